Source: an optimization exercise on an open RTL-to-GDS flow (aim: small area). Production flows keep margins and buffers that such runs may drop. RTL that was checked went through simulation tests only; none was proved equivalent to the original. The runs stand in the order in which they began. Some may have run side by side, so a run need not build on the results above it, and the first need not be the original design. Not every run is shown, and edits may drop behaviour that the tests do not exercise. Function not checked in run 2: the RTL went through the layout flow alone. In runs 16 and 18 to 20 the design's own scripts or RTL, not TritonCTS, make the clock network. The clock port is modelled as an ideal driver, which makes a skipped or thinned clock tree look cheaper than it is; a real chip needs a root buffer or a tree. Power figures rest on the tool's default switching activity, not on a simulated workload.

--- flow/design.v ---
module Counter10(Q, nCR, EN, CP);
    input CP, nCR, EN;
    output [3:0]	Q;
    reg    [3:0] 	Q;
    always @(posedge CP or negedge nCR)
    begin
      if(~nCR)    Q <= 4'b0000;          
      else if(~EN)  Q <= Q;                
      else if(Q == 4'b1001)  Q <= 4'b0000; 
      else 	Q <= Q + 1'b1;        
    end
endmodule 
module Counter6(Q, nCR, EN, CP);
    input CP, nCR, EN;
    output [3:0] Q;
    reg    [3:0] Q;
    always @(posedge CP or negedge nCR)
    begin
      if(~nCR)  Q <= 4'b0000;    
      else if(~EN)  Q <= Q;      
      else if(Q == 4'b0101) Q <= 4'b0000;
      else 	Q <= Q + 1'b1;       
    end
endmodule 
module Counter60(Cnt, nCR, EN, CP);
    input CP, nCR, EN;
    output wire [7:0] Cnt;        
    wire  ENP;                  
   Counter10 UC0 (Cnt[3:0], nCR, EN, CP);   
   Counter6  UC1 (Cnt[7:4], nCR, ENP, CP);  
   assign  ENP = (Cnt[3:0]==4'h9) &EN;  
endmodule 
module Counter24 (CntH, CntL, nCR, EN, CP);
input CP, nCR, EN;   
output [3:0] CntH, CntL;   
reg [3:0] CntH, CntL;   
      always @(posedge CP or negedge nCR) 
      begin
      if(~nCR)     {CntH, CntL} <= 8'h00;      
      else if(~EN) {CntH, CntL} <= {CntH, CntL};  
	else if ((CntH>2)||(CntL>9)||((CntH==2)&&(CntL>=3)))
  		{CntH, CntL} <= 8'h00;   
	else if ((CntH==2)&&(CntL<3))        
		begin  CntH <= CntH;  CntL <= CntL + 1'b1; end
      	else if (CntL==9)      
		begin  CntH <= CntH + 1'b1;  CntL <= 4'b0000; end
	else                 
		begin  CntH <= CntH;  CntL <= CntL + 1'b1; end
	end
endmodule
module Top_Clock (pulse_day, Hour, Minute, Second, clk, tick, nCR, AdjMinKey, AdjHrKey);
    input  clk, tick, nCR, AdjHrKey, AdjMinKey;
    output [7:0] Hour, Minute, Second;
    output pulse_day;
    wire [7:0] Hour, Minute, Second;
    wire MinEN, HrEN;
    Counter60 UT1(Second, nCR, tick, clk);
    Counter60 UT2(Minute, nCR, MinEN, clk);
    Counter24 UT3(Hour[7:4], Hour[3:0], nCR, HrEN, clk);
    assign MinEN = tick & (AdjMinKey | (Second == 8'h59));
    assign HrEN  = tick & (AdjHrKey  | ({Minute, Second} == 16'h5959));
    assign pulse_day = ({Hour, Minute, Second} == 24'h235959) ? 1'b1 : 1'b0;
endmodule
module wannianli(clk, nCR, tick, pulse_day, day_add, month_add, year_add,
                 day_bcd, month_bcd, year_bcd, runnian, xqj);
    input  clk, nCR, tick;
    input  pulse_day, day_add, month_add, year_add;
    output reg [7:0]  day_bcd;
    output reg [7:0]  month_bcd;
    output reg [15:0] year_bcd;
    output runnian;
    output [2:0] xqj;
    reg [4:0]  day;
    reg [3:0]  month;
    reg [13:0] year;
    wire leap = ((year % 4 == 0) && (year % 100 != 0)) || (year % 400 == 0);
    assign runnian = leap;
    reg [4:0] mlen;
    always @* begin
        if (month == 1 || month == 3 || month == 5 || month == 7 || month == 8 || month == 10 || month == 12)
            mlen = 5'd31;
        else if (month == 4 || month == 6 || month == 9 || month == 11)
            mlen = 5'd30;
        else if (month == 2 && leap)
            mlen = 5'd29;
        else
            mlen = 5'd28;
    end
    wire [4:0]  day_next   = (day >= mlen) ? 5'd1 : day + 5'd1;
    wire [3:0]  month_next = (month >= 12) ? 4'd1 : month + 4'd1;
    wire [13:0] year_next  = (year >= 9999) ? 14'd1 : year + 14'd1;
    wire pulse_month = pulse_day && (day == mlen);
    wire pulse_year  = pulse_month && (month == 4'd12);
    always @(posedge clk or negedge nCR) begin
        if (!nCR) begin
            day   <= 5'd12;
            month <= 4'd12;
            year  <= 14'd2023;
        end else if (tick) begin
            if (pulse_day)      day <= day_next;
            else if (day_add)   day <= day_next;
            if (pulse_month)    month <= month_next;
            else if (month_add) month <= month_next;
            if (pulse_year)     year <= year_next;
            else if (year_add)  year <= year_next;
        end
    end
    integer i, j, n;
    always @* begin
        day_bcd = 8'b0;
        for (i = 4; i >= 0; i = i - 1) begin
            if (day_bcd[3:0] >= 5) day_bcd[3:0] = day_bcd[3:0] + 3;
            if (day_bcd[7:4] >= 5) day_bcd[7:4] = day_bcd[7:4] + 3;
            day_bcd = day_bcd << 1;
            day_bcd[0] = day[i];
        end
    end
    always @* begin
        month_bcd = 8'b0;
        for (j = 3; j >= 0; j = j - 1) begin
            if (month_bcd[3:0] >= 5) month_bcd[3:0] = month_bcd[3:0] + 3;
            month_bcd = month_bcd << 1;
            month_bcd[0] = month[j];
        end
    end
    always @* begin
        year_bcd = 16'b0;
        for (n = 13; n >= 0; n = n - 1) begin
            if (year_bcd[3:0]   >= 5) year_bcd[3:0]   = year_bcd[3:0]   + 3;
            if (year_bcd[7:4]   >= 5) year_bcd[7:4]   = year_bcd[7:4]   + 3;
            if (year_bcd[11:8]  >= 5) year_bcd[11:8]  = year_bcd[11:8]  + 3;
            if (year_bcd[15:12] >= 5) year_bcd[15:12] = year_bcd[15:12] + 3;
            year_bcd = year_bcd << 1;
            year_bcd[0] = year[n];
        end
    end
    reg [13:0] y;
    reg [4:0]  m;
    reg [6:0]  k;
    reg [6:0]  p;
    reg [9:0]  s;
    reg [2:0]  h;
    always @* begin
        if (month == 1 || month == 2) begin
            m = {1'b0, month} + 5'd12;
            y = year - 14'd1;
        end else begin
            m = {1'b0, month};
            y = year;
        end
        k = y % 100;
        p = y / 100;
        s = day + (13 * (m + 1)) / 5 + k + k / 4 + p / 4 + 5 * p;
        h = s % 7;
    end
    assign xqj = (h == 3'd0) ? 3'd6 : h - 3'd1;
endmodule
module calendar_clock (
    input         clk,
    input         rst_n,
    input         tick,
    input         adj_min,
    input         adj_hr,
    input         day_add,
    input         month_add,
    input         year_add,
    input         set_min,
    input         set_hr,
    input         bell_en,
    output [7:0]  hour,
    output [7:0]  minute,
    output [7:0]  second,
    output [7:0]  day,
    output [7:0]  month,
    output [15:0] year,
    output        leap,
    output [2:0]  weekday,
    output        pulse_day,
    output [7:0]  alarm_hr,
    output [7:0]  alarm_min,
    output        alarm,
    output        chime
);
    Top_Clock U1 (.pulse_day(pulse_day), .Hour(hour), .Minute(minute), .Second(second),
                  .clk(clk), .tick(tick), .nCR(rst_n), .AdjMinKey(adj_min), .AdjHrKey(adj_hr));
    wannianli U4 (.clk(clk), .nCR(rst_n), .tick(tick), .pulse_day(pulse_day),
                  .day_add(day_add), .month_add(month_add), .year_add(year_add),
                  .day_bcd(day), .month_bcd(month), .year_bcd(year),
                  .runnian(leap), .xqj(weekday));
    Counter60 SU1 (alarm_min, rst_n, tick & set_min, clk);
    Counter24 SU2 (alarm_hr[7:4], alarm_hr[3:0], rst_n, tick & set_hr, clk);
    assign alarm = bell_en & (alarm_hr == hour) & (alarm_min == minute);
    assign chime = (minute == 8'h59) & ((second == 8'h55) | (second == 8'h59));
endmodule
--- flow/run.sh ---
#!/bin/bash
# synth_recipe.tcl (not shown) runs the flow's synth.tcl, then flattens the netlist and writes it again
# the make line also repeats each setting of config.mk as NAME=value (left out here)
make -C /OpenROAD-flow-scripts/flow DESIGN_CONFIG=/design/flow/config.mk WORK_HOME=/design/flow/orfs CLKGATE_MAP_FILE= SYNTH_SCRIPT=/design/flow/synth_recipe.tcl finish
--- flow/config.mk ---
export PLATFORM = sky130hd
export DESIGN_NAME = calendar_clock
export DESIGN_NICKNAME = calendar_clock
export VERILOG_FILES = /design/flow/design.v
export SDC_FILE = /design/flow/constraint.sdc
export NUM_CORES = 4
export LEC_CHECK = 0
export ABC_AREA = 1
export CAP_MARGIN = 20
export CORE_MARGIN = 2
export CORE_UTILIZATION = 40
export PLACE_DENSITY = 0.6
export SLEW_MARGIN = 20
--- flow/constraint.sdc ---
create_clock -name core_clock -period 24.0 [get_ports {clk}]
set_input_delay 4.8000 -clock core_clock [delete_from_list [all_inputs] [get_ports {clk}]]
set_output_delay 4.8000 -clock core_clock [all_outputs]
set_load 0.01 [all_outputs]
==> results of run 1 <==
==> path summary, 6_finish.rpt <==
check / startpoint / to / slack [ns] / cells past startpoint
min in group asynchronous: rst_n / SU2.CntH[3]$_DFFE_PN0P_ / 4.65 / 2
max in group asynchronous: rst_n / U4.year[12]$_DFFE_PN0P_ / 18.79 / 2
worst max register to register: U4.year[1]$_DFFE_PN1P_ / U4.year[12]$_DFFE_PN0P_ / 14.69 / 60
worst max-delay path: U4.month[2]$_DFFE_PN1P_ / weekday[2] / 1.78 / 115
worst min-delay path: U1.UT1.UC1.Q[0]$_DFFE_PN0P_ / U1.UT1.UC1.Q[0]$_DFFE_PN0P_ / 0.50 / 1
worst min register to register: U1.UT1.UC1.Q[0]$_DFFE_PN0P_ / U1.UT1.UC1.Q[0]$_DFFE_PN0P_ / 0.50 / 1
==> registers in the layout, indices dropped and copies added (netlist names) <==
register / count
SU2.CntH: 4
U4.month: 4
U1.UT3.CntL: 4
SU2.CntL: 4
U1.UT3.CntH: 4
U1.UT1.UC0.Q: 4
SU1.UC1.Q: 4
U1.UT1.UC1.Q: 4
SU1.UC0.Q: 4
U4.year: 14
U1.UT2.UC1.Q: 4
U4.day: 5
U1.UT2.UC0.Q: 4
==> cells by family (layout without fill, tap and decap cells) <==
logic type | Yosys count | after routing | share of synthesized area
AND/OR/NAND/NOR | 1186 | 1186 | 0.407
other | 2 | 8 | 0.000523
adder cells (fa/ha/maj) | 169 | 169 | 0.163
AO/OA/AOI/OAI | 288 | 288 | 0.116
flip-flops | 63 | 63 | 0.111
XOR/XNOR | 118 | 118 | 0.0725
buffers and inverters | 458 | 529 | 0.130
==> cells in the final DEF (no fill, tap or decap), drive strengths merged, types with 2 or more instances in the layout <==
| cell | n |
|---|---|
| dfstp | 13 |
| a21boi | 3 |
| nor3 | 20 |
| clkinv | 10 |
| nand3b | 13 |
| o21ai | 155 |
| o22ai | 12 |
| o21a | 4 |
| fa | 31 |
| xnor2 | 17 |
| ha | 138 |
| clkbuf | 10 |
| a21oi | 84 |
| o21bai | 4 |
| a31o | 2 |
| conb | 8 |
| nor4 | 5 |
| or2 | 13 |
| nor2 | 228 |
| nand3 | 186 |
| a211oi | 2 |
| dfrtp | 50 |
| xor2 | 101 |
| nand2 | 630 |
| nand4 | 87 |
| a31oi | 2 |
| o31ai | 3 |
| o211ai | 7 |
| buf | 4 |
| clkdlybuf4s50 | 83 |
| a221oi | 4 |
| inv | 420 |
==> stage by stage <==
step | utilization | hold slack, ns | cells
floorplan | - | 0.522 | 2290
global placement | 0.438 | 0.498 | 2805
detailed placement | 0.438 | 0.502 | 2805
CTS | 0.446 | 0.514 | 2821
global route | 0.449 | 0.547 | 2822
finish | 0.449 | 0.504 | 2822
==> repair_timing <==
item / CTS / global route
hold buffers: 0 / 0
hold endpoints to repair: 0 / 0
buffers inserted: 0 / 1
gates resized for setup: 0 / 17
setup endpoints to repair: 0 / 3
==> area by class of cell <==
cell class                      count  area [µm²]
Inverter                          426        1600
Clock inverter                      6        61.3
Fill cell                        3732       19600
Timing Repair Buffer               87         858
Sequential cell                    63        1590
Tap cell                          461         577
Multi-Input combinational cell   1769       11000
Clock buffer                       10         229
==> metal layers <==
metal	part of all wire	global-route usage
met5	0	0
met4	0.017	0.0401
met3	0.041	0.0197
met2	0.46	0.324
met1	0.49	0.258
==> worst max-delay path: cells and delay by family, from the launching register on <==
kind | cells | cell delay [ns]
compound gates | 8 | 1.32
simple gates | 69 | 7.55
xor+xnor | 4 | 0.85
buf+inv | 19 | 1.75
fa+ha+maj | 15 | 4.94
flops | 1 | 0.64
==> key figures, run 1 <==
Run status
  – Status: no timing/DRC/antenna violations

Global routing
  – Global router's overall resource usage: 0.189
  – Overflow left after global routing: 0
  – Global-route wire length before repair: 61.5 mm
  – Number of antenna violations at the first check in global routing: 0
  – Pin count of the biggest net entering global routing: 64
  – Vias in the first global route: 13.3k

Floorplan
  – Initial cell density of the core: 0.405
  – Die extent in y: 193 µm
  – Die width: 193 µm
  – Core Box Area: 35500 µm²
  – Total I/O pin count: 90
  – Std-Cell Rows: 69
  – Die ar.: 37400 µm²

Synth
  – Synth cell types: 66
  – Post-synth top area cell: nand2_1
  – Proportion of synthesized chip area in sequential cells: 0.111
  – Number of synthesized flops with an enable pin: 0
  – Main flop type after synthesis: dfrtp_1
  – Yosys top cell area share: 0.144
  – Warnings, synthesis: 4
  – Register bit count reported by yosys: 63
  – Mean instance size in the synthesized netlist: 6.29 µm²
  – Synthesized cell area: 14400 µm²
  – Mapped Cells: 2284
  – Main area contributors after synthesis: nand2_1, ha_1, inv_1, dfrtp_1, xor2_1
  – Library cell with the highest instance count after synthesis: nand2_1
  – Proportion of synthesized flip-flops having asynchronous set or reset: 1.00
  – Leading post-synthesis cells by instance count: nand2_1, inv_1, nor2_1

Routing
  – Remaining number of nets flagged by the antenna check after routing: 0
  – Iter 0 DRT Violations: 692
  – Via count normalized by instance count: 5.00
  – Routed via count: 14.1k
  – Drt first pass iters: 5
  – Final routed DRC violation total: 0
  – Wirelength per Cell: 12.8 µm
  – Final wirelength: 36.0 mm

STA
  – Transition at the pin with the smallest max-transition slack: 0.842 ns
  – Slew Viols, Final: 0
  – Post-layout worst setup margin: 1.78 ns
  – Minimum period implied by the final worst setup slack: 22.22 ns
  – Final clock period utilization by the worst path: 0.926
  – Final setup TNS: 0 ns
  – Final setup vio count: 0
  – Max Clk Rate: 45.0 MHz
  – Number of endpoints with negative hold slack in the final report: 0
  – Clock skew: 0.00898 ns
  – Max-Slew Margin vs Limit: 0.439

Flow run
  – Max-capacitance violation count: 0

Clock tree
  – Clock buffer depth: 2
  – Clock sink count: 63
  – Clock tree from TritonCTS: yes
  – Post-CTS clock slew at the launch and capture registers of the worst setup and hold paths: 0.06 ns
  – Cell at the root of the clock tree: clkbuf_16
  – Number of H-tree levels: 3
  – Clock latency of the later-clocked register in the worst-skew pair: 0.33 ns
  – Number of buffers created by CTS: 9

Worst hold path
  – Worst hold path type: flop to flop

Finish
  – Number of diodes: 0
  – Total Nets Final: 2536
  – Share of cells above drive strength 1: 0.100
  – Area of all placed cells without fillers: 15900 µm²
  – Signed area change from the synthesized netlist to the final layout: 10.8%

Worst setup path
  – Maximum fanout along the worst path: 12
  – Category of the critical setup timing path: flop to output pin
  – Required time at the endpoint of the critical path: 19.20 ns
  – Worst Setup Start Kind: flop
  – Kind of end point of the critical path: output pin
  – Peak per-stage delay on the critical path: 0.64 ns
  – Worst path arrival time: 17.42 ns
  – Most numerous cell on the critical path: nand2_1
  – Cell at the slowest stage of the critical path: dfstp_2

Placement
  – Pre-CTS setup slack: 1.58 ns
  – HPWL Detailed: 29.7 mm
  – Total of buffers placed on input and output ports: 84
  – Cell area after placement: 15500 µm²
  – Final Wtd Congestion: 0.862
Power of run 1 is left out: the tool's default activity adds up to more than one toggle a clock period on the data nets, which glitch-free logic cannot reach.
==> inputs of run 2 (changes only) <==
==> flow/design.v (replaced) <==
module calendar_clock (
    input         clk,
    input         rst_n,
    input         tick,
    input         adj_min,
    input         adj_hr,
    input         day_add,
    input         month_add,
    input         year_add,
    input         set_min,
    input         set_hr,
    input         bell_en,
    output [7:0]  hour,
    output [7:0]  minute,
    output [7:0]  second,
    output [7:0]  day,
    output [7:0]  month,
    output [15:0] year,
    output        leap,
    output [2:0]  weekday,
    output        pulse_day,
    output [7:0]  alarm_hr,
    output [7:0]  alarm_min,
    output        alarm,
    output        chime
);
    function [3:0] inc10(input [3:0] u);
        inc10 = {u[3] ^ (u[0] & (u[3] | (u[1] & u[2]))),
                 u[2] ^ (u[0] & u[1]),
                 u[1] ^ (u[0] & ~u[3]),
                 ~u[0]};
    endfunction
    function [2:0] inc6(input [2:0] t);
        inc6 = {t[2] ^ (t[0] & (t[1] | t[2])),
                t[1] ^ (t[0] & ~t[2]),
                ~t[0]};
    endfunction
    function is9(input [3:0] u);
        is9 = u[3] & u[0];
    endfunction
    function is5(input [2:0] t);
        is5 = t[2] & t[0];
    endfunction
    reg [2:0] s_t, m_t, am_t;
    reg [3:0] s_u, m_u, am_u;
    reg [1:0] h_t, ah_t, d_t;
    reg [3:0] h_u, ah_u, d_u;
    reg [3:0] mo;                  
    reg [3:0] y3, y2, y1, y0;      
    wire s59   = is5(s_t) & is9(s_u);
    wire m59   = is5(m_t) & is9(m_u);
    wire h23   = h_t[1] & h_u[1] & h_u[0];
    wire ah23  = ah_t[1] & ah_u[1] & ah_u[0];
    assign pulse_day = h23 & m59 & s59;
    wire feb  = ~mo[3] & ~mo[2] & mo[1] & ~mo[0];
    wire l31  = mo[3] ^ mo[0];
    wire l30  = ~l31 & ~feb;
    wire l29  = feb & leap;
    wire l28  = feb & ~leap;
    wire dt3  = d_t[1] & d_t[0];
    wire dt2  = d_t[1] & ~d_t[0];
    wire day_ge = dt3 ? (~l31 | d_u[0]) : (dt2 & (l29 ? is9(d_u) : l28 & d_u[3]));
    wire day_eq = (l31 & dt3 & d_u[0]) | (l30 & dt3 & ~d_u[0]) |
                  (l29 & dt2 & is9(d_u)) | (l28 & dt2 & d_u[3] & ~d_u[0]);
    wire pulse_month = pulse_day & day_eq;
    wire pulse_year  = pulse_month & mo[3] & mo[2];
    wire y9999 = is9(y3) & is9(y2) & is9(y1) & is9(y0);
    wire en_min = tick & (adj_min | s59);
    wire en_hr  = tick & (adj_hr | (m59 & s59));
    wire en_day = tick & (pulse_day | day_add);
    wire en_mon = tick & (pulse_month | month_add);
    wire en_yr  = tick & (pulse_year | year_add);
    always @(posedge clk or negedge rst_n) begin
        if (!rst_n) begin
            s_t <= 3'd0; s_u <= 4'd0;
            m_t <= 3'd0; m_u <= 4'd0;
            h_t <= 2'd0; h_u <= 4'd0;
            am_t <= 3'd0; am_u <= 4'd0;
            ah_t <= 2'd0; ah_u <= 4'd0;
            d_t <= 2'd1; d_u <= 4'd2;
            mo  <= 4'd12;
            y3 <= 4'd2; y2 <= 4'd0; y1 <= 4'd2; y0 <= 4'd3;
        end else begin
            if (tick) begin
                s_u <= inc10(s_u);
                if (is9(s_u)) s_t <= inc6(s_t);
            end
            if (en_min) begin
                m_u <= inc10(m_u);
                if (is9(m_u)) m_t <= inc6(m_t);
            end
            if (en_hr) begin
                if (h23) begin
                    h_t <= 2'd0; h_u <= 4'd0;
                end else begin
                    h_u <= inc10(h_u);
                    if (is9(h_u)) h_t <= h_t + 2'd1;
                end
            end
            if (tick & set_min) begin
                am_u <= inc10(am_u);
                if (is9(am_u)) am_t <= inc6(am_t);
            end
            if (tick & set_hr) begin
                if (ah23) begin
                    ah_t <= 2'd0; ah_u <= 4'd0;
                end else begin
                    ah_u <= inc10(ah_u);
                    if (is9(ah_u)) ah_t <= ah_t + 2'd1;
                end
            end
            if (en_day) begin
                if (day_ge) begin
                    d_t <= 2'd0; d_u <= 4'd1;
                end else begin
                    d_u <= inc10(d_u);
                    if (is9(d_u)) d_t <= d_t + 2'd1;
                end
            end
            if (en_mon)
                mo <= (mo[3] & mo[2]) ? 4'd1 : mo + 4'd1;
            if (en_yr) begin
                y0 <= y9999 ? 4'd1 : inc10(y0);
                if (is9(y0)) y1 <= inc10(y1);
                if (is9(y0) & is9(y1)) y2 <= inc10(y2);
                if (is9(y0) & is9(y1) & is9(y2)) y3 <= inc10(y3);
            end
        end
    end
    assign second    = {1'b0, s_t, s_u};
    assign minute    = {1'b0, m_t, m_u};
    assign hour      = {2'b0, h_t, h_u};
    assign alarm_min = {1'b0, am_t, am_u};
    assign alarm_hr  = {2'b0, ah_t, ah_u};
    assign day       = {2'b0, d_t, d_u};
    wire mo_ten = mo[3] & (mo[2] | mo[1]);
    assign month     = {3'b0, mo_ten, mo[3] & ~mo_ten, mo[2] & ~mo_ten,
                        mo_ten ? mo[2] : mo[1], mo[0]};
    assign year      = {y3, y2, y1, y0};
    wire k4 = ~y0[0] & (y0[1] ~^ y1[0]);      
    wire j4 = ~y2[0] & (y2[1] ~^ y3[0]);      
    wire kz = (y1 == 4'd0) & (y0 == 4'd0);
    assign leap = k4 & (~kz | j4);
    assign alarm = bell_en & (alarm_hr == hour) & (alarm_min == minute);
    assign chime = m59 & is5(s_t) & s_u[0] & (s_u[3] | (s_u[2] & ~s_u[1]));
    reg [2:0] am;
    always @* begin
        case (mo)
            4'd1:  am = leap ? 3'd5 : 3'd6;
            4'd2:  am = leap ? 3'd1 : 3'd2;
            4'd3:  am = 3'd2;
            4'd4:  am = 3'd5;
            4'd5:  am = 3'd0;
            4'd6:  am = 3'd3;
            4'd7:  am = 3'd5;
            4'd8:  am = 3'd1;
            4'd9:  am = 3'd4;
            4'd10: am = 3'd6;
            4'd11: am = 3'd2;
            default: am = 3'd4;
        endcase
    end
    wire [4:0] k2 = {y1, 1'b0} + {1'b0, y0};       
    wire [4:0] j2 = {y3, 1'b0} + {1'b0, y2};
    wire [7:0] wsum = {6'd0, d_t} * 8'd3 + d_u + am
                    + y1 * 8'd5 + y0 + k2[4:2]
                    + y3 * 8'd3 + y2 * 8'd5 + j2[4:2];
    wire [4:0] f1 = wsum[7:6] + wsum[5:3] + wsum[2:0];
    wire [3:0] f2 = f1[4:3] + f1[2:0];
    wire [2:0] f3 = f2[3] + f2[2:0];
    assign weekday = (f3 == 3'd7) ? 3'd0 : f3;
endmodule
==> run 2 against run 1 <==
  * Final area is 59% lower
  * Wire length is 67% lower
  * Global-route usage is 1.2 points lower
  * Clock-buffer cell count is 2 higher
  * Critical path type unchanged
  * Flip-flop and latch count is 4 lower
  * Sequential share of layout area is 13 points higher
  * Worst setup slack better by 8.1 ns
  * Synthesized area is 63% lower
==> key figures, run 2 <==
Flow run
  – Max-capacitance violation count: 0

Synth
  – Mapped Cells: 644
  – Main flop type after synthesis: dfrtp_1
  – Register bit count reported by yosys: 59
  – Post-synth top area cell: dfrtp_1
  – Proportion of synthesized chip area in sequential cells: 0.278
  – Mean instance size in the synthesized netlist: 8.31 µm²
  – Library cell with the highest instance count after synthesis: inv_1
  – Proportion of synthesized flip-flops having asynchronous set or reset: 1.00
  – Number of synthesized flops with an enable pin: 0
  – Synthesized cell area: 5350 µm²
  – Yosys top cell area share: 0.238
  – Main area contributors after synthesis: dfrtp_1, fa_1, ha_1, inv_1, nand2_1
  – Warnings, synthesis: 1
  – Synth cell types: 40
  – Leading post-synthesis cells by instance count: inv_1, nand2_1, dfrtp_1

Clock tree
  – Resized Gates After CTS: 0
  – Post-CTS clock slew at the launch and capture registers of the worst setup and hold paths: 0.06 ns
  – Number of hold-repair buffers added at the cts stage: 0
  – Clock tree from TritonCTS: yes
  – Clock latency of the later-clocked register in the worst-skew pair: 0.34 ns
  – Number of H-tree levels: 3
  – Post-CTS setup-driven buffer insertion count: 0
  – Clock sink count: 59
  – Clock buffer depth: 2
  – Number of buffers created by CTS: 9
  – Cell at the root of the clock tree: clkbuf_16

Floorplan
  – Initial cell density of the core: 0.408
  – Std-Cell Rows: 42
  – Die width: 120 µm
  – Core Box Area: 13100 µm²
  – Die extent in y: 120 µm
  – Die ar.: 14300 µm²
  – Total I/O pin count: 90

Run status
  – Status: no timing/DRC/antenna violations

Global routing
  – Global-route wire length before repair: 20.2 mm
  – Number of antenna violations at the first check in global routing: 0
  – Global router's overall resource usage: 0.178
  – Pin count of the biggest net entering global routing: 60
  – Vias in the first global route: 4320
  – Overflow left after global routing: 0

Worst setup path
  – Most numerous cell on the critical path: inv_1
  – Category of the critical setup timing path: flop to output pin
  – Crit path buffers/inverters: 11
  – Peak per-stage delay on the critical path: 0.56 ns
  – Worst path arrival time: 9.31 ns
  – Required time at the endpoint of the critical path: 19.20 ns
  – Logic depth of the worst register-to-register path: 10
  – Largest delay share family, worst path: adder cells
  – Cell at the slowest stage of the critical path: dfrtp_1
  – R2r startpoint: d_t[1]$_DFFE_PN0P_
  – Worst Setup Start Kind: flop
  – Maximum fanout along the worst path: 11
  – Startpoint of the worst setup timing path: y1[0]$_DFFE_PN0P_
  – Kind of end point of the critical path: output pin
  – R2R Setup Slk: 21.79 ns
  – Crit Reg-Reg Endpoint: y3[0]$_DFFE_PN0P_

Finish
  – Commonest non-fill, non-tap cell in the layout: inv_1
  – Commonest cells after routing, fill and taps aside: inv_1, nand2_1, clkdlybuf4s50_1
  – Signed area change from the synthesized netlist to the final layout: 21.6%
  – Number of diodes: 0
  – Multi-input logic area: 3240 µm²
  – Share of cells above drive strength 1: 0.0495
  – Total Nets Final: 824
  – Fill cell instance count of the final layout: 1276
  – Area taken by flip-flops and latches: 1490 µm²

STA
  – Max-Slew Margin vs Limit: 0.484
  – Slew Viols, Final: 0
  – Minimum period implied by the final worst setup slack: 14.11 ns
  – Final clock period utilization by the worst path: 0.588
  – Clock skew: 0.00767 ns
  – RSZ-0062 raised after global routing: no
  – Post-layout worst setup margin: 9.89 ns
  – Final setup TNS: 0 ns
  – Worst hold margin: 0.514 ns
  – Max Clk Rate: 70.9 MHz
  – Transition at the pin with the smallest max-transition slack: 0.775 ns
  – Final setup vio count: 0
  – Number of endpoints with negative hold slack in the final report: 0

Routing
  – Drt first pass iters: 4
  – Iter 0 DRT Violations: 237
  – Final wirelength: 12.0 mm
  – Via count normalized by instance count: 4.87
  – Remaining number of nets flagged by the antenna check after routing: 0
  – Routed via count: 4398
  – Final routed DRC violation total: 0
  – Wirelength per Cell: 13.3 µm

Placement
  – HPWL Detailed: 9.45 mm
  – Final Wtd Congestion: 0.840
  – Total of buffers placed on input and output ports: 77
  – Pre-CTS setup slack: 10.25 ns

Worst hold path
  – Launch instance of the worst min-delay path: s_t[1]$_DFFE_PN0P_
  – Worst hold path type: flop to flop
  – Number of cells on the worst hold path: 1
  – Hold Path End: s_t[1]$_DFFE_PN0P_
==> run 2: changes by cell type after synthesis, moves of 67 or more <==
cell     change
nand2_1    -433
inv_1      -270
nor2_1     -155
nand3_1    -130
o21ai_0     -96
ha_1        -88
xor2_1      -72
nand4_1     -67
==> run 2: per-layer routing <==
layer  wire length (µm)  global-route usage  part of all wire  vias up
met1               5430               0.224              0.45     2154
met5                  0                   0                 0        -
li1                   -                   -                 -     2156
met3                411              0.0404             0.034       13
met4                131              0.0515             0.011        0
met2               6030               0.305              0.50       75
==> run 2: final cells by class <==
type                            instances  share of cell area
Multi-Input combinational cell        437               0.497
Sequential cell                        59               0.228
Timing Repair Buffer                   79               0.120
Inverter                              137              0.0790
Clock buffer                           12              0.0378
Tap cell                              176              0.0338
Clock inverter                          4             0.00423
==> run 2: cells by family after synthesis <==
logic type / synth area share
other: 0.000700
AO/OA/AOI/OAI: 0.0792
adder cells (fa/ha/maj): 0.266
AND/OR/NAND/NOR: 0.180
XOR/XNOR: 0.0703
buffers and inverters: 0.125
flip-flops: 0.278
==> run 2: how the worst max path moves through the flow <==
stage | end | slack, ns | cells past startpoint
2_1_floorplan | weekday[0] | 11.06 | 34
3_3_place_gp | weekday[1] | 10.45 | 38
3_5_place_dp | weekday[1] | 10.25 | 35
4_1_cts | weekday[1] | 9.86 | 38
5_1_grt | weekday[0] | 9.29 | 38
6_report | weekday[1] | 9.89 | 38
==> run 2: per-stage QoR <==
step	cells	instance area, µm²	utilization
after global routing	904	6510	0.496
after floorplan	655	5400	-
after global placement	888	6240	0.475
after CTS	904	6510	0.496
after detailed placement	888	6240	0.475
final	904	6510	0.496
==> run 2: worst register-to-register path: stages, from the launching register on <==
cell and delay, ns:
dfrtp_1 0.60, ha_1 0.23, nand2_1 0.08, nor3_1 0.31
nand3_1 0.11, nand3_1 0.15, nand3_2 0.10, nand2_4 0.19
nand3_1 0.18, nand2_1 0.10, nand2_1 0.05
Power of run 2 is left out for the same reason.
==> inputs of run 3 (changes only) <==
--- a/flow/design.v
+++ b/flow/design.v
@@ -143,30 +143,67 @@
     assign leap = k4 & (~kz | j4);
     assign alarm = bell_en & (alarm_hr == hour) & (alarm_min == minute);
     assign chime = m59 & is5(s_t) & s_u[0] & (s_u[3] | (s_u[2] & ~s_u[1]));
-    reg [2:0] am;
+    weekday_calc U_wd (.dt(d_t), .du(d_u), .mo(mo), .leap(leap),
+                       .y3(y3), .y2(y2), .y1(y1), .y0(y0), .weekday(weekday));
+endmodule
+module weekday_calc (
+    input  [1:0] dt,
+    input  [3:0] du,
+    input  [3:0] mo,
+    input        leap,
+    input  [3:0] y3, y2, y1, y0,
+    output [2:0] weekday
+);
+    wire [2:0] t1 = {du[2], du[1] | (du[3] & du[0]), du[0] ^ du[3]};         
+    wire [2:0] t2 = {dt[1] & ~dt[0], dt[1] | dt[0], dt[0] & ~dt[1]};         
+    wire [2:0] t3 = {y1[1] | (y1[3] & y1[0]), y1[0] ^ y1[3], y1[2]};         
+    reg  [2:0] t4;                                                           
+    always @* begin
+        case ({y1[0], y0})
+            5'd0:  t4 = 3'd0; 5'd1:  t4 = 3'd1; 5'd2:  t4 = 3'd2; 5'd3:  t4 = 3'd3;
+            5'd4:  t4 = 3'd5; 5'd5:  t4 = 3'd6; 5'd6:  t4 = 3'd0; 5'd7:  t4 = 3'd1;
+            5'd8:  t4 = 3'd3; 5'd9:  t4 = 3'd4;
+            5'd16: t4 = 3'd3; 5'd17: t4 = 3'd4; 5'd18: t4 = 3'd6; 5'd19: t4 = 3'd0;
+            5'd20: t4 = 3'd1; 5'd21: t4 = 3'd2; 5'd22: t4 = 3'd4; 5'd23: t4 = 3'd5;
+            5'd24: t4 = 3'd6; 5'd25: t4 = 3'd0;
+            default: t4 = 3'bxxx;
+        endcase
+    end
+    wire [1:0] rj = {y2[1] ^ y3[0], y2[0]};
+    wire [2:0] t6 = {rj[0] & ~rj[1], rj[1] & ~rj[0], rj[0] | rj[1]};         
+    reg  [2:0] t7;
     always @* begin
         case (mo)
-            4'd1:  am = leap ? 3'd5 : 3'd6;
-            4'd2:  am = leap ? 3'd1 : 3'd2;
-            4'd3:  am = 3'd2;
-            4'd4:  am = 3'd5;
-            4'd5:  am = 3'd0;
-            4'd6:  am = 3'd3;
-            4'd7:  am = 3'd5;
-            4'd8:  am = 3'd1;
-            4'd9:  am = 3'd4;
-            4'd10: am = 3'd6;
-            4'd11: am = 3'd2;
-            default: am = 3'd4;
+            4'd1:  t7 = leap ? 3'd5 : 3'd6;
+            4'd2:  t7 = leap ? 3'd1 : 3'd2;
+            4'd3:  t7 = 3'd2;
+            4'd4:  t7 = 3'd5;
+            4'd5:  t7 = 3'd0;
+            4'd6:  t7 = 3'd3;
+            4'd7:  t7 = 3'd5;
+            4'd8:  t7 = 3'd1;
+            4'd9:  t7 = 3'd4;
+            4'd10: t7 = 3'd6;
+            4'd11: t7 = 3'd2;
+            4'd12: t7 = 3'd4;
+            default: t7 = 3'bxxx;
         endcase
     end
-    wire [4:0] k2 = {y1, 1'b0} + {1'b0, y0};       
-    wire [4:0] j2 = {y3, 1'b0} + {1'b0, y2};
-    wire [7:0] wsum = {6'd0, d_t} * 8'd3 + d_u + am
-                    + y1 * 8'd5 + y0 + k2[4:2]
-                    + y3 * 8'd3 + y2 * 8'd5 + j2[4:2];
-    wire [4:0] f1 = wsum[7:6] + wsum[5:3] + wsum[2:0];
-    wire [3:0] f2 = f1[4:3] + f1[2:0];
-    wire [2:0] f3 = f2[3] + f2[2:0];
-    assign weekday = (f3 == 3'd7) ? 3'd0 : f3;
+    function [1:0] fa(input a, input b, input c);    
+        fa = {(a & b) | (a & c) | (b & c), a ^ b ^ c};
+    endfunction
+    wire [1:0] a0 = fa(t1[0], t2[0], t3[0]), b0 = fa(t4[0], t6[0], t7[0]);
+    wire [1:0] a1 = fa(t1[1], t2[1], t3[1]), b1 = fa(t4[1], t6[1], t7[1]);
+    wire [1:0] a2 = fa(t1[2], t2[2], t3[2]), b2 = fa(t4[2], t6[2], t7[2]);
+    wire [1:0] c0 = fa(a0[0], b0[0], a2[1]);
+    wire [1:0] c1 = fa(a1[0], b1[0], a0[1]);
+    wire [1:0] c2 = fa(a2[0], b2[0], a1[1]);
+    wire [1:0] e0 = fa(c0[0], b2[1], c2[1]);
+    wire [1:0] e1 = fa(c1[0], b0[1], c0[1]);
+    wire [1:0] e2 = fa(c2[0], b1[1], c1[1]);
+    wire [2:0] x = {e2[0], e1[0], e0[0]};
+    wire [2:0] y = {e1[1], e0[1], e2[1]};
+    wire [3:0] s = x + y;
+    wire [2:0] r = s[2:0] + s[3];
+    assign weekday = (r == 3'd7) ? 3'd0 : r;
 endmodule
--- a/flow/config.mk
+++ b/flow/config.mk
@@ -9,5 +9,6 @@
 export CAP_MARGIN = 20
 export CORE_MARGIN = 2
 export CORE_UTILIZATION = 40
+export CTS_BUF_LIST = sky130_fd_sc_hd__clkbuf_2 sky130_fd_sc_hd__clkbuf_4
 export PLACE_DENSITY = 0.6
 export SLEW_MARGIN = 20
==> run 3 against run 2 <==
  * Still clean
  * Critical path depth decreased by 32
  * Hold slack got worse by 0.0039 ns
  * Utilization increased by 0.88 points
  * Non-clock buffer count unchanged
  * Clock skew about the same
  * Global-route usage increased by 0.86 points
  * Maximum frequency increased by 27%
  * Clock-buffer cell count decreased by 3
  * Cell count decreased by 16%
==> key figures, run 3 <==
Worst setup path
  – Largest delay share family, worst path: buffers and inverters
  – Category of the critical setup timing path: primary input to output pin
  – Required time at the endpoint of the critical path: 19.20 ns
  – Cell at the slowest stage of the critical path: clkdlybuf4s50_1
  – Crit path buffers/inverters: 2
  – Worst path arrival time: 6.27 ns
  – R2R Setup Slk: 21.81 ns
  – CP Cell Sequence: clkdlybuf4s50_1, nand2_1, nor4_1, nand2_1, nor2_1, clkdlybuf4s50_1
  – Peak per-stage delay on the critical path: 0.53 ns
  – Kind of end point of the critical path: output pin
  – Worst Setup Start Kind: primary input
  – Maximum fanout along the worst path: 1

Synth
  – Register bit count reported by yosys: 59
  – Mean instance size in the synthesized netlist: 7.83 µm²
  – Synth cell types: 45
  – Yosys top cell area share: 0.303
  – Leading post-synthesis cells by instance count: nand2_1, inv_1, dfrtp_1
  – Proportion of synthesized flip-flops having asynchronous set or reset: 1.00
  – Synthesized cell area: 4210 µm²
  – Main flop type after synthesis: dfrtp_1
  – Number of synthesized flops with an enable pin: 0
  – Warnings, synthesis: 2
  – Library cell with the highest instance count after synthesis: nand2_1
  – Proportion of synthesized chip area in sequential cells: 0.353
  – Post-synth top area cell: dfrtp_1
  – Mapped Cells: 537
  – Main area contributors after synthesis: dfrtp_1, nand2_1, inv_1, ha_1, fa_1

Floorplan
  – Core Box Area: 10300 µm²
  – Die extent in y: 107 µm
  – Die width: 107 µm
  – Total I/O pin count: 90
  – Std-Cell Rows: 37
  – Die ar.: 11300 µm²
  – Initial cell density of the core: 0.409

Finish
  – Multi-input logic area: 2240 µm²
  – Fill cell instance count of the final layout: 1017
  – Commonest cells after routing, fill and taps aside: nand2_1, inv_1, clkdlybuf4s50_1
  – Commonest non-fill, non-tap cell in the layout: nand2_1
  – Number of diodes: 0
  – Total Nets Final: 662
  – Area of all placed cells without fillers: 5180 µm²
  – Signed area change from the synthesized netlist to the final layout: 23.3%
  – Share of cells above drive strength 1: 0.0788
  – Fin cells: 758
  – Area taken by flip-flops and latches: 1490 µm²

Clock tree
  – Post-CTS clock slew at the launch and capture registers of the worst setup and hold paths: 0.11 ns
  – Cell at the root of the clock tree: clkbuf_4
  – Number of hold-repair buffers added at the cts stage: 0
  – Clock sink count: 59
  – Resized Gates After CTS: 0
  – Clock buffer depth: 2
  – Clock tree from TritonCTS: yes
  – Post-CTS setup-driven buffer insertion count: 0
  – Number of buffers created by CTS: 9
  – Clock latency of the later-clocked register in the worst-skew pair: 0.43 ns
  – Number of H-tree levels: 3

STA
  – Max Clk Rate: 90.3 MHz
  – Transition at the pin with the smallest max-transition slack: 0.770 ns
  – Post-layout worst setup margin: 12.93 ns
  – Max-Slew Margin vs Limit: 0.487
  – Number of endpoints with negative hold slack in the final report: 0
  – Slew Viols, Final: 0
  – Minimum period implied by the final worst setup slack: 11.07 ns
  – Final setup TNS: 0 ns
  – RSZ-0062 raised after global routing: no
  – Final clock period utilization by the worst path: 0.461
  – Clock skew: 0.00783 ns
  – Final setup vio count: 0

Routing
  – Via count normalized by instance count: 4.92
  – Remaining number of nets flagged by the antenna check after routing: 0
  – Wirelength per Cell: 13.2 µm
  – Final wirelength: 9.98 mm
  – Final routed DRC violation total: 0
  – Drt first pass iters: 4
  – Iter 0 DRT Violations: 142
  – Routed via count: 3727

Global routing
  – Global-route wire length before repair: 16.6 mm
  – Pin count of the biggest net entering global routing: 60
  – Overflow left after global routing: 0
  – Global router's overall resource usage: 0.186
  – Number of antenna violations at the first check in global routing: 0
  – Vias in the first global route: 3614

Run status
  – Status: no timing/DRC/antenna violations

Placement
  – Cell area after placement: 5050 µm²
  – Total of buffers placed on input and output ports: 77
  – Total placed cells including tap cells: 742
  – Pre-CTS setup slack: 12.92 ns
  – HPWL Detailed: 7.49 mm
  – Final Wtd Congestion: 0.903

Flow run
  – Max-capacitance violation count: 0

Worst hold path
  – Worst hold path type: flop to flop
## run 3: cell types whose count changed in the layout (fill, tap and decap cells not counted), moves of 4 or more
cell	previous run	this run
clkbuf_16	9	0
clkbuf_4	0	9
fa_1	40	13
ha_1	50	21
inv_1	135	91
inv_2	1	7
nand2_1	119	109
nand3_1	26	30
o21ai_0	26	18
o21ai_1	0	9
o22ai_1	7	11
xnor2_1	15	7
xor2_1	28	19
## run 3: final timing paths
path | depth (start not counted) | to | startpoint
worst min register to register | 2 | y3[1]$_DFFE_PN1P_ | y3[1]$_DFFE_PN1P_
worst max register to register | 14 | y3[3]$_DFFE_PN0P_ | y0[0]$_DFFE_PN1P_
worst max-delay path | 6 | alarm | bell_en
worst min-delay path | 2 | y3[1]$_DFFE_PN1P_ | y3[1]$_DFFE_PN1P_
min in group asynchronous | 2 | am_t[2]$_DFFE_PN0P_ | rst_n
max in group asynchronous | 2 | mo[0]$_DFFE_PN0P_ | rst_n
## run 3: worst reg2reg max path, cell delays in order, from the launching register on
cell and delay [ns]:
dfstp_2 0.63, inv_1 0.11, ha_1 0.24, nand2_1 0.07, nor2_1 0.04, nand2_1 0.08, nand3_1 0.10, nand2_1 0.07
inv_1 0.04, nand2_2 0.07, nand3_2 0.09, nand2_4 0.18, nand3_1 0.18, nand2_1 0.11, nand2_1 0.06
## run 3: routing by layer
layer / GRT usage / wire, µm / vias to the layer above
met4: 0.0853 / 251 / 0
met2: 0.310 / 4770 / 100
li1: - / - / 1856
met5: 0 / 0 / -
met3: 0.0362 / 448 / 20
met1: 0.233 / 4510 / 1751
## run 3: final cells by class
| cell class | count | share of cell area |
|---|---|---|
| clock buffers | 9 | 0.0130 |
| clock inverters | 7 | 0.0133 |
| inverters | 99 | 0.0717 |
| multi-input cells | 369 | 0.432 |
| flip-flops and latches | 59 | 0.287 |
| well taps | 136 | 0.0328 |
| repair buffers | 79 | 0.151 |
## run 3: cell families (layout without fill, tap and decap cells)
logic type / Yosys count / in the layout / synth area share
AO/OA/AOI/OAI: 81 / 81 / 0.110
XOR/XNOR: 26 / 26 / 0.0542
buffers and inverters: 120 / 194 / 0.124
flip-flops: 59 / 59 / 0.353
adder cells (fa/ha/maj): 34 / 34 / 0.124
other: 1 / 12 / 0.000892
AND/OR/NAND/NOR: 216 / 216 / 0.233
## run 3: through the flow
stage	utilization	hold WS (ns)
2_1_floorplan	-	0.493
3_3_place_gp	0.491	0.485
3_5_place_dp	0.491	0.495
4_1_cts	0.505	0.514
5_1_grt	0.505	0.539
6_report	0.505	0.511
Power of run 3 is left out for the same reason.
==> inputs of run 4 (changes only) <==
==> flow/flow/run.sh (new file) <==
#!/bin/bash
# Own flow: the standard synthesis, then the combinational logic between the
# (unchanged) registers is re-mapped by ABC for area, then the standard
# layout, with the port buffers made from the smallest buffer cell.
set -euo pipefail
W=$(pwd)
F=$W/flow
R=$W/orfs/results/$FLOW_PLATFORM/calendar_clock/base
LIB=$FLOW_HOME/platforms/$FLOW_PLATFORM/lib/sky130_fd_sc_hd__tt_025C_1v80.lib
export BUFFER_PORTS_ARGS="-buffer_cell sky130_fd_sc_hd__buf_1"

bash standard.sh synth > $W/standard_synth.log 2>&1

cp $R/1_2_yosys.v $W/synth_standard.v
DU=$(sed -n '/DONT_USE_CELLS/,/^$/p' $FLOW_HOME/platforms/$FLOW_PLATFORM/config.mk | grep -o 'sky130_fd_sc_hd__[a-z0-9_]*' | sed 's/^/-dont_use /' | tr '\n' ' ')
cat > $W/remap.ys <<EOY
read_liberty -ignore_miss_func $LIB
read_verilog $W/synth_standard.v
hierarchy -top $FLOW_TOP
blackbox sky130_fd_sc_hd__df*
flatten
rename -hide w:* i:* o:* %u %d
opt_clean
tee -o $W/remap_stat_before.txt stat -liberty $LIB
abc -liberty $LIB -script $F/remap.abc $DU
opt_clean -purge
hilomap -hicell sky130_fd_sc_hd__conb_1 HI -locell sky130_fd_sc_hd__conb_1 LO
splitnets
opt_clean -purge
hierarchy -top $FLOW_TOP
tee -o $W/remap_stat_after.txt stat -liberty $LIB
write_verilog -noattr -nohex -nodec $W/synth_remap.v
EOY
yosys -s $W/remap.ys > $W/remap.log 2>&1

# Prove the re-mapped netlist equal to the standard one (same registers,
# internal nets hidden); keep the standard netlist if the proof fails.
cat > $W/remap_eq.ys <<EOY
read_liberty -ignore_miss_func $LIB
read_verilog $W/synth_standard.v
rename $FLOW_TOP gold
read_verilog $W/synth_remap.v
rename $FLOW_TOP gate
flatten gold gate
rename -hide gold/w:* gold/i:* gold/o:* %u %d
rename -hide gate/w:* gate/i:* gate/o:* %u %d
opt_clean
async2sync
equiv_make gold gate eq
hierarchy -top eq
equiv_simple -seq 2
equiv_induct -seq 2
equiv_status -assert
EOY
if yosys -s $W/remap_eq.ys > $W/remap_eq.log 2>&1; then
  cp $W/synth_remap.v $R/1_2_yosys.v
  touch $R/1_2_yosys.v
else
  echo "re-mapped netlist not proven equal; keeping the standard netlist" >> $W/remap_eq.log
fi

bash standard.sh > $W/standard_layout.log 2>&1
==> flow/flow/remap.abc (new file) <==
strash
&get -n
&deepsyn -T 30
&put
dch -f
amap
==> flow/standard.sh (new file) <==
#!/bin/bash
# synth_recipe.tcl (not shown) runs the flow's synth.tcl, then flattens the netlist and writes it again
# the make line also repeats each setting of config.mk as NAME=value (left out here)
make -C /OpenROAD-flow-scripts/flow DESIGN_CONFIG=/design/flow/config.mk WORK_HOME=/design/flow/orfs CLKGATE_MAP_FILE= SYNTH_SCRIPT=/design/flow/synth_recipe.tcl "${@:-finish}"
removed: flow/run.sh
==> run 4 against run 3 <==
  * Wire length decreased by 18%
  * Clock-buffer cell count up 3
  * Utilization fell by 2.4 points
  * Synthesized cell count down 14%
  * Sequential share of layout area up 9.2 points
  * Still clean
  * Largest cell class unchanged
  * First-iteration DRC count increased by 5.6%
==> key figures, run 4 <==
Run status
  – Status: no timing/DRC/antenna violations

Finish
  – Fill cell instance count of the final layout: 879
  – Number of diodes: 0
  – Signed area change from the synthesized netlist to the final layout: 16.7%
  – Commonest non-fill, non-tap cell in the layout: nor2_1
  – Total Nets Final: 560
  – Share of cells above drive strength 1: 0.0433
  – Commonest cells after routing, fill and taps aside: nor2_1, buf_1, clkinv_1

STA
  – Final clock period utilization by the worst path: 0.439
  – Clock skew: 0.0220 ns
  – Final setup TNS: 0 ns
  – Final setup vio count: 0
  – Number of endpoints with negative hold slack in the final report: 0
  – Transition at the pin with the smallest max-transition slack: 0.736 ns
  – Slew Viols, Final: 0
  – Max Clk Rate: 94.8 MHz
  – Minimum period implied by the final worst setup slack: 10.55 ns
  – Max-Slew Margin vs Limit: 0.509
  – RSZ-0062 raised after global routing: no

Floorplan
  – Die extent in y: 95.7 µm
  – Die ar.: 9160 µm²
  – Core Box Area: 8180 µm²
  – Total I/O pin count: 90
  – Std-Cell Rows: 33
  – Initial cell density of the core: 0.412
  – Die width: 95.7 µm

Clock tree
  – Resized Gates After CTS: 0
  – Clock buffer depth: 2
  – Number of hold-repair buffers added at the cts stage: 0
  – Clock latency of the later-clocked register in the worst-skew pair: 0.39 ns
  – Clock tree from TritonCTS: yes
  – Number of buffers created by CTS: 9
  – Number of H-tree levels: 3
  – Post-CTS setup-driven buffer insertion count: 0
  – Cell at the root of the clock tree: clkbuf_4
  – Post-CTS clock slew at the launch and capture registers of the worst setup and hold paths: 0.09 ns
  – Clock sink count: 59

Routing
  – Wirelength per Cell: 12.4 µm
  – Final wirelength: 8.15 mm
  – Via count normalized by instance count: 5.05
  – Routed via count: 3328
  – Iter 0 DRT Violations: 150
  – Final routed DRC violation total: 0
  – Drt first pass iters: 5
  – Remaining number of nets flagged by the antenna check after routing: 0

Worst setup path
  – Maximum fanout along the worst path: 1
  – Critical Path End: alarm
  – Kind of end point of the critical path: output pin
  – Worst path arrival time: 5.75 ns
  – Worst Setup Start Kind: primary input
  – Required time at the endpoint of the critical path: 19.20 ns
  – Crit Reg-Reg Endpoint: y0[0]$_DFFE_PN1P_
  – R2r startpoint: s_u[0]$_DFFE_PN0P_
  – Category of the critical setup timing path: primary input to output pin
  – Logic depth of the worst register-to-register path: 16
  – R2R Setup Slk: 20.09 ns
  – Startpoint of the worst setup timing path: bell_en

Placement
  – Total of buffers placed on input and output ports: 77
  – Final Wtd Congestion: 0.819
  – HPWL Detailed: 6.49 mm

Synth
  – Mean instance size in the synthesized netlist: 7.32 µm²
  – Warnings, synthesis: 2
  – Synthesized cell area: 3370 µm²
  – Mapped Cells: 460

Worst hold path
  – Number of cells on the worst hold path: 1
  – Worst hold path type: flop to flop

Flow run
  – Max-capacitance violation count: 0

Global routing
  – Global router's overall resource usage: 0.194
  – Vias in the first global route: 3098
  – Global-route wire length before repair: 13.8 mm
  – Number of antenna violations at the first check in global routing: 0
  – Pin count of the biggest net entering global routing: 60
  – Overflow left after global routing: 0
[run 4: cell count changes in the layout (fill, tap and decap cells not counted), moves of 11 or more]
cell             previous run  this run
inv_1                      91         0
nor2_1                     41       120
buf_1                       0        76
clkdlybuf4s50_1            76         0
nand2_1                   109        40
clkinv_1                    2        61
nand3_1                    30         8
ha_1                       21         0
o21ai_0                    18        39
xor2_1                     19         0
fa_1                       13         0
nand4_1                    13         1
nor3_1                      3        14
[run 4: worst max-delay path, cell delays in order]
cell and delay [ns]:
buf_1 0.07, o21ai_0 0.07, or4_1 0.39, nor4_1 0.23
buf_1 0.18
[run 4: worst min-delay path by stage]
stage / start / end / slack, ns
floorplan: mo[3]$_DFFE_PN1P_ / mo[3]$_DFFE_PN1P_ / 0.51
global placement: s_t[1]$_DFFE_PN0P_ / s_t[1]$_DFFE_PN0P_ / 0.49
detailed placement: s_t[1]$_DFFE_PN0P_ / s_t[1]$_DFFE_PN0P_ / 0.50
CTS: s_t[1]$_DFFE_PN0P_ / s_t[1]$_DFFE_PN0P_ / 0.52
global route: y2[2]$_DFFE_PN0P_ / y2[2]$_DFFE_PN0P_ / 0.56
finish: s_t[1]$_DFFE_PN0P_ / s_t[1]$_DFFE_PN0P_ / 0.51
[run 4: area by class of cell]
type                       count  area [µm²]  share of cell area
tap                          105         131              0.0335
timing repair buffer          78         298              0.0758
multi-input combinational    342        1660               0.422
inverter                      59         221              0.0564
clock inverter                 4        42.5              0.0108
sequential                    59        1490               0.378
clock buffer                  12        90.1              0.0229
[run 4: metrics by stage]
stage | area, µm² | utilization | setup slack [ns] | hold WS (ns) | cells
6_report | 3930 | 0.480 | 13.45 | 0.510 | 659
4_1_cts | 3930 | 0.480 | 13.45 | 0.521 | 659
3_3_place_gp | 3790 | 0.464 | 13.48 | 0.493 | 643
5_1_grt | 3930 | 0.480 | 13.36 | 0.562 | 659
2_1_floorplan | 3370 | - | 13.54 | 0.513 | 460
3_5_place_dp | 3790 | 0.464 | 13.45 | 0.504 | 643
[run 4: routing by layer]
layer  routed length [µm]  global-route usage  part of all wire
met1                 3700               0.244              0.45
met2                 3950               0.331              0.48
met3                  434              0.0470             0.053
met4                   68              0.0560            0.0083
met5                    0                   0                 0
Power of run 4 is not shown: the default activity estimate is doubtful for this run.
==> inputs of run 5 (changes only) <==
--- a/flow/design.v
+++ b/flow/design.v
@@ -143,67 +143,30 @@
     assign leap = k4 & (~kz | j4);
     assign alarm = bell_en & (alarm_hr == hour) & (alarm_min == minute);
     assign chime = m59 & is5(s_t) & s_u[0] & (s_u[3] | (s_u[2] & ~s_u[1]));
-    weekday_calc U_wd (.dt(d_t), .du(d_u), .mo(mo), .leap(leap),
-                       .y3(y3), .y2(y2), .y1(y1), .y0(y0), .weekday(weekday));
+    reg [2:0] wd;
+    assign weekday = wd;
+    wire [2:0] dd = ~en_day ? 3'd0 :
+                    ~day_ge ? 3'd1 :
+                    d_t[0] ? {1'b1, ~d_u[0], d_u[0]} : {2'b00, ~d_u[0]};
+    wire y99   = is9(y1) & is9(y0);
+    wire k3    = y0[0] & (y0[1] ^ y1[0]);           
+    wire j3    = y2[0] & (y2[1] ^ y3[0]);           
+    wire leap1 = k3 & (~y99 | j3);
+    wire lnew  = en_yr ? (leap1 & ~y9999) : leap;
+    wire janfeb = ~mo[3] & ~mo[2] & ~(mo[1] & mo[0]);
+    wire dec   = mo[3] & mo[2];
+    wire [1:0] dm = ~en_mon ? 2'd0 :
+                    feb ? {1'b0, lnew} :
+                    dec ? {~lnew, lnew} :
+                    l31 ? 2'd3 : 2'd2;
+    wire [1:0] dy = ~en_yr ? 2'd0 :
+                    y9999 ? 2'd3 :
+                    {janfeb ? leap : leap1, ~(janfeb ? leap : leap1)};
+    wire [4:0] wsum = wd + dd + dm + dy;
+    wire [3:0] wf1  = wsum[4:3] + wsum[2:0];
+    wire [2:0] wf2  = wf1[3] + wf1[2:0];
+    wire [2:0] wd_next = (wf2 == 3'd7) ? 3'd0 : wf2;
+    always @(posedge clk or negedge rst_n)
+        if (!rst_n) wd <= 3'd2;         
+        else        wd <= wd_next;
 endmodule
-module weekday_calc (
-    input  [1:0] dt,
-    input  [3:0] du,
-    input  [3:0] mo,
-    input        leap,
-    input  [3:0] y3, y2, y1, y0,
-    output [2:0] weekday
-);
-    wire [2:0] t1 = {du[2], du[1] | (du[3] & du[0]), du[0] ^ du[3]};         
-    wire [2:0] t2 = {dt[1] & ~dt[0], dt[1] | dt[0], dt[0] & ~dt[1]};         
-    wire [2:0] t3 = {y1[1] | (y1[3] & y1[0]), y1[0] ^ y1[3], y1[2]};         
-    reg  [2:0] t4;                                                           
-    always @* begin
-        case ({y1[0], y0})
-            5'd0:  t4 = 3'd0; 5'd1:  t4 = 3'd1; 5'd2:  t4 = 3'd2; 5'd3:  t4 = 3'd3;
-            5'd4:  t4 = 3'd5; 5'd5:  t4 = 3'd6; 5'd6:  t4 = 3'd0; 5'd7:  t4 = 3'd1;
-            5'd8:  t4 = 3'd3; 5'd9:  t4 = 3'd4;
-            5'd16: t4 = 3'd3; 5'd17: t4 = 3'd4; 5'd18: t4 = 3'd6; 5'd19: t4 = 3'd0;
-            5'd20: t4 = 3'd1; 5'd21: t4 = 3'd2; 5'd22: t4 = 3'd4; 5'd23: t4 = 3'd5;
-            5'd24: t4 = 3'd6; 5'd25: t4 = 3'd0;
-            default: t4 = 3'bxxx;
-        endcase
-    end
-    wire [1:0] rj = {y2[1] ^ y3[0], y2[0]};
-    wire [2:0] t6 = {rj[0] & ~rj[1], rj[1] & ~rj[0], rj[0] | rj[1]};         
-    reg  [2:0] t7;
-    always @* begin
-        case (mo)
-            4'd1:  t7 = leap ? 3'd5 : 3'd6;
-            4'd2:  t7 = leap ? 3'd1 : 3'd2;
-            4'd3:  t7 = 3'd2;
-            4'd4:  t7 = 3'd5;
-            4'd5:  t7 = 3'd0;
-            4'd6:  t7 = 3'd3;
-            4'd7:  t7 = 3'd5;
-            4'd8:  t7 = 3'd1;
-            4'd9:  t7 = 3'd4;
-            4'd10: t7 = 3'd6;
-            4'd11: t7 = 3'd2;
-            4'd12: t7 = 3'd4;
-            default: t7 = 3'bxxx;
-        endcase
-    end
-    function [1:0] fa(input a, input b, input c);    
-        fa = {(a & b) | (a & c) | (b & c), a ^ b ^ c};
-    endfunction
-    wire [1:0] a0 = fa(t1[0], t2[0], t3[0]), b0 = fa(t4[0], t6[0], t7[0]);
-    wire [1:0] a1 = fa(t1[1], t2[1], t3[1]), b1 = fa(t4[1], t6[1], t7[1]);
-    wire [1:0] a2 = fa(t1[2], t2[2], t3[2]), b2 = fa(t4[2], t6[2], t7[2]);
-    wire [1:0] c0 = fa(a0[0], b0[0], a2[1]);
-    wire [1:0] c1 = fa(a1[0], b1[0], a0[1]);
-    wire [1:0] c2 = fa(a2[0], b2[0], a1[1]);
-    wire [1:0] e0 = fa(c0[0], b2[1], c2[1]);
-    wire [1:0] e1 = fa(c1[0], b0[1], c0[1]);
-    wire [1:0] e2 = fa(c2[0], b1[1], c1[1]);
-    wire [2:0] x = {e2[0], e1[0], e0[0]};
-    wire [2:0] y = {e1[1], e0[1], e2[1]};
-    wire [3:0] s = x + y;
-    wire [2:0] r = s[2:0] + s[3];
-    assign weekday = (r == 3'd7) ? 3'd0 : r;
-endmodule
==> run 5 against run 4 <==
  * Synthesized cell count down 10%
  * Worst setup slack better by 0.026 ns
  * Flip-flop and latch count up 3
  * Final area down 4.2%
  * Highest routed layer unchanged
  * Clock-buffer cell count up 1
  * Synthesized area down 4.9%
  * Critical endpoint unchanged
  * Utilization up 0.66 points
==> key figures, run 5 <==
Worst setup path
  – Logic depth of the worst register-to-register path: 23
  – Kind of end point of the critical path: output pin
  – Startpoint of the worst setup timing path: bell_en
  – R2R Setup Slk: 19.26 ns
  – Crit Reg-Reg Endpoint: wd[1]$_DFF_PN1_
  – Maximum fanout along the worst path: 1
  – Worst Setup Start Kind: primary input
  – R2r startpoint: m_t[2]$_DFFE_PN0P_
  – Required time at the endpoint of the critical path: 19.20 ns
  – Category of the critical setup timing path: primary input to output pin
  – Critical Path End: alarm
  – Worst path arrival time: 5.72 ns

Floorplan
  – Std-Cell Rows: 32
  – Initial cell density of the core: 0.414
  – Die ar.: 8740 µm²
  – Die extent in y: 93.5 µm
  – Core Box Area: 7730 µm²
  – Total I/O pin count: 90
  – Die width: 93.5 µm

Run status
  – Status: no timing/DRC/antenna violations

Clock tree
  – Number of H-tree levels: 3
  – Number of hold-repair buffers added at the cts stage: 0
  – Clock sink count: 62
  – Clock latency of the later-clocked register in the worst-skew pair: 0.38 ns
  – Resized Gates After CTS: 0
  – Clock tree from TritonCTS: yes
  – Cell at the root of the clock tree: clkbuf_4
  – Clock buffer depth: 2
  – Post-CTS setup-driven buffer insertion count: 0
  – Number of buffers created by CTS: 9
  – Post-CTS clock slew at the launch and capture registers of the worst setup and hold paths: 0.09 ns

Global routing
  – Pin count of the biggest net entering global routing: 63
  – Number of antenna violations at the first check in global routing: 0
  – Global-route wire length before repair: 12.9 mm
  – Global router's overall resource usage: 0.187
  – Vias in the first global route: 2730
  – Overflow left after global routing: 0

STA
  – Number of endpoints with negative hold slack in the final report: 0
  – Worst hold margin: 0.507 ns
  – Clock skew: 0.0164 ns
  – Transition at the pin with the smallest max-transition slack: 0.795 ns
  – Final setup vio count: 0
  – Final clock period utilization by the worst path: 0.438
  – Minimum period implied by the final worst setup slack: 10.52 ns
  – RSZ-0062 raised after global routing: no
  – Max Clk Rate: 95.1 MHz
  – Max-Slew Margin vs Limit: 0.470
  – Final setup TNS: 0 ns
  – Slew Viols, Final: 0

Pwr
  – Static leakage: 1.49 nW
  – Combinational share of power: 0.450
  – Fraction of power consumed by sequential logic: 0.405
  – Internal power of the cells: 0.000270 W
  – Peak ir drop on the vdd network: 0.0000476 V
  – Power density over cell area: 134 nW/µm²
  – Total power consumption of the routed design: 0.000503 W
  – Net switching share of the total power: 0.462
  – Net switching power: 0.000232 W
  – Clock network fraction of design power: 0.145

Synth
  – Mapped Cells: 413
  – Mean instance size in the synthesized netlist: 7.75 µm²
  – Warnings, synthesis: 1
  – Synthesized cell area: 3200 µm²

Placement
  – Total placed cells including tap cells: 593
  – HPWL Detailed: 5.82 mm
  – Final Wtd Congestion: 0.886
  – Total of buffers placed on input and output ports: 77

Worst hold path
  – Worst hold path type: flop to flop

Routing
  – Final routed DRC violation total: 0
  – Final wirelength: 7.62 mm
  – Remaining number of nets flagged by the antenna check after routing: 0
  – Iter 0 DRT Violations: 120
  – Routed via count: 2991
  – Via count normalized by instance count: 4.91
  – Drt first pass iters: 4
  – Wirelength per Cell: 12.5 µm

Finish
  – Commonest non-fill, non-tap cell in the layout: nor2_1
  – Share of cells above drive strength 1: 0.0513
  – Commonest cells after routing, fill and taps aside: nor2_1, buf_1, clkinv_1
  – Number of diodes: 0
  – Signed area change from the synthesized netlist to the final layout: 17.5%
  – Total Nets Final: 513
  – Fin cells: 609

Flow run
  – Max-capacitance violation count: 0
[run 5: how the worst min path moves through the flow]
stage	startpoint	to	slack [ns]	cells past startpoint
final	d_t[0]$_DFFE_PN1P_	d_t[0]$_DFFE_PN1P_	0.51	2
after CTS	d_t[0]$_DFFE_PN1P_	d_t[0]$_DFFE_PN1P_	0.51	2
after global placement	y3[1]$_DFFE_PN1P_	y3[1]$_DFFE_PN1P_	0.49	2
after global routing	d_t[0]$_DFFE_PN1P_	d_t[0]$_DFFE_PN1P_	0.53	2
after detailed placement	d_t[0]$_DFFE_PN1P_	d_t[0]$_DFFE_PN1P_	0.49	2
after floorplan	d_t[0]$_DFFE_PN1P_	d_t[0]$_DFFE_PN1P_	0.50	2
[run 5: cell type report]
cell class                 count  area (µm²)
inverter                      62         233
clock inverter                 3        38.8
multi-input combinational    289        1410
timing repair buffer          78         298
sequential                    62        1560
clock buffer                  13        97.6
fill                         803        3960
tap                          102         128
[run 5: worst max-delay path, stage by stage]
cell and delay [ns]:
buf_1 0.06, o21ai_0 0.06, or4_1 0.40, nor4_1 0.22
buf_1 0.18
[run 5: metrics by stage]
stage	utilization	instance area, µm²	setup slack, ns
detailed placement	0.469	3630	13.47
floorplan	-	3200	13.54
global route	0.487	3760	13.35
CTS	0.487	3760	13.47
finish	0.487	3760	13.48
global placement	0.469	3630	13.48
[run 5: power by group through the flow]
stage	sequential, W	combinational [W]	clock (W)
2_1_floorplan	0.000215	0.000140	0
3_3_place_gp	0.000204	0.000222	0
3_5_place_dp	0.000205	0.000227	0
4_1_cts	0.000204	0.000228	0.0000760
5_1_grt	0.000212	0.000264	0.0000806
6_report	0.000203	0.000226	0.0000729
[run 5: metal layers]
layer  wire length [µm]  share of wire  up-vias  GRT usage
li1                   -              -     1580          -
met1               3940           0.52     1343      0.274
met2               3250           0.43       64      0.274
met3                376          0.049        4     0.0467
met4                 55         0.0072        0     0.0551
met5                  0              0        -          0
==> inputs of run 6 (changes only) <==
--- a/flow/config.mk
+++ b/flow/config.mk
@@ -10,5 +10,7 @@
 export CORE_MARGIN = 2
 export CORE_UTILIZATION = 40
 export CTS_BUF_LIST = sky130_fd_sc_hd__clkbuf_2 sky130_fd_sc_hd__clkbuf_4
+export CTS_CLUSTER_DIAMETER = 100
+export CTS_CLUSTER_SIZE = 30
 export PLACE_DENSITY = 0.6
 export SLEW_MARGIN = 20
==> run 6 against run 5 <==
  * Still clean
  * Global-route usage is the same
  * Largest power group unchanged
  * Worst setup slack is the same
  * Cell count is the same
  * Via count is the same
  * Synthesized area is the same
  * Flip-flop and latch count is the same
==> key figures, run 6 <==
STA
  – Transition at the pin with the smallest max-transition slack: 0.795 ns
  – RSZ-0062 raised after global routing: no
  – Post-layout worst setup margin: 13.48 ns
  – Final clock period utilization by the worst path: 0.438
  – Max-Slew Margin vs Limit: 0.470
  – Max Clk Rate: 95.1 MHz
  – Minimum period implied by the final worst setup slack: 10.52 ns
  – Clock skew: 0.0164 ns
  – Number of endpoints with negative hold slack in the final report: 0
  – Final setup vio count: 0
  – Slew Viols, Final: 0
  – Final setup TNS: 0 ns

Finish
  – Area of all placed cells without fillers: 3760 µm²
  – Commonest cells after routing, fill and taps aside: nor2_1, buf_1, clkinv_1
  – Total Nets Final: 513
  – Number of diodes: 0
  – Share of cells above drive strength 1: 0.0513
  – Fill cell instance count of the final layout: 803
  – Multi-input logic area: 1410 µm²
  – Area taken by flip-flops and latches: 1560 µm²
  – Signed area change from the synthesized netlist to the final layout: 17.5%
  – Commonest non-fill, non-tap cell in the layout: nor2_1

Floorplan
  – Die extent in y: 93.5 µm
  – Total I/O pin count: 90
  – Initial cell density of the core: 0.414
  – Die ar.: 8740 µm²
  – Std-Cell Rows: 32
  – Core Box Area: 7730 µm²
  – Die width: 93.5 µm

Worst setup path
  – R2R Setup Slk: 19.26 ns
  – Worst path arrival time: 5.72 ns
  – Worst Setup Start Kind: primary input
  – R2r startpoint: m_t[2]$_DFFE_PN0P_
  – Required time at the endpoint of the critical path: 19.20 ns
  – Logic depth of the worst register-to-register path: 23
  – Crit Reg-Reg Endpoint: wd[1]$_DFF_PN1_
  – Kind of end point of the critical path: output pin
  – Category of the critical setup timing path: primary input to output pin
  – Maximum fanout along the worst path: 1

Flow run
  – Max-capacitance violation count: 0

Clock tree
  – Number of hold-repair buffers added at the cts stage: 0
  – Post-CTS clock slew at the launch and capture registers of the worst setup and hold paths: 0.09 ns
  – Cell at the root of the clock tree: clkbuf_4
  – Resized Gates After CTS: 0
  – Number of buffers created by CTS: 9
  – Number of H-tree levels: 3
  – Clock buffer depth: 2
  – Clock sink count: 62
  – Clock latency of the later-clocked register in the worst-skew pair: 0.38 ns
  – Post-CTS setup-driven buffer insertion count: 0
  – Clock tree from TritonCTS: yes

Pwr
  – Peak ir drop on the vdd network: 0.0000476 V
  – Power density over cell area: 134 nW/µm²
  – Static leakage: 1.49 nW

Routing
  – Final routed DRC violation total: 0
  – DR WL met3: 376 µm
  – Highest routed layer: met4
  – Iter 0 DRT Violations: 120
  – Wirelength per Cell: 12.5 µm
  – Remaining number of nets flagged by the antenna check after routing: 0
  – Drt first pass iters: 4
  – Via count normalized by instance count: 4.91
  – Met2 Wirelength: 3.25 mm
  – Final wirelength: 7.62 mm
  – Post-route met1 wirelength: 3.94 mm
  – Routed via count: 2991

Run status
  – Status: no timing/DRC/antenna violations

Placement
  – Total of buffers placed on input and output ports: 77
  – HPWL Detailed: 5.82 mm
  – Final Wtd Congestion: 0.886
  – Cell area after placement: 3630 µm²
  – Pre-CTS setup slack: 13.47 ns

Synth
  – Warnings, synthesis: 1
  – Mean instance size in the synthesized netlist: 7.75 µm²
  – Mapped Cells: 413
  – Synthesized cell area: 3200 µm²

Global routing
  – Number of antenna violations at the first check in global routing: 0
  – Vias in the first global route: 2730
  – Global-route wire length before repair: 12.9 mm
  – Overflow left after global routing: 0
  – Pin count of the biggest net entering global routing: 63
  – Global router's overall resource usage: 0.187

Worst hold path
  – Worst hold path type: flop to flop
  – Launch instance of the worst min-delay path: d_t[0]$_DFFE_PN1P_
  – Hold Path End: d_t[0]$_DFFE_PN1P_
  – Number of cells on the worst hold path: 2
[run 6: stage by stage]
| step | util | total power [W] | cells | hold WS [ns] |
|---|---|---|---|---|
| 2_1_floorplan | - | 0.000355 | 413 | 0.496 |
| 3_3_place_gp | 0.469 | 0.000427 | 593 | 0.494 |
| 3_5_place_dp | 0.469 | 0.000433 | 593 | 0.492 |
| 4_1_cts | 0.487 | 0.000508 | 609 | 0.508 |
| 5_1_grt | 0.487 | 0.000556 | 609 | 0.532 |
| 6_report | 0.487 | 0.000503 | 609 | 0.507 |
[run 6: worst max path at each step]
stage / start / end / slack (ns) / cells after the start
detailed placement: bell_en / alarm / 13.47 / 5
CTS: bell_en / alarm / 13.47 / 5
global route: bell_en / alarm / 13.35 / 5
finish: bell_en / alarm / 13.48 / 5
global placement: bell_en / alarm / 13.48 / 5
floorplan: bell_en / alarm / 13.54 / 3
[run 6: final cells by class]
cell class,count,share of cell area
clock buffers,13,0.0259
repair buffers,78,0.0791
inverters,62,0.0618
clock inverters,3,0.0103
well taps,102,0.0339
flip-flops and latches,62,0.415
multi-input cells,289,0.374
[run 6: report_power, final]
part / switching (W) / internal (W) / leakage (nW)
clock network: 0.0000368 / 0.0000362 / 0.0794
logic: 0.000146 / 0.0000803 / 0.697
registers: 0.0000495 / 0.000154 / 0.715
total: 0.000232 / 0.000270 / 1.49
[run 6: critical path, cell delays in order]
cell and delay [ns]:
buf_1 0.06, o21ai_0 0.06, or4_1 0.40, nor4_1 0.22, buf_1 0.18
[run 6: metal layers]
| layer | vias up | track usage |
|---|---|---|
| li1 | 1580 | - |
| met1 | 1343 | 0.274 |
| met2 | 64 | 0.274 |
| met3 | 4 | 0.0467 |
| met4 | 0 | 0.0551 |
| met5 | - | 0 |
==> inputs of run 7 (changes only) <==
--- a/flow/config.mk
+++ b/flow/config.mk
@@ -9,8 +9,8 @@
 export CAP_MARGIN = 20
 export CORE_MARGIN = 2
 export CORE_UTILIZATION = 40
-export CTS_BUF_LIST = sky130_fd_sc_hd__clkbuf_2 sky130_fd_sc_hd__clkbuf_4
-export CTS_CLUSTER_DIAMETER = 100
-export CTS_CLUSTER_SIZE = 30
+export CTS_BUF_LIST = sky130_fd_sc_hd__clkbuf_4 sky130_fd_sc_hd__clkbuf_8
+export CTS_CLUSTER_DIAMETER = 300
+export CTS_CLUSTER_SIZE = 64
 export PLACE_DENSITY = 0.6
 export SLEW_MARGIN = 20
==> run 7 against run 6 <==
  * Still clean on timing, DRC and antenna
  * Non-clock buffer count did not move
  * Utilization increased by 0.86 points
  * Critical path depth unchanged
  * Total power up 4.7%
  * Clock skew fell by 0.0080 ns
  * Global-route usage grew 0.29 points
  * Clock-buffer cell count increased by 1
  * Highest routed layer unchanged
==> key figures, run 7 <==
Run status
  – Status: no timing/DRC/antenna violations

Finish
  – Area taken by flip-flops and latches: 1560 µm²
  – Final standard cell utilization of the core: 0.496
  – Commonest non-fill, non-tap cell in the layout: nor2_1
  – Share of cells above drive strength 1: 0.0533
  – Number of diodes: 0
  – Total Nets Final: 513
  – Multi-input logic area: 1410 µm²
  – Commonest cells after routing, fill and taps aside: nor2_1, buf_1, clkinv_1
  – Fill cell instance count of the final layout: 796
  – Signed area change from the synthesized netlist to the final layout: 19.6%
  – Area of all placed cells without fillers: 3830 µm²

Clock tree
  – Clock buffer depth: 2
  – Clock sink count: 62
  – Cell at the root of the clock tree: clkbuf_8
  – Number of buffers created by CTS: 9
  – Clock tree from TritonCTS: yes
  – Post-CTS clock slew at the launch and capture registers of the worst setup and hold paths: 0.06 ns
  – Resized Gates After CTS: 0
  – Number of H-tree levels: 3
  – Number of hold-repair buffers added at the cts stage: 0
  – Clock latency of the later-clocked register in the worst-skew pair: 0.34 ns
  – Post-CTS setup-driven buffer insertion count: 0

Worst setup path
  – Kind of end point of the critical path: output pin
  – Worst Setup Start Kind: primary input
  – Maximum fanout along the worst path: 1
  – Required time at the endpoint of the critical path: 19.20 ns
  – Worst path arrival time: 5.72 ns
  – Category of the critical setup timing path: primary input to output pin

Routing
  – Final routed DRC violation total: 0
  – Drt first pass iters: 4
  – Routed via count: 3006
  – Remaining number of nets flagged by the antenna check after routing: 0
  – Iter 0 DRT Violations: 121
  – Via count normalized by instance count: 4.94
  – Final wirelength: 7.71 mm
  – Wirelength per Cell: 12.7 µm

Synth
  – Synthesized cell area: 3200 µm²
  – Warnings, synthesis: 1
  – Mean instance size in the synthesized netlist: 7.75 µm²
  – Mapped Cells: 413

Pwr
  – Total power consumption of the routed design: 0.000526 W
  – Static leakage: 1.52 nW
  – Power density over cell area: 137 nW/µm²
  – Peak ir drop on the vdd network: 0.0000544 V

Placement
  – Final Wtd Congestion: 0.886
  – HPWL Detailed: 5.82 mm
  – Total of buffers placed on input and output ports: 77
  – Cell area after placement: 3630 µm²

Floorplan
  – Std-Cell Rows: 32
  – Die width: 93.5 µm
  – Die extent in y: 93.5 µm
  – Die ar.: 8740 µm²
  – Initial cell density of the core: 0.414
  – Total I/O pin count: 90
  – Core Box Area: 7730 µm²

STA
  – Transition at the pin with the smallest max-transition slack: 0.798 ns
  – Final setup vio count: 0
  – Slew Viols, Final: 0
  – Max-Slew Margin vs Limit: 0.468
  – Minimum period implied by the final worst setup slack: 10.52 ns
  – Max Clk Rate: 95.0 MHz
  – RSZ-0062 raised after global routing: no
  – Final setup TNS: 0 ns
  – Final clock period utilization by the worst path: 0.438
  – Clock skew: 0.00841 ns
  – Number of endpoints with negative hold slack in the final report: 0

Global routing
  – Pin count of the biggest net entering global routing: 63
  – Global-route wire length before repair: 13.0 mm
  – Global router's overall resource usage: 0.190
  – Overflow left after global routing: 0
  – Vias in the first global route: 2734
  – Number of antenna violations at the first check in global routing: 0

Worst hold path
  – Worst hold path type: flop to flop

Flow run
  – Max-capacitance violation count: 0
run 7: final cells by class:
type | instances | share of cell area
flip-flops and latches | 62 | 0.408
multi-input cells | 289 | 0.367
repair buffers | 78 | 0.0778
inverters | 62 | 0.0608
clock buffers | 14 | 0.0438
well taps | 102 | 0.0333
clock inverters | 2 | 0.00915
run 7: layer usage:
metal / up-vias / track usage / routed length, µm
li1: 1575 / - / -
met1: 1352 / 0.274 / 3870
met3: 9 / 0.0467 / 447
met4: 0 / 0.0699 / 114
met2: 70 / 0.277 / 3270
met5: - / 0 / 0
run 7: final timing paths:
path                                    startpoint                  to  slack, ns  cells after the start
worst max-delay path                       bell_en               alarm      13.48                      5
worst min-delay path            d_t[0]$_DFFE_PN1P_  d_t[0]$_DFFE_PN1P_       0.50                      2
worst max register to register  m_t[2]$_DFFE_PN0P_     wd[1]$_DFF_PN1_      19.28                     23
worst min register to register  d_t[0]$_DFFE_PN1P_  d_t[0]$_DFFE_PN1P_       0.50                      2
max in group asynchronous                    rst_n   mo[1]$_DFFE_PN0P_      18.84                      2
min in group asynchronous                    rst_n     wd[2]$_DFF_PN0_       4.61                      2
run 7: critical path: stages:
cell and delay, ns:
buf_1 0.06, o21ai_0 0.06, or4_1 0.40, nor4_1 0.22, buf_1 0.18
run 7: per-stage QoR:
stage               hold WS (ns)  cells  worst slack, ns
floorplan                  0.496    413            13.54
global placement           0.494    593            13.48
global route               0.527    609            13.35
CTS                        0.503    609            13.47
finish                     0.502    609            13.48
detailed placement         0.492    593            13.47
run 7: power breakdown:
part | switching (W) | leakage [nW] | total, W | internal [W]
clock | 0.0000407 | 0.108 | 0.0000961 | 0.0000554
sequential | 0.0000495 | 0.715 | 0.000204 | 0.000154
combinational | 0.000146 | 0.697 | 0.000226 | 0.0000803
total | 0.000236 | 1.52 | 0.000526 | 0.000290
==> inputs of run 8 (changes only) <==
==> flow/flow/run.sh (replaced) <==
#!/bin/bash
# Own flow: the standard synthesis; then the combinational logic between the
# (unchanged) registers is re-mapped by ABC for area with a few scripts, and
# the smallest result that is proven equal to the standard netlist is kept;
# then the standard layout, with port buffers of the smallest buffer cell
# and, if flow/cts_args.txt exists, those clock tree options.
set -euo pipefail
W=$(pwd)
F=$W/flow
R=$W/orfs/results/$FLOW_PLATFORM/calendar_clock/base
LIB=$FLOW_HOME/platforms/$FLOW_PLATFORM/lib/sky130_fd_sc_hd__tt_025C_1v80.lib
export BUFFER_PORTS_ARGS="-buffer_cell sky130_fd_sc_hd__buf_1"
if [[ -f $F/cts_args.txt ]]; then
  export CTS_ARGS="$(cat $F/cts_args.txt)"
fi

bash standard.sh synth > $W/standard_synth.log 2>&1
cp $R/1_2_yosys.v $W/synth_standard.v

DU=$(sed -n '/DONT_USE_CELLS/,/^$/p' $FLOW_HOME/platforms/$FLOW_PLATFORM/config.mk | grep -o 'sky130_fd_sc_hd__[a-z0-9_]*' | sed 's/^/-dont_use /' | tr '\n' ' ')

remap() {   # remap N: re-map with flow/remapN.abc into synth_remapN.v
  local n=$1
  cat > $W/remap$n.ys <<EOY
read_liberty -ignore_miss_func $LIB
read_verilog $W/synth_standard.v
hierarchy -top $FLOW_TOP
blackbox sky130_fd_sc_hd__df*
flatten
rename -hide w:* i:* o:* %u %d
opt_clean
abc -liberty $LIB -script $F/remap$n.abc $DU
opt_clean -purge
hilomap -hicell sky130_fd_sc_hd__conb_1 HI -locell sky130_fd_sc_hd__conb_1 LO
splitnets
opt_clean -purge
hierarchy -top $FLOW_TOP
tee -o $W/remap${n}_stat.txt stat -liberty $LIB
write_verilog -noattr -nohex -nodec $W/synth_remap$n.v
EOY
  yosys -s $W/remap$n.ys > $W/remap$n.log 2>&1 || true
}

equal() {   # equal FILE: prove FILE equal to the standard netlist
  local n=$1
  cat > $W/remap${n}_eq.ys <<EOY
read_liberty -ignore_miss_func $LIB
read_verilog $W/synth_standard.v
rename $FLOW_TOP gold
read_verilog $W/synth_remap$n.v
rename $FLOW_TOP gate
flatten gold gate
rename -hide gold/w:* gold/i:* gold/o:* %u %d
rename -hide gate/w:* gate/i:* gate/o:* %u %d
opt_clean
async2sync
equiv_make gold gate eq
hierarchy -top eq
equiv_simple -seq 2
equiv_induct -seq 2
equiv_status -assert
EOY
  yosys -s $W/remap${n}_eq.ys > $W/remap${n}_eq.log 2>&1
}

N=$(ls $F/remap*.abc | wc -l)
for n in $(seq 1 $N); do remap $n & done
wait
: > $W/remap_choice.txt
for n in $(seq 1 $N); do
  a=$(grep -s 'Chip area' $W/remap${n}_stat.txt | awk '{print $NF}' || true)
  [[ -n "$a" && -f $W/synth_remap$n.v ]] && echo "$a $n" >> $W/remap_choice.txt
done
chosen=""
for n in $(sort -g $W/remap_choice.txt | awk '{print $2}'); do
  if equal $n; then chosen=$n; break; fi
done
if [[ -n "$chosen" ]]; then
  echo "chosen: remap$chosen" >> $W/remap_choice.txt
  cp $W/synth_remap$chosen.v $R/1_2_yosys.v
  touch $R/1_2_yosys.v
else
  echo "none proven equal; keeping the standard netlist" >> $W/remap_choice.txt
fi

bash standard.sh > $W/standard_layout.log 2>&1
==> flow/flow/cts_args.txt (new file) <==
-sink_clustering_enable -repair_clock_nets -dont_use_dummy_load -sink_clustering_size 16 -sink_clustering_max_diameter 300 -buf_list {sky130_fd_sc_hd__clkbuf_2 sky130_fd_sc_hd__clkbuf_4}
==> flow/flow/remap1.abc (new file) <==
strash
&get -n
&deepsyn -T 20
&put
dch -f
amap
strash
&get -n
&deepsyn -T 20
&put
dch -f
amap
==> flow/flow/remap2.abc (new file) <==
strash
&get -n
&deepsyn -T 20
&put
dch -f
amap
mfs3 -a
strash
&get -n
&deepsyn -T 20
&put
dch -f
amap
==> flow/flow/remap3.abc (new file) <==
strash
&get -n
&deepsyn -T 20
&put
dch -f
amap
strash
&get -n
&deepsyn -T 20
&put
dch -f
amap
strash
&get -n
&deepsyn -T 20
&put
dch -f
amap
==> flow/flow/remap4.abc (new file) <==
strash
&get -n
&deepsyn -T 60
&put
dch -f
amap
--- a/flow/config.mk
+++ b/flow/config.mk
@@ -9,8 +9,6 @@
 export CAP_MARGIN = 20
 export CORE_MARGIN = 2
 export CORE_UTILIZATION = 40
-export CTS_BUF_LIST = sky130_fd_sc_hd__clkbuf_4 sky130_fd_sc_hd__clkbuf_8
-export CTS_CLUSTER_DIAMETER = 300
-export CTS_CLUSTER_SIZE = 64
+export CTS_BUF_LIST = sky130_fd_sc_hd__clkbuf_2 sky130_fd_sc_hd__clkbuf_4
 export PLACE_DENSITY = 0.6
 export SLEW_MARGIN = 20
removed: flow/flow/remap.abc
==> run 8 against run 7 <==
  * Non-clock buffer count is the same
  * Via count fell by 3.8%
  * Wire length decreased by 5.4%
  * Synthesized cell count down 6.1%
  * Sequential power barely moved
  * Register-to-register slack got worse by 0.67 ns
  * Utilization fell by 2.3 points
  * Total power decreased by 11%
  * Critical path type unchanged
  * Largest cell class unchanged
  * Highest routed layer unchanged
==> key figures, run 8 <==
Run status
  – Status: no timing/DRC/antenna violations

Worst setup path
  – Critical Path Stages: 5
  – Kind of end point of the critical path: output pin
  – Worst path arrival time: 5.83 ns
  – CP Cell Sequence: buf_1, o21ai_0, or4_1, nor4_1, buf_1
  – Logic depth of the worst register-to-register path: 29
  – Crit path buffers/inverters: 2
  – Category of the critical setup timing path: primary input to output pin
  – Peak per-stage delay on the critical path: 0.41 ns
  – Required time at the endpoint of the critical path: 19.20 ns
  – Largest delay share family, worst path: simple AND/OR/NAND/NOR gates
  – Cell at the slowest stage of the critical path: or4_1
  – R2R Setup Slk: 18.61 ns
  – Maximum fanout along the worst path: 1
  – Worst Setup Start Kind: primary input
  – Most numerous cell on the critical path: buf_1

Clock tree
  – Post-CTS setup-driven buffer insertion count: 0
  – Resized Gates After CTS: 0
  – Number of hold-repair buffers added at the cts stage: 0
  – Cell at the root of the clock tree: clkbuf_4
  – Clock buffer depth: 2
  – Clock sink count: 62
  – Clock tree from TritonCTS: yes
  – Post-CTS clock slew at the launch and capture registers of the worst setup and hold paths: 0.10 ns
  – Clock latency of the later-clocked register in the worst-skew pair: 0.39 ns
  – Number of H-tree levels: 3
  – Number of buffers created by CTS: 9

Worst hold path
  – Number of cells on the worst hold path: 1
  – Worst hold path type: flop to flop

Routing
  – Final wirelength: 7.29 mm
  – Wirelength per Cell: 12.6 µm
  – Iter 0 DRT Violations: 72
  – Remaining number of nets flagged by the antenna check after routing: 0
  – Via count normalized by instance count: 5.01
  – Drt first pass iters: 4
  – Final routed DRC violation total: 0
  – Routed via count: 2891

Synth
  – Mapped Cells: 388
  – Synthesized cell area: 3120 µm²
  – Warnings, synthesis: 1
  – Mean instance size in the synthesized netlist: 8.05 µm²

Finish
  – Multi-input logic area: 1360 µm²
  – Number of diodes: 0
  – Share of cells above drive strength 1: 0.0421
  – Commonest non-fill, non-tap cell in the layout: nor2_1
  – Signed area change from the synthesized netlist to the final layout: 15.8%
  – Area taken by flip-flops and latches: 1560 µm²
  – Area of all placed cells without fillers: 3620 µm²
  – Commonest cells after routing, fill and taps aside: nor2_1, buf_1, clkinv_1, dfrtp_1, nand2_1
  – Total Nets Final: 488
  – Fill cell instance count of the final layout: 809

STA
  – Transition at the pin with the smallest max-transition slack: 0.802 ns
  – Final clock period utilization by the worst path: 0.443
  – Max-Slew Margin vs Limit: 0.465
  – Number of endpoints with negative hold slack in the final report: 0
  – Slew Viols, Final: 0
  – Clock skew: 0.0213 ns
  – Worst hold margin: 0.497 ns
  – RSZ-0062 raised after global routing: no
  – Final setup vio count: 0
  – Max Clk Rate: 94.1 MHz
  – Final setup TNS: 0 ns
  – Minimum period implied by the final worst setup slack: 10.63 ns

Global routing
  – Number of antenna violations at the first check in global routing: 0
  – Overflow left after global routing: 0
  – Global-route wire length before repair: 12.3 mm
  – Global router's overall resource usage: 0.182
  – Pin count of the biggest net entering global routing: 63
  – Vias in the first global route: 2673

Placement
  – Total of buffers placed on input and output ports: 77
  – Final Wtd Congestion: 0.872
  – Cell area after placement: 3550 µm²
  – HPWL Detailed: 5.50 mm

Pwr
  – Fraction of power consumed by sequential logic: 0.444
  – Peak ir drop on the vdd network: 0.0000546 V
  – Combinational share of power: 0.447
  – Internal power of the cells: 0.000250 W
  – Total power consumption of the routed design: 0.000467 W
  – Net switching share of the total power: 0.464
  – Clock network fraction of design power: 0.110
  – Net switching power: 0.000217 W
  – Power density over cell area: 129 nW/µm²
  – Static leakage: 1.42 nW

Floorplan
  – Die width: 92.4 µm
  – Initial cell density of the core: 0.408
  – Total I/O pin count: 90
  – Die extent in y: 92.4 µm
  – Die ar.: 8530 µm²
  – Std-Cell Rows: 32
  – Core Box Area: 7650 µm²

Flow run
  – Max-capacitance violation count: 0
-- run 8: layout make-up --
type,count,share of cell area
multi-input combinational,273,0.376
tap,102,0.0353
timing repair buffer,78,0.0824
clock buffer,9,0.0187
sequential,62,0.432
inverter,53,0.0550
-- run 8: power by group through the flow --
stage,Combinational (W),Clock (W),Sequential (W)
after floorplan,0.000127,0,0.000219
after global placement,0.000207,0,0.000209
after detailed placement,0.000210,0,0.000210
after CTS,0.000211,0.0000537,0.000208
after global routing,0.000242,0.0000581,0.000216
final,0.000209,0.0000513,0.000207
-- run 8: stage by stage --
step / worst slack (ns) / cells / utilization
after floorplan: 13.54 / 388 / -
after global placement: 13.36 / 568 / 0.464
after detailed placement: 13.38 / 568 / 0.464
after CTS: 13.37 / 577 / 0.473
after global routing: 13.27 / 577 / 0.473
final: 13.37 / 577 / 0.473
-- run 8: layer usage --
layer | wire [µm] | vias to the layer above | GRT usage
met5 | 0 | - | 0
met4 | 131 | 0 | 0.0709
met3 | 364 | 11 | 0.0358
met2 | 3110 | 69 | 0.269
met1 | 3680 | 1304 | 0.263
li1 | - | 1507 | -
-- run 8: final timing paths --
path / startpoint / end
min reg2reg: y1[2]$_DFFE_PN0P_ / y1[2]$_DFFE_PN0P_
max: bell_en / alarm
min in group asynchronous: rst_n / y0[3]$_DFFE_PN0P_
min: y1[2]$_DFFE_PN0P_ / y1[2]$_DFFE_PN0P_
max reg2reg: y3[0]$_DFFE_PN0P_ / wd[1]$_DFF_PN1_
max in group asynchronous: rst_n / m_u[0]$_DFFE_PN0P_
==> inputs of run 9 (changes only) <==
==> flow/flow/cts_args.txt (replaced) <==
-sink_clustering_enable -repair_clock_nets -dont_use_dummy_load -sink_clustering_size 32 -sink_clustering_max_diameter 400 -buf_list {sky130_fd_sc_hd__clkbuf_4 sky130_fd_sc_hd__clkbuf_8}
==> run 9 against run 8 <==
  * Maximum frequency hardly changed
  * Die area stayed put
  * First-iteration DRC count is 13% higher
  * Critical path type unchanged
==> key figures, run 9 <==
Clock tree
  – Number of hold-repair buffers added at the cts stage: 0
  – Number of buffers created by CTS: 9
  – Cell at the root of the clock tree: clkbuf_8
  – Clock buffer depth: 2
  – Post-CTS setup-driven buffer insertion count: 0
  – Clock sink count: 62
  – Clock tree from TritonCTS: yes
  – Number of H-tree levels: 3
  – Post-CTS clock slew at the launch and capture registers of the worst setup and hold paths: 0.06 ns
  – Clock latency of the later-clocked register in the worst-skew pair: 0.32 ns
  – Resized Gates After CTS: 0

Synth
  – Mean instance size in the synthesized netlist: 8.05 µm²
  – Warnings, synthesis: 1
  – Synthesized cell area: 3120 µm²
  – Mapped Cells: 388

Worst hold path
  – Worst hold path type: flop to flop
  – Launch instance of the worst min-delay path: y1[2]$_DFFE_PN0P_
  – Number of cells on the worst hold path: 1

STA
  – Final setup TNS: 0 ns
  – Final clock period utilization by the worst path: 0.443
  – Number of endpoints with negative hold slack in the final report: 0
  – Transition at the pin with the smallest max-transition slack: 0.797 ns
  – Final setup vio count: 0
  – RSZ-0062 raised after global routing: no
  – Clock skew: 0.0118 ns
  – Minimum period implied by the final worst setup slack: 10.63 ns
  – Slew Viols, Final: 0
  – Max Clk Rate: 94.1 MHz
  – Max-Slew Margin vs Limit: 0.468

Pwr
  – Static leakage: 1.44 nW
  – Total power consumption of the routed design: 0.000484 W
  – Power density over cell area: 132 nW/µm²
  – Peak ir drop on the vdd network: 0.0000547 V

Finish
  – Commonest non-fill, non-tap cell in the layout: nor2_1
  – Area of all placed cells without fillers: 3670 µm²
  – Signed area change from the synthesized netlist to the final layout: 17.6%
  – Total Nets Final: 488
  – Share of cells above drive strength 1: 0.0421
  – Commonest cells after routing, fill and taps aside: nor2_1, buf_1, clkinv_1, dfrtp_1, nand2_1
  – Number of diodes: 0

Routing
  – Drt first pass iters: 4
  – Final routed DRC violation total: 0
  – Remaining number of nets flagged by the antenna check after routing: 0
  – Routed via count: 2903
  – Wirelength per Cell: 12.6 µm
  – Final wirelength: 7.26 mm
  – Iter 0 DRT Violations: 81
  – Via count normalized by instance count: 5.03

Floorplan
  – Initial cell density of the core: 0.408
  – Core Box Area: 7650 µm²
  – Std-Cell Rows: 32
  – Die width: 92.4 µm
  – Die ar.: 8530 µm²
  – Total I/O pin count: 90
  – Die extent in y: 92.4 µm

Worst setup path
  – Startpoint of the worst setup timing path: bell_en
  – Required time at the endpoint of the critical path: 19.20 ns
  – Worst Setup Start Kind: primary input
  – Maximum fanout along the worst path: 1
  – Worst path arrival time: 5.83 ns
  – Category of the critical setup timing path: primary input to output pin
  – R2r startpoint: m_t[2]$_DFFE_PN0P_
  – Logic depth of the worst register-to-register path: 29
  – Kind of end point of the critical path: output pin

Placement
  – Cell area after placement: 3550 µm²
  – Total of buffers placed on input and output ports: 77
  – HPWL Detailed: 5.50 mm
  – Final Wtd Congestion: 0.872

Global routing
  – Global router's overall resource usage: 0.181
  – Global-route wire length before repair: 12.3 mm
  – Number of antenna violations at the first check in global routing: 0
  – Grt met2 use: 0.271
  – Global-route track usage on met1: 0.263
  – Overflow left after global routing: 0
  – Vias in the first global route: 2676
  – Pin count of the biggest net entering global routing: 63
  – Layer with the highest usage after global routing: met2
  – Grt met3 use: 0.0334

Flow run
  – Max-capacitance violation count: 0

Run status
  – Status: no timing/DRC/antenna violations
run 9: layout make-up:
type / instances / area, µm²
flip-flops and latches: 62 / 1560
fillers: 796 / 3980
repair buffers: 78 / 298
clock buffers: 9 / 124
inverters: 53 / 199
well taps: 102 / 128
multi-input cells: 273 / 1360
run 9: critical path: stages:
cell and delay, ns:
buf_1 0.06, o21ai_0 0.10, or4_1 0.41, nor4_1 0.26, buf_1 0.19
run 9: worst paths after layout:
check | endpoint | slack, ns
setup reg to reg | wd[1]$_DFF_PN1_ | 18.57
min in group asynchronous | y0[3]$_DFFE_PN0P_ | 4.64
hold reg to reg | y1[2]$_DFFE_PN0P_ | 0.49
max in group asynchronous | d_t[1]$_DFFE_PN0P_ | 18.82
setup / recovery | alarm | 13.37
hold / removal | y1[2]$_DFFE_PN0P_ | 0.49
run 9: power by group:
| part | leakage [nW] | internal (W) | switching [W] |
|---|---|---|---|
| logic | 0.670 | 0.0000781 | 0.000131 |
| registers | 0.707 | 0.000155 | 0.0000524 |
| clock network | 0.0647 | 0.0000334 | 0.0000344 |
| total | 1.44 | 0.000267 | 0.000218 |
run 9: through the flow:
stage	utilization	cells	setup WS, ns	hold slack [ns]
floorplan	-	388	13.54	0.500
global placement	0.464	568	13.36	0.485
detailed placement	0.464	568	13.38	0.488
CTS	0.480	577	13.37	0.497
global route	0.480	577	13.27	0.547
finish	0.480	577	13.37	0.492
run 9: metal layers:
layer  routed length, µm  vias to the layer above
li1                    -                     1509
met1                3650                     1319
met2                3190                       69
met3                 333                        6
met4                  78                        0
met5                   0                        -
==> inputs of run 10 (changes only) <==
==> flow/flow/cts_args.txt (replaced) <==
-sink_clustering_enable -repair_clock_nets -dont_use_dummy_load -sink_clustering_size 32 -sink_clustering_max_diameter 500 -sink_clustering_levels 1 -buf_list {sky130_fd_sc_hd__clkbuf_4}
==> run 10 against run 9 <==
  * Clock skew rose by 0.011 ns
  * Flip-flop and latch count stayed put
  * Non-clock buffer count unchanged
  * Synthesized area up 1.1%
  * Sequential share of layout area increased by 0.26 points
  * Die area grew 1.0%
==> key figures, run 10 <==
Run status
  – Status: no timing/DRC/antenna violations

Routing
  – Remaining number of nets flagged by the antenna check after routing: 0
  – Drt first pass iters: 4
  – Final routed DRC violation total: 0
  – Iter 0 DRT Violations: 132
  – Wirelength per Cell: 12.6 µm
  – Final wirelength: 7.41 mm
  – Routed via count: 2948
  – Via count normalized by instance count: 5.02

Worst setup path
  – CP Cell Sequence: buf_1, o21ai_0, or4_1, nor4b_1, buf_1
  – Maximum fanout along the worst path: 1
  – Worst path arrival time: 5.81 ns
  – R2R Setup Slk: 18.57 ns
  – Most numerous cell on the critical path: buf_1
  – Kind of end point of the critical path: output pin
  – Category of the critical setup timing path: primary input to output pin
  – Cell at the slowest stage of the critical path: or4_1
  – Logic depth of the worst register-to-register path: 28
  – Crit Reg-Reg Endpoint: wd[2]$_DFF_PN0_
  – Peak per-stage delay on the critical path: 0.40 ns
  – Required time at the endpoint of the critical path: 19.20 ns
  – R2r startpoint: y3[0]$_DFFE_PN0P_
  – Worst Setup Start Kind: primary input

STA
  – Number of endpoints with negative hold slack in the final report: 0
  – Clock skew: 0.0223 ns
  – Final setup vio count: 0
  – Worst hold margin: 0.520 ns
  – Slew Viols, Final: 0
  – RSZ-0062 raised after global routing: no
  – Max Clk Rate: 94.3 MHz
  – Max-Slew Margin vs Limit: 0.464
  – Final clock period utilization by the worst path: 0.442
  – Minimum period implied by the final worst setup slack: 10.61 ns
  – Transition at the pin with the smallest max-transition slack: 0.803 ns
  – Final setup TNS: 0 ns

Finish
  – Multi-input logic area: 1390 µm²
  – Signed area change from the synthesized netlist to the final layout: 15.6%
  – Commonest non-fill, non-tap cell in the layout: nor2_1
  – Area taken by flip-flops and latches: 1560 µm²
  – Commonest cells after routing, fill and taps aside: nor2_1, buf_1, clkinv_1
  – Fill cell instance count of the final layout: 819
  – Total Nets Final: 498
  – Number of diodes: 0
  – Share of cells above drive strength 1: 0.0412

Global routing
  – Pin count of the biggest net entering global routing: 63
  – Global-route wire length before repair: 12.6 mm
  – Vias in the first global route: 2767
  – Global router's overall resource usage: 0.186
  – Overflow left after global routing: 0
  – Number of antenna violations at the first check in global routing: 0

Clock tree
  – Resized Gates After CTS: 0
  – Clock sink count: 62
  – Cell at the root of the clock tree: clkbuf_4
  – Post-CTS setup-driven buffer insertion count: 0
  – Clock buffer depth: 2
  – Number of buffers created by CTS: 9
  – Post-CTS clock slew at the launch and capture registers of the worst setup and hold paths: 0.10 ns
  – Number of H-tree levels: 3
  – Clock tree from TritonCTS: yes
  – Clock latency of the later-clocked register in the worst-skew pair: 0.38 ns
  – Number of hold-repair buffers added at the cts stage: 0

Pwr
  – Net switching share of the total power: 0.464
  – Power density over cell area: 125 nW/µm²
  – Fraction of power consumed by sequential logic: 0.444
  – Combinational share of power: 0.447
  – Peak ir drop on the vdd network: 0.0000516 V
  – Static leakage: 1.44 nW
  – Internal power of the cells: 0.000245 W
  – Net switching power: 0.000212 W
  – Clock network fraction of design power: 0.109

Floorplan
  – Std-Cell Rows: 32
  – Total I/O pin count: 90
  – Die width: 92.8 µm
  – Die extent in y: 92.8 µm
  – Core Box Area: 7690 µm²
  – Die ar.: 8620 µm²
  – Initial cell density of the core: 0.411

Flow run
  – Max-capacitance violation count: 0

Synth
  – Mean instance size in the synthesized netlist: 7.93 µm²
  – Mapped Cells: 398
  – Synthesized cell area: 3160 µm²
  – Warnings, synthesis: 1

Worst hold path
  – Launch instance of the worst min-delay path: mo[2]$_DFFE_PN1P_
  – Hold Path End: mo[2]$_DFFE_PN1P_
  – Number of cells on the worst hold path: 2
  – Worst hold path type: flop to flop

Placement
  – Total of buffers placed on input and output ports: 77
  – Final Wtd Congestion: 0.850
  – HPWL Detailed: 5.66 mm
-- run 10: power groups by stage --
| stage | clock, W | combinational, W | sequential [W] |
|---|---|---|---|
| after floorplan | 0 | 0.000124 | 0.000214 |
| after global placement | 0 | 0.000203 | 0.000205 |
| after detailed placement | 0 | 0.000205 | 0.000205 |
| after CTS | 0.0000531 | 0.000207 | 0.000203 |
| after global routing | 0.0000577 | 0.000235 | 0.000212 |
| final | 0.0000496 | 0.000205 | 0.000203 |
-- run 10: cell type report --
type	count	share of cell area
clock buffers	9	0.0185
inverters	54	0.0555
multi-input cells	282	0.381
flip-flops and latches	62	0.428
well taps	102	0.0350
repair buffers	78	0.0816
-- run 10: per-layer routing --
metal	vias up	wire [µm]	track usage
li1	1524	-	-
met1	1341	3390	0.237
met2	81	3510	0.306
met3	2	477	0.0651
met4	0	26	0.0417
met5	-	0	0
-- run 10: how the worst max path moves through the flow --
stage | startpoint | slack (ns) | cells past startpoint | to
final | bell_en | 13.39 | 5 | alarm
after global routing | bell_en | 13.31 | 5 | alarm
after CTS | bell_en | 13.39 | 5 | alarm
after detailed placement | bell_en | 13.40 | 5 | alarm
after global placement | bell_en | 13.46 | 5 | alarm
after floorplan | bell_en | 13.51 | 3 | alarm
-- run 10: stage by stage --
stage	instances	total power, W	worst slack, ns	area [µm²]	utilization
6_report	587	0.000457	13.39	3650	0.475
4_1_cts	587	0.000463	13.39	3650	0.475
5_1_grt	587	0.000504	13.31	3650	0.475
3_3_place_gp	578	0.000408	13.46	3580	0.466
2_1_floorplan	398	0.000338	13.51	3160	-
3_5_place_dp	578	0.000410	13.40	3580	0.466
-- run 10: critical path, delay by kind of cell --
kind / cells / cell delay [ns]
buffers and inverters: 2 / 0.25
AO/OA/AOI/OAI: 1 / 0.07
AND/OR/NAND/NOR: 2 / 0.69
==> inputs of run 11 (changes only) <==
==> flow/flow/cts_args.txt (replaced) <==
-repair_clock_nets -dont_use_dummy_load -root_buf sky130_fd_sc_hd__clkbuf_4 -distance_between_buffers 500 -buf_list {sky130_fd_sc_hd__clkbuf_4}
==> run 11 against run 10 <==
  * Synthesized area is the same
  * Clock power is essentially flat
  * Cell count is the same
  * Largest power group unchanged
  * Sequential share of layout area is the same
  * Non-clock buffer count is the same
  * Still clean
  * Clock-buffer cell count is the same
  * Critical path type unchanged
  * Sequential power is essentially flat
  * Worst setup slack is the same
  * Hold slack is the same
  * Flip-flop and latch count is the same
  * Maximum frequency is the same
  * Final area is the same
==> key figures, run 11 <==
Finish
  – Share of cells above drive strength 1: 0.0412
  – Fin cells: 587
  – Commonest cells after routing, fill and taps aside: nor2_1, buf_1, clkinv_1
  – Number of diodes: 0
  – Total Nets Final: 498
  – Commonest non-fill, non-tap cell in the layout: nor2_1
  – Signed area change from the synthesized netlist to the final layout: 15.6%

Global routing
  – Number of antenna violations at the first check in global routing: 0
  – Global router's overall resource usage: 0.186
  – Global-route wire length before repair: 12.6 mm
  – Overflow left after global routing: 0
  – Vias in the first global route: 2767
  – Pin count of the biggest net entering global routing: 63

Routing
  – Final routed DRC violation total: 0
  – Remaining number of nets flagged by the antenna check after routing: 0
  – Via count normalized by instance count: 5.02
  – Final wirelength: 7.41 mm
  – Wirelength per Cell: 12.6 µm
  – Iter 0 DRT Violations: 132
  – Drt first pass iters: 4
  – Routed via count: 2948

Floorplan
  – Initial cell density of the core: 0.411
  – Die extent in y: 92.8 µm
  – Std-Cell Rows: 32
  – Core Box Area: 7690 µm²
  – Total I/O pin count: 90
  – Die width: 92.8 µm
  – Die ar.: 8620 µm²

Worst setup path
  – Peak per-stage delay on the critical path: 0.40 ns
  – R2R Setup Slk: 18.57 ns
  – Worst Setup Start Kind: primary input
  – Maximum fanout along the worst path: 1
  – Crit Reg-Reg Endpoint: wd[2]$_DFF_PN0_
  – Worst path arrival time: 5.81 ns
  – Kind of end point of the critical path: output pin
  – Required time at the endpoint of the critical path: 19.20 ns
  – Cell at the slowest stage of the critical path: or4_1
  – Logic depth of the worst register-to-register path: 28
  – CP Cell Sequence: buf_1, o21ai_0, or4_1, nor4b_1, buf_1
  – Most numerous cell on the critical path: buf_1
  – R2r startpoint: y3[0]$_DFFE_PN0P_
  – Category of the critical setup timing path: primary input to output pin

STA
  – Final clock period utilization by the worst path: 0.442
  – Post-layout worst setup margin: 13.39 ns
  – Slew Viols, Final: 0
  – Max-Slew Margin vs Limit: 0.464
  – Worst hold margin: 0.520 ns
  – Final setup TNS: 0 ns
  – Number of endpoints with negative hold slack in the final report: 0
  – Transition at the pin with the smallest max-transition slack: 0.803 ns
  – Final setup vio count: 0
  – RSZ-0062 raised after global routing: no
  – Clock skew: 0.0223 ns
  – Max Clk Rate: 94.3 MHz
  – Minimum period implied by the final worst setup slack: 10.61 ns

Clock tree
  – Clock buffer depth: 2
  – Clock latency of the later-clocked register in the worst-skew pair: 0.38 ns
  – Resized Gates After CTS: 0
  – Clock tree from TritonCTS: yes
  – Cell at the root of the clock tree: clkbuf_4
  – Post-CTS setup-driven buffer insertion count: 0
  – Number of hold-repair buffers added at the cts stage: 0
  – Clock sink count: 62
  – Number of H-tree levels: 3
  – Post-CTS clock slew at the launch and capture registers of the worst setup and hold paths: 0.10 ns
  – Number of buffers created by CTS: 9

Pwr
  – Power density over cell area: 125 nW/µm²
  – Combinational share of power: 0.447
  – Net switching power: 0.000212 W
  – Static leakage: 1.44 nW
  – Net switching share of the total power: 0.464
  – Fraction of power consumed by sequential logic: 0.444
  – Clock network fraction of design power: 0.109
  – Internal power of the cells: 0.000245 W
  – Peak ir drop on the vdd network: 0.0000516 V

Synth
  – Warnings, synthesis: 1
  – Mapped Cells: 398
  – Mean instance size in the synthesized netlist: 7.93 µm²
  – Synthesized cell area: 3160 µm²

Worst hold path
  – Hold Path End: mo[2]$_DFFE_PN1P_
  – Number of cells on the worst hold path: 2
  – Launch instance of the worst min-delay path: mo[2]$_DFFE_PN1P_
  – Worst hold path type: flop to flop

Placement
  – Total placed cells including tap cells: 578
  – Pre-CTS setup slack: 13.40 ns
  – Total of buffers placed on input and output ports: 77
  – HPWL Detailed: 5.66 mm
  – Final Wtd Congestion: 0.850

Flow run
  – Max-capacitance violation count: 0

Run status
  – Status: no timing/DRC/antenna violations
run 11: worst max path at each step:
stage,startpoint,endpoint,slack (ns),depth (start not counted)
after floorplan,bell_en,alarm,13.51,3
after global placement,bell_en,alarm,13.46,5
after detailed placement,bell_en,alarm,13.40,5
after CTS,bell_en,alarm,13.39,5
after global routing,bell_en,alarm,13.31,5
final,bell_en,alarm,13.39,5
run 11: metrics by stage:
| step | util | power (W) | area [µm²] |
|---|---|---|---|
| after CTS | 0.475 | 0.000463 | 3650 |
| after floorplan | - | 0.000338 | 3160 |
| after global routing | 0.475 | 0.000504 | 3650 |
| after global placement | 0.466 | 0.000408 | 3580 |
| after detailed placement | 0.466 | 0.000410 | 3580 |
| final | 0.475 | 0.000457 | 3650 |
run 11: power groups by stage:
stage	Clock (W)	Combinational [W]	Sequential, W
CTS	0.0000531	0.000207	0.000203
finish	0.0000496	0.000205	0.000203
global placement	0	0.000203	0.000205
detailed placement	0	0.000205	0.000205
floorplan	0	0.000124	0.000214
global route	0.0000577	0.000235	0.000212
run 11: layer usage:
layer | wire [µm] | GRT usage | vias to the layer above
met5 | 0 | 0 | -
met3 | 477 | 0.0651 | 2
li1 | - | - | 1524
met1 | 3390 | 0.237 | 1341
met2 | 3510 | 0.306 | 81
met4 | 26 | 0.0417 | 0
run 11: cell type report:
class	count	area, µm²
inverters	54	203
flip-flops and latches	62	1560
clock buffers	9	67.6
fillers	819	4040
well taps	102	128
repair buffers	78	298
multi-input cells	282	1390
run 11: critical path: cells and delay by family:
kind | cells | cell delay, ns
buf+inv | 2 | 0.25
compound gates | 1 | 0.07
simple gates | 2 | 0.69
==> inputs of run 12 (changes only) <==
--- a/flow/flow/run.sh
+++ b/flow/flow/run.sh
@@ -64,8 +64,9 @@
 }
 
 N=$(ls $F/remap*.abc | wc -l)
-for n in $(seq 1 $N); do remap $n & done
-wait
+export -f remap
+export W F LIB DU FLOW_TOP
+seq 1 $N | xargs -P ${NUM_CORES:-4} -I{} bash -c 'remap {}'
 : > $W/remap_choice.txt
 for n in $(seq 1 $N); do
   a=$(grep -s 'Chip area' $W/remap${n}_stat.txt | awk '{print $NF}' || true)
==> flow/flow/cts_args.txt (replaced) <==
-sink_clustering_enable -repair_clock_nets -dont_use_dummy_load -sink_clustering_size 16 -sink_clustering_max_diameter 300 -buf_list {sky130_fd_sc_hd__clkbuf_2 sky130_fd_sc_hd__clkbuf_4}
==> flow/flow/remap1.abc (replaced) <==
strash
&get -n
&deepsyn -S 1 -T 20
&put
dch -f
amap
mfs3 -a
strash
&get -n
&deepsyn -S 21 -T 20
&put
dch -f
amap
==> flow/flow/remap2.abc (replaced) <==
strash
&get -n
&deepsyn -S 2 -T 20
&put
dch -f
amap
mfs3 -a
strash
&get -n
&deepsyn -S 22 -T 20
&put
dch -f
amap
==> flow/flow/remap3.abc (replaced) <==
strash
&get -n
&deepsyn -S 3 -T 20
&put
dch -f
amap
mfs3 -a
strash
&get -n
&deepsyn -S 23 -T 20
&put
dch -f
amap
==> flow/flow/remap4.abc (replaced) <==
strash
&get -n
&deepsyn -S 4 -T 20
&put
dch -f
amap
mfs3 -a
strash
&get -n
&deepsyn -S 24 -T 20
&put
dch -f
amap
==> flow/flow/remap5.abc (new file) <==
strash
&get -n
&deepsyn -S 5 -T 40
&put
dch -f
amap
mfs3 -a
strash
&get -n
&deepsyn -S 25 -T 20
&put
dch -f
amap
==> flow/flow/remap6.abc (new file) <==
strash
&get -n
&deepsyn -S 6 -T 40
&put
dch -f
amap
mfs3 -a
strash
&get -n
&deepsyn -S 26 -T 20
&put
dch -f
amap
==> flow/flow/remap7.abc (new file) <==
strash
&get -n
&deepsyn -S 7 -T 40
&put
dch -f
amap
mfs3 -a
strash
&get -n
&deepsyn -S 27 -T 20
&put
dch -f
amap
==> flow/flow/remap8.abc (new file) <==
strash
&get -n
&deepsyn -S 8 -T 40
&put
dch -f
amap
mfs3 -a
strash
&get -n
&deepsyn -S 28 -T 20
&put
dch -f
amap
==> run 12 against run 11 <==
  * Clock-buffer cell count unchanged
  * Clock skew down 0.0011 ns
  * Synthesized area up 0.28%
  * Total power up 1.0%
  * Critical path type unchanged
  * Still clean on timing, DRC and antenna
  * Global-route usage down 0.19 points
  * Cell count up 0.68%
  * Flip-flop and latch count unchanged
  * Largest cell class unchanged
  * Critical endpoint unchanged
  * Worst setup slack worse by 0.0015 ns
  * Critical path depth unchanged
  * Die area up 0.27%
==> key figures, run 12 <==
Run status
  – Status: no timing/DRC/antenna violations

Worst setup path
  – Crit Reg-Reg Endpoint: wd[1]$_DFF_PN1_
  – Most numerous cell on the critical path: buf_1
  – Crit path buffers/inverters: 2
  – Critical Path End: alarm
  – Startpoint of the worst setup timing path: bell_en
  – Category of the critical setup timing path: primary input to output pin
  – Maximum fanout along the worst path: 1
  – Kind of end point of the critical path: output pin
  – Worst path arrival time: 5.81 ns
  – Worst Setup Start Kind: primary input
  – R2r startpoint: y3[0]$_DFFE_PN0P_
  – R2R Setup Slk: 17.85 ns
  – Cell at the slowest stage of the critical path: or4_1
  – Critical Path Stages: 5
  – Required time at the endpoint of the critical path: 19.20 ns
  – Logic depth of the worst register-to-register path: 37
  – Largest delay share family, worst path: simple AND/OR/NAND/NOR gates
  – Peak per-stage delay on the critical path: 0.46 ns
  – CP Cell Sequence: buf_1, o21ai_0, or4_1, nor4_1, buf_1

Pwr
  – Total power consumption of the routed design: 0.000462 W
  – Clock network fraction of design power: 0.109
  – Net switching power: 0.000216 W
  – Static leakage: 1.45 nW
  – Peak ir drop on the vdd network: 0.0000438 V
  – Combinational share of power: 0.446
  – Power density over cell area: 126 nW/µm²
  – Net switching share of the total power: 0.468
  – Fraction of power consumed by sequential logic: 0.445
  – Internal power of the cells: 0.000246 W

STA
  – Final clock period utilization by the worst path: 0.442
  – RSZ-0062 raised after global routing: no
  – Minimum period implied by the final worst setup slack: 10.61 ns
  – Slew Viols, Final: 0
  – Clock skew: 0.0213 ns
  – Transition at the pin with the smallest max-transition slack: 0.792 ns
  – Final setup TNS: 0 ns
  – Final setup vio count: 0
  – Number of endpoints with negative hold slack in the final report: 0
  – Worst hold margin: 0.522 ns
  – Max Clk Rate: 94.2 MHz
  – Max-Slew Margin vs Limit: 0.472

Routing
  – Highest routed layer: met4
  – Iter 0 DRT Violations: 99
  – Final routed DRC violation total: 0
  – Post-route met1 wirelength: 3.65 mm
  – DR WL met3: 376 µm
  – Via count normalized by instance count: 5.07
  – Wirelength per Cell: 12.6 µm
  – Final wirelength: 7.47 mm
  – Routed via count: 2999
  – Drt first pass iters: 4
  – Met2 Wirelength: 3.37 mm
  – Remaining number of nets flagged by the antenna check after routing: 0

Floorplan
  – Die width: 93.0 µm
  – Die ar.: 8640 µm²
  – Std-Cell Rows: 32
  – Total I/O pin count: 90
  – Initial cell density of the core: 0.412
  – Core Box Area: 7690 µm²
  – Die extent in y: 93.0 µm

Worst hold path
  – Worst hold path type: flop to flop

Clock tree
  – Number of H-tree levels: 3
  – Cell at the root of the clock tree: clkbuf_4
  – Clock tree from TritonCTS: yes
  – Post-CTS setup-driven buffer insertion count: 0
  – Clock latency of the later-clocked register in the worst-skew pair: 0.40 ns
  – Number of hold-repair buffers added at the cts stage: 0
  – Resized Gates After CTS: 0
  – Clock buffer depth: 2
  – Number of buffers created by CTS: 9
  – Clock sink count: 62
  – Post-CTS clock slew at the launch and capture registers of the worst setup and hold paths: 0.08 ns

Global routing
  – Vias in the first global route: 2666
  – Number of antenna violations at the first check in global routing: 0
  – Global-route wire length before repair: 12.6 mm
  – Global router's overall resource usage: 0.184
  – Overflow left after global routing: 0
  – Pin count of the biggest net entering global routing: 63

Synth
  – Synthesized cell area: 3170 µm²
  – Mapped Cells: 402
  – Warnings, synthesis: 1
  – Mean instance size in the synthesized netlist: 7.87 µm²

Placement
  – Total of buffers placed on input and output ports: 77
  – Final Wtd Congestion: 0.829
  – HPWL Detailed: 5.63 mm

Flow run
  – Max-capacitance violation count: 0

Finish
  – Total Nets Final: 502
  – Signed area change from the synthesized netlist to the final layout: 15.6%
  – Commonest cells after routing, fill and taps aside: nor2_1, buf_1, clkinv_1, dfrtp_1, a21oi_1
  – Share of cells above drive strength 1: 0.0409
  – Final standard cell utilization of the core: 0.476
  – Commonest non-fill, non-tap cell in the layout: nor2_1
  – Number of diodes: 0
## run 12: worst min-delay path by stage
stage,startpoint,end,cells past startpoint
finish,s_u[1]$_DFFE_PN0P_,s_u[1]$_DFFE_PN0P_,1
global placement,d_u[1]$_DFFE_PN1P_,d_u[1]$_DFFE_PN1P_,2
floorplan,d_t[0]$_DFFE_PN1P_,d_t[0]$_DFFE_PN1P_,2
CTS,s_u[1]$_DFFE_PN0P_,s_u[1]$_DFFE_PN0P_,1
detailed placement,s_u[1]$_DFFE_PN0P_,s_u[1]$_DFFE_PN0P_,1
global route,d_u[1]$_DFFE_PN1P_,d_u[1]$_DFFE_PN1P_,2
## run 12: through the flow
stage          worst slack [ns]  area, µm²  cells
6_report                  13.39       3660    591
2_1_floorplan             13.47       3170    402
3_5_place_dp              13.37       3590    582
3_3_place_gp              13.41       3590    582
4_1_cts                   13.37       3660    591
5_1_grt                   13.31       3660    591
## run 12: layout make-up
type	instances	area, µm²
Fill cell	814	4030
Clock buffer	9	67.6
Inverter	53	199
Multi-Input combinational cell	287	1400
Tap cell	102	128
Timing Repair Buffer	78	298
Sequential cell	62	1560
## run 12: power groups by stage
stage	Combinational (W)	Sequential [W]	Clock (W)
after global routing	0.000236	0.000214	0.0000578
after detailed placement	0.000207	0.000207	0
after global placement	0.000203	0.000207	0
after floorplan	0.000124	0.000217	0
final	0.000206	0.000206	0.0000504
after CTS	0.000208	0.000206	0.0000535
## run 12: layer usage
metal	up-vias	global-route usage
met2	62	0.276
li1	1534	-
met1	1397	0.262
met3	6	0.0391
met4	0	0.0699
met5	-	0
==> inputs of run 13 (changes only) <==
--- a/flow/flow/run.sh
+++ b/flow/flow/run.sh
@@ -10,6 +10,8 @@
 R=$W/orfs/results/$FLOW_PLATFORM/calendar_clock/base
 LIB=$FLOW_HOME/platforms/$FLOW_PLATFORM/lib/sky130_fd_sc_hd__tt_025C_1v80.lib
 export BUFFER_PORTS_ARGS="-buffer_cell sky130_fd_sc_hd__buf_1"
+[[ -f $F/pre_cts.tcl ]] && export PRE_CTS_TCL=$F/pre_cts.tcl
+[[ -f $F/post_cts.tcl ]] && export POST_CTS_TCL=$F/post_cts.tcl
 if [[ -f $F/cts_args.txt ]]; then
   export CTS_ARGS="$(cat $F/cts_args.txt)"
 fi
==> flow/flow/cts_args.txt (replaced) <==
-sink_clustering_enable -repair_clock_nets -dont_use_dummy_load -sink_clustering_size 32 -sink_clustering_max_diameter 400 -buf_list {sky130_fd_sc_hd__clkbuf_4 sky130_fd_sc_hd__clkbuf_8}
==> flow/flow/post_cts.tcl (new file) <==
set_max_fanout 100000 [current_design]
==> flow/flow/pre_cts.tcl (new file) <==
set_max_fanout 32 [current_design]
==> run 13 against run 12 <==
  * Still clean on timing, DRC and antenna
  * Sequential share of layout area fell by 0.65 points
  * Register-to-register slack barely moved
  * Maximum frequency barely moved
  * Via count rose by 1.5%
  * Critical path depth did not move
  * Hold slack got worse by 0.0023 ns
  * Utilization rose by 0.73 points
==> key figures, run 13 <==
Finish
  – Total Nets Final: 502
  – Commonest non-fill, non-tap cell in the layout: nor2_1
  – Fin cells: 591
  – Share of cells above drive strength 1: 0.0409
  – Fill cell instance count of the final layout: 805
  – Number of diodes: 0
  – Signed area change from the synthesized netlist to the final layout: 17.4%
  – Commonest cells after routing, fill and taps aside: nor2_1, buf_1, clkinv_1, dfrtp_1, a21oi_1

Worst setup path
  – CP Cell Sequence: buf_1, o21ai_0, or4_1, nor4_1, buf_1
  – Worst path arrival time: 5.81 ns
  – Cell at the slowest stage of the critical path: or4_1
  – Crit path buffers/inverters: 2
  – Logic depth of the worst register-to-register path: 37
  – Kind of end point of the critical path: output pin
  – Maximum fanout along the worst path: 1
  – Required time at the endpoint of the critical path: 19.20 ns
  – Worst Setup Start Kind: primary input
  – Peak per-stage delay on the critical path: 0.46 ns
  – Largest delay share family, worst path: simple AND/OR/NAND/NOR gates
  – R2r startpoint: y3[0]$_DFFE_PN0P_
  – Crit Reg-Reg Endpoint: wd[1]$_DFF_PN1_
  – R2R Setup Slk: 17.86 ns
  – Most numerous cell on the critical path: buf_1
  – Startpoint of the worst setup timing path: bell_en
  – Category of the critical setup timing path: primary input to output pin

Placement
  – Total of buffers placed on input and output ports: 77
  – Pre-CTS setup slack: 13.37 ns
  – Final Wtd Congestion: 0.829
  – Total placed cells including tap cells: 582
  – HPWL Detailed: 5.63 mm

Routing
  – Final wirelength: 7.59 mm
  – Iter 0 DRT Violations: 96
  – Wirelength per Cell: 12.8 µm
  – Drt first pass iters: 4
  – Remaining number of nets flagged by the antenna check after routing: 0
  – Via count normalized by instance count: 5.15
  – Final routed DRC violation total: 0
  – Routed via count: 3043

Global routing
  – Overflow left after global routing: 0
  – Global-route wire length before repair: 12.7 mm
  – Pin count of the biggest net entering global routing: 63
  – Vias in the first global route: 2668
  – Number of antenna violations at the first check in global routing: 0
  – Global router's overall resource usage: 0.185

Floorplan
  – Total I/O pin count: 90
  – Die extent in y: 93.0 µm
  – Initial cell density of the core: 0.412
  – Die ar.: 8640 µm²
  – Std-Cell Rows: 32
  – Die width: 93.0 µm
  – Core Box Area: 7690 µm²

Clock tree
  – Clock latency of the later-clocked register in the worst-skew pair: 0.34 ns
  – Post-CTS clock slew at the launch and capture registers of the worst setup and hold paths: 0.05 ns
  – Clock sink count: 62
  – Clock tree from TritonCTS: yes

Worst hold path
  – Hold Path End: s_u[1]$_DFFE_PN0P_
  – Number of cells on the worst hold path: 1
  – Launch instance of the worst min-delay path: s_u[1]$_DFFE_PN0P_
  – Worst hold path type: flop to flop

STA
  – Final setup TNS: 0 ns
  – Number of endpoints with negative hold slack in the final report: 0
  – Transition at the pin with the smallest max-transition slack: 0.798 ns
  – Worst hold margin: 0.519 ns
  – Slew Viols, Final: 0
  – Final setup vio count: 0
  – Max Clk Rate: 94.2 MHz
  – Clock skew: 0.0137 ns
  – Post-layout worst setup margin: 13.39 ns
  – RSZ-0062 raised after global routing: no
  – Final clock period utilization by the worst path: 0.442
  – Minimum period implied by the final worst setup slack: 10.61 ns
  – Max-Slew Margin vs Limit: 0.468

Synth
  – Mapped Cells: 402
  – Warnings, synthesis: 1
  – Mean instance size in the synthesized netlist: 7.87 µm²
  – Synthesized cell area: 3170 µm²

Pwr
  – Power density over cell area: 130 nW/µm²
  – Total power consumption of the routed design: 0.000482 W
  – Peak ir drop on the vdd network: 0.0000457 V
  – Static leakage: 1.47 nW

Run status
  – Status: no timing/DRC/antenna violations

Flow run
  – Max-capacitance violation count: 0
run 13: worst max-delay path by stage:
stage | to | depth (start not counted)
global placement | alarm | 5
global route | alarm | 5
detailed placement | alarm | 5
finish | alarm | 5
floorplan | alarm | 3
run 13: where the power goes:
part,switching [W],leakage [nW],internal [W]
Sequential,0.0000528,0.709,0.000154
Clock,0.0000356,0.0647,0.0000334
Combinational,0.000131,0.695,0.0000752
run 13: metal layers:
| layer | vias to the layer above | global-route usage | part of all wire |
|---|---|---|---|
| met5 | - | 0 | 0 |
| met4 | 0 | 0.0662 | 0.014 |
| met3 | 9 | 0.0366 | 0.055 |
| met2 | 70 | 0.282 | 0.45 |
| met1 | 1437 | 0.262 | 0.48 |
| li1 | 1527 | - | - |
run 13: cell type report:
cell class                      count  area (µm²)  share of cell area
Clock buffer                        9         124              0.0333
Inverter                           53         199              0.0536
Multi-Input combinational cell    287        1400               0.378
Sequential cell                    62        1560               0.421
Tap cell                          102         128              0.0344
Timing Repair Buffer               78         298              0.0802
run 13: metrics by stage:
| stage | cell area, µm² | util |
|---|---|---|
| final | 3710 | 0.483 |
| after global routing | 3710 | 0.483 |
| after detailed placement | 3590 | 0.467 |
| after global placement | 3590 | 0.467 |
| after floorplan | 3170 | - |
==> inputs of run 14 (changes only) <==
--- a/flow/flow/run.sh
+++ b/flow/flow/run.sh
@@ -10,8 +10,6 @@
 R=$W/orfs/results/$FLOW_PLATFORM/calendar_clock/base
 LIB=$FLOW_HOME/platforms/$FLOW_PLATFORM/lib/sky130_fd_sc_hd__tt_025C_1v80.lib
 export BUFFER_PORTS_ARGS="-buffer_cell sky130_fd_sc_hd__buf_1"
-[[ -f $F/pre_cts.tcl ]] && export PRE_CTS_TCL=$F/pre_cts.tcl
-[[ -f $F/post_cts.tcl ]] && export POST_CTS_TCL=$F/post_cts.tcl
 if [[ -f $F/cts_args.txt ]]; then
   export CTS_ARGS="$(cat $F/cts_args.txt)"
 fi
==> flow/flow/cts_args.txt (replaced) <==
-sink_clustering_enable -repair_clock_nets -dont_use_dummy_load -sink_clustering_size 16 -sink_clustering_max_diameter 300 -buf_list {sky130_fd_sc_hd__clkbuf_2 sky130_fd_sc_hd__clkbuf_4}
==> flow/flow/remap1.abc (replaced) <==
strash
&get -n
&deepsyn -S 0 -T 20
&put
dch -f
amap
mfs3 -a
strash
&get -n
&deepsyn -S 0 -T 20
&put
dch -f
amap
==> flow/flow/remap10.abc (new file) <==
strash
&get -n
&deepsyn -S 9 -T 20
&put
dch -f
amap
mfs3 -a
strash
&get -n
&deepsyn -S 9 -T 20
&put
dch -f
amap
==> flow/flow/remap11.abc (new file) <==
strash
&get -n
&deepsyn -S 10 -T 20
&put
dch -f
amap
mfs3 -a
strash
&get -n
&deepsyn -S 10 -T 20
&put
dch -f
amap
==> flow/flow/remap12.abc (new file) <==
strash
&get -n
&deepsyn -S 11 -T 20
&put
dch -f
amap
mfs3 -a
strash
&get -n
&deepsyn -S 11 -T 20
&put
dch -f
amap
==> flow/flow/remap2.abc (replaced) <==
strash
&get -n
&deepsyn -S 1 -T 20
&put
dch -f
amap
mfs3 -a
strash
&get -n
&deepsyn -S 1 -T 20
&put
dch -f
amap
==> flow/flow/remap3.abc (replaced) <==
strash
&get -n
&deepsyn -S 2 -T 20
&put
dch -f
amap
mfs3 -a
strash
&get -n
&deepsyn -S 2 -T 20
&put
dch -f
amap
==> flow/flow/remap4.abc (replaced) <==
strash
&get -n
&deepsyn -S 3 -T 20
&put
dch -f
amap
mfs3 -a
strash
&get -n
&deepsyn -S 3 -T 20
&put
dch -f
amap
==> flow/flow/remap5.abc (replaced) <==
strash
&get -n
&deepsyn -S 4 -T 20
&put
dch -f
amap
mfs3 -a
strash
&get -n
&deepsyn -S 4 -T 20
&put
dch -f
amap
==> flow/flow/remap6.abc (replaced) <==
strash
&get -n
&deepsyn -S 5 -T 20
&put
dch -f
amap
mfs3 -a
strash
&get -n
&deepsyn -S 5 -T 20
&put
dch -f
amap
==> flow/flow/remap7.abc (replaced) <==
strash
&get -n
&deepsyn -S 6 -T 20
&put
dch -f
amap
mfs3 -a
strash
&get -n
&deepsyn -S 6 -T 20
&put
dch -f
amap
==> flow/flow/remap8.abc (replaced) <==
strash
&get -n
&deepsyn -S 7 -T 20
&put
dch -f
amap
mfs3 -a
strash
&get -n
&deepsyn -S 7 -T 20
&put
dch -f
amap
==> flow/flow/remap9.abc (new file) <==
strash
&get -n
&deepsyn -S 8 -T 20
&put
dch -f
amap
mfs3 -a
strash
&get -n
&deepsyn -S 8 -T 20
&put
dch -f
amap
removed: flow/flow/post_cts.tcl
removed: flow/flow/pre_cts.tcl
==> run 14 against run 13 <==
  * Still clean
  * Clock skew up 0.0076 ns
  * Non-clock buffer count did not move
  * Global-route usage is 0.29 points lower
  * Clock power decreased by 26%
  * Register-to-register slack gained 0.75 ns
  * Total power is 2.9% lower
  * Largest power group is now combinational logic
==> key figures, run 14 <==
Clock tree
  – Number of hold-repair buffers added at the cts stage: 0
  – Post-CTS clock slew at the launch and capture registers of the worst setup and hold paths: 0.10 ns
  – Post-CTS setup-driven buffer insertion count: 0
  – Number of H-tree levels: 3
  – Clock latency of the later-clocked register in the worst-skew pair: 0.39 ns
  – Clock buffer depth: 2
  – Clock sink count: 62
  – Resized Gates After CTS: 0
  – Clock tree from TritonCTS: yes
  – Number of buffers created by CTS: 9
  – Cell at the root of the clock tree: clkbuf_4

Pwr
  – Net switching share of the total power: 0.464
  – Peak ir drop on the vdd network: 0.0000546 V
  – Static leakage: 1.42 nW
  – Internal power of the cells: 0.000250 W
  – Fraction of power consumed by sequential logic: 0.444
  – Combinational share of power: 0.447
  – Clock network fraction of design power: 0.110
  – Net switching power: 0.000217 W
  – Power density over cell area: 129 nW/µm²

Routing
  – Via count normalized by instance count: 5.01
  – Final wirelength: 7.29 mm
  – Routed via count: 2891
  – Final routed DRC violation total: 0
  – Wirelength per Cell: 12.6 µm
  – Drt first pass iters: 4
  – Remaining number of nets flagged by the antenna check after routing: 0
  – Iter 0 DRT Violations: 72

Finish
  – Fin cells: 577
  – Commonest cells after routing, fill and taps aside: nor2_1, buf_1, clkinv_1, dfrtp_1, nand2_1
  – Fill cell instance count of the final layout: 809
  – Share of cells above drive strength 1: 0.0421
  – Number of diodes: 0
  – Total Nets Final: 488
  – Commonest non-fill, non-tap cell in the layout: nor2_1
  – Signed area change from the synthesized netlist to the final layout: 15.8%
  – Area of all placed cells without fillers: 3620 µm²
  – Final standard cell utilization of the core: 0.473

STA
  – Final setup TNS: 0 ns
  – Slew Viols, Final: 0
  – Clock skew: 0.0213 ns
  – Minimum period implied by the final worst setup slack: 10.63 ns
  – Max-Slew Margin vs Limit: 0.465
  – Transition at the pin with the smallest max-transition slack: 0.802 ns
  – Final setup vio count: 0
  – Final clock period utilization by the worst path: 0.443
  – RSZ-0062 raised after global routing: no
  – Number of endpoints with negative hold slack in the final report: 0
  – Max Clk Rate: 94.1 MHz
  – Post-layout worst setup margin: 13.37 ns

Placement
  – Total placed cells including tap cells: 568
  – HPWL Detailed: 5.50 mm
  – Cell area after placement: 3550 µm²
  – Total of buffers placed on input and output ports: 77
  – Pre-CTS setup slack: 13.38 ns
  – Final Wtd Congestion: 0.872

Worst hold path
  – Worst hold path type: flop to flop
  – Launch instance of the worst min-delay path: y1[2]$_DFFE_PN0P_

Synth
  – Mean instance size in the synthesized netlist: 8.05 µm²
  – Synthesized cell area: 3120 µm²
  – Warnings, synthesis: 1
  – Mapped Cells: 388

Floorplan
  – Initial cell density of the core: 0.408
  – Total I/O pin count: 90
  – Die width: 92.4 µm
  – Die ar.: 8530 µm²
  – Die extent in y: 92.4 µm
  – Core Box Area: 7650 µm²
  – Std-Cell Rows: 32

Global routing
  – Global-route wire length before repair: 12.3 mm
  – Global router's overall resource usage: 0.182
  – Overflow left after global routing: 0
  – Pin count of the biggest net entering global routing: 63
  – Number of antenna violations at the first check in global routing: 0
  – Vias in the first global route: 2673

Worst setup path
  – R2R Setup Slk: 18.61 ns
  – R2r startpoint: y3[0]$_DFFE_PN0P_
  – Critical Path End: alarm
  – Kind of end point of the critical path: output pin
  – Maximum fanout along the worst path: 1
  – Crit Reg-Reg Endpoint: wd[1]$_DFF_PN1_
  – Worst Setup Start Kind: primary input
  – Startpoint of the worst setup timing path: bell_en
  – Worst path arrival time: 5.83 ns
  – Logic depth of the worst register-to-register path: 29
  – Required time at the endpoint of the critical path: 19.20 ns
  – Category of the critical setup timing path: primary input to output pin

Run status
  – Status: no timing/DRC/antenna violations

Flow run
  – Max-capacitance violation count: 0
[run 14: layer usage]
metal | vias up | global-route usage | part of all wire
li1 | 1507 | - | -
met1 | 1304 | 0.263 | 0.51
met2 | 69 | 0.269 | 0.43
met3 | 11 | 0.0358 | 0.050
met4 | 0 | 0.0709 | 0.018
met5 | - | 0 | 0
[run 14: worst min path at each step]
| stage | endpoint | slack, ns | cells past startpoint |
|---|---|---|---|
| after floorplan | mo[3]$_DFFE_PN1P_ | 0.50 | 2 |
| after global placement | y1[2]$_DFFE_PN0P_ | 0.49 | 1 |
| after detailed placement | y1[2]$_DFFE_PN0P_ | 0.49 | 1 |
| after CTS | y1[2]$_DFFE_PN0P_ | 0.50 | 1 |
| after global routing | y1[2]$_DFFE_PN0P_ | 0.55 | 1 |
| final | y1[2]$_DFFE_PN0P_ | 0.50 | 1 |
[run 14: cell type report]
| type | instances | area (µm²) | share of cell area |
|---|---|---|---|
| flip-flops and latches | 62 | 1560 | 0.432 |
| multi-input cells | 273 | 1360 | 0.376 |
| clock buffers | 9 | 67.6 | 0.0187 |
| repair buffers | 78 | 298 | 0.0824 |
| inverters | 53 | 199 | 0.0550 |
| well taps | 102 | 128 | 0.0353 |
[run 14: critical path, stage by stage]
cell,delay (ns)
buf_1,0.06
o21ai_0,0.10
or4_1,0.41
nor4_1,0.26
buf_1,0.19
[run 14: per-stage QoR]
stage	power (W)	hold slack, ns
2_1_floorplan	0.000346	0.500
3_3_place_gp	0.000415	0.485
3_5_place_dp	0.000420	0.488
4_1_cts	0.000472	0.502
5_1_grt	0.000516	0.552
6_report	0.000467	0.497
[run 14: power groups by stage]
stage	clock network [W]	registers (W)	logic, W
2_1_floorplan	0	0.000219	0.000127
3_3_place_gp	0	0.000209	0.000207
3_5_place_dp	0	0.000210	0.000210
4_1_cts	0.0000537	0.000208	0.000211
5_1_grt	0.0000581	0.000216	0.000242
6_report	0.0000513	0.000207	0.000209
==> inputs of run 15 (changes only) <==
--- a/flow/flow/run.sh
+++ b/flow/flow/run.sh
@@ -10,6 +10,7 @@
 R=$W/orfs/results/$FLOW_PLATFORM/calendar_clock/base
 LIB=$FLOW_HOME/platforms/$FLOW_PLATFORM/lib/sky130_fd_sc_hd__tt_025C_1v80.lib
 export BUFFER_PORTS_ARGS="-buffer_cell sky130_fd_sc_hd__buf_1"
+export SKIP_REPAIR_TIE_FANOUT=1
 if [[ -f $F/cts_args.txt ]]; then
   export CTS_ARGS="$(cat $F/cts_args.txt)"
 fi
@@ -31,7 +32,7 @@
 opt_clean
 abc -liberty $LIB -script $F/remap$n.abc $DU
 opt_clean -purge
-hilomap -hicell sky130_fd_sc_hd__conb_1 HI -locell sky130_fd_sc_hd__conb_1 LO
+hilomap -singleton -hicell sky130_fd_sc_hd__conb_1 HI -locell sky130_fd_sc_hd__conb_1 LO
 splitnets
 opt_clean -purge
 hierarchy -top $FLOW_TOP
removed: flow/flow/remap10.abc
removed: flow/flow/remap11.abc
removed: flow/flow/remap12.abc
removed: flow/flow/remap2.abc
removed: flow/flow/remap3.abc
removed: flow/flow/remap4.abc
removed: flow/flow/remap5.abc
removed: flow/flow/remap6.abc
removed: flow/flow/remap7.abc
removed: flow/flow/remap8.abc
removed: flow/flow/remap9.abc
==> run 15 against run 14 <==
  * Still clean
  * Maximum frequency is 0.29% higher
  * Critical path type unchanged
  * Sequential power hardly changed
  * Clock-buffer cell count stayed put
  * Total power is 0.12% lower
  * Highest routed layer unchanged
==> key figures, run 15 <==
Synth
  – Mapped Cells: 377
  – Mean instance size in the synthesized netlist: 8.17 µm²
  – Warnings, synthesis: 1
  – Synthesized cell area: 3080 µm²

Clock tree
  – Number of H-tree levels: 3
  – Clock buffer depth: 2
  – Number of hold-repair buffers added at the cts stage: 0
  – Post-CTS setup-driven buffer insertion count: 0
  – Post-CTS clock slew at the launch and capture registers of the worst setup and hold paths: 0.08 ns
  – Clock sink count: 62
  – Cell at the root of the clock tree: clkbuf_4
  – Resized Gates After CTS: 0
  – Number of buffers created by CTS: 9
  – Clock latency of the later-clocked register in the worst-skew pair: 0.38 ns
  – Clock tree from TritonCTS: yes

STA
  – Final setup vio count: 0
  – RSZ-0062 raised after global routing: no
  – Minimum period implied by the final worst setup slack: 10.60 ns
  – Final clock period utilization by the worst path: 0.442
  – Max-Slew Margin vs Limit: 0.474
  – Max Clk Rate: 94.4 MHz
  – Worst hold margin: 0.497 ns
  – Clock skew: 0.0305 ns
  – Transition at the pin with the smallest max-transition slack: 0.789 ns
  – Number of endpoints with negative hold slack in the final report: 0
  – Slew Viols, Final: 0
  – Final setup TNS: 0 ns

Global routing
  – Vias in the first global route: 2566
  – Global router's overall resource usage: 0.183
  – Number of antenna violations at the first check in global routing: 0
  – Overflow left after global routing: 0
  – Global-route wire length before repair: 12.2 mm
  – Pin count of the biggest net entering global routing: 63

Worst setup path
  – Worst Setup Start Kind: primary input
  – Crit path buffers/inverters: 2
  – Most numerous cell on the critical path: buf_1
  – Worst path arrival time: 5.80 ns
  – CP Cell Sequence: buf_1, o21ai_0, or4_1, nor4_1, buf_1
  – R2R Setup Slk: 18.58 ns
  – Peak per-stage delay on the critical path: 0.41 ns
  – Cell at the slowest stage of the critical path: or4_1
  – Kind of end point of the critical path: output pin
  – Largest delay share family, worst path: simple AND/OR/NAND/NOR gates
  – Required time at the endpoint of the critical path: 19.20 ns
  – Maximum fanout along the worst path: 1
  – Category of the critical setup timing path: primary input to output pin

Pwr
  – Static leakage: 1.38 nW
  – Peak ir drop on the vdd network: 0.0000492 V
  – Power density over cell area: 131 nW/µm²

Routing
  – DR WL met3: 266 µm
  – Routed via count: 2839
  – Iter 0 DRT Violations: 94
  – Post-route met1 wirelength: 3.71 mm
  – Highest routed layer: met4
  – Final wirelength: 7.26 mm
  – Met2 Wirelength: 3.23 mm
  – Wirelength per Cell: 12.8 µm
  – Final routed DRC violation total: 0
  – Via count normalized by instance count: 5.02
  – Remaining number of nets flagged by the antenna check after routing: 0
  – Drt first pass iters: 6

Placement
  – Final Wtd Congestion: 0.810
  – Total of buffers placed on input and output ports: 77
  – HPWL Detailed: 5.49 mm

Floorplan
  – Initial cell density of the core: 0.405
  – Total I/O pin count: 90
  – Die ar.: 8420 µm²
  – Std-Cell Rows: 32
  – Die width: 91.8 µm
  – Core Box Area: 7610 µm²
  – Die extent in y: 91.8 µm

Worst hold path
  – Worst hold path type: flop to flop

Finish
  – Signed area change from the synthesized netlist to the final layout: 16.0%
  – Commonest non-fill, non-tap cell in the layout: nor2_1
  – Commonest cells after routing, fill and taps aside: nor2_1, buf_1, clkinv_1, dfrtp_1, nand2_1
  – Number of diodes: 0
  – Total Nets Final: 477
  – Share of cells above drive strength 1: 0.0431

Flow run
  – Max-capacitance violation count: 0

Run status
  – Status: no timing/DRC/antenna violations
run 15: cell types whose count changed in the layout (fill, tap and decap cells not counted), sizes merged:
cell and change:
conb -11
run 15: report_power, final:
group          switching (W)  internal, W   total, W
combinational       0.000131    0.0000781   0.000209
sequential         0.0000524     0.000155   0.000207
clock              0.0000328    0.0000175  0.0000502
run 15: layer usage:
metal	vias to the layer above	global-route usage
li1	1484	-
met1	1296	0.266
met2	55	0.270
met3	4	0.0370
met4	0	0.0709
met5	-	0
run 15: metrics by stage:
stage / instances / area [µm²] / worst slack, ns / utilization / total power (W)
finish: 566 / 3570 / 13.40 / 0.470 / 0.000467
global route: 566 / 3570 / 13.30 / 0.470 / 0.000515
CTS: 566 / 3570 / 13.38 / 0.470 / 0.000472
detailed placement: 557 / 3510 / 13.39 / 0.461 / 0.000420
global placement: 557 / 3510 / 13.38 / 0.461 / 0.000415
floorplan: 377 / 3080 / 13.54 / - / 0.000346
run 15: final timing paths:
check	startpoint	to	depth (start not counted)
max	bell_en	alarm	5
min	y1[2]$_DFFE_PN0P_	y1[2]$_DFFE_PN0P_	1
max reg2reg	y3[0]$_DFFE_PN0P_	wd[1]$_DFF_PN1_	29
min reg2reg	y1[2]$_DFFE_PN0P_	y1[2]$_DFFE_PN0P_	1
max in group asynchronous	rst_n	wd[2]$_DFF_PN0_	2
min in group asynchronous	rst_n	mo[0]$_DFFE_PN0P_	2
run 15: area by class of cell:
cell class,instances,area [µm²]
Fill cell,809,4030
Tap cell,102,128
Timing Repair Buffer,78,298
Multi-Input combinational cell,262,1320
Sequential cell,62,1560
Clock buffer,9,67.6
Inverter,53,199
run 15: worst reg2reg max path, delay by kind of cell (launching register included):
family / cells / cell delay, ns
AND/OR/NAND/NOR: 13 / 2.69
AO/OA/AOI/OAI: 13 / 1.84
flip-flops: 1 / 0.44
buffers and inverters: 3 / 0.39
==> inputs of run 16 (changes only) <==
--- a/flow/flow/run.sh
+++ b/flow/flow/run.sh
@@ -10,7 +10,7 @@
 R=$W/orfs/results/$FLOW_PLATFORM/calendar_clock/base
 LIB=$FLOW_HOME/platforms/$FLOW_PLATFORM/lib/sky130_fd_sc_hd__tt_025C_1v80.lib
 export BUFFER_PORTS_ARGS="-buffer_cell sky130_fd_sc_hd__buf_1"
-export SKIP_REPAIR_TIE_FANOUT=1
+export PRE_CTS_TCL=$F/pre_cts.tcl
 if [[ -f $F/cts_args.txt ]]; then
   export CTS_ARGS="$(cat $F/cts_args.txt)"
 fi
@@ -32,7 +32,7 @@
 opt_clean
 abc -liberty $LIB -script $F/remap$n.abc $DU
 opt_clean -purge
-hilomap -singleton -hicell sky130_fd_sc_hd__conb_1 HI -locell sky130_fd_sc_hd__conb_1 LO
+hilomap -hicell sky130_fd_sc_hd__conb_1 HI -locell sky130_fd_sc_hd__conb_1 LO
 splitnets
 opt_clean -purge
 hierarchy -top $FLOW_TOP
==> flow/flow/pre_cts.tcl (new file) <==
# Clock tree built here instead of by clock_tree_synthesis: the flip-flops
# are split into four groups by position (halves in x, then halves in y)
# and each group is driven by one clock buffer placed at its centre; the
# four buffers are fed by the clock port.
set block [ord::get_db_block]
set db [ord::get_db]
set clknet [$block findNet clk]
set items {}
foreach it [$clknet getITerms] {
  set loc [[$it getInst] getLocation]
  lappend items [list [lindex $loc 0] [lindex $loc 1] $it]
}
set n [llength $items]
set byx [lsort -integer -index 0 $items]
set h [expr {$n / 2}]
set groups {}
foreach half [list [lrange $byx 0 [expr {$h - 1}]] [lrange $byx $h end]] {
  set byy [lsort -integer -index 1 $half]
  set m [expr {[llength $byy] / 2}]
  lappend groups [lrange $byy 0 [expr {$m - 1}]] [lrange $byy $m end]
}
set master [$db findMaster sky130_fd_sc_hd__clkbuf_8]
set i 0
foreach g $groups {
  set sx 0
  set sy 0
  foreach e $g {
    incr sx [lindex $e 0]
    incr sy [lindex $e 1]
  }
  set cx [expr {$sx / [llength $g]}]
  set cy [expr {$sy / [llength $g]}]
  set buf [odb::dbInst_create $block $master clkbuf_leaf_$i]
  set net [odb::dbNet_create $block clknet_leaf_$i]
  $net setSigType CLOCK
  [$buf findITerm A] connect $clknet
  [$buf findITerm X] connect $net
  foreach e $g {
    set it [lindex $e 2]
    $it disconnect
    $it connect $net
  }
  $buf setLocation $cx $cy
  $buf setPlacementStatus PLACED
  puts "clock buffer clkbuf_leaf_$i drives [llength $g] flip-flops"
  incr i
}
$clknet setSigType CLOCK
global_connect
rename clock_tree_synthesis __cts_not_used
proc clock_tree_synthesis { args } {
  puts "clock tree built by flow/pre_cts.tcl"
  set_propagated_clock [all_clocks]
}
removed: flow/flow/cts_args.txt
==> run 16 against run 15 <==
  * Clock power down 14%
  * Highest routed layer unchanged
  * Via count up 2.7%
  * Still clean on timing, DRC and antenna
  * Die area up 2.3%
  * First-iteration DRC count down 21%
  * Utilization up 0.32 points
  * Hold slack better by 0.024 ns
  * Sequential share of layout area down 0.75 points
  * Largest cell class unchanged
  * Clock skew down 0.019 ns
  * Global-route usage down 1.1 points
  * Wire length up 1.1%
  * Register-to-register slack about the same
  * Maximum frequency about the same
==> key figures, run 16 <==
Run status
  – Status: no timing/DRC/antenna violations

Global routing
  – Vias in the first global route: 2716
  – Global-route wire length before repair: 12.5 mm
  – Overflow left after global routing: 0
  – Pin count of the biggest net entering global routing: 63
  – Global router's overall resource usage: 0.172
  – Number of antenna violations at the first check in global routing: 0

STA
  – Clock skew: 0.0117 ns
  – Final clock period utilization by the worst path: 0.442
  – Transition at the pin with the smallest max-transition slack: 0.792 ns
  – Max Clk Rate: 94.3 MHz
  – RSZ-0062 raised after global routing: no
  – Number of endpoints with negative hold slack in the final report: 0
  – Final setup vio count: 0
  – Minimum period implied by the final worst setup slack: 10.60 ns
  – Final setup TNS: 0 ns
  – Max-Slew Margin vs Limit: 0.472
  – Slew Viols, Final: 0

Routing
  – Routed via count: 2916
  – Final wirelength: 7.34 mm
  – Final routed DRC violation total: 0
  – Remaining number of nets flagged by the antenna check after routing: 0
  – Drt first pass iters: 4
  – Iter 0 DRT Violations: 74
  – Wirelength per Cell: 12.6 µm
  – Via count normalized by instance count: 5.01

Flow run
  – Max-capacitance violation count: 0

Finish
  – Commonest cells after routing, fill and taps aside: nor2_1, buf_1, clkinv_1
  – Fin cells: 582
  – Fill cell instance count of the final layout: 820
  – Commonest non-fill, non-tap cell in the layout: nor2_1
  – Number of diodes: 0
  – Share of cells above drive strength 1: 0.0313
  – Total Nets Final: 493
  – Signed area change from the synthesized netlist to the final layout: 15.2%

Floorplan
  – Total I/O pin count: 90
  – Std-Cell Rows: 32
  – Die extent in y: 92.8 µm
  – Core Box Area: 7690 µm²
  – Initial cell density of the core: 0.411
  – Die ar.: 8620 µm²
  – Die width: 92.8 µm

Placement
  – Final Wtd Congestion: 0.850
  – Total placed cells including tap cells: 578
  – Total of buffers placed on input and output ports: 77
  – HPWL Detailed: 5.66 mm

Pwr
  – Static leakage: 1.42 nW
  – Power density over cell area: 124 nW/µm²
  – Peak ir drop on the vdd network: 0.0000574 V

Synth
  – Warnings, synthesis: 1
  – Synthesized cell area: 3160 µm²
  – Mean instance size in the synthesized netlist: 7.93 µm²
  – Mapped Cells: 398

Worst setup path
  – Logic depth of the worst register-to-register path: 28
  – R2r startpoint: y3[0]$_DFFE_PN0P_
  – Kind of end point of the critical path: output pin
  – Crit Reg-Reg Endpoint: wd[2]$_DFF_PN0_
  – Worst Setup Start Kind: primary input
  – Required time at the endpoint of the critical path: 19.20 ns
  – Worst path arrival time: 5.80 ns
  – R2R Setup Slk: 18.57 ns
  – Maximum fanout along the worst path: 1
  – Category of the critical setup timing path: primary input to output pin

Clock tree
  – Clock latency of the later-clocked register in the worst-skew pair: 0.16 ns
  – Post-CTS clock slew at the launch and capture registers of the worst setup and hold paths: 0.11 ns
  – Post-CTS setup-driven buffer insertion count: 0
  – Resized Gates After CTS: 0
  – Number of hold-repair buffers added at the cts stage: 0

Worst hold path
  – Number of cells on the worst hold path: 2
  – Worst hold path type: flop to flop
  – Launch instance of the worst min-delay path: mo[2]$_DFFE_PN1P_
  – Hold Path End: mo[2]$_DFFE_PN1P_
run 16: cell types whose count changed in the layout (fill, tap and decap cells not counted), moves of 4 or more:
| cell | change |
|---|---|
| conb_1 | +11 |
| clkbuf_4 | -9 |
| a211oi_1 | +5 |
| nor2_1 | +5 |
| a22oi_1 | +4 |
| clkbuf_8 | +4 |
| nor3_1 | +4 |
| o21ai_0 | +4 |
run 16: worst max path at each step:
stage,cells past startpoint,endpoint,slack [ns],startpoint
global placement,5,alarm,13.46,bell_en
floorplan,3,alarm,13.51,bell_en
finish,5,alarm,13.40,bell_en
detailed placement,5,alarm,13.40,bell_en
CTS,5,alarm,13.39,bell_en
global route,5,alarm,13.31,bell_en
run 16: report_power, final:
group          internal, W   total, W  switching (W)
clock            0.0000155  0.0000433      0.0000278
sequential        0.000153   0.000203      0.0000502
combinational    0.0000746   0.000204       0.000130
total             0.000243   0.000451       0.000208
run 16: through the flow:
step	instance area [µm²]	power (W)	hold slack (ns)	util	worst slack, ns
2_1_floorplan	3160	0.000338	0.495	-	13.51
3_3_place_gp	3580	0.000408	0.507	0.466	13.46
3_5_place_dp	3580	0.000410	0.507	0.466	13.40
4_1_cts	3640	0.000454	0.524	0.473	13.39
5_1_grt	3640	0.000495	0.544	0.473	13.31
6_report	3640	0.000451	0.521	0.473	13.40
run 16: routing by layer:
layer	global-route usage	vias up	part of all wire
met5	0	-	0
met4	0.0221	0	0.016
met3	0.0163	8	0.047
met2	0.298	67	0.46
met1	0.242	1329	0.48
li1	-	1512	-
run 16: layout make-up:
type	count	area, µm²	area share
sequential	62	1560	0.430
inverter	54	203	0.0557
tap	102	128	0.0351
buffer	4	55.1	0.0151
multi-input combinational	282	1390	0.383
timing repair buffer	78	298	0.0819
run 16: worst max-delay path: stages:
cell     delay, ns
buf_1         0.06
o21ai_0       0.07
or4_1         0.40
nor4b_1       0.29
buf_1         0.19
==> inputs of run 17 (changes only) <==
--- a/flow/flow/run.sh
+++ b/flow/flow/run.sh
@@ -3,14 +3,15 @@
 # (unchanged) registers is re-mapped by ABC for area with a few scripts, and
 # the smallest result that is proven equal to the standard netlist is kept;
 # then the standard layout, with port buffers of the smallest buffer cell
-# and, if flow/cts_args.txt exists, those clock tree options.
+# and, if flow/cts_args.txt exists, those clock tree options. The constant
+# outputs share one tie cell (hilomap -singleton, no tie fanout repair).
 set -euo pipefail
 W=$(pwd)
 F=$W/flow
 R=$W/orfs/results/$FLOW_PLATFORM/calendar_clock/base
 LIB=$FLOW_HOME/platforms/$FLOW_PLATFORM/lib/sky130_fd_sc_hd__tt_025C_1v80.lib
 export BUFFER_PORTS_ARGS="-buffer_cell sky130_fd_sc_hd__buf_1"
-export PRE_CTS_TCL=$F/pre_cts.tcl
+export SKIP_REPAIR_TIE_FANOUT=1
 if [[ -f $F/cts_args.txt ]]; then
   export CTS_ARGS="$(cat $F/cts_args.txt)"
 fi
@@ -32,7 +33,7 @@
 opt_clean
 abc -liberty $LIB -script $F/remap$n.abc $DU
 opt_clean -purge
-hilomap -hicell sky130_fd_sc_hd__conb_1 HI -locell sky130_fd_sc_hd__conb_1 LO
+hilomap -singleton -hicell sky130_fd_sc_hd__conb_1 HI -locell sky130_fd_sc_hd__conb_1 LO
 splitnets
 opt_clean -purge
 hierarchy -top $FLOW_TOP
==> flow/flow/cts_args.txt (new file) <==
-sink_clustering_enable -repair_clock_nets -dont_use_dummy_load -sink_clustering_size 16 -sink_clustering_max_diameter 300 -buf_list {sky130_fd_sc_hd__clkbuf_2 sky130_fd_sc_hd__clkbuf_4}
==> flow/flow/remap10.abc (new file) <==
strash
&get -n
&deepsyn -S 9 -T 20
&put
dch -f
amap
mfs3 -a
strash
&get -n
&deepsyn -S 9 -T 20
&put
dch -f
amap
==> flow/flow/remap11.abc (new file) <==
strash
&get -n
&deepsyn -S 10 -T 20
&put
dch -f
amap
mfs3 -a
strash
&get -n
&deepsyn -S 10 -T 20
&put
dch -f
amap
==> flow/flow/remap12.abc (new file) <==
strash
&get -n
&deepsyn -S 11 -T 20
&put
dch -f
amap
mfs3 -a
strash
&get -n
&deepsyn -S 11 -T 20
&put
dch -f
amap
==> flow/flow/remap2.abc (new file) <==
strash
&get -n
&deepsyn -S 1 -T 20
&put
dch -f
amap
mfs3 -a
strash
&get -n
&deepsyn -S 1 -T 20
&put
dch -f
amap
==> flow/flow/remap3.abc (new file) <==
strash
&get -n
&deepsyn -S 2 -T 20
&put
dch -f
amap
mfs3 -a
strash
&get -n
&deepsyn -S 2 -T 20
&put
dch -f
amap
==> flow/flow/remap4.abc (new file) <==
strash
&get -n
&deepsyn -S 3 -T 20
&put
dch -f
amap
mfs3 -a
strash
&get -n
&deepsyn -S 3 -T 20
&put
dch -f
amap
==> flow/flow/remap5.abc (new file) <==
strash
&get -n
&deepsyn -S 4 -T 20
&put
dch -f
amap
mfs3 -a
strash
&get -n
&deepsyn -S 4 -T 20
&put
dch -f
amap
==> flow/flow/remap6.abc (new file) <==
strash
&get -n
&deepsyn -S 5 -T 20
&put
dch -f
amap
mfs3 -a
strash
&get -n
&deepsyn -S 5 -T 20
&put
dch -f
amap
==> flow/flow/remap7.abc (new file) <==
strash
&get -n
&deepsyn -S 6 -T 20
&put
dch -f
amap
mfs3 -a
strash
&get -n
&deepsyn -S 6 -T 20
&put
dch -f
amap
==> flow/flow/remap8.abc (new file) <==
strash
&get -n
&deepsyn -S 7 -T 20
&put
dch -f
amap
mfs3 -a
strash
&get -n
&deepsyn -S 7 -T 20
&put
dch -f
amap
==> flow/flow/remap9.abc (new file) <==
strash
&get -n
&deepsyn -S 8 -T 20
&put
dch -f
amap
mfs3 -a
strash
&get -n
&deepsyn -S 8 -T 20
&put
dch -f
amap
removed: flow/flow/pre_cts.tcl
==> run 17 against run 16 <==
  * Maximum frequency down 0.19%
  * Cell count shrank 2.6%
  * Total power fell by 0.34%
  * Synthesized cell count fell by 5.0%
  * Global-route usage up 1.2 points
  * Die area down 2.0%
  * Critical path type unchanged
  * Still clean on timing, DRC and antenna
  * Utilization is 0.21 points lower
==> key figures, run 17 <==
Clock tree
  – Number of buffers created by CTS: 9
  – Number of H-tree levels: 3
  – Post-CTS clock slew at the launch and capture registers of the worst setup and hold paths: 0.10 ns
  – Number of hold-repair buffers added at the cts stage: 0
  – Cell at the root of the clock tree: clkbuf_4
  – Clock latency of the later-clocked register in the worst-skew pair: 0.37 ns
  – Clock sink count: 62
  – Clock tree from TritonCTS: yes
  – Clock buffer depth: 2
  – Post-CTS setup-driven buffer insertion count: 0
  – Resized Gates After CTS: 0

Worst setup path
  – R2r startpoint: m_u[3]$_DFFE_PN0P_
  – Worst Setup Start Kind: primary input
  – Kind of end point of the critical path: output pin
  – Cell at the slowest stage of the critical path: or4_1
  – R2R Setup Slk: 18.04 ns
  – Maximum fanout along the worst path: 1
  – Most numerous cell on the critical path: buf_1
  – Peak per-stage delay on the critical path: 0.46 ns
  – Crit Reg-Reg Endpoint: wd[2]$_DFF_PN0_
  – Logic depth of the worst register-to-register path: 31
  – CP Cell Sequence: buf_1, o21ai_0, or4_1, nor4b_1, buf_1
  – Required time at the endpoint of the critical path: 19.20 ns
  – Category of the critical setup timing path: primary input to output pin
  – Worst path arrival time: 5.82 ns

Routing
  – Drt first pass iters: 4
  – Via count normalized by instance count: 5.03
  – Wirelength per Cell: 12.9 µm
  – Iter 0 DRT Violations: 134
  – Final routed DRC violation total: 0
  – Routed via count: 2854
  – Remaining number of nets flagged by the antenna check after routing: 0
  – Final wirelength: 7.29 mm

Pwr
  – Clock network fraction of design power: 0.110
  – Peak ir drop on the vdd network: 0.0000482 V
  – Combinational share of power: 0.439
  – Net switching power: 0.000207 W
  – Internal power of the cells: 0.000242 W
  – Net switching share of the total power: 0.460
  – Power density over cell area: 125 nW/µm²
  – Fraction of power consumed by sequential logic: 0.451
  – Total power consumption of the routed design: 0.000449 W
  – Static leakage: 1.41 nW

Worst hold path
  – Worst hold path type: flop to flop
  – Number of cells on the worst hold path: 1
  – Hold Path End: s_t[1]$_DFFE_PN0P_
  – Launch instance of the worst min-delay path: s_t[1]$_DFFE_PN0P_

STA
  – Post-layout worst setup margin: 13.38 ns
  – Final clock period utilization by the worst path: 0.443
  – Max-Slew Margin vs Limit: 0.481
  – Slew Viols, Final: 0
  – Final setup TNS: 0 ns
  – RSZ-0062 raised after global routing: no
  – Minimum period implied by the final worst setup slack: 10.62 ns
  – Number of endpoints with negative hold slack in the final report: 0
  – Clock skew: 0.0242 ns
  – Transition at the pin with the smallest max-transition slack: 0.778 ns
  – Final setup vio count: 0
  – Max Clk Rate: 94.1 MHz

Floorplan
  – Die ar.: 8450 µm²
  – Initial cell density of the core: 0.406
  – Die extent in y: 91.9 µm
  – Total I/O pin count: 90
  – Std-Cell Rows: 32
  – Die width: 91.9 µm
  – Core Box Area: 7610 µm²

Synth
  – Warnings, synthesis: 1
  – Mapped Cells: 378
  – Synthesized cell area: 3090 µm²
  – Mean instance size in the synthesized netlist: 8.18 µm²

Finish
  – Total Nets Final: 478
  – Commonest non-fill, non-tap cell in the layout: buf_1
  – Share of cells above drive strength 1: 0.0430
  – Fill cell instance count of the final layout: 785
  – Number of diodes: 0
  – Commonest cells after routing, fill and taps aside: buf_1, nor2_1, dfrtp_1
  – Signed area change from the synthesized netlist to the final layout: 16.0%

Run status
  – Status: no timing/DRC/antenna violations

Placement
  – HPWL Detailed: 5.47 mm
  – Pre-CTS setup slack: 13.36 ns
  – Final Wtd Congestion: 0.835
  – Total of buffers placed on input and output ports: 77

Global routing
  – Vias in the first global route: 2699
  – Global-route wire length before repair: 12.5 mm
  – Global router's overall resource usage: 0.185
  – Pin count of the biggest net entering global routing: 63
  – Overflow left after global routing: 0
  – Number of antenna violations at the first check in global routing: 0

Flow run
  – Max-capacitance violation count: 0
## run 17: cell count changes in the layout (fill, tap and decap cells not counted), sizes merged, moves of 3 or more
cell	delta
a211oi	-6
o21a	+6
a31oi	+3
nor2	-11
clkbuf	+5
a22oi	-4
nor3	+4
conb	-11
o211ai	+3
## run 17: how the worst max path moves through the flow
stage          depth (start not counted)  slack (ns)  startpoint  endpoint
6_report                               5       13.38     bell_en     alarm
5_1_grt                                5       13.24     bell_en     alarm
4_1_cts                                5       13.36     bell_en     alarm
3_5_place_dp                           5       13.36     bell_en     alarm
3_3_place_gp                           5       13.41     bell_en     alarm
2_1_floorplan                          3       13.44     bell_en     alarm
## run 17: metrics by stage
step | instance area, µm² | hold slack, ns | cells | util
4_1_cts | 3580 | 0.500 | 567 | 0.471
6_report | 3580 | 0.499 | 567 | 0.471
5_1_grt | 3580 | 0.525 | 567 | 0.471
2_1_floorplan | 3090 | 0.495 | 378 | -
3_5_place_dp | 3520 | 0.483 | 558 | 0.462
3_3_place_gp | 3520 | 0.482 | 558 | 0.462
## run 17: layout make-up
class	count	area, µm²	share of cell area
sequential	62	1560	0.436
multi-input combinational	264	1330	0.372
timing repair buffer	78	298	0.0831
inverter	52	195	0.0545
tap	102	128	0.0356
clock buffer	9	67.6	0.0189
## run 17: worst max-delay path: cells and delay by family
kind	cells	cell delay, ns
buffers and inverters	2	0.25
AO/OA/AOI/OAI	1	0.06
AND/OR/NAND/NOR	2	0.72
## run 17: routing by layer
layer | vias to the layer above | wire length, µm | GRT usage
met4 | 0 | 57 | 0.0759
met1 | 1274 | 3580 | 0.270
met2 | 85 | 3210 | 0.267
met5 | - | 0 | 0
li1 | 1491 | - | -
met3 | 4 | 449 | 0.0394
## run 17: power groups by stage
stage	clock [W]	sequential [W]	combinational, W
floorplan	0	0.000213	0.000118
global placement	0	0.000204	0.000196
detailed placement	0	0.000204	0.000198
CTS	0.0000518	0.000203	0.000200
global route	0.0000567	0.000211	0.000228
finish	0.0000494	0.000202	0.000197
==> inputs of run 18 (changes only) <==
--- a/flow/flow/run.sh
+++ b/flow/flow/run.sh
@@ -11,6 +11,7 @@
 R=$W/orfs/results/$FLOW_PLATFORM/calendar_clock/base
 LIB=$FLOW_HOME/platforms/$FLOW_PLATFORM/lib/sky130_fd_sc_hd__tt_025C_1v80.lib
 export BUFFER_PORTS_ARGS="-buffer_cell sky130_fd_sc_hd__buf_1"
+export PRE_CTS_TCL=$F/pre_cts.tcl
 export SKIP_REPAIR_TIE_FANOUT=1
 if [[ -f $F/cts_args.txt ]]; then
   export CTS_ARGS="$(cat $F/cts_args.txt)"
==> flow/flow/pre_cts.tcl (new file) <==
# Clock tree built here instead of by clock_tree_synthesis: the flip-flops
# are split into four groups by position (halves in x, then halves in y)
# and each group is driven by one clock buffer placed at its centre; the
# four buffers are fed by the clock port.
set block [ord::get_db_block]
set db [ord::get_db]
set clknet [$block findNet clk]
set items {}
foreach it [$clknet getITerms] {
  set loc [[$it getInst] getLocation]
  lappend items [list [lindex $loc 0] [lindex $loc 1] $it]
}
set n [llength $items]
set byx [lsort -integer -index 0 $items]
set h [expr {$n / 2}]
set groups {}
foreach half [list [lrange $byx 0 [expr {$h - 1}]] [lrange $byx $h end]] {
  set byy [lsort -integer -index 1 $half]
  set m [expr {[llength $byy] / 2}]
  lappend groups [lrange $byy 0 [expr {$m - 1}]] [lrange $byy $m end]
}
set master [$db findMaster sky130_fd_sc_hd__clkbuf_8]
set i 0
foreach g $groups {
  set sx 0
  set sy 0
  foreach e $g {
    incr sx [lindex $e 0]
    incr sy [lindex $e 1]
  }
  set cx [expr {$sx / [llength $g]}]
  set cy [expr {$sy / [llength $g]}]
  set buf [odb::dbInst_create $block $master clkbuf_leaf_$i]
  set net [odb::dbNet_create $block clknet_leaf_$i]
  $net setSigType CLOCK
  [$buf findITerm A] connect $clknet
  [$buf findITerm X] connect $net
  foreach e $g {
    set it [lindex $e 2]
    $it disconnect
    $it connect $net
  }
  $buf setLocation $cx $cy
  $buf setPlacementStatus PLACED
  puts "clock buffer clkbuf_leaf_$i drives [llength $g] flip-flops"
  incr i
}
$clknet setSigType CLOCK
global_connect
rename clock_tree_synthesis __cts_not_used
proc clock_tree_synthesis { args } {
  puts "clock tree built by flow/pre_cts.tcl"
  set_propagated_clock [all_clocks]
}
removed: flow/flow/cts_args.txt
removed: flow/flow/remap10.abc
removed: flow/flow/remap11.abc
removed: flow/flow/remap12.abc
removed: flow/flow/remap2.abc
removed: flow/flow/remap3.abc
removed: flow/flow/remap4.abc
removed: flow/flow/remap5.abc
removed: flow/flow/remap6.abc
removed: flow/flow/remap7.abc
removed: flow/flow/remap8.abc
removed: flow/flow/remap9.abc
==> run 18 against run 17 <==
  * First-iteration DRC count down 23%
  * Total power grew 2.3%
  * Maximum frequency is 0.25% higher
  * Clock power is 13% lower
  * Critical path type unchanged
==> key figures, run 18 <==
Pwr
  – Total power consumption of the routed design: 0.000459 W
  – Power density over cell area: 129 nW/µm²
  – Peak ir drop on the vdd network: 0.0000619 V
  – Static leakage: 1.37 nW

Routing
  – Remaining number of nets flagged by the antenna check after routing: 0
  – Iter 0 DRT Violations: 103
  – Wirelength per Cell: 12.8 µm
  – Met2 Wirelength: 3.13 mm
  – Final wirelength: 7.16 mm
  – Drt first pass iters: 4
  – Final routed DRC violation total: 0
  – Highest routed layer: met4
  – Post-route met1 wirelength: 3.57 mm
  – DR WL met3: 352 µm
  – Via count normalized by instance count: 5.01
  – Routed via count: 2813

Placement
  – Final Wtd Congestion: 0.810
  – HPWL Detailed: 5.49 mm
  – Total of buffers placed on input and output ports: 77
  – Total placed cells including tap cells: 557
  – Pre-CTS setup slack: 13.39 ns

STA
  – Transition at the pin with the smallest max-transition slack: 0.793 ns
  – Max-Slew Margin vs Limit: 0.472
  – Post-layout worst setup margin: 13.40 ns
  – Final setup TNS: 0 ns
  – Final clock period utilization by the worst path: 0.442
  – Max Clk Rate: 94.4 MHz
  – Final setup vio count: 0
  – Minimum period implied by the final worst setup slack: 10.60 ns
  – Clock skew: 0.0140 ns
  – RSZ-0062 raised after global routing: no
  – Number of endpoints with negative hold slack in the final report: 0
  – Slew Viols, Final: 0

Clock tree
  – Post-CTS setup-driven buffer insertion count: 0
  – Clock latency of the later-clocked register in the worst-skew pair: 0.16 ns
  – Post-CTS clock slew at the launch and capture registers of the worst setup and hold paths: 0.09 ns
  – Resized Gates After CTS: 0
  – Number of hold-repair buffers added at the cts stage: 0

Floorplan
  – Std-Cell Rows: 32
  – Die extent in y: 91.8 µm
  – Initial cell density of the core: 0.405
  – Core Box Area: 7610 µm²
  – Total I/O pin count: 90
  – Die width: 91.8 µm
  – Die ar.: 8420 µm²

Worst setup path
  – Maximum fanout along the worst path: 1
  – CP Cell Sequence: buf_1, o21ai_0, or4_1, nor4_1, buf_1
  – Category of the critical setup timing path: primary input to output pin
  – Crit path buffers/inverters: 2
  – Worst path arrival time: 5.80 ns
  – Cell at the slowest stage of the critical path: or4_1
  – Kind of end point of the critical path: output pin
  – Required time at the endpoint of the critical path: 19.20 ns
  – Worst Setup Start Kind: primary input
  – Peak per-stage delay on the critical path: 0.41 ns
  – Most numerous cell on the critical path: buf_1
  – Largest delay share family, worst path: simple AND/OR/NAND/NOR gates

Global routing
  – Number of antenna violations at the first check in global routing: 0
  – Overflow left after global routing: 0
  – Global-route wire length before repair: 12.0 mm
  – Pin count of the biggest net entering global routing: 63
  – Vias in the first global route: 2528
  – Global router's overall resource usage: 0.170

Finish
  – Number of diodes: 0
  – Commonest non-fill, non-tap cell in the layout: nor2_1
  – Signed area change from the synthesized netlist to the final layout: 15.6%
  – Fin cells: 561
  – Commonest cells after routing, fill and taps aside: nor2_1, buf_1, clkinv_1, dfrtp_1, nand2_1
  – Total Nets Final: 472
  – Share of cells above drive strength 1: 0.0327

Run status
  – Status: no timing/DRC/antenna violations

Worst hold path
  – Worst hold path type: flop to flop

Synth
  – Mean instance size in the synthesized netlist: 8.17 µm²
  – Synthesized cell area: 3080 µm²
  – Mapped Cells: 377
  – Warnings, synthesis: 1

Flow run
  – Max-capacitance violation count: 0
run 18: worst reg2reg max path: cells and delay by family, from the launching register on:
family	cells	cell delay, ns
AND/OR/NAND/NOR	13	2.69
AO/OA/AOI/OAI	13	1.83
flip-flops	1	0.45
buffers and inverters	3	0.38
run 18: through the flow:
stage | util | cell area (µm²) | hold WS (ns)
2_1_floorplan | - | 3080 | 0.500
3_3_place_gp | 0.461 | 3510 | 0.486
3_5_place_dp | 0.461 | 3510 | 0.491
4_1_cts | 0.468 | 3560 | 0.505
5_1_grt | 0.468 | 3560 | 0.549
6_report | 0.468 | 3560 | 0.498
run 18: final cells by class:
type,count,area [µm²]
well taps,102,128
inverters,53,199
flip-flops and latches,62,1560
fillers,811,4050
repair buffers,78,298
multi-input cells,262,1320
plain buffers,4,55.1
run 18: path summary, 6_finish.rpt:
path	slack, ns	cells past startpoint	endpoint	startpoint
hold reg to reg	0.50	1	y1[2]$_DFFE_PN0P_	y1[2]$_DFFE_PN0P_
min in group asynchronous	4.79	2	mo[0]$_DFFE_PN0P_	rst_n
setup / recovery	13.40	5	alarm	bell_en
setup reg to reg	18.60	29	wd[1]$_DFF_PN1_	y3[0]$_DFFE_PN0P_
hold / removal	0.50	1	y1[2]$_DFFE_PN0P_	y1[2]$_DFFE_PN0P_
max in group asynchronous	18.68	2	ah_t[0]$_DFFE_PN0P_	rst_n
run 18: metal layers:
layer  GRT usage  up-vias
li1            -     1477
met1       0.261     1262
met2       0.274       69
met3     0.00904        5
met4      0.0224        0
met5           0        -
run 18: report_power, final:
part	internal [W]	total (W)	leakage (nW)	switching, W
Clock	0.0000155	0.0000430	0.0288	0.0000275
Combinational	0.0000781	0.000209	0.634	0.000131
Sequential	0.000155	0.000207	0.707	0.0000524
Total	0.000249	0.000459	1.37	0.000211
==> inputs of run 19 (changes only) <==
--- a/flow/flow/pre_cts.tcl
+++ b/flow/flow/pre_cts.tcl
@@ -19,7 +19,7 @@
   set m [expr {[llength $byy] / 2}]
   lappend groups [lrange $byy 0 [expr {$m - 1}]] [lrange $byy $m end]
 }
-set master [$db findMaster sky130_fd_sc_hd__clkbuf_8]
+set master [$db findMaster sky130_fd_sc_hd__buf_6]
 set i 0
 foreach g $groups {
   set sx 0
==> run 19 against run 18 <==
  * Flip-flop and latch count unchanged
  * Clock skew decreased by 0.0051 ns
  * Combinational power about the same
  * Synthesized area unchanged
  * First-iteration DRC count decreased by 13%
  * Hold slack gained 0.0016 ns
  * Maximum frequency about the same
  * Register-to-register slack about the same
  * Sequential share of layout area up 0.12 points
  * Still clean
  * Largest power group unchanged
  * Critical path type unchanged
  * Utilization is 0.13 points lower
  * Global-route usage about the same
==> key figures, run 19 <==
Floorplan
  – Total I/O pin count: 90
  – Initial cell density of the core: 0.405
  – Std-Cell Rows: 32
  – Die width: 91.8 µm
  – Die ar.: 8420 µm²
  – Core Box Area: 7610 µm²
  – Die extent in y: 91.8 µm

Clock tree
  – Post-CTS clock slew at the launch and capture registers of the worst setup and hold paths: 0.10 ns
  – Post-CTS setup-driven buffer insertion count: 0
  – Number of hold-repair buffers added at the cts stage: 0
  – Clock latency of the later-clocked register in the worst-skew pair: 0.14 ns
  – Resized Gates After CTS: 0

Routing
  – Remaining number of nets flagged by the antenna check after routing: 0
  – Via count normalized by instance count: 5.01
  – Drt first pass iters: 4
  – Iter 0 DRT Violations: 90
  – Final routed DRC violation total: 0
  – Final wirelength: 7.17 mm
  – Wirelength per Cell: 12.8 µm
  – Routed via count: 2812

Worst setup path
  – Most numerous cell on the critical path: buf_1
  – CP Cell Sequence: buf_1, o21ai_0, or4_1, nor4_1, buf_1
  – Worst Setup Start Kind: primary input
  – Kind of end point of the critical path: output pin
  – Startpoint of the worst setup timing path: bell_en
  – Maximum fanout along the worst path: 1
  – Category of the critical setup timing path: primary input to output pin
  – Cell at the slowest stage of the critical path: or4_1
  – Required time at the endpoint of the critical path: 19.20 ns
  – Peak per-stage delay on the critical path: 0.41 ns
  – R2r startpoint: y3[0]$_DFFE_PN0P_
  – Logic depth of the worst register-to-register path: 29
  – Worst path arrival time: 5.80 ns

Placement
  – Pre-CTS setup slack: 13.39 ns
  – Total of buffers placed on input and output ports: 77
  – Cell area after placement: 3510 µm²
  – HPWL Detailed: 5.49 mm
  – Final Wtd Congestion: 0.810

Finish
  – Fill cell instance count of the final layout: 810
  – Area of all placed cells without fillers: 3550 µm²
  – Signed area change from the synthesized netlist to the final layout: 15.3%
  – Total Nets Final: 472
  – Multi-input logic area: 1320 µm²
  – Share of cells above drive strength 1: 0.0327
  – Commonest cells after routing, fill and taps aside: nor2_1, buf_1, clkinv_1, dfrtp_1, nand2_1
  – Area taken by flip-flops and latches: 1560 µm²
  – Commonest non-fill, non-tap cell in the layout: nor2_1
  – Number of diodes: 0

Synth
  – Synthesized cell area: 3080 µm²
  – Mean instance size in the synthesized netlist: 8.17 µm²
  – Warnings, synthesis: 1
  – Mapped Cells: 377

Flow run
  – Max-capacitance violation count: 0

Global routing
  – Global router's overall resource usage: 0.170
  – Pin count of the biggest net entering global routing: 63
  – Global-route wire length before repair: 12.1 mm
  – Overflow left after global routing: 0
  – Number of antenna violations at the first check in global routing: 0
  – Vias in the first global route: 2547

Worst hold path
  – Worst hold path type: flop to flop
  – Launch instance of the worst min-delay path: y1[2]$_DFFE_PN0P_
  – Number of cells on the worst hold path: 1

STA
  – Post-layout worst setup margin: 13.40 ns
  – Max Clk Rate: 94.4 MHz
  – Number of endpoints with negative hold slack in the final report: 0
  – RSZ-0062 raised after global routing: no
  – Final setup TNS: 0 ns
  – Slew Viols, Final: 0
  – Transition at the pin with the smallest max-transition slack: 0.792 ns
  – Final clock period utilization by the worst path: 0.442
  – Final setup vio count: 0
  – Clock skew: 0.00892 ns
  – Max-Slew Margin vs Limit: 0.472
  – Minimum period implied by the final worst setup slack: 10.60 ns
  – Worst hold margin: 0.500 ns

Pwr
  – Internal power of the cells: 0.000247 W
  – Clock network fraction of design power: 0.091
  – Peak ir drop on the vdd network: 0.0000606 V
  – Power density over cell area: 129 nW/µm²
  – Fraction of power consumed by sequential logic: 0.453
  – Static leakage: 1.37 nW
  – Net switching share of the total power: 0.462
  – Combinational share of power: 0.457
  – Net switching power: 0.000212 W
  – Total power consumption of the routed design: 0.000458 W

Run status
  – Status: no timing/DRC/antenna violations
run 19: cell types whose count changed in the layout (fill, tap and decap cells not counted):
| cell | change |
|---|---|
| clkbuf_8 | -4 |
| buf_6 | +4 |
run 19: per-stage QoR:
step | utilization | instances
detailed placement | 0.461 | 557
global placement | 0.461 | 557
finish | 0.467 | 561
CTS | 0.467 | 561
global route | 0.467 | 561
floorplan | - | 377
run 19: path summary, 6_finish.rpt:
path / slack [ns] / to
min in group asynchronous: 4.81 / mo[0]$_DFFE_PN0P_
max in group asynchronous: 18.67 / ah_t[0]$_DFFE_PN0P_
worst min register to register: 0.50 / y1[2]$_DFFE_PN0P_
worst max register to register: 18.60 / wd[1]$_DFF_PN1_
worst max-delay path: 13.40 / alarm
worst min-delay path: 0.50 / y1[2]$_DFFE_PN0P_
run 19: area by class of cell:
| cell class | count | share of cell area |
|---|---|---|
| timing repair buffer | 78 | 0.0838 |
| multi-input combinational | 262 | 0.372 |
| tap | 102 | 0.0359 |
| sequential | 62 | 0.440 |
| buffer | 4 | 0.0127 |
| inverter | 53 | 0.0560 |
run 19: power by group through the flow:
stage	clock network, W	logic (W)	registers (W)
after floorplan	0	0.000127	0.000219
after global placement	0	0.000207	0.000208
after detailed placement	0	0.000211	0.000210
after CTS	0.0000430	0.000211	0.000208
after global routing	0.0000470	0.000241	0.000216
final	0.0000416	0.000209	0.000207
run 19: layer usage:
metal / GRT usage / vias up / routed length (µm)
li1: - / 1476 / -
met1: 0.262 / 1263 / 3610
met2: 0.274 / 67 / 3130
met3: 0.00904 / 6 / 336
met4: 0.0211 / 0 / 93
met5: 0 / - / 0
run 19: worst max-delay path, delay by kind of cell:
family,cells,cell delay [ns]
and+or+nand+nor,2,0.66
AOI/OAI and AO/OA,1,0.09
buffers and inverters,2,0.24
==> inputs of run 20 (changes only) <==
--- a/flow/flow/run.sh
+++ b/flow/flow/run.sh
@@ -3,19 +3,17 @@
 # (unchanged) registers is re-mapped by ABC for area with a few scripts, and
 # the smallest result that is proven equal to the standard netlist is kept;
 # then the standard layout, with port buffers of the smallest buffer cell
-# and, if flow/cts_args.txt exists, those clock tree options. The constant
-# outputs share one tie cell (hilomap -singleton, no tie fanout repair).
+# and the clock tree of flow/pre_cts.tcl (four clock buffers, each driving a
+# quarter of the flip-flops). The constant outputs share one tie cell
+# (hilomap -singleton, no tie fanout repair).
 set -euo pipefail
 W=$(pwd)
 F=$W/flow
 R=$W/orfs/results/$FLOW_PLATFORM/calendar_clock/base
 LIB=$FLOW_HOME/platforms/$FLOW_PLATFORM/lib/sky130_fd_sc_hd__tt_025C_1v80.lib
 export BUFFER_PORTS_ARGS="-buffer_cell sky130_fd_sc_hd__buf_1"
+export SKIP_REPAIR_TIE_FANOUT=1
 export PRE_CTS_TCL=$F/pre_cts.tcl
-export SKIP_REPAIR_TIE_FANOUT=1
-if [[ -f $F/cts_args.txt ]]; then
-  export CTS_ARGS="$(cat $F/cts_args.txt)"
-fi
 
 bash standard.sh synth > $W/standard_synth.log 2>&1
 cp $R/1_2_yosys.v $W/synth_standard.v
--- a/flow/flow/pre_cts.tcl
+++ b/flow/flow/pre_cts.tcl
@@ -19,7 +19,7 @@
   set m [expr {[llength $byy] / 2}]
   lappend groups [lrange $byy 0 [expr {$m - 1}]] [lrange $byy $m end]
 }
-set master [$db findMaster sky130_fd_sc_hd__buf_6]
+set master [$db findMaster sky130_fd_sc_hd__clkbuf_8]
 set i 0
 foreach g $groups {
   set sx 0
==> flow/flow/remap10.abc (new file) <==
strash
&get -n
&deepsyn -S 9 -T 20
&put
dch -f
amap
mfs3 -a
strash
&get -n
&deepsyn -S 9 -T 20
&put
dch -f
amap
==> flow/flow/remap11.abc (new file) <==
strash
&get -n
&deepsyn -S 10 -T 20
&put
dch -f
amap
mfs3 -a
strash
&get -n
&deepsyn -S 10 -T 20
&put
dch -f
amap
==> flow/flow/remap12.abc (new file) <==
strash
&get -n
&deepsyn -S 11 -T 20
&put
dch -f
amap
mfs3 -a
strash
&get -n
&deepsyn -S 11 -T 20
&put
dch -f
amap
==> flow/flow/remap13.abc (new file) <==
strash
&get -n
&deepsyn -S 12 -T 20
&put
dch -f
amap
mfs3 -a
strash
&get -n
&deepsyn -S 12 -T 20
&put
dch -f
amap
==> flow/flow/remap14.abc (new file) <==
strash
&get -n
&deepsyn -S 13 -T 20
&put
dch -f
amap
mfs3 -a
strash
&get -n
&deepsyn -S 13 -T 20
&put
dch -f
amap
==> flow/flow/remap15.abc (new file) <==
strash
&get -n
&deepsyn -S 14 -T 20
&put
dch -f
amap
mfs3 -a
strash
&get -n
&deepsyn -S 14 -T 20
&put
dch -f
amap
==> flow/flow/remap16.abc (new file) <==
strash
&get -n
&deepsyn -S 15 -T 20
&put
dch -f
amap
mfs3 -a
strash
&get -n
&deepsyn -S 15 -T 20
&put
dch -f
amap
==> flow/flow/remap2.abc (new file) <==
strash
&get -n
&deepsyn -S 1 -T 20
&put
dch -f
amap
mfs3 -a
strash
&get -n
&deepsyn -S 1 -T 20
&put
dch -f
amap
==> flow/flow/remap3.abc (new file) <==
strash
&get -n
&deepsyn -S 2 -T 20
&put
dch -f
amap
mfs3 -a
strash
&get -n
&deepsyn -S 2 -T 20
&put
dch -f
amap
==> flow/flow/remap4.abc (new file) <==
strash
&get -n
&deepsyn -S 3 -T 20
&put
dch -f
amap
mfs3 -a
strash
&get -n
&deepsyn -S 3 -T 20
&put
dch -f
amap
==> flow/flow/remap5.abc (new file) <==
strash
&get -n
&deepsyn -S 4 -T 20
&put
dch -f
amap
mfs3 -a
strash
&get -n
&deepsyn -S 4 -T 20
&put
dch -f
amap
==> flow/flow/remap6.abc (new file) <==
strash
&get -n
&deepsyn -S 5 -T 20
&put
dch -f
amap
mfs3 -a
strash
&get -n
&deepsyn -S 5 -T 20
&put
dch -f
amap
==> flow/flow/remap7.abc (new file) <==
strash
&get -n
&deepsyn -S 6 -T 20
&put
dch -f
amap
mfs3 -a
strash
&get -n
&deepsyn -S 6 -T 20
&put
dch -f
amap
==> flow/flow/remap8.abc (new file) <==
strash
&get -n
&deepsyn -S 7 -T 20
&put
dch -f
amap
mfs3 -a
strash
&get -n
&deepsyn -S 7 -T 20
&put
dch -f
amap
==> flow/flow/remap9.abc (new file) <==
strash
&get -n
&deepsyn -S 8 -T 20
&put
dch -f
amap
mfs3 -a
strash
&get -n
&deepsyn -S 8 -T 20
&put
dch -f
amap
==> run 20 against run 19 <==
  * Still clean on timing, DRC and antenna
  * Hold slack worse by 0.0016 ns
  * Synthesized cell count unchanged
  * Cell count did not move
  * Maximum frequency barely moved
  * Combinational power about the same
  * Flip-flop and latch count unchanged
  * Sequential power about the same
  * Clock power up 3%
  * Highest routed layer unchanged
==> key figures, run 20 <==
Routing
  – Routed via count: 2813
  – Wirelength per Cell: 12.8 µm
  – Met2 Wirelength: 3.13 mm
  – Remaining number of nets flagged by the antenna check after routing: 0
  – Final routed DRC violation total: 0
  – DR WL met3: 352 µm
  – Iter 0 DRT Violations: 103
  – Via count normalized by instance count: 5.01
  – Drt first pass iters: 4
  – Post-route met1 wirelength: 3.57 mm
  – Final wirelength: 7.16 mm
  – Highest routed layer: met4

Worst setup path
  – Most numerous cell on the critical path: buf_1
  – Worst path arrival time: 5.80 ns
  – CP Cell Sequence: buf_1, o21ai_0, or4_1, nor4_1, buf_1
  – Largest delay share family, worst path: simple AND/OR/NAND/NOR gates
  – Required time at the endpoint of the critical path: 19.20 ns
  – Worst Setup Start Kind: primary input
  – Category of the critical setup timing path: primary input to output pin
  – Peak per-stage delay on the critical path: 0.41 ns
  – Crit path buffers/inverters: 2
  – Maximum fanout along the worst path: 1
  – Cell at the slowest stage of the critical path: or4_1
  – Kind of end point of the critical path: output pin

STA
  – Max-Slew Margin vs Limit: 0.472
  – Slew Viols, Final: 0
  – Minimum period implied by the final worst setup slack: 10.60 ns
  – Final setup TNS: 0 ns
  – Transition at the pin with the smallest max-transition slack: 0.793 ns
  – RSZ-0062 raised after global routing: no
  – Final setup vio count: 0
  – Post-layout worst setup margin: 13.40 ns
  – Max Clk Rate: 94.4 MHz
  – Clock skew: 0.0140 ns
  – Number of endpoints with negative hold slack in the final report: 0
  – Final clock period utilization by the worst path: 0.442

Clock tree
  – Number of hold-repair buffers added at the cts stage: 0
  – Resized Gates After CTS: 0
  – Post-CTS clock slew at the launch and capture registers of the worst setup and hold paths: 0.09 ns
  – Post-CTS setup-driven buffer insertion count: 0
  – Clock latency of the later-clocked register in the worst-skew pair: 0.16 ns

Finish
  – Fill cell instance count of the final layout: 811
  – Share of cells above drive strength 1: 0.0327
  – Commonest cells after routing, fill and taps aside: nor2_1, buf_1, clkinv_1, dfrtp_1, nand2_1
  – Area of all placed cells without fillers: 3560 µm²
  – Final standard cell utilization of the core: 0.468
  – Commonest non-fill, non-tap cell in the layout: nor2_1
  – Number of diodes: 0
  – Signed area change from the synthesized netlist to the final layout: 15.6%
  – Total Nets Final: 472

Global routing
  – Vias in the first global route: 2528
  – Global router's overall resource usage: 0.170
  – Number of antenna violations at the first check in global routing: 0
  – Overflow left after global routing: 0
  – Pin count of the biggest net entering global routing: 63
  – Global-route wire length before repair: 12.0 mm

Placement
  – Pre-CTS setup slack: 13.39 ns
  – Total of buffers placed on input and output ports: 77
  – Cell area after placement: 3510 µm²
  – Final Wtd Congestion: 0.810
  – HPWL Detailed: 5.49 mm

Synth
  – Synthesized cell area: 3080 µm²
  – Mapped Cells: 377
  – Warnings, synthesis: 1
  – Mean instance size in the synthesized netlist: 8.17 µm²

Flow run
  – Max-capacitance violation count: 0

Worst hold path
  – Worst hold path type: flop to flop

Pwr
  – Internal power of the cells: 0.000249 W
  – Total power consumption of the routed design: 0.000459 W
  – Power density over cell area: 129 nW/µm²
  – Net switching power: 0.000211 W
  – Peak ir drop on the vdd network: 0.0000619 V
  – Clock network fraction of design power: 0.094
  – Net switching share of the total power: 0.459
  – Fraction of power consumed by sequential logic: 0.451
  – Static leakage: 1.37 nW
  – Combinational share of power: 0.455

Floorplan
  – Die extent in y: 91.8 µm
  – Initial cell density of the core: 0.405
  – Die ar.: 8420 µm²
  – Core Box Area: 7610 µm²
  – Total I/O pin count: 90
  – Die width: 91.8 µm
  – Std-Cell Rows: 32

Run status
  – Status: no timing/DRC/antenna violations
run 20: power by group through the flow:
stage          clock network [W]  registers (W)  logic (W)
5_1_grt                0.0000486       0.000217   0.000241
3_3_place_gp                   0       0.000208   0.000207
4_1_cts                0.0000448       0.000208   0.000211
3_5_place_dp                   0       0.000210   0.000211
6_report               0.0000430       0.000207   0.000209
2_1_floorplan                  0       0.000219   0.000127
run 20: layer usage:
layer	up-vias	GRT usage
met5	-	0
met4	0	0.0224
met3	5	0.00904
met2	69	0.274
met1	1262	0.261
li1	1477	-
run 20: worst paths after layout:
kind | start | to | slack (ns) | cells after the start
worst max-delay path | bell_en | alarm | 13.40 | 5
worst min-delay path | y1[2]$_DFFE_PN0P_ | y1[2]$_DFFE_PN0P_ | 0.50 | 1
worst max register to register | y3[0]$_DFFE_PN0P_ | wd[1]$_DFF_PN1_ | 18.60 | 29
worst min register to register | y1[2]$_DFFE_PN0P_ | y1[2]$_DFFE_PN0P_ | 0.50 | 1
max in group asynchronous | rst_n | ah_t[0]$_DFFE_PN0P_ | 18.68 | 2
min in group asynchronous | rst_n | mo[0]$_DFFE_PN0P_ | 4.79 | 2
run 20: layout make-up:
class	instances	area, µm²	area share
sequential	62	1560	0.439
multi-input combinational	262	1320	0.371
timing repair buffer	78	298	0.0836
inverter	53	199	0.0558
tap	102	128	0.0358
buffer	4	55.1	0.0155
run 20: worst register-to-register path: cells and delay by family (launching register included):
family | cells | cell delay [ns]
flops | 1 | 0.45
simple gates | 13 | 2.69
compound gates | 13 | 1.83
buf+inv | 3 | 0.38
run 20: per-stage QoR:
step / hold slack [ns] / instances
final: 0.498 / 561
after global routing: 0.549 / 561
after CTS: 0.505 / 561
after floorplan: 0.500 / 377
after global placement: 0.486 / 557
after detailed placement: 0.491 / 557

## port drivers added, routing unchanged
The results above use ideal ports. As a check the final layouts listed here were re-extracted and re-timed, cells and wires unchanged.
Step 1 sets driving cells, clkbuf_16 on the clock port and buf_2 on the other inputs (assumed; they add their load-dependent delay and slew).
Step 2, shift: input delay + t, output delay - t, t = (earliest + latest rising clock arrival at the registers) / 2. This alone moves slack from input paths to output paths.
a / b / c = ideal ports / drivers / drivers and shift; a / b = the first two.
run | t, ns | setup WS [ns] | clock arrival spread, ns
run 1 | 0.358 | 1.780 / 1.744 / 2.103 | 0.009 / 0.009
run 2 | 0.371 | 9.890 / 9.853 / 10.224 | 0.008 / 0.007
run 3 | 0.454 | 12.927 / 12.901 / 12.901 | 0.008 / 0.007
run 4 | 0.407 | 13.454 / 13.433 / 13.433 | 0.022 / 0.022
run 5 | 0.401 | 13.480 / 13.457 / 13.457 | 0.018 / 0.017
run 6 | 0.401 | 13.480 / 13.457 / 13.457 | 0.018 / 0.017
run 7 | 0.361 | 13.478 / 13.455 / 13.455 | 0.009 / 0.009
run 8 | 0.410 | 13.371 / 13.347 / 13.347 | 0.023 / 0.023
run 9 | 0.346 | 13.371 / 13.346 / 13.346 | 0.014 / 0.014
run 10 | 0.400 | 13.391 / 13.367 / 13.367 | 0.022 / 0.023
run 11 | 0.400 | 13.391 / 13.367 / 13.367 | 0.022 / 0.023
run 12 | 0.415 | 13.389 / 13.367 / 13.367 | 0.021 / 0.022
run 13 | 0.360 | 13.390 / 13.367 / 13.367 | 0.014 / 0.014
run 14 | 0.410 | 13.371 / 13.347 / 13.347 | 0.023 / 0.023
run 15 | 0.399 | 13.402 / 13.377 / 13.377 | 0.031 / 0.031
run 16 | 0.218 | 13.396 / 13.373 / 13.373 | 0.012 / 0.012
run 17 | 0.388 | 13.377 / 13.355 / 13.355 | 0.024 / 0.024
run 18 | 0.217 | 13.403 / 13.379 / 13.379 | 0.014 / 0.014
run 19 | 0.198 | 13.403 / 13.379 / 13.379 | 0.009 / 0.009
run 20 | 0.217 | 13.403 / 13.379 / 13.379 | 0.014 / 0.014
After both steps every run listed still meets setup and hold. For run 3, which loses most, drivers alone change the setup slack by -0.026 ns; drivers and shift together by -0.026 ns.
